This is an optimization exercise on Yosys and OpenROAD, whose aim is small area, not a production implementation. Where RTL was checked, it was by simulation tests only, not by an equivalence proof against the original. Order is by start time. A run may have started before the one above it ended, and the first run may already hold edits. Not every run is shown, and edits may drop behaviour that the tests do not exercise. No functional check of the RTL was part of runs 4 and 5. Power figures rest on the tool's default switching activity, not on a simulated workload.

==> flow/design.v <==
module i2c_top(
    input           clk,
    input           rstn,
    input           apb_sel,
    input           apb_en,
    input           apb_write,
    output          apb_ready,
    input  [31:0]   apb_addr,
    input  [31:0]   apb_wdata,
    output [31:0]   apb_rdata,
    output          i2c_irq,
    input           i2c_scl_i,
    output          i2c_scl_o,
    input           i2c_sda_i,
    output          i2c_sda_o
);
    wire [4:0]                  tx_fifo_ocy                     ;
    wire                        tx_fifo_wr                      ;
    wire [9:0]                  tx_fifo_din                     ;
    wire [4:0]                  rx_fifo_ocy                     ;
    wire                        rx_fifo_rd                      ;
    wire [7:0]                  rx_fifo_dout                    ;
    wire [4:0]                  rx_fifo_pirq                    ;
    wire [9:0]                  slv_adr                         ;
    wire                        srstn                           ;
    wire [6:0]                  cr                              ;
    wire [7:0]                  cr_clr                          ;
    wire [6:0]                  cr_set                          ;  
    wire [7:0]                  sr                              ;
    wire [7:0]                  irq_req                         ;
    wire [31:0]                 tsusta                          ;
    wire [31:0]                 tsusto                          ;
    wire [31:0]                 thdsta                          ;
    wire [31:0]                 tsudat                          ;
    wire [31:0]                 tbuf                            ;
    wire [31:0]                 thigh                           ;
    wire [31:0]                 tlow                            ;
    wire [31:0]                 thddat                          ;
    wire                        cr_msms                         ;
i2c_reg u_i2c_reg ( 
        .clk                    (clk                            ),  
        .rstn                   (rstn                           ),  
        .apb_sel                (apb_sel                        ),  
        .apb_en                 (apb_en                         ),  
        .apb_write              (apb_write                      ),  
        .apb_ready              (apb_ready                      ),  
        .apb_addr               (apb_addr[31:0]                 ),  
        .apb_wdata              (apb_wdata[31:0]                ),  
        .apb_rdata              (apb_rdata[31:0]                ),  
        .irq                    (i2c_irq                        ),  
        .tx_fifo_ocy            (tx_fifo_ocy[4:0]               ),  
        .tx_fifo_wr             (tx_fifo_wr                     ),  
        .tx_fifo_wdat           (tx_fifo_din[9:0]               ),  
        .rx_fifo_ocy            (rx_fifo_ocy[4:0]               ),  
        .rx_fifo_rd             (rx_fifo_rd                     ),  
        .rx_fifo_rdat           (rx_fifo_dout[7:0]              ),  
        .rx_fifo_pirq           (rx_fifo_pirq[4:0]              ),  
        .slv_adr                (slv_adr[9:0]                   ),  
        .srstn                  (srstn                          ),  
        .cr                     (cr[6:0]                        ),  
        .cr_clr                 (cr_clr[6:0]                    ),  
        .cr_set                 (cr_set[6:0]                    ),  
        .sr                     (sr[7:0]                        ),  
        .irq_req                (irq_req[7:0]                   ),  
        .tsusta                 (tsusta[31:0]                   ),  
        .tsusto                 (tsusto[31:0]                   ),  
        .thdsta                 (thdsta[31:0]                   ),  
        .tsudat                 (tsudat[31:0]                   ),  
        .tbuf                   (tbuf[31:0]                     ),  
        .thigh                  (thigh[31:0]                    ),  
        .tlow                   (tlow[31:0]                     ),  
        .thddat                 (thddat[31:0]                   )   
    );
i2c_core u_i2c_core( 
        .clk                    (clk                            ),  
        .rstn                   (rstn                           ),  
        .slv_adr                (slv_adr[6:0]                   ),  
        .cr                     ({1'b0, cr[6:0]}                ),  
        .cr_clr                 (cr_clr[7:0]                    ),  
        .cr_set                 (cr_set[6:0]                    ),  
        .sr                     (sr[7:0]                        ),  
        .irq_req                (irq_req[7:0]                   ),  
        .tx_fifo_ocy            (tx_fifo_ocy[4:0]               ),  
        .tx_fifo_wr             (tx_fifo_wr                     ),  
        .tx_fifo_din            (tx_fifo_din[9:0]               ),  
        .rx_fifo_pirq           (rx_fifo_pirq[4:0]              ),  
        .rx_fifo_ocy            (rx_fifo_ocy[4:0]               ),  
        .rx_fifo_rd             (rx_fifo_rd                     ),  
        .rx_fifo_dout           (rx_fifo_dout[7:0]              ),  
        .debounce_cnt           (14'd10                         ),  
        .tsusta                 (tsusta[31:0]                   ),  
        .thdsta                 (thdsta[31:0]                   ),  
        .tsusto                 (tsusto[31:0]                   ),  
        .tsudat                 (tsudat[31:0]                   ),  
        .thddat                 (thddat[31:0]                   ),  
        .tlow                   (tlow[31:0]                     ),  
        .thigh                  (thigh[31:0]                    ),  
        .tbuf                   (tbuf[31:0]                     ),  
        .sda_in                 (i2c_sda_i                      ),  
        .sda_out                (i2c_sda_o                      ),  
        .scl_in                 (i2c_scl_i                      ),  
        .scl_out                (i2c_scl_o                      )   
    );
endmodule
module i2c_reg(
    input               clk,
    input               rstn,
    input               apb_sel,
    input               apb_en,
    input               apb_write,
    output              apb_ready,
    input       [31:0]  apb_addr,
    input       [31:0]  apb_wdata,
    output reg  [31:0]  apb_rdata,
    output              irq,
    input       [4:0]   tx_fifo_ocy,
    output              tx_fifo_wr,
    output      [9:0]   tx_fifo_wdat,
    input       [4:0]   rx_fifo_ocy,
    output              rx_fifo_rd,
    input       [7:0]   rx_fifo_rdat,
    output      [4:0]   rx_fifo_pirq,
    output      [9:0]   slv_adr,
    output reg          srstn,
    output reg  [6:0]   cr,
    input       [6:0]   cr_clr,
    input       [6:0]   cr_set,
    input       [7:0]   sr,
    input       [7:0]   irq_req,
    output reg  [31:0]  tsusta,
    output reg  [31:0]  tsusto,
    output reg  [31:0]  thdsta,
    output reg  [31:0]  tsudat,
    output reg  [31:0]  tbuf,
    output reg  [31:0]  thigh,
    output reg  [31:0]  tlow,
    output reg  [31:0]  thddat
);
reg         gie;
reg  [7:0]  isr;
wire [7:0]  isr_nxt;
wire [7:0]  isr_clr;
wire [7:0]  isr_set;
reg  [7:0]  ier;
reg  [9:0]  txr;
reg  [6:0]  adr;
reg  [2:0]  ten_adr;
reg  [4:0]  rx_pirq;
wire        srst_set;
wire        srst_clr;
reg  [3:0]  srst_cnt;
wire        wr_en;
wire        rd_en;
wire        wr_isr;
assign apb_ready = 1'b1;
assign rx_fifo_pirq[4:0] = rx_pirq[4:0];
assign slv_adr      = {ten_adr, adr};
assign wr_en =  apb_write & apb_en & apb_sel;
assign rd_en = ~apb_write & apb_en & apb_sel;
always @(posedge clk or negedge rstn)
begin
    if (!rstn) begin
        gie         <= 1'b0;
        ier         <= 8'h0;
        adr         <= 7'b0;
        ten_adr     <= 3'b0;
        rx_pirq     <= 5'b1;
        txr         <= 10'b0;
        tsusta      <= 'h23a;
        tsusto      <= 'h1f4;
        thdsta      <= 'h1ae;
        tsudat      <= 'h100;
        tbuf        <= 'h1f4;
        thigh       <= 'h1ed;
        tlow        <= 'h1ed;
        thddat      <= 'h40;
    end else if (wr_en) begin
        case (apb_addr[8:0])
            9'h01c : gie        <= apb_wdata[31];
            9'h028 : ier        <= apb_wdata[7:0];
            9'h108 : txr        <= apb_wdata[9:0];
            9'h110 : adr        <= apb_wdata[7:1];
            9'h11c : ten_adr    <= apb_wdata[2:0];
            9'h120 : rx_pirq    <= apb_wdata[4:0];
            9'h128 : tsusta     <= apb_wdata[31:0];
            9'h12c : tsusto     <= apb_wdata[31:0];
            9'h130 : thdsta     <= apb_wdata[31:0];
            9'h134 : tsudat     <= apb_wdata[31:0];
            9'h138 : tbuf       <= apb_wdata[31:0];
            9'h13c : thigh      <= apb_wdata[31:0];
            9'h140 : tlow       <= apb_wdata[31:0];
            9'h144 : thddat     <= apb_wdata[31:0];
            default: ;
        endcase
    end
end
always @(posedge clk or negedge rstn)
begin
    if (!rstn) begin
        cr[6:0] <= 7'b0;
    end else begin
        if(wr_en && apb_addr[8:0] == 9'h100)
            cr[6:0]<= apb_wdata[6:0];
        else
            cr[6:0] <=(cr[6:0] | cr_set) & (~cr_clr);
    end
end
always @(posedge clk)
begin
    case (apb_addr[8:0]) 
        9'h01c: apb_rdata <= {gie, 31'b0 };
        9'h020: apb_rdata <= {24'b0, isr };
        9'h028: apb_rdata <= {24'b0, ier }; 
        9'h100: apb_rdata <= {25'b0, cr  }; 
        9'h104: apb_rdata <= {24'b0, sr  }; 
        9'h108: apb_rdata <= {24'b0, txr };
        9'h10c: apb_rdata <= {26'b0, rx_fifo_rdat};
        9'h110: apb_rdata <= {26'b0, adr, 1'b0};
        9'h114: apb_rdata <= {27'b0, tx_fifo_ocy};
        9'h118: apb_rdata <= {27'b0, rx_fifo_ocy};
        9'h11c: apb_rdata <= {29'b0, ten_adr};
        9'h120: apb_rdata <= {27'b0, rx_pirq};
        9'h128: apb_rdata <= tsusta;
        9'h12c: apb_rdata <= tsusto;
        9'h130: apb_rdata <= thdsta;
        9'h134: apb_rdata <= tsudat;
        9'h138: apb_rdata <= tbuf;
        9'h13c: apb_rdata <= thigh;
        9'h140: apb_rdata <= tlow;
        9'h144: apb_rdata <= thddat;
        default : apb_rdata <= 32'hdeadbeef;
    endcase
end
assign srst_set = wr_en && 
                  apb_addr[8:0] == 9'h040 &&
                  apb_wdata[31:0] == 32'ha;
assign srst_clr = srst_cnt == 0;
always@(posedge clk)
begin
    if(srst_set)
        srst_cnt <= 4'ha;
    else if(|srst_cnt)
        srst_cnt <= srst_cnt - 1'b1;
    if(srst_set)
        srstn <= 1'b0;
    else if(srst_clr)
        srstn <= 1'b1;
end
always @(posedge clk or negedge rstn)
begin
    if (!rstn)
        isr <= 8'h0;
    else
        isr <= isr_nxt;
end
assign tx_fifo_wr   = wr_en && (apb_addr[8:0] == 9'h108);
assign tx_fifo_wdat = apb_wdata[9:0];
assign rx_fifo_rd   = rd_en && (apb_addr[8:0] == 9'h10c);
assign wr_isr       = wr_en && (apb_addr[8:0] == 9'h020);
assign isr_clr[7:0] = {8{wr_isr}} & apb_wdata[7:0];
assign isr_set[7:0] = irq_req[7:0];
assign isr_nxt[7:0] = (isr[7:0] & (~isr_clr[7:0])) | isr_set[7:0];
assign irq          = |(isr & ier) & gie;
endmodule
module i2c_core(
    input           clk,
    input           rstn,
    input   [6:0]   slv_adr,
    input   [7:0]   cr,
    output  [7:0]   cr_clr,
    output  [6:0]   cr_set,
    output  [7:0]   sr,
    output  [7:0]   irq_req,
    output  [4:0]   tx_fifo_ocy,
    input           tx_fifo_wr,
    input   [9:0]   tx_fifo_din,
    input   [4:0]   rx_fifo_pirq,
    output  [4:0]   rx_fifo_ocy,
    input           rx_fifo_rd,
    output  [7:0]   rx_fifo_dout,
    input      [13:0]   debounce_cnt,
    input      [31:0]   tsusta,
    input      [31:0]   thdsta,
    input      [31:0]   tsusto,
    input      [31:0]   tsudat,
    input      [31:0]   thddat,
    input      [31:0]   tlow,
    input      [31:0]   thigh,
    input      [31:0]   tbuf,
    input           sda_in,
    output          sda_out,
    input           scl_in,
    output          scl_out
);
    wire                        sr_bb                           ;
    wire                        cr_rsta_set                     ;
    wire                        cr_tx_set                       ;
    wire                        cr_tx_clr                       ;
    wire                        cr_txak_set                     ;
    wire                        cr_txak_clr                     ;
    wire                        cr_msms_set                     ;
    wire                        cr_msms_clr                     ;
    wire                        tx_fifo_rd                      ;
    wire [9:0]                  tx_fifo_dout                    ;
    wire                        tx_fifo_empty                   ;
    wire                        tx_fifo_full                    ;
    wire                        rx_fifo_empty                   ;
    wire                        rx_fifo_wr                      ;
    wire [7:0]                  rx_fifo_din                     ;
    wire                        rx_fifo_full                    ;
    wire                        cr_en                           ;
    wire                        dyna_msms_set                   ;
    wire                        dyna_msms_clr                   ;
    wire                        dyna_txak_set                   ;
    wire                        dyna_txak_clr                   ;
    wire                        dyna_tx_set                     ;
    wire                        dyna_tx_clr                     ;
    wire                        dyna_rsta_set                   ;
    wire                        fsm_msms_clr                    ;  
    wire                        cr_tx                           ;
    wire                        cr_gcen                         ;
    wire                        cr_txak                         ;
    wire                        cr_rsta                         ;
    wire                        cr_rsta_clr                     ;
    wire                        sr_abgc                         ;
    wire                        sr_aas                          ;
    wire                        sr_srw                          ;
    wire                        irq_nas                         ;
    wire                        irq_tx_err                      ;
    wire                        irq_tx_empty                    ;
    wire [3:0]                  cmd                             ;
    wire                        cmd_ack                         ;
    wire                        phy_rx                          ;
    wire                        phy_tx                          ;
    wire                        al                              ;
    wire                        irq_rx_pfull                   ;
    wire                        scl_gauge_en                    ;
    wire                        msms                            ;
    wire                        rsta_det                        ;
    wire                        sta_det                         ;
    wire                        sto_det                         ;
    wire                        busy                            ;
    wire                        scl_rising                      ;
    wire                        scl_faling                      ;
    wire                        cr_msms                         ;
    wire                        cr_txfifo_rst                   ;
    wire [4:0] tx_usedw; 
    wire [4:0] rx_usedw; 
    wire [4:0] rx_fifo_pfull_th;
    wire fsm_tx_set;
    wire fsm_tx_clr;
assign sr_bb = busy;
assign {
    cr_gcen,
    cr_rsta,
    cr_txak,
    cr_tx,
    cr_msms,
    cr_txfifo_rst,
    cr_en } = cr;
assign cr_clr = {
    1'b0,
    cr_rsta_clr,
    cr_txak_clr,
    cr_tx_clr,
    cr_msms_clr, 2'b0};
assign cr_set = {
    1'b0,
    cr_rsta_set,
    cr_txak_set,
    cr_tx_set,
    cr_msms_set,
    2'b0
    };
assign cr_rsta_set = dyna_rsta_set;
assign cr_tx_set   = dyna_tx_set || fsm_tx_set;
assign cr_tx_clr   = dyna_tx_clr || fsm_tx_clr;
assign cr_txak_set = dyna_txak_set;
assign cr_txak_clr = dyna_txak_clr;
assign cr_msms_set = dyna_msms_set;
assign cr_msms_clr = al || dyna_msms_clr || fsm_msms_clr;
assign sr = {
    tx_fifo_empty,
    rx_fifo_empty,
    rx_fifo_full,
    tx_fifo_full,
    sr_srw,
    sr_bb,
    sr_aas,
    sr_abgc
    };
assign irq_req = {
    !tx_fifo_ocy[3],
    irq_nas,
    sr_aas,
    !sr_bb,
    irq_rx_pfull,
    irq_tx_empty,
    irq_tx_err,
    al};
assign tx_fifo_ocy[4:0] = tx_usedw[4:0] - !tx_fifo_empty;
assign rx_fifo_ocy[4:0] = rx_usedw[4:0] - !rx_fifo_empty;
assign rx_fifo_pfull_th[4:0] = rx_fifo_pirq[4:0];
sync_fifo#(.DW(10), .DEPTH(16)) u_tx_fifo ( 
        .clk                    (clk                            ),  
        .rstn                   (rstn && (!cr_txfifo_rst)       ),  
        .rd                     (tx_fifo_rd                     ),  
        .dout                   (tx_fifo_dout[9:0]              ),  
        .empty                  (tx_fifo_empty                  ),  
        .wr                     (tx_fifo_wr                     ),  
        .din                    (tx_fifo_din[9:0]               ),  
        .full                   (tx_fifo_full                   ),  
        .usedw                  (tx_usedw[4:0]               )   
    );
sync_fifo #( .DW(8), .DEPTH(16)) u_rx_fifo ( 
        .clk                    (clk                            ),  
        .rstn                   (rstn                           ),  
        .rd                     (rx_fifo_rd                     ),  
        .dout                   (rx_fifo_dout[7:0]              ),  
        .empty                  (rx_fifo_empty                  ),  
        .wr                     (rx_fifo_wr                     ),  
        .din                    (rx_fifo_din[7:0]               ),  
        .full                   (rx_fifo_full                   ),  
        .usedw                  (rx_usedw[4:0]               )   
    );
i2c_dynamic_ctrl u_i2c_dynamic_ctrl( 
        .clk                    (clk                            ),  
        .rstn                   (rstn                           ),  
        .cr_en                  (cr_en                          ),  
        .cr_msms                (cr_msms                        ),  
        .dyna_msms_set          (dyna_msms_set                  ),  
        .dyna_msms_clr          (dyna_msms_clr                  ),  
        .dyna_txak_set          (dyna_txak_set                  ),  
        .dyna_txak_clr          (dyna_txak_clr                  ),  
        .dyna_tx_set            (dyna_tx_set                    ),  
        .dyna_tx_clr            (dyna_tx_clr                    ),  
        .dyna_rsta_set          (dyna_rsta_set                  ),  
        .tx_fifo_empty          (tx_fifo_empty                  ),  
        .tx_fifo_rd             (tx_fifo_rd                     ),  
        .tx_fifo_dout           (tx_fifo_dout[9:0]              ),  
        .tx_fifo_wr             (tx_fifo_wr                     ),  
        .tx_fifo_din            (tx_fifo_din[9:0]               ),  
        .rx_fifo_wr             (rx_fifo_wr                     )   
    );
i2c_core_fsm u_i2c_core_fsm( 
        .clk                    (clk                            ),  
        .rstn                   (rstn                           ),  
        .slv_addr               (slv_adr[6:0]                   ),  
        .cr_msms                (cr_msms                        ),  
        .cr_msms_clr            (fsm_msms_clr                   ),  
        .cr_tx                  (cr_tx                          ),  
        .cr_tx_set              (fsm_tx_set                     ),  
        .cr_tx_clr              (fsm_tx_clr                     ),  
        .cr_gcen                (cr_gcen                        ),  
        .cr_txak                (cr_txak                        ),  
        .cr_en                  (cr_en                          ),  
        .cr_rsta                (cr_rsta                        ),  
        .cr_rsta_clr            (cr_rsta_clr                    ),  
        .sr_abgc                (sr_abgc                        ),  
        .sr_aas                 (sr_aas                         ),  
        .sr_srw                 (sr_srw                         ),  
        .irq_nas                (irq_nas                        ),  
        .irq_tx_err             (irq_tx_err                     ),  
        .irq_tx_empty           (irq_tx_empty                   ),  
        .irq_rx_pfull           (irq_rx_pfull                   ),  
        .cmd                    (cmd[3:0]                       ),  
        .cmd_ack                (cmd_ack                        ),  
        .phy_rx                 (phy_rx                         ),  
        .phy_tx                 (phy_tx                         ),  
        .phy_abort              (al                             ),  
        .rx_fifo_pirq           (rx_fifo_pfull_th[4:0]          ),  
        .rx_fifo_wr             (rx_fifo_wr                     ),  
        .rx_fifo_din            (rx_fifo_din[7:0]               ),  
        .rx_fifo_ocy            (rx_fifo_ocy[4:0]               ),  
        .rx_fifo_empty          (rx_fifo_empty                  ),  
        .tx_fifo_empty          (tx_fifo_empty                  ),  
        .tx_fifo_rd             (tx_fifo_rd                     ),  
        .tx_fifo_dout           (tx_fifo_dout[9:0]              ),  
        .tx_fifo_ocy            (tx_fifo_ocy[4:0]               ),  
        .scl_gauge_en           (scl_gauge_en                   ),  
        .msms                   (msms                           ),  
        .rcv_rsta               (rsta_det                       ),  
        .rcv_sta                (sta_det                        ),  
        .rcv_sto                (sto_det                        )   
    );
i2c_phy u_i2c_phy( 
        .clk                    (clk                            ),  
        .rstn                   (rstn                           ),  
        .ena                    (cr_en                          ),  
        .cmd                    (cmd[3:0]                       ),  
        .cmd_ack                (cmd_ack                        ),  
        .al                     (al                             ),  
        .rsta_det               (rsta_det                       ),  
        .din                    (phy_tx                         ),  
        .dout                   (phy_rx                         ),  
        .debounce_cnt           (debounce_cnt[13:0]             ),  
        .tsusta                 (tsusta[31:0]                   ),  
        .thdsta                 (thdsta[31:0]                   ),  
        .tsusto                 (tsusto[31:0]                   ),  
        .tsudat                 (tsudat[31:0]                   ),  
        .thddat                 (thddat[31:0]                   ),  
        .tlow                   (tlow[31:0]                     ),  
        .thigh                  (thigh[31:0]                    ),  
        .tbuf                   (tbuf[31:0]                     ),  
        .cr_msms                (msms                           ),  
        .sta_det                (sta_det                        ),  
        .sto_det                (sto_det                        ),  
        .busy                   (busy                           ),  
        .scl_rising             (scl_rising                     ),  
        .scl_faling             (scl_faling                     ),  
        .scl_gauge_en           (scl_gauge_en                   ),  
        .scl_in                 (scl_in                         ),  
        .scl_out                (scl_out                        ),  
        .sda_in                 (sda_in                         ),  
        .sda_out                (sda_out                        )   
    );
endmodule
module sync_fifo#(
    parameter DW = 8,
    parameter DEPTH = 128,
    parameter AW = clog2(DEPTH)
)(
    input               clk,
    input               rstn,
    input               rd,
    output      [DW-1:0]dout,
    output  reg         empty,
    input               wr,
    input       [DW-1:0]din,
    output  reg         full,
    output  reg  [AW:0] usedw
);
reg  [DW-1:0]   mem [DEPTH-1:0];
wire [AW-1:0]   rptr_nxt;
wire [AW-1:0]   wptr_nxt;
reg  [AW-1:0]   rptr;
reg  [AW-1:0]   wptr;
wire            empty_set;
wire            empty_clr;
wire            empty_nxt;
wire            full_set;
wire            full_clr;
wire            full_nxt;
reg  [DW-1:0]   q_cache;
reg  [DW-1:0]   q_tmp;
reg             show_ahead;
wire            wr_int;
wire            rd_int;
assign wr_int     = wr & (!full);
assign rd_int     = rd & (!empty);
assign wptr_nxt   = wr_int? wptr + 1 : wptr;
assign rptr_nxt   = rd_int? rptr + 1 : rptr;
assign empty_set  = rd_int && !wr_int && (usedw == 1);
assign empty_clr  = wr_int;
assign empty_nxt  = empty_set ? 1'b1 :
                    empty_clr ? 1'b0 : empty;
assign full_set = wr_int && !rd_int && (usedw == DEPTH - 1);
assign full_clr = rd_int;
assign full_nxt = full_set ? 1'b1 : 
                  full_clr ? 1'b0 : (usedw == DEPTH);
always @(posedge clk or negedge rstn) 
begin
    if(!rstn) begin
        wptr        <= 0;
        rptr        <= 0;
        empty       <= 1'b1;
        full        <= 1'b0;
        show_ahead  <= 1'b0;
    end
    else begin
        wptr        <= wptr_nxt;
        rptr        <= rptr_nxt;
        empty       <= empty_nxt;
        full        <= full_nxt;
        if(wr_int && (usedw == {{AW-1{1'b0}}, rd_int}))
            show_ahead <= 1'b1;
        else 
            show_ahead <= 1'b0;
    end
end
always @(posedge clk or negedge rstn) begin : proc_usedw
    if(!rstn) begin
        usedw <= 0;
    end else if(rd_int && !wr_int) begin
        usedw <= usedw - 1;
    end else if(!rd_int && wr_int) begin
        usedw <= usedw + 1;
    end
end
always @(posedge clk) begin
    if(wr_int)
        mem[wptr] <= din;
    q_tmp   <= mem[rptr_nxt];
    q_cache <= din;
end
assign dout = empty ? {DW{1'b0}} : show_ahead ? q_cache : q_tmp;
function integer clog2;
    input integer depth;
begin
    depth = depth - 1;
    for(clog2 = 1; depth > 1; depth = depth >> 1)
        clog2 = clog2 + 1;
end
endfunction
endmodule  
module i2c_dynamic_ctrl(
    input           clk,
    input           rstn,
    input           cr_en,
    input           cr_msms,
    output          dyna_msms_set,
    output          dyna_msms_clr,
    output          dyna_txak_set,
    output          dyna_txak_clr,
    output          dyna_tx_set,
    output          dyna_tx_clr,
    output          dyna_rsta_set,
    input           tx_fifo_empty,
    input           tx_fifo_rd,
    input   [9:0]   tx_fifo_dout,
    input           tx_fifo_wr,
    input   [9:0]   tx_fifo_din,
    input           rx_fifo_wr
);
reg [7:0]   rcnt;
reg         load;
reg         start_hold;
wire        start_set;
wire        start;
assign start         = !tx_fifo_empty & tx_fifo_dout[8] |
                        tx_fifo_empty & tx_fifo_wr & tx_fifo_din[8];
assign start_set     = !start_hold & start;
assign dyna_msms_set = start_set & cr_en & !cr_msms;
assign dyna_rsta_set = start_set & cr_en &  cr_msms;
assign dyna_msms_clr = (tx_fifo_rd | (rx_fifo_wr & rcnt == 1)) & tx_fifo_dout[9];
assign dyna_txak_set = rx_fifo_wr && rcnt == 2;
assign dyna_txak_clr = start_set & cr_en;
assign dyna_tx_set   = tx_fifo_rd && tx_fifo_dout[8] && (!tx_fifo_dout[0]);
assign dyna_tx_clr   = tx_fifo_rd && tx_fifo_dout[9] || 
                       tx_fifo_rd && tx_fifo_dout[8] && tx_fifo_dout[0];
always@(posedge clk or negedge rstn)
begin
    if(!rstn) begin
        rcnt <= 8'b0;
        load <= 1'b0;
        start_hold <= 1'b0;
    end
    else begin
        load <= tx_fifo_rd && tx_fifo_dout[8] && tx_fifo_dout[0];
        start_hold <= start;
        if(load)
            rcnt <= tx_fifo_dout[7:0];
        else if(rx_fifo_wr)
            rcnt <= rcnt - 1;
    end
end
endmodule
module i2c_core_fsm(
    input               clk,
    input               rstn,
    input       [6:0]   slv_addr,
    input               cr_msms,
    output              cr_msms_clr,
    input               cr_tx,
    output              cr_tx_set,
    output              cr_tx_clr,
    input               cr_gcen,
    input               cr_txak,
    input               cr_en,
    input               cr_rsta,
    output              cr_rsta_clr,
    output reg          sr_abgc,
    output reg          sr_aas,
    output reg          sr_srw,
    output reg          irq_nas, 
    output              irq_tx_err,
    output              irq_tx_empty,
    output              irq_rx_pfull,
    output reg [ 3:0]   cmd,       
    input               cmd_ack,   
    input               phy_rx,
    output reg          phy_tx,
    input               phy_abort,
    input       [4:0]   rx_fifo_pirq,
    output              rx_fifo_wr, 
    output      [7:0]   rx_fifo_din,
    input       [4:0]   rx_fifo_ocy,
    input               rx_fifo_empty,
    input               tx_fifo_empty,
    output              tx_fifo_rd,
    input       [9:0]   tx_fifo_dout,
    input       [4:0]   tx_fifo_ocy,
    output              scl_gauge_en,
    output reg          msms,
    input               rcv_rsta,
    input               rcv_sta,
    input               rcv_sto
);
    localparam ST_IDLE  = 4'h0;
    localparam ST_START = 4'h1;
    localparam ST_READ  = 4'h3;
    localparam ST_RACK  = 4'h4;
    localparam ST_WRITE = 4'h5;
    localparam ST_WACK  = 4'h6;
    localparam ST_WSUSP = 4'h8;
    localparam ST_RSUSP = 4'h9;
    localparam ST_STOP  = 4'h7;
    reg  [3:0]  cstate;
    reg  [3:0]  nstate;
    reg  [3:0]  pstate;
    reg  [2:0]  cnt;
    wire [2:0]  cnt_x;
    reg  [7:0]  sr;
    wire        load;
    wire        tx_ready;
    wire        rx_ready;
    reg         cr_msms_r;
    wire        msms_set;
    wire        msms_clr;
    wire        msms_x;
    wire        active_abort;
    wire        tx; 
    wire        cnt_clr;
    reg         adr_phase;
    wire        adr_phase_x;
    wire        adr_phase_set;
    wire        ack_done;
    wire                        aas_set                         ;
    wire                        gc_set                          ;
    wire                        aas_x                           ;
    wire                        abgc_x                          ;
    wire                        nas_clr                         ;
    wire                        nas_set                         ;
    wire                        nas_x                           ;
    wire                        shift                           ;
    wire                        cnt_done                       ;
    wire rack_done;
    wire wack_done;
assign msms_set = cr_msms && !cr_msms_r;
assign msms_clr = cstate == ST_STOP && cmd_ack;
assign msms_x   = msms_set ? 1'b1:
                  msms_clr ? 1'b0:
                  msms;
assign tx            = msms? cr_tx : (aas_set? phy_rx : sr_srw);
assign scl_gauge_en  = cstate == ST_READ && adr_phase;
assign rack_done     = (cstate == ST_RACK) & cmd_ack;
assign wack_done     = (cstate == ST_WACK) & cmd_ack;
assign ack_done      = rack_done | wack_done;
assign adr_phase_set = (cstate == ST_IDLE)  & rcv_sta |
                       (cstate == ST_START) & cmd_ack;
assign adr_phase_x   = ack_done ? 1'b0 :
                       adr_phase_set ? 1'b1 : adr_phase;
assign active_abort   = !cr_msms & msms;
always@(*)
begin
    nstate = cstate;
    cmd    = 4'h0;
    phy_tx = 1'b0;
    case(cstate)
        ST_IDLE : begin
            if(msms && tx_ready)
                nstate = ST_START;
            else if(rcv_sta)
                nstate = ST_READ;
        end
        ST_START : begin
            cmd  = 4'h1;
            if(cmd_ack) nstate = ST_WRITE; 
        end
        ST_READ  : begin
            cmd = 4'h4;
            if(cnt_done) nstate = ST_RACK;
        end
        ST_RACK : begin
            cmd    = 4'h3;
            phy_tx = adr_phase & !(sr_aas | sr_abgc) | !adr_phase & cr_txak;
            if(cmd_ack) begin
                if(!msms & phy_rx)
                    nstate = ST_IDLE;
                else if(tx)
                    nstate = ST_WSUSP;
                else
                    nstate = ST_RSUSP;
            end
        end
        ST_WRITE : begin
            cmd = 4'h3;
            phy_tx = sr[7];
            if(phy_abort)
                nstate = ST_IDLE;
            else if(cnt_done) 
                nstate = ST_WACK;
        end
        ST_WACK : begin
            cmd = 4'h4;
            if(cmd_ack) begin
                if(phy_rx | active_abort)
                    nstate = msms ? ST_STOP : ST_IDLE;
                else if(tx)
                    nstate = ST_WSUSP;
                else
                    nstate = ST_RSUSP;
            end
        end
        ST_WSUSP : begin
            cmd = 4'h5;
            if(tx_ready)
                nstate = cr_rsta? ST_START : ST_WRITE;
        end
        ST_RSUSP : begin
            cmd = 4'h5;
            if(cr_rsta)
                nstate = ST_WSUSP;
            else if(rx_ready)
                nstate = active_abort ? ST_STOP : ST_READ;
        end
        ST_STOP : begin
            cmd = 4'h2;
            if(cmd_ack) nstate = ST_IDLE;
        end
        default:;
    endcase
end
assign cnt_clr       = cnt_done || rcv_rsta;
assign cnt_x         = cnt_clr ? 3'h7 :
                       shift   ? cnt - 1'b1 : cnt;
assign cnt_done      = ~(|cnt) & cmd_ack;
assign rx_ready      = rx_fifo_ocy[4:0] < rx_fifo_pirq[4:0] | rx_fifo_empty;
assign rx_fifo_wr    = rack_done && !adr_phase;
assign rx_fifo_din   = sr[7:0];
assign tx_ready      = !tx_fifo_empty;
assign tx_fifo_rd    = load;
assign shift = (cstate == ST_READ || cstate == ST_WRITE) && cmd_ack;
assign load  = (cstate != ST_WRITE) && (nstate == ST_WRITE);
assign gc_set    = !msms & adr_phase & cnt_done & (sr[6:0] == 7'b0) & cr_gcen;
assign aas_set   = !msms & adr_phase & cnt_done & (sr[6:0] == slv_addr[6:0]);
assign cr_tx_set =  msms & adr_phase & cnt_done & !phy_rx;
assign cr_tx_clr =  msms & adr_phase & cnt_done &  phy_rx;
assign cr_msms_clr = wack_done & phy_rx;
assign cr_rsta_clr = cr_rsta && (cstate == ST_START) && cmd_ack;
assign aas_x     = rcv_sto ? 1'b0 : 
                   aas_set ? 1'b1 : 
                   sr_aas;
assign abgc_x    = rcv_sto  ? 1'b0 :
                   gc_set   ? 1'b1 :
                   sr_abgc;
assign nas_clr   = aas_set | gc_set;
assign nas_set   = rcv_sto;
assign nas_x     = nas_clr ? 1'b0 : 
                   nas_set ? 1'b1 :
                   irq_nas ;
assign irq_tx_err   = ack_done & phy_rx;
assign irq_tx_empty = (cstate == ST_WSUSP) && tx_fifo_empty;
assign irq_rx_pfull = !rx_ready && (cstate == ST_RSUSP);
always@(posedge clk or negedge rstn)
begin
    if(!rstn) begin
        cstate          <= ST_IDLE;
        pstate          <= ST_IDLE;
        cnt             <= 3'h7; 
        irq_nas         <= 1'b1;
        sr_aas          <= 1'b0;
        sr_abgc         <= 1'b0;
        sr_srw          <= 1'b0;
        cr_msms_r       <= 1'b0;
        msms            <= 1'b0;
        adr_phase       <= 1'b0;
    end
    else begin
        cstate          <= nstate;
        cnt             <= cnt_x;
        pstate          <= (nstate == cstate)? pstate : cstate;
        sr_srw          <= aas_set ? phy_rx : sr_srw;
        irq_nas         <= nas_x;
        sr_aas          <= aas_x;
        sr_abgc         <= abgc_x;
        cr_msms_r       <= cr_msms;
        msms            <= msms_x;
        adr_phase       <= adr_phase_x;
    end
end
always @(posedge clk or negedge rstn)
begin
    if (!rstn)      sr <= 8'h0;
    else if (load)       sr <= tx_fifo_dout[7:0];
    else if(shift)  sr <= {sr[6:0], phy_rx};
end
endmodule
module i2c_phy(
    input               clk,
    input               rstn,
    input               ena,
    input      [ 3:0]   cmd,
    output              cmd_ack,
    output              al,
    output              rsta_det,
    input               din,
    output              dout,
    input      [13:0]   debounce_cnt,
    input      [31:0]   tsusta,
    input      [31:0]   thdsta,
    input      [31:0]   tsusto,
    input      [31:0]   tsudat,
    input      [31:0]   thddat,
    input      [31:0]   tlow,
    input      [31:0]   thigh,
    input      [31:0]   tbuf,
    input               cr_msms,
    output              sta_det,
    output              sto_det,
    output              busy,
    output              scl_rising,
    output              scl_faling,
    input               scl_gauge_en,
    input               scl_in,
    output              scl_out,
    input               sda_in,
    output              sda_out
);
    wire [31:0]                 thigh_gauge                     ;
    wire [31:0]                 tlow_gauge                      ;
    wire                        scl_o                           ;
    wire                        scl_i                           ;
    wire                        sda_o                           ;
    wire                        sda_i                           ;
    wire [31:0]                 tlow_mux                        ;
    wire [31:0]                 thigh_mux                       ;
assign scl_out = scl_o;
assign sda_out = sda_o;
assign tlow_mux  = cr_msms ? tlow  : tlow_gauge;
assign thigh_mux = cr_msms ? thigh : thigh_gauge;
i2c_phy_debounce u_i2c_phy_debounce( 
        .clk                    (clk                            ),  
        .rstn                   (rstn                           ),  
        .scl                    (scl_in                         ),  
        .sda                    (sda_in                         ),  
        .debounce_cnt           (debounce_cnt[13:0]             ),  
        .sta_det                (sta_det                        ),  
        .sto_det                (sto_det                        ),  
        .busy                   (busy                           ),  
        .scl_rising             (scl_rising                     ),  
        .scl_faling             (scl_faling                     ),  
        .scl_gauge_en           (scl_gauge_en                   ),  
        .thigh                  (thigh_gauge[31:0]              ),  
        .tlow                   (tlow_gauge[31:0]               ),  
        .scl_o                  (scl_o                          ),  
        .scl_i                  (scl_i                          ),  
        .sda_o                  (sda_o                          ),  
        .sda_i                  (sda_i                          )   
    );
i2c_phy_fsm u_i2c_phy_fsm( 
        .clk                    (clk                            ),  
        .rstn                   (rstn                           ),  
        .ena                    (ena                            ),  
        .msms                   (cr_msms                        ),  
        .cmd                    (cmd[3:0]                       ),  
        .cmd_ack                (cmd_ack                        ),  
        .al                     (al                             ),  
        .rsta_det               (rsta_det                       ),  
        .din                    (din                            ),  
        .dout                   (dout                           ),  
        .tsusta                 (tsusta[31:0]                   ),  
        .thdsta                 (thdsta[31:0]                   ),  
        .tsusto                 (tsusto[31:0]                   ),  
        .tsudat                 (tsudat[31:0]                   ),  
        .thddat                 (thddat[31:0]                   ),  
        .tlow                   (tlow_mux[31:0]                 ),  
        .thigh                  (thigh_mux[31:0]                ),  
        .tbuf                   (tbuf[31:0]                     ),  
        .sto_det                (sto_det                        ),  
        .sta_det                (sta_det                        ),  
        .scl_rising             (scl_rising                     ),  
        .scl_falling            (scl_faling                     ),  
        .scl_i                  (scl_i                          ),  
        .sda_i                  (sda_i                          ),  
        .scl_o                  (scl_o                          ),  
        .sda_o                  (sda_o                          )   
    );
endmodule
module i2c_phy_debounce (
    input               clk,
    input               rstn,
    input               scl,
    input               sda,
    input       [13:0]  debounce_cnt,
    output              sta_det,
    output              sto_det,
    output  reg         busy,
    output              scl_rising,
    output              scl_faling,
    input               scl_gauge_en,
    output  reg [31:0]  thigh,
    output  reg [31:0]  tlow,
    input               scl_o,
    output              scl_i,
    input               sda_o,
    output              sda_i
);
reg [ 1:0] cSCL, cSDA;       
reg [ 2:0] fSCL, fSDA;       
reg        sSCL, sSDA;       
reg        dSCL, dSDA;       
reg [13:0] filter_cnt;       
reg [31:0] timing_cnt;
always@(posedge clk or negedge rstn)
begin
    if(!rstn) begin
        timing_cnt <= 32'b0;
        thigh      <= 32'hffff_ffff;
        tlow       <= 32'hffff_ffff;
    end
    else if(scl_gauge_en) begin
        if(scl_rising || scl_faling)
            timing_cnt <= 32'b0;
        else if(busy)
            timing_cnt <= timing_cnt + 1'b1;
        if(scl_rising) tlow  <= timing_cnt;
        if(scl_faling) thigh <= timing_cnt;
    end
end
always @(posedge clk or negedge rstn)
    if (!rstn) begin
        cSCL <= 2'b00;
        cSDA <= 2'b00;
    end else begin
        cSCL <= {cSCL[0],scl};
        cSDA <= {cSDA[0],sda};
    end
always @(posedge clk or negedge rstn)
    if (!rstn) 
        filter_cnt <= 14'h0;
    else if (~|filter_cnt)
        filter_cnt <= debounce_cnt;  
    else
        filter_cnt <= filter_cnt -1;
always @(posedge clk or negedge rstn)
    if (!rstn) begin
        fSCL <= 3'b111;
        fSDA <= 3'b111;
    end else if (~|filter_cnt) begin
        fSCL <= {fSCL[1:0],cSCL[1]};
        fSDA <= {fSDA[1:0],cSDA[1]};
    end
always @(posedge clk or negedge rstn)
    if (~rstn) begin
        sSCL <= 1'b1;
        sSDA <= 1'b1;
        dSCL <= 1'b1;
        dSDA <= 1'b1;
    end else begin
        sSCL <= &fSCL[2:1] | &fSCL[1:0] | (fSCL[2] & fSCL[0]);
        sSDA <= &fSDA[2:1] | &fSDA[1:0] | (fSDA[2] & fSDA[0]);
        dSCL <= sSCL;
        dSDA <= sSDA;
    end
always @(posedge clk or negedge rstn)
    if (~rstn)
        busy <= 1'b0;
    else if(sta_det)
        busy <= 1'b1;
    else if(sto_det)
        busy <= 1'b0;
assign sta_det = sSCL && (!sSDA) && dSDA;
assign sto_det = sSCL && sSDA && (!dSDA);
assign scl_i   = dSCL;
assign sda_i   = dSDA;
assign scl_faling = dSCL && (!sSCL);
assign scl_rising = (!dSCL) && sSCL;
endmodule
module i2c_phy_fsm (
    input             clk,       
    input             rstn,      
    input             ena,       
    input             msms,      
    input      [ 3:0] cmd,       
    output            cmd_ack,   
    output reg        al,        
    output reg        rsta_det,
    input             din,
    output reg        dout,
    input      [31:0] tsusta,
    input      [31:0] thdsta,
    input      [31:0] tsusto,
    input      [31:0] tsudat,
    input      [31:0] thddat,
    input      [31:0] tlow,
    input      [31:0] thigh,
    input      [31:0] tbuf,
    input             sto_det,
    input             sta_det,
    input             scl_rising,
    input             scl_falling,
    input             scl_i,     
    input             sda_i,     
    output reg        scl_o,     
    output reg        sda_o      
);
    localparam idle    = 4'd1;
    localparam start_a = 4'd2;
    localparam start_b = 4'd3;
    localparam start_c = 4'd4;
    localparam start_d = 4'd5;
    localparam stop_a  = 4'd6;
    localparam stop_b  = 4'd7;
    localparam stop_c  = 4'd8;
    localparam rd_a    = 4'd9;
    localparam rd_b    = 4'd10;
    localparam rd_c    = 4'd11;
    localparam wr_a    = 4'd12;
    localparam wr_b    = 4'd13;
    localparam wr_c    = 4'd14;
    localparam hang    = 4'd15;
    parameter TSUSTA = 0;
    parameter THDSTA = 1;
    parameter THDSTO = 2;
    parameter TSUDAT = 3;
    parameter THDDAT = 4;
    parameter TLOW   = 5;
    parameter THIGH  = 6;
    parameter TBUF   = 7;
    reg        dscl_o  ;         
    wire       sda_chk;          
    reg        slv_wait;       
    wire       slv_wait_set;
    wire       slv_wait_clr;
    reg [31:0] cnt;              
    wire[31:0] cnt_nxt;
    wire       cnt_clr;
    wire       wait_thigh_done;
    wire       wait_tlow_done;  
    wire       wait_tbuf_done;  
    wire       wait_tsusta_done;
    wire       wait_thdsta_done;
    wire       wait_tsudat_done;
    wire       wait_thddat_done;
    wire       wait_tsusto_done;
    reg       scl_x;
    reg       sda_x;
    reg [3:0] cstate, nstate; 
    assign cnt_clr = cstate != nstate;
    assign cnt_nxt = cnt_clr ? 32'b0 : 
                     slv_wait ? cnt : cnt + 1'b1;
    assign wait_thigh_done  = cnt >= thigh;
    assign wait_tlow_done  = cnt >= (tlow[31:1] + tlow[0]);
    assign wait_tbuf_done  = cnt >= (tbuf[31:1] + tlow[0]);
    assign wait_tsusta_done = cnt == tsusta;
    assign wait_thdsta_done = cnt == thdsta;
    assign wait_tsudat_done = cnt == tsudat;
    assign wait_thddat_done = cnt == thddat;
    assign wait_tsusto_done = cnt == tsusto;
    assign cmd_ack = cstate == start_d & wait_tlow_done |
                     cstate == stop_c  & wait_tbuf_done |
                     cstate == rd_c    & (wait_tlow_done || !msms) |
                     cstate == wr_c    & wait_thddat_done;
    always @(posedge clk or negedge rstn)
      if (!rstn) dscl_o <= 1'b1;
      else       dscl_o <= scl_o  ;
    assign slv_wait_set = (!dscl_o & scl_o) & (!scl_i);
    assign slv_wait_clr = slv_wait & scl_i;
    always @(posedge clk or negedge rstn)
      if (!rstn) slv_wait <= 1'b0;
      else       slv_wait <= (slv_wait & ~slv_wait_clr) | slv_wait_set ;
    wire cmd_stop;
    assign cmd_stop = (cmd == 4'h2);
    assign sda_chk = cstate == wr_b && nstate == wr_c;
    always @(posedge clk or negedge rstn)
      if (~rstn)
          al <= 1'b0;
      else
          al <= (sda_chk & ~sda_i & sda_o) | (sto_det & ~cmd_stop & msms);
    always @(posedge clk or negedge rstn)
      if (!rstn) begin
        dout     <= 1'b1;
        rsta_det <= 1'b0;
      end
      else begin
      if (scl_rising) dout <= sda_i;
      if (scl_falling && (dout != sda_i) && cstate == rd_b) 
          rsta_det <=1'b1;
      else if(cmd_ack)
          rsta_det <=1'b0;
      end
    always @(posedge clk or negedge rstn)
      if (!rstn) begin
          cstate <= idle;
          scl_o   <= 1'b1;
          sda_o   <= 1'b1;
          cnt     <= 32'b0;
      end
      else if (al) begin
          cstate <= idle;
          scl_o   <= 1'b1;
          sda_o   <= 1'b1;
          cnt     <= 32'b0;
      end
      else if(ena) begin 
        cnt     <= cnt_nxt;
        cstate  <= nstate;
        scl_o   <= scl_x;
        sda_o   <= sda_x;
      end
    always@(*) begin
        nstate = cstate;
        scl_x  = scl_o;
        sda_x  = sda_o;
        case (cstate) 
              idle: begin
                  case (cmd) 
                       4'h1: nstate = start_a;
                       4'h2:  nstate = stop_a; 
                       4'h3: nstate = wr_a;
                       4'h4:  nstate = rd_a;
                       4'h5:  nstate = hang;
                       default:        nstate = idle;
                  endcase
                  scl_x   = scl_o  ;  
                  sda_x   = sda_o  ;  
              end
              start_a: begin
                  scl_x = scl_o; 
                  sda_x = 1'b1; 
                  if(wait_tlow_done) nstate = start_b;
              end
              start_b: begin
                  scl_x = 1'b1;
                  sda_x = 1'b1;
                  if(wait_tsusta_done) nstate = start_c;
              end
              start_c: begin
                  scl_x = 1'b1;
                  sda_x = 1'b0;
                  if(wait_thdsta_done) nstate = start_d;
              end
              start_d: begin
                  scl_x = 1'b0; 
                  sda_x = 1'b0; 
                  if(wait_tlow_done) nstate = idle;
              end
              stop_a: begin
                  scl_x = 1'b0;  
                  sda_x = 1'b0;  
                  if(wait_tsudat_done) nstate = stop_b;
              end
              stop_b: begin
                  scl_x = 1'b1;  
                  sda_x = 1'b0;  
                  if(wait_tsusto_done) nstate = stop_c;
              end
              stop_c: begin
                  scl_x = 1'b1;  
                  sda_x = 1'b1;  
                  if(wait_tbuf_done) nstate = idle;
              end
              rd_a: begin
                  scl_x = !msms;  
                  sda_x = 1'b1;  
                  if(wait_tlow_done && msms || scl_rising && !msms) nstate = rd_b;
              end
              rd_b: begin
                  scl_x = 1'b1;  
                  sda_x = 1'b1;  
                  if(wait_thigh_done && msms || scl_falling && !msms) nstate = rd_c;
              end
              rd_c: begin
                  scl_x = !msms;  
                  sda_x = 1'b1;  
                  if(wait_tlow_done || !msms) nstate = idle;
              end
              wr_a: begin
                  scl_x = 1'b0;  
                  sda_x = din;   
                  if(wait_tsudat_done) nstate = wr_b;
              end
              wr_b: begin
                  scl_x = 1'b1;  
                  sda_x = din;   
                  if(wait_thigh_done && msms || scl_falling && !msms) nstate = wr_c;
              end
              wr_c: begin
                  scl_x = !msms;  
                  sda_x = din;
                  if(wait_thddat_done) nstate = idle;
              end
              hang: begin
                  scl_x = 1'b0;  
                  sda_x = sda_o;
                  if(cmd != 4'h5) nstate = idle;
              end
              default: ;
        endcase
    end
endmodule
==> flow/run.sh <==
#!/bin/bash
# synth_recipe.tcl (not shown) runs the flow's synth.tcl, then flattens the netlist and writes it again
# the make line also repeats each setting of config.mk as NAME=value (left out here)
make -C /OpenROAD-flow-scripts/flow DESIGN_CONFIG=/design/flow/config.mk WORK_HOME=/design/flow/orfs CLKGATE_MAP_FILE= SYNTH_SCRIPT=/design/flow/synth_recipe.tcl finish
==> flow/config.mk <==
export PLATFORM = sky130hd
export DESIGN_NAME = i2c_top
export DESIGN_NICKNAME = i2c_top
export VERILOG_FILES = /design/flow/design.v
export SDC_FILE = /design/flow/constraint.sdc
export NUM_CORES = 4
export LEC_CHECK = 0
export CAP_MARGIN = 20
export CORE_MARGIN = 2
export CORE_UTILIZATION = 40
export SLEW_MARGIN = 20
==> flow/constraint.sdc <==
create_clock -name core_clock -period 12.0 [get_ports {clk}]
set_input_delay 2.4000 -clock core_clock [delete_from_list [all_inputs] [get_ports {clk}]]
set_output_delay 2.4000 -clock core_clock [all_outputs]
set_load 0.01 [all_outputs]
==> results of run 1 <==
power by group:
group	total [mW]	internal (mW)	switching [mW]
clock network	3.26	1.93	1.33
registers	3.45	3.26	0.192
logic	1.09	0.371	0.716
total	7.80	5.56	2.23
final timing paths:
check,to,slack (ps),cells past startpoint
worst max-delay path,u_i2c_core.u_tx_fifo.q_tmp[2],2120,29
worst min-delay path,u_i2c_core.u_i2c_phy.u_i2c_phy_debounce.cSCL[1],350,0
worst max register to register,u_i2c_core.u_tx_fifo.q_tmp[2],2120,29
worst min register to register,u_i2c_core.u_i2c_phy.u_i2c_phy_debounce.cSCL[1],350,0
max in group asynchronous,asynchronous set/reset pin,7860,3
min in group asynchronous,u_i2c_core.u_tx_fifo.full,400,2
per-stage QoR:
stage,std cells,worst slack (ps),hold slack (ps),utilization [%],power (mW)
floorplan,4030,3300,331,-,4.12
global placement,5460,2130,336,42.7,4.56
detailed placement,5462,2010,338,42.7,4.57
CTS,5647,1980,352,45.8,7.84
global route,5649,1560,356,45.9,8.09
finish,5650,2120,350,45.9,7.80
cells by family (layout without fill, tap and decap cells):
| family | Yosys count | count (layout) |
|---|---|---|
| other cells | 1 | 2 |
| compound gates | 672 | 672 |
| fa+ha+maj | 143 | 143 |
| xor+xnor | 319 | 319 |
| flops | 893 | 893 |
| mux | 505 | 505 |
| simple gates | 1195 | 1195 |
| buf+inv | 302 | 421 |
metal layers:
layer | up-vias | part of all wire [%] | GRT usage (%)
li1 | 14900 | - | -
met1 | 16900 | 45 | 34.6
met2 | 1271 | 45 | 37.1
met3 | 212 | 7.0 | 3.76
met4 | 0 | 3.0 | 7.60
met5 | - | 0 | 0
area by class of cell:
type                    count  area (µm²)  area share [%]
flip-flops and latches    893       23600            45.6
inverters                  82         308           0.595
clock buffers             126        2710            5.24
diodes                      1        2.50         0.00484
well taps                1500        1880            3.63
clock inverters            59         805            1.55
repair buffers            154        1420            2.75
multi-input cells        2835       21000            40.6
Yosys cell counts, types with 77 or more instances:
cell type                  count
sky130_fd_sc_hd__edfxtp_1    288
sky130_fd_sc_hd__nand3_1     135
sky130_fd_sc_hd__nor2_1      232
sky130_fd_sc_hd__a21oi_1     124
sky130_fd_sc_hd__mux2_2      368
sky130_fd_sc_hd__xnor2_1     115
sky130_fd_sc_hd__nand4_1      81
sky130_fd_sc_hd__xor2_1      204
sky130_fd_sc_hd__o21ai_0     119
sky130_fd_sc_hd__ha_1        141
sky130_fd_sc_hd__dfstp_2     125
sky130_fd_sc_hd__clkbuf_1    152
sky130_fd_sc_hd__a22oi_1      77
sky130_fd_sc_hd__dfrtp_1     412
sky130_fd_sc_hd__nand2_1     443
sky130_fd_sc_hd__mux2i_1     115
==> flow_metrics.env, run 1 <==
export IMPL_cts_tree="built"
export IMPL_avgRoutedWirePerCell_um=25.1
export IMPL_crit_path_class="reg2reg"
export IMPL_worst_pin_slew_ps=1170
export IMPL_report_final_setup_viol=0
export IMPL_worstSetupEndpointType="flip-flop"
export IMPL_final_min_period_over_clock_period_pct=82.3
export IMPL_netlist_top_cell_by_area="sky130_fd_sc_hd__dfrtp_1"
export IMPL_io_buffers=82
export IMPL_synth_net_count=4242
export IMPL_r2r_start="u_i2c_core.u_i2c_core_fsm.msms"
export IMPL_crit_top_cell="sky130_fd_sc_hd__nand2_1"
export IMPL_register_ranked_first_by_flip_flop_count="u_i2c_core.u_tx_fifo.mem"
export IMPL_critPathArrivalTime_ps=10470
export IMPL_synth_seq_cells=893
export IMPL_die_boundary_height_um=342
export IMPL_clk_root_buffer_cell="sky130_fd_sc_hd__clkbuf_16"
export IMPL_postPlaceCellArea_mm2=0.0482
export IMPL_core_region_area_mm2=0.113
export IMPL_synth_top_family_by_area="multiplexers"
export IMPL_post_cts_setup_buffers=0
export IMPL_antenna_violations_before_repair=2
export IMPL_cts_buffers_inserted=98
export IMPL_track_usage_pct=24.0
export IMPL_synth_enable_flop_cells=288
export IMPL_max_slew_margin_rel_pct=21.9
export IMPL_critPathMaxFanout=40
export IMPL_slowest_delay_ps=650
export IMPL_first_global_vias=32000
export IMPL_synthDominantCellAreaShare_pct=22.6
export IMPL_drive_gt1_share_pct=19.5
export IMPL_ctsLongestPathBuffers=3
export IMPL_syn_inst=4030
export IMPL_final_hold_violation_count=0
export IMPL_finalCriticalPeriod_ps=9880
export IMPL_synth_cell_type_count=94
export IMPL_largest_reg_flops=160
export IMPL_most_common_library_cell_in_the_layout_ignoring_fill_and_taps="sky130_fd_sc_hd__nand2_1"
export IMPL_critPathSlowestCell="sky130_fd_sc_hd__mux2_2"
export IMPL_top_level_ports=107
export IMPL_avgViaCountPerCell=5.88
export IMPL_async_reset_ff_share_pct=60.1
export IMPL_cap_viol_max_count=0
export IMPL_worstSetupStartpoint="u_i2c_core.u_i2c_core_fsm.msms"
export IMPL_final_antenna_net_count=0
export IMPL_post_cts_hold_buffer_count=0
export IMPL_drc_errors=0
export IMPL_yosys_mux_area_fraction_pct=12.7
export IMPL_grt_first_pass_wirelength_um=212000
export IMPL_ctsHtreeMaxLevel=3
export IMPL_hold_path_startpoint="u_i2c_core.u_i2c_phy.u_i2c_phy_debounce.cSCL[0]"
export IMPL_drt_first_iter_violations=3276
export IMPL_mostFrequentLayoutCells="sky130_fd_sc_hd__nand2_1 (441), sky130_fd_sc_hd__dfrtp_1 (411), sky130_fd_sc_hd__mux2_2 (368), sky130_fd_sc_hd__edfxtp_1 (288), sky130_fd_sc_hd__nor2_1 (222)"
export IMPL_total_number_of_vias=33200
export IMPL_max_clock_freq_mhz=101
export IMPL_post_synth_main_area_contributors="sky130_fd_sc_hd__dfrtp_1 (23%), sky130_fd_sc_hd__edfxtp_1 (19%), sky130_fd_sc_hd__mux2_2 (9.1%)"
export IMPL_final_design_area_no_fill_mm2=0.0517
export IMPL_power_leakage_nw=21.7
export IMPL_outcome="finished clean"
export IMPL_power_density_cell_area_mw_per_mm2=151
export IMPL_class_of_the_worst_hold_path="reg2reg"
export IMPL_synth_seq_area_share_pct=51.7
export IMPL_first_pass_iters=6
export IMPL_timing_critical_path_from_type="flip-flop"
export IMPL_cts_sinks=893
export IMPL_fin_worst_skew_ps=68.2
export IMPL_worst_ir_drop_vdd_uv=128
export IMPL_globalplace_congestion=0.956
export IMPL_setup_tns_ps=0
export IMPL_worst_ep_required_time_ps=12590
export IMPL_critPathTopFamily="compound AO/OA/AOI/OAI gates"
export IMPL_globalRoute_totalOverflow=0
export IMPL_synth_area_mm2=0.0457
export IMPL_synth_warning_count=7
export IMPL_largestRegisters="u_i2c_core.u_tx_fifo.mem (160), u_i2c_core.u_rx_fifo.mem (128)"
export IMPL_clock_insertion_delay_worst_skew_ps=730
export IMPL_synthXorXnorAreaFrac_pct=6.12
export IMPL_synth_compound_area_share_pct=10.6
export IMPL_postSynth_topFlopCell="sky130_fd_sc_hd__dfrtp_1"
export IMPL_flow_area_growth_from_synthesis_pct=13.3
export IMPL_finalWirelength_um=142000
export IMPL_synthesis_area_per_instance_um2=11.3
export IMPL_post_synth_and_or_nand_nor_area_fraction_pct=12.4
export IMPL_floorplan_initialDensity_pct=40.5
export IMPL_drv_slew=0
export IMPL_fp_dieArea_mm2=0.117
export IMPL_grt_max_degree=148
export IMPL_cts_resized=0
export IMPL_rows=123
export IMPL_grt_setup_unrepaired="false"
export IMPL_fillCellCount=10300
export IMPL_place_detailed_hpwl_um=95900
export IMPL_nNetsFinal=4276
export IMPL_synthAdderAreaFrac_pct=3.91
export IMPL_chipWidth_um=342
export IMPL_clk_pin_slew_ps=60
export IMPL_critPathBufInv=2
==> run 2: changes to the inputs <==
--- a/flow/design.v
+++ b/flow/design.v
@@ -24,3 +24,2 @@
     wire [9:0]                  slv_adr                         ;
-    wire                        srstn                           ;
     wire [6:0]                  cr                              ;
@@ -58,3 +57,2 @@
         .slv_adr                (slv_adr[9:0]                   ),  
-        .srstn                  (srstn                          ),  
         .cr                     (cr[6:0]                        ),  
@@ -123,3 +121,2 @@
     output      [9:0]   slv_adr,
-    output reg          srstn,
     output reg  [6:0]   cr,
@@ -148,5 +145,2 @@
 reg  [4:0]  rx_pirq;
-wire        srst_set;
-wire        srst_clr;
-reg  [3:0]  srst_cnt;
 wire        wr_en;
@@ -233,17 +227,2 @@
 end
-assign srst_set = wr_en && 
-                  apb_addr[8:0] == 9'h040 &&
-                  apb_wdata[31:0] == 32'ha;
-assign srst_clr = srst_cnt == 0;
-always@(posedge clk)
-begin
-    if(srst_set)
-        srst_cnt <= 4'ha;
-    else if(|srst_cnt)
-        srst_cnt <= srst_cnt - 1'b1;
-    if(srst_set)
-        srstn <= 1'b0;
-    else if(srst_clr)
-        srstn <= 1'b1;
-end
 always @(posedge clk or negedge rstn)
@@ -346,4 +325,2 @@
     wire                        cr_txfifo_rst                   ;
-    wire [4:0] tx_usedw; 
-    wire [4:0] rx_usedw; 
     wire [4:0] rx_fifo_pfull_th;
@@ -400,4 +377,2 @@
     al};
-assign tx_fifo_ocy[4:0] = tx_usedw[4:0] - !tx_fifo_empty;
-assign rx_fifo_ocy[4:0] = rx_usedw[4:0] - !rx_fifo_empty;
 assign rx_fifo_pfull_th[4:0] = rx_fifo_pirq[4:0];
@@ -412,3 +387,3 @@
         .full                   (tx_fifo_full                   ),  
-        .usedw                  (tx_usedw[4:0]               )   
+        .ocy                    (tx_fifo_ocy[4:0]               )   
     );
@@ -423,3 +398,3 @@
         .full                   (rx_fifo_full                   ),  
-        .usedw                  (rx_usedw[4:0]               )   
+        .ocy                    (rx_fifo_ocy[4:0]               )   
     );
@@ -519,4 +494,4 @@
     parameter DW = 8,
-    parameter DEPTH = 128,
-    parameter AW = clog2(DEPTH)
+    parameter DEPTH = 16,
+    parameter AW = 4
 )(
@@ -529,77 +504,34 @@
     input       [DW-1:0]din,
-    output  reg         full,
-    output  reg  [AW:0] usedw
+    output              full,
+    output      [AW:0]  ocy
 );
-reg  [DW-1:0]   mem [DEPTH-1:0];
-wire [AW-1:0]   rptr_nxt;
-wire [AW-1:0]   wptr_nxt;
-reg  [AW-1:0]   rptr;
-reg  [AW-1:0]   wptr;
-wire            empty_set;
-wire            empty_clr;
-wire            empty_nxt;
-wire            full_set;
-wire            full_clr;
-wire            full_nxt;
-reg  [DW-1:0]   q_cache;
-reg  [DW-1:0]   q_tmp;
-reg             show_ahead;
-wire            wr_int;
-wire            rd_int;
-assign wr_int     = wr & (!full);
-assign rd_int     = rd & (!empty);
-assign wptr_nxt   = wr_int? wptr + 1 : wptr;
-assign rptr_nxt   = rd_int? rptr + 1 : rptr;
-assign empty_set  = rd_int && !wr_int && (usedw == 1);
-assign empty_clr  = wr_int;
-assign empty_nxt  = empty_set ? 1'b1 :
-                    empty_clr ? 1'b0 : empty;
-assign full_set = wr_int && !rd_int && (usedw == DEPTH - 1);
-assign full_clr = rd_int;
-assign full_nxt = full_set ? 1'b1 : 
-                  full_clr ? 1'b0 : (usedw == DEPTH);
-always @(posedge clk or negedge rstn) 
+reg  [DW*DEPTH-1:0] mem;
+reg  [AW-1:0]       cnt;
+wire                wr_int;
+wire                rd_int;
+assign full   = !empty & (&cnt);
+assign wr_int = wr & !full;
+assign rd_int = rd & !empty;
+assign ocy    = {1'b0, cnt};
+always @(posedge clk or negedge rstn)
 begin
     if(!rstn) begin
-        wptr        <= 0;
-        rptr        <= 0;
-        empty       <= 1'b1;
-        full        <= 1'b0;
-        show_ahead  <= 1'b0;
+        empty <= 1'b1;
+        cnt   <= {AW{1'b0}};
     end
-    else begin
-        wptr        <= wptr_nxt;
-        rptr        <= rptr_nxt;
-        empty       <= empty_nxt;
-        full        <= full_nxt;
-        if(wr_int && (usedw == {{AW-1{1'b0}}, rd_int}))
-            show_ahead <= 1'b1;
-        else 
-            show_ahead <= 1'b0;
+    else if(wr_int && !rd_int) begin
+        empty <= 1'b0;
+        if(!empty) cnt <= cnt + 1'b1;
     end
-end
-always @(posedge clk or negedge rstn) begin : proc_usedw
-    if(!rstn) begin
-        usedw <= 0;
-    end else if(rd_int && !wr_int) begin
-        usedw <= usedw - 1;
-    end else if(!rd_int && wr_int) begin
-        usedw <= usedw + 1;
+    else if(rd_int && !wr_int) begin
+        if(cnt == 0) empty <= 1'b1;
+        else         cnt   <= cnt - 1'b1;
     end
 end
-always @(posedge clk) begin
-    if(wr_int)
-        mem[wptr] <= din;
-    q_tmp   <= mem[rptr_nxt];
-    q_cache <= din;
-end
-assign dout = empty ? {DW{1'b0}} : show_ahead ? q_cache : q_tmp;
-function integer clog2;
-    input integer depth;
+always @(posedge clk)
 begin
-    depth = depth - 1;
-    for(clog2 = 1; depth > 1; depth = depth >> 1)
-        clog2 = clog2 + 1;
+    if(wr_int)
+        mem <= {mem[DW*(DEPTH-1)-1:0], din};
 end
-endfunction
+assign dout = empty ? {DW{1'b0}} : mem[cnt*DW +: DW];
 endmodule  
@@ -919,3 +851,2 @@
 );
-    wire [31:0]                 thigh_gauge                     ;
     wire [31:0]                 tlow_gauge                      ;
@@ -930,3 +861,3 @@
 assign tlow_mux  = cr_msms ? tlow  : tlow_gauge;
-assign thigh_mux = cr_msms ? thigh : thigh_gauge;
+assign thigh_mux = thigh;
 i2c_phy_debounce u_i2c_phy_debounce( 
@@ -943,3 +874,2 @@
         .scl_gauge_en           (scl_gauge_en                   ),  
-        .thigh                  (thigh_gauge[31:0]              ),  
         .tlow                   (tlow_gauge[31:0]               ),  
@@ -991,3 +921,2 @@
     input               scl_gauge_en,
-    output  reg [31:0]  thigh,
     output  reg [31:0]  tlow,
@@ -1002,3 +931,3 @@
 reg        dSCL, dSDA;       
-reg [13:0] filter_cnt;       
+reg [3:0]  filter_cnt;       
 reg [31:0] timing_cnt;
@@ -1008,3 +937,2 @@
         timing_cnt <= 32'b0;
-        thigh      <= 32'hffff_ffff;
         tlow       <= 32'hffff_ffff;
@@ -1017,3 +945,2 @@
         if(scl_rising) tlow  <= timing_cnt;
-        if(scl_faling) thigh <= timing_cnt;
     end
@@ -1030,5 +957,5 @@
     if (!rstn) 
-        filter_cnt <= 14'h0;
+        filter_cnt <= 4'h0;
     else if (~|filter_cnt)
-        filter_cnt <= debounce_cnt;  
+        filter_cnt <= debounce_cnt[3:0];  
     else
@@ -1143,4 +1070,4 @@
     assign wait_thigh_done  = cnt >= thigh;
-    assign wait_tlow_done  = cnt >= (tlow[31:1] + tlow[0]);
-    assign wait_tbuf_done  = cnt >= (tbuf[31:1] + tlow[0]);
+    assign wait_tlow_done  = {cnt, 1'b0} >= {1'b0, tlow};
+    assign wait_tbuf_done  = {cnt, 1'b0} >= {1'b0, tbuf[31:1], tlow[0]};
     assign wait_tsusta_done = cnt == tsusta;
==> flow_metrics.env, run 2 <==
export IMPL_outcome="finished clean"
export IMPL_synthesis_area_per_instance_um2=12.9
export IMPL_post_cts_hold_buffer_count=0
export IMPL_worst_ep_required_time_ps=12540
export IMPL_first_pass_iters=6
export IMPL_worst_ir_drop_vdd_uv=110
export IMPL_grt_setup_unrepaired="false"
export IMPL_grtUsageMet2_pct=36.0
export IMPL_nNetsFinal=3213
export IMPL_critPathMaxFanout=68
export IMPL_fp_dieArea_mm2=0.0987
export IMPL_clk_pin_slew_ps=60
export IMPL_post_route_worst_setup_slack_ps=5720
export IMPL_power_density_cell_area_mw_per_mm2=146
export IMPL_antenna_violations_before_repair=6
export IMPL_synth_seq_area_share_pct=55.2
export IMPL_synth_enable_flop_cells=288
export IMPL_ctsHtreeMaxLevel=3
export IMPL_die_boundary_height_um=314
export IMPL_globalplace_congestion=0.957
export IMPL_setup_tns_ps=0
export IMPL_final_min_period_over_clock_period_pct=52.3
export IMPL_cts_buffers_inserted=87
export IMPL_largest_reg_flops=160
export IMPL_post_place_cells=4203
export IMPL_avgRoutedWirePerCell_um=26.8
export IMPL_synth_area_mm2=0.0385
export IMPL_class_of_the_worst_hold_path="reg2reg"
export IMPL_post_synth_top_count_cell="sky130_fd_sc_hd__dfrtp_1"
export IMPL_avgViaCountPerCell=6.02
export IMPL_total_number_of_vias=26300
export IMPL_cts_sinks=793
export IMPL_finalCriticalPeriod_ps=6280
export IMPL_final_antenna_net_count=0
export IMPL_drc_errors=0
export IMPL_syn_inst=2974
export IMPL_synthDominantCellAreaShare_pct=24.7
export IMPL_globalRouteMet3Util_pct=4.16
export IMPL_flow_area_growth_from_synthesis_pct=13.2
export IMPL_grt_busiest_layer="met2"
export IMPL_synth_cell_type_count=84
export IMPL_synth_net_count=3160
export IMPL_drive_gt1_share_pct=24.1
export IMPL_drv_slew=0
export IMPL_most_common_library_cell_in_the_layout_ignoring_fill_and_taps="sky130_fd_sc_hd__dfrtp_1"
export IMPL_floorplan_initialDensity_pct=40.4
export IMPL_clock_insertion_delay_worst_skew_ps=680
export IMPL_mostFrequentLayoutCells="sky130_fd_sc_hd__dfrtp_1 (376), sky130_fd_sc_hd__mux2_2 (336), sky130_fd_sc_hd__edfxtp_1 (288), sky130_fd_sc_hd__nand2_1 (156), sky130_fd_sc_hd__nor2_1 (131)"
export IMPL_first_global_vias=26400
export IMPL_cts_resized=0
export IMPL_core_region_area_mm2=0.0952
export IMPL_max_clock_freq_mhz=159
export IMPL_final_cell_count_no_fill=4368
export IMPL_detailedPlace_worstSlack_ps=5120
export IMPL_critPathArrivalTime_ps=6820
export IMPL_met1_usage_pct=34.2
export IMPL_power_leakage_nw=17.8
export IMPL_clk_root_buffer_cell="sky130_fd_sc_hd__clkbuf_16"
export IMPL_synth_warning_count=7
export IMPL_drt_first_iter_violations=2940
export IMPL_max_slew_margin_rel_pct=18.0
export IMPL_final_hold_violation_count=0
export IMPL_async_reset_ff_share_pct=59.6
export IMPL_place_detailed_hpwl_um=79900
export IMPL_finalWirelength_um=117000
export IMPL_io_buffers=82
export IMPL_worst_pin_slew_ps=1220
export IMPL_netlist_top_cell_by_area="sky130_fd_sc_hd__dfrtp_1"
export IMPL_postSynth_topFlopCell="sky130_fd_sc_hd__dfrtp_1"
export IMPL_crit_path_class="in2reg"
export IMPL_synth_seq_cells=793
export IMPL_cap_viol_max_count=0
export IMPL_report_final_setup_viol=0
export IMPL_chipWidth_um=314
export IMPL_design_power_total_mw=6.38
export IMPL_globalRoute_totalOverflow=0
export IMPL_post_cts_setup_buffers=0
export IMPL_fin_worst_skew_ps=24.4
export IMPL_rows=113
export IMPL_grt_max_degree=154
export IMPL_cts_tree="built"
export IMPL_register_ranked_first_by_flip_flop_count="u_i2c_core.u_tx_fifo.mem"
export IMPL_post_synth_main_area_contributors="sky130_fd_sc_hd__dfrtp_1 (25%), sky130_fd_sc_hd__edfxtp_1 (22%), sky130_fd_sc_hd__mux2_2 (9.8%)"
export IMPL_ctsLongestPathBuffers=3
export IMPL_top_level_ports=107
export IMPL_grt_first_pass_wirelength_um=175000
export IMPL_timing_critical_path_from_type="primary input"
export IMPL_synth_top_cells_by_count="sky130_fd_sc_hd__dfrtp_1 (380), sky130_fd_sc_hd__mux2_2 (336), sky130_fd_sc_hd__edfxtp_1 (288), sky130_fd_sc_hd__nand2_1 (157), sky130_fd_sc_hd__nor2_1 (142)"
export IMPL_track_usage_pct=23.6
export IMPL_worstSetupEndpointType="flip-flop"
export IMPL_largestRegisters="u_i2c_core.u_tx_fifo.mem (160), u_i2c_core.u_rx_fifo.mem (128)"
run 2: changes by cell type after synthesis, moves of 37 or more:
cell | previous run | this run
sky130_fd_sc_hd__nand2_1 | 443 | 157
sky130_fd_sc_hd__a21oi_1 | 124 | 74
sky130_fd_sc_hd__clkbuf_1 | 152 | 94
sky130_fd_sc_hd__mux4_2 | 22 | 90
sky130_fd_sc_hd__xor2_1 | 204 | 128
sky130_fd_sc_hd__nor2_1 | 232 | 142
sky130_fd_sc_hd__inv_1 | 74 | 115
sky130_fd_sc_hd__mux2i_1 | 115 | 39
sky130_fd_sc_hd__nand3_1 | 135 | 62
sky130_fd_sc_hd__o21ai_0 | 119 | 60
sky130_fd_sc_hd__and2_1 | 47 | 7
sky130_fd_sc_hd__and3_1 | 58 | 21
run 2: worst paths after layout:
check                                                                start                                         endpoint  slack [ps]  cells after the start
setup / recovery                                               apb_addr[5]                      u_i2c_core.u_tx_fifo.cnt[3]        5720                     16
hold / removal             u_i2c_core.u_i2c_phy.u_i2c_phy_debounce.cSDA[0]  u_i2c_core.u_i2c_phy.u_i2c_phy_debounce.cSDA[1]         350                      0
setup reg to reg                            u_i2c_core.u_i2c_core_fsm.msms                      u_i2c_core.u_rx_fifo.cnt[3]        5720                     20
hold reg to reg            u_i2c_core.u_i2c_phy.u_i2c_phy_debounce.cSDA[0]  u_i2c_core.u_i2c_phy.u_i2c_phy_debounce.cSDA[1]         350                      0
max in group asynchronous                                             rstn                      u_i2c_core.u_tx_fifo.cnt[0]        7900                      4
min in group asynchronous                                  u_i2c_reg.cr[1]                      u_i2c_core.u_tx_fifo.cnt[3]         390                      1
run 2: cell families (layout without fill, tap and decap cells):
family / Yosys count / in the layout / synth area share (%)
buf+inv: 285 / 413 / 3.01
compound gates: 446 / 446 / 8.29
fa+ha+maj: 117 / 117 / 3.83
mux: 465 / 465 / 16.1
simple gates: 646 / 646 / 8.51
flops: 793 / 793 / 55.2
xor+xnor: 221 / 221 / 5.03
other cells: 1 / 2 / 0.00975
run 2: stage by stage:
stage / hold WS (ps) / util, % / instance area, µm²
floorplan: 263 / - / 38500
global placement: 333 / 42.7 / 40600
detailed placement: 336 / 42.7 / 40600
CTS: 348 / 45.8 / 43500
global route: 363 / 45.8 / 43600
finish: 346 / 45.8 / 43600
run 2: cell type report:
type | instances | area, µm²
timing repair buffer | 132 | 1220
inverter | 117 | 439
multi-input combinational | 1896 | 16200
fill | 8469 | 51600
tap | 1265 | 1580
clock inverter | 39 | 404
sequential | 793 | 21200
antenna | 1 | 2.50
clock buffer | 125 | 2490
run 2: routing by layer:
metal | vias up | part of all wire (%)
li1 | 11300 | -
met1 | 13700 | 44
met2 | 1115 | 45
met3 | 229 | 8.1
met4 | 6 | 3.0
met5 | - | 0.032
run 2: report_power, final:
group | leakage [nW] | switching [mW] | total, mW | internal [mW]
registers | 8.91 | 0.122 | 2.97 | 2.85
clock network | 1.41 | 1.16 | 2.70 | 1.55
logic | 7.49 | 0.459 | 0.700 | 0.241
total | 17.8 | 1.74 | 6.38 | 4.64
run 2: critical path: stages:
cell                              delay (ps)
sky130_fd_sc_hd__clkdlybuf4s50_1         500
sky130_fd_sc_hd__nor2_1                  240
sky130_fd_sc_hd__nand2_1                 160
sky130_fd_sc_hd__nor3_1                  230
sky130_fd_sc_hd__buf_4                   260
sky130_fd_sc_hd__nand3_1                 560
sky130_fd_sc_hd__nor2_4                  250
sky130_fd_sc_hd__buf_4                   680
sky130_fd_sc_hd__ha_1                    380
sky130_fd_sc_hd__inv_1                   130
sky130_fd_sc_hd__ha_1                    290
sky130_fd_sc_hd__a21o_1                  160
sky130_fd_sc_hd__a21oi_1                 180
sky130_fd_sc_hd__xnor2_1                 140
sky130_fd_sc_hd__nor2_1                   80
sky130_fd_sc_hd__xor2_1                  130
==> run 3: changes to the inputs <==
--- a/flow/design.v
+++ b/flow/design.v
@@ -37,2 +37,3 @@
     wire [31:0]                 thddat                          ;
+    wire [7:0]                  tim_dflt                        ;
     wire                        cr_msms                         ;
@@ -69,3 +70,4 @@
         .tlow                   (tlow[31:0]                     ),  
-        .thddat                 (thddat[31:0]                   )   
+        .thddat                 (thddat[31:0]                   ),  
+        .tim_dflt               (tim_dflt[7:0]                  )   
     );
@@ -93,2 +95,3 @@
         .thddat                 (thddat[31:0]                   ),  
+        .tim_dflt               (tim_dflt[7:0]                  ),  
         .tlow                   (tlow[31:0]                     ),  
@@ -133,9 +136,15 @@
     output reg  [31:0]  tlow,
-    output reg  [31:0]  thddat
+    output reg  [31:0]  thddat,
+    output reg  [7:0]   tim_dflt    
 );
+localparam [31:0] D_TSUSTA = 32'h23a;
+localparam [31:0] D_TSUSTO = 32'h1f4;
+localparam [31:0] D_THDSTA = 32'h1ae;
+localparam [31:0] D_TSUDAT = 32'h100;
+localparam [31:0] D_TBUF   = 32'h1f4;
+localparam [31:0] D_THIGH  = 32'h1ed;
+localparam [31:0] D_TLOW   = 32'h1ed;
+localparam [31:0] D_THDDAT = 32'h40;
 reg         gie;
 reg  [7:0]  isr;
-wire [7:0]  isr_nxt;
-wire [7:0]  isr_clr;
-wire [7:0]  isr_set;
 reg  [7:0]  ier;
@@ -147,3 +156,2 @@
 wire        rd_en;
-wire        wr_isr;
 assign apb_ready = 1'b1;
@@ -153,2 +161,28 @@
 assign rd_en = ~apb_write & apb_en & apb_sel;
+wire [8:0] a = apb_addr[8:0];
+wire a_gie    = a == 9'h01c;
+wire a_isr    = a == 9'h020;
+wire a_ier    = a == 9'h028;
+wire a_cr     = a == 9'h100;
+wire a_sr     = a == 9'h104;
+wire a_txr    = a == 9'h108;
+wire a_rx     = a == 9'h10c;
+wire a_adr    = a == 9'h110;
+wire a_txocy  = a == 9'h114;
+wire a_rxocy  = a == 9'h118;
+wire a_tenadr = a == 9'h11c;
+wire a_pirq   = a == 9'h120;
+wire a_tsusta = a == 9'h128;
+wire a_tsusto = a == 9'h12c;
+wire a_thdsta = a == 9'h130;
+wire a_tsudat = a == 9'h134;
+wire a_tbuf   = a == 9'h138;
+wire a_thigh  = a == 9'h13c;
+wire a_tlow   = a == 9'h140;
+wire a_thddat = a == 9'h144;
+wire a_none   = !(a_gie | a_isr | a_ier | a_cr | a_sr | a_txr | a_rx | a_adr |
+                  a_txocy | a_rxocy | a_tenadr | a_pirq | a_tsusta | a_tsusto |
+                  a_thdsta | a_tsudat | a_tbuf | a_thigh | a_tlow | a_thddat);
+wire [7:0] a_tim = {a_thddat, a_tlow, a_thigh, a_tbuf, a_tsudat, a_thdsta, a_tsusto, a_tsusta};
+wire [7:0] we_tim = {8{wr_en}} & a_tim;
 always @(posedge clk or negedge rstn)
@@ -162,28 +196,9 @@
         txr         <= 10'b0;
-        tsusta      <= 'h23a;
-        tsusto      <= 'h1f4;
-        thdsta      <= 'h1ae;
-        tsudat      <= 'h100;
-        tbuf        <= 'h1f4;
-        thigh       <= 'h1ed;
-        tlow        <= 'h1ed;
-        thddat      <= 'h40;
     end else if (wr_en) begin
-        case (apb_addr[8:0])
-            9'h01c : gie        <= apb_wdata[31];
-            9'h028 : ier        <= apb_wdata[7:0];
-            9'h108 : txr        <= apb_wdata[9:0];
-            9'h110 : adr        <= apb_wdata[7:1];
-            9'h11c : ten_adr    <= apb_wdata[2:0];
-            9'h120 : rx_pirq    <= apb_wdata[4:0];
-            9'h128 : tsusta     <= apb_wdata[31:0];
-            9'h12c : tsusto     <= apb_wdata[31:0];
-            9'h130 : thdsta     <= apb_wdata[31:0];
-            9'h134 : tsudat     <= apb_wdata[31:0];
-            9'h138 : tbuf       <= apb_wdata[31:0];
-            9'h13c : thigh      <= apb_wdata[31:0];
-            9'h140 : tlow       <= apb_wdata[31:0];
-            9'h144 : thddat     <= apb_wdata[31:0];
-            default: ;
-        endcase
+        if (a_gie)    gie     <= apb_wdata[31];
+        if (a_ier)    ier     <= apb_wdata[7:0];
+        if (a_txr)    txr     <= apb_wdata[9:0];
+        if (a_adr)    adr     <= apb_wdata[7:1];
+        if (a_tenadr) ten_adr <= apb_wdata[2:0];
+        if (a_pirq)   rx_pirq <= apb_wdata[4:0];
     end
@@ -192,2 +207,18 @@
 begin
+    if (!rstn) tim_dflt <= 8'hff;
+    else       tim_dflt <= tim_dflt & ~we_tim;
+end
+always @(posedge clk)
+begin
+    if (we_tim[0]) tsusta <= apb_wdata;
+    if (we_tim[1]) tsusto <= apb_wdata;
+    if (we_tim[2]) thdsta <= apb_wdata;
+    if (we_tim[3]) tsudat <= apb_wdata;
+    if (we_tim[4]) tbuf   <= apb_wdata;
+    if (we_tim[5]) thigh  <= apb_wdata;
+    if (we_tim[6]) tlow   <= apb_wdata;
+    if (we_tim[7]) thddat <= apb_wdata;
+end
+always @(posedge clk or negedge rstn)
+begin
     if (!rstn) begin
@@ -195,3 +226,3 @@
     end else begin
-        if(wr_en && apb_addr[8:0] == 9'h100)
+        if(wr_en && a_cr)
             cr[6:0]<= apb_wdata[6:0];
@@ -201,27 +232,35 @@
 end
+wire [7:0] rs_tim = a_tim & ~tim_dflt;
+wire [7:0] rd_tim = a_tim &  tim_dflt;
 always @(posedge clk)
 begin
-    case (apb_addr[8:0]) 
-        9'h01c: apb_rdata <= {gie, 31'b0 };
-        9'h020: apb_rdata <= {24'b0, isr };
-        9'h028: apb_rdata <= {24'b0, ier }; 
-        9'h100: apb_rdata <= {25'b0, cr  }; 
-        9'h104: apb_rdata <= {24'b0, sr  }; 
-        9'h108: apb_rdata <= {24'b0, txr };
-        9'h10c: apb_rdata <= {26'b0, rx_fifo_rdat};
-        9'h110: apb_rdata <= {26'b0, adr, 1'b0};
-        9'h114: apb_rdata <= {27'b0, tx_fifo_ocy};
-        9'h118: apb_rdata <= {27'b0, rx_fifo_ocy};
-        9'h11c: apb_rdata <= {29'b0, ten_adr};
-        9'h120: apb_rdata <= {27'b0, rx_pirq};
-        9'h128: apb_rdata <= tsusta;
-        9'h12c: apb_rdata <= tsusto;
-        9'h130: apb_rdata <= thdsta;
-        9'h134: apb_rdata <= tsudat;
-        9'h138: apb_rdata <= tbuf;
-        9'h13c: apb_rdata <= thigh;
-        9'h140: apb_rdata <= tlow;
-        9'h144: apb_rdata <= thddat;
-        default : apb_rdata <= 32'hdeadbeef;
-    endcase
+    apb_rdata <= ({32{a_gie}}    & {gie, 31'b0})
+               | ({32{a_isr}}    & {24'b0, isr})
+               | ({32{a_ier}}    & {24'b0, ier})
+               | ({32{a_cr}}     & {25'b0, cr})
+               | ({32{a_sr}}     & {24'b0, sr})
+               | ({32{a_txr}}    & {22'b0, txr})
+               | ({32{a_rx}}     & {24'b0, rx_fifo_rdat})
+               | ({32{a_adr}}    & {24'b0, adr, 1'b0})
+               | ({32{a_txocy}}  & {27'b0, tx_fifo_ocy})
+               | ({32{a_rxocy}}  & {27'b0, rx_fifo_ocy})
+               | ({32{a_tenadr}} & {29'b0, ten_adr})
+               | ({32{a_pirq}}   & {27'b0, rx_pirq})
+               | ({32{rs_tim[0]}} & tsusta)
+               | ({32{rs_tim[1]}} & tsusto)
+               | ({32{rs_tim[2]}} & thdsta)
+               | ({32{rs_tim[3]}} & tsudat)
+               | ({32{rs_tim[4]}} & tbuf)
+               | ({32{rs_tim[5]}} & thigh)
+               | ({32{rs_tim[6]}} & tlow)
+               | ({32{rs_tim[7]}} & thddat)
+               | ({32{rd_tim[0]}} & D_TSUSTA)
+               | ({32{rd_tim[1]}} & D_TSUSTO)
+               | ({32{rd_tim[2]}} & D_THDSTA)
+               | ({32{rd_tim[3]}} & D_TSUDAT)
+               | ({32{rd_tim[4]}} & D_TBUF)
+               | ({32{rd_tim[5]}} & D_THIGH)
+               | ({32{rd_tim[6]}} & D_TLOW)
+               | ({32{rd_tim[7]}} & D_THDDAT)
+               | ({32{a_none}}   & 32'hdeadbeef);
 end
@@ -232,11 +271,7 @@
     else
-        isr <= isr_nxt;
+        isr <= (isr & ~({8{wr_en & a_isr}} & apb_wdata[7:0])) | irq_req;
 end
-assign tx_fifo_wr   = wr_en && (apb_addr[8:0] == 9'h108);
+assign tx_fifo_wr   = wr_en && a_txr;
 assign tx_fifo_wdat = apb_wdata[9:0];
-assign rx_fifo_rd   = rd_en && (apb_addr[8:0] == 9'h10c);
-assign wr_isr       = wr_en && (apb_addr[8:0] == 9'h020);
-assign isr_clr[7:0] = {8{wr_isr}} & apb_wdata[7:0];
-assign isr_set[7:0] = irq_req[7:0];
-assign isr_nxt[7:0] = (isr[7:0] & (~isr_clr[7:0])) | isr_set[7:0];
+assign rx_fifo_rd   = rd_en && a_rx;
 assign irq          = |(isr & ier) & gie;
@@ -265,2 +300,3 @@
     input      [31:0]   thddat,
+    input      [7:0]    tim_dflt,
     input      [31:0]   tlow,
@@ -476,2 +512,3 @@
         .thddat                 (thddat[31:0]                   ),  
+        .tim_dflt               (tim_dflt[7:0]                  ),  
         .tlow                   (tlow[31:0]                     ),  
@@ -836,2 +873,3 @@
     input      [31:0]   thddat,
+    input      [7:0]    tim_dflt,
     input      [31:0]   tlow,
@@ -852,2 +890,3 @@
     wire [31:0]                 tlow_gauge                      ;
+    wire                        tlow_g_dflt                     ;
     wire                        scl_o                           ;
@@ -856,3 +895,2 @@
     wire                        sda_i                           ;
-    wire [31:0]                 tlow_mux                        ;
     wire [31:0]                 thigh_mux                       ;
@@ -860,3 +898,2 @@
 assign sda_out = sda_o;
-assign tlow_mux  = cr_msms ? tlow  : tlow_gauge;
 assign thigh_mux = thigh;
@@ -875,2 +912,3 @@
         .tlow                   (tlow_gauge[31:0]               ),  
+        .tlow_dflt              (tlow_g_dflt                    ),  
         .scl_o                  (scl_o                          ),  
@@ -896,3 +934,6 @@
         .thddat                 (thddat[31:0]                   ),  
-        .tlow                   (tlow_mux[31:0]                 ),  
+        .tim_dflt               (tim_dflt[7:0]                  ),  
+        .tlow                   (tlow[31:0]                     ),  
+        .tlow_g                 (tlow_gauge[31:0]               ),  
+        .tlow_g_dflt            (tlow_g_dflt                    ),  
         .thigh                  (thigh_mux[31:0]                ),  
@@ -921,3 +962,4 @@
     input               scl_gauge_en,
-    output  reg [31:0]  tlow,
+    output  reg [31:0]  tlow,        
+    output  reg         tlow_dflt,   
     input               scl_o,
@@ -937,3 +979,3 @@
         timing_cnt <= 32'b0;
-        tlow       <= 32'hffff_ffff;
+        tlow_dflt  <= 1'b1;
     end
@@ -944,5 +986,9 @@
             timing_cnt <= timing_cnt + 1'b1;
-        if(scl_rising) tlow  <= timing_cnt;
+        if(scl_rising) tlow_dflt <= 1'b0;
     end
 end
+always@(posedge clk)
+begin
+    if(scl_gauge_en && scl_rising) tlow <= timing_cnt;
+end
 always @(posedge clk or negedge rstn)
@@ -1013,2 +1059,5 @@
     input      [31:0] tlow,
+    input      [31:0] tlow_g,    
+    input             tlow_g_dflt,  
+    input      [7:0]  tim_dflt,  
     input      [31:0] thigh,
@@ -1024,17 +1073,17 @@
 );
-    localparam idle    = 4'd1;
-    localparam start_a = 4'd2;
-    localparam start_b = 4'd3;
-    localparam start_c = 4'd4;
-    localparam start_d = 4'd5;
-    localparam stop_a  = 4'd6;
-    localparam stop_b  = 4'd7;
-    localparam stop_c  = 4'd8;
-    localparam rd_a    = 4'd9;
-    localparam rd_b    = 4'd10;
-    localparam rd_c    = 4'd11;
-    localparam wr_a    = 4'd12;
-    localparam wr_b    = 4'd13;
-    localparam wr_c    = 4'd14;
-    localparam hang    = 4'd15;
+    localparam idle    = 4'b0000;
+    localparam hang    = 4'b0001;
+    localparam wr_c    = 4'b0010;    
+    localparam start_a = 4'b0100;    
+    localparam start_d = 4'b0101;    
+    localparam rd_a    = 4'b0110;    
+    localparam rd_c    = 4'b0111;    
+    localparam rd_b    = 4'b1000;    
+    localparam wr_b    = 4'b1001;    
+    localparam stop_a  = 4'b1010;    
+    localparam wr_a    = 4'b1011;    
+    localparam start_b = 4'b1100;    
+    localparam start_c = 4'b1101;    
+    localparam stop_b  = 4'b1110;    
+    localparam stop_c  = 4'b1111;    
     parameter TSUSTA = 0;
@@ -1069,10 +1118,42 @@
                      slv_wait ? cnt : cnt + 1'b1;
-    assign wait_thigh_done  = cnt >= thigh;
-    assign wait_tlow_done  = {cnt, 1'b0} >= {1'b0, tlow};
-    assign wait_tbuf_done  = {cnt, 1'b0} >= {1'b0, tbuf[31:1], tlow[0]};
-    assign wait_tsusta_done = cnt == tsusta;
-    assign wait_thdsta_done = cnt == thdsta;
-    assign wait_tsudat_done = cnt == tsudat;
-    assign wait_thddat_done = cnt == thddat;
-    assign wait_tsusto_done = cnt == tsusto;
+    wire       s_tlow   = cstate[3:2] == 2'b01;
+    wire       s_thigh  = cstate[3:1] == 3'b100;
+    wire       s_tsudat = cstate[3:1] == 3'b101;
+    wire       s_tsusta = cstate == start_b;
+    wire       s_thdsta = cstate == start_c;
+    wire       s_tsusto = cstate == stop_b;
+    wire       s_tbuf   = cstate == stop_c;
+    wire       s_thddat = cstate == wr_c;
+    wire [7:0] d        = tim_dflt;
+    wire       tlow0    = msms ? (tlow[0] | d[6]) : (tlow_g[0] | tlow_g_dflt);
+    wire       s_tlow_m = s_tlow &  msms;
+    wire       s_tlow_g = s_tlow & !msms;
+    wire [32:0] tsel    = ({33{s_tlow_m & !d[6]}}    & {1'b0, tlow})
+                        | ({33{s_tlow_m &  d[6]}}    & {1'b0, 32'h1ed})
+                        | ({33{s_tlow_g & !tlow_g_dflt}} & {1'b0, tlow_g})
+                        | ({33{s_tlow_g &  tlow_g_dflt}} & {1'b0, 32'hffff_ffff})
+                        | ({33{s_tbuf & !d[4]}}      & {1'b0, tbuf[31:1], tlow0})
+                        | ({33{s_tbuf &  d[4]}}      & {1'b0, 31'h1f4 >> 1, tlow0})
+                        | ({33{s_thigh & !d[5]}}     & {thigh,  1'b0})
+                        | ({33{s_thigh &  d[5]}}     & {32'h1ed, 1'b0})
+                        | ({33{s_tsudat & !d[3]}}    & {tsudat, 1'b0})
+                        | ({33{s_tsudat &  d[3]}}    & {32'h100, 1'b0})
+                        | ({33{s_tsusta & !d[0]}}    & {tsusta, 1'b0})
+                        | ({33{s_tsusta &  d[0]}}    & {32'h23a, 1'b0})
+                        | ({33{s_thdsta & !d[2]}}    & {thdsta, 1'b0})
+                        | ({33{s_thdsta &  d[2]}}    & {32'h1ae, 1'b0})
+                        | ({33{s_tsusto & !d[1]}}    & {tsusto, 1'b0})
+                        | ({33{s_tsusto &  d[1]}}    & {32'h1f4, 1'b0})
+                        | ({33{s_thddat & !d[7]}}    & {thddat, 1'b0})
+                        | ({33{s_thddat &  d[7]}}    & {32'h40, 1'b0});
+    wire       cnt_ge   = {cnt, 1'b0} >= tsel;
+    wire       cnt_eq   = {cnt, 1'b0} == tsel;
+    assign wait_thigh_done  = cnt_ge;
+    assign wait_tlow_done   = cnt_ge;
+    assign wait_tbuf_done   = cnt_ge;
+    assign wait_tsusta_done = cnt_eq;
+    assign wait_thdsta_done = cnt_eq;
+    assign wait_tsudat_done = cnt_eq;
+    assign wait_thddat_done = cnt_eq;
+    assign wait_tsusto_done = cnt_eq;
     assign cmd_ack = cstate == start_d & wait_tlow_done |
==> flow_metrics.env, run 3 <==
export IMPL_power_leakage_nw=13.7
export IMPL_power_combinational_fraction_pct=7.4
export IMPL_grt_first_pass_wirelength_um=149000
export IMPL_synth_seq_area_share_pct=65.5
export IMPL_p_clk_share_pct=43.3
export IMPL_critPathTopFamily="simple AND/OR/NAND/NOR gates"
export IMPL_final_hold_violation_count=0
export IMPL_antenna_violations_before_repair=5
export IMPL_syn_inst=2485
export IMPL_floorplan_initialDensity_pct=40.2
export IMPL_power_density_cell_area_mw_per_mm2=155
export IMPL_cts_tree="built"
export IMPL_post_cts_hold_buffer_count=0
export IMPL_clk_root_buffer_cell="sky130_fd_sc_hd__clkbuf_16"
export IMPL_cellInternalPower_mw=4.72
export IMPL_synth_net_count=2609
export IMPL_max_slew_margin_rel_pct=20.4
export IMPL_worst_ir_drop_vdd_uv=98.8
export IMPL_outcome="finished clean"
export IMPL_total_number_of_vias=23400
export IMPL_final_antenna_net_count=0
export IMPL_cts_buffers_inserted=84
export IMPL_top_level_ports=107
export IMPL_power_switching_share_pct=23.8
export IMPL_fp_dieArea_mm2=0.0895
export IMPL_first_pass_iters=8
export IMPL_largestRegisters="u_i2c_core.u_tx_fifo.mem (160), u_i2c_core.u_rx_fifo.mem (128)"
export IMPL_synthDominantCellAreaShare_pct=49.6
export IMPL_avgViaCountPerCell=6.16
export IMPL_drive_gt1_share_pct=15.0
export IMPL_regToRegSetupSlack_ps=3940
export IMPL_ctsLongestPathBuffers=3
export IMPL_grt_max_degree=98
export IMPL_grt_setup_unrepaired="false"
export IMPL_synth_seq_cells=802
export IMPL_synth_enable_flop_cells=576
export IMPL_rows=108
export IMPL_flow_area_growth_from_synthesis_pct=14.8
export IMPL_power_switching_mw=1.47
export IMPL_nNetsFinal=2700
export IMPL_timing_rr_end="u_i2c_core.u_rx_fifo.cnt[3]"
export IMPL_r2r_start="u_i2c_core.u_i2c_phy.u_i2c_phy_fsm.cstate[1]"
export IMPL_place_detailed_hpwl_um=61700
export IMPL_io_buffers=82
export IMPL_fillCellCount=7460
export IMPL_finalCriticalPeriod_ps=8060
export IMPL_synthesis_area_per_instance_um2=14.0
export IMPL_post_cts_setup_buffers=0
export IMPL_finalWirelength_um=99100
export IMPL_globalRoute_totalOverflow=0
export IMPL_first_global_vias=23500
export IMPL_cts_sinks=802
export IMPL_final_min_period_over_clock_period_pct=67.2
export IMPL_cts_resized=0
export IMPL_chipWidth_um=299
export IMPL_synth_cell_type_count=87
export IMPL_post_synth_top_count_cell="sky130_fd_sc_hd__edfxtp_1"
export IMPL_class_of_the_worst_hold_path="reg2reg"
export IMPL_critPathBufInv=4
export IMPL_register_ranked_first_by_flip_flop_count="u_i2c_core.u_tx_fifo.mem"
export IMPL_clk_pin_slew_ps=60
export IMPL_synth_top_cells_by_count="sky130_fd_sc_hd__edfxtp_1 (576), sky130_fd_sc_hd__a22oi_1 (176), sky130_fd_sc_hd__nand2_1 (176), sky130_fd_sc_hd__dfrtp_1 (164), sky130_fd_sc_hd__nor2_1 (152)"
export IMPL_setup_tns_ps=0
export IMPL_largest_reg_flops=160
export IMPL_worst_pin_slew_ps=1180
export IMPL_clock_insertion_delay_worst_skew_ps=650
export IMPL_critPathArrivalTime_ps=8570
export IMPL_share_seq_of_total_power_pct=49.3
export IMPL_die_boundary_height_um=299
export IMPL_synth_warning_count=7
export IMPL_critPathSlowestCell="sky130_fd_sc_hd__dfrtp_1"
export IMPL_worstSetupEndpointType="flip-flop"
export IMPL_drv_slew=0
export IMPL_mostFrequentLayoutCells="sky130_fd_sc_hd__edfxtp_1 (576), sky130_fd_sc_hd__nand2_1 (176), sky130_fd_sc_hd__a22oi_1 (176), sky130_fd_sc_hd__dfrtp_1 (161), sky130_fd_sc_hd__nor2_1 (135)"
export IMPL_worst_ep_required_time_ps=12510
export IMPL_core_region_area_mm2=0.0866
export IMPL_finalHoldWorstSlack_ps=347
export IMPL_worstSetupStartpoint="u_i2c_core.u_i2c_phy.u_i2c_phy_fsm.cstate[1]"
export IMPL_report_final_setup_viol=0
export IMPL_timing_critical_path_from_type="flip-flop"
export IMPL_slowest_delay_ps=950
export IMPL_globalplace_congestion=0.899
export IMPL_track_usage_pct=21.8
export IMPL_setup_worst_path_end="u_i2c_core.u_rx_fifo.cnt[3]"
export IMPL_post_synth_main_area_contributors="sky130_fd_sc_hd__edfxtp_1 (50%), sky130_fd_sc_hd__dfrtp_1 (12%), sky130_fd_sc_hd__mux4_2 (5.8%)"
export IMPL_fin_worst_skew_ps=20.3
export IMPL_crit_path_class="reg2reg"
export IMPL_most_common_library_cell_in_the_layout_ignoring_fill_and_taps="sky130_fd_sc_hd__edfxtp_1"
export IMPL_async_reset_ff_share_pct=24.2
export IMPL_drt_first_iter_violations=3209
export IMPL_avgRoutedWirePerCell_um=26.1
export IMPL_drc_errors=0
export IMPL_cap_viol_max_count=0
export IMPL_critPathMaxFanout=66
export IMPL_synth_area_mm2=0.0349
export IMPL_reg2reg_depth=26
export IMPL_netlist_top_cell_by_area="sky130_fd_sc_hd__edfxtp_1"
export IMPL_postSynth_topFlopCell="sky130_fd_sc_hd__edfxtp_1"
export IMPL_cp_num_cells=26
export IMPL_max_clock_freq_mhz=124
export IMPL_ctsHtreeMaxLevel=3
==> run 3: how the worst min path moves through the flow <==
| stage | from | end | slack [ps] | depth (start not counted) |
|---|---|---|---|---|
| floorplan | u_i2c_reg.cr[1] | u_i2c_core.u_tx_fifo.cnt[0] | 270 | 1 |
| global placement | u_i2c_core.u_i2c_phy.u_i2c_phy_debounce.cSCL[0] | u_i2c_core.u_i2c_phy.u_i2c_phy_debounce.cSCL[1] | 330 | 0 |
| detailed placement | u_i2c_core.u_i2c_phy.u_i2c_phy_debounce.cSDA[0] | u_i2c_core.u_i2c_phy.u_i2c_phy_debounce.cSDA[1] | 340 | 0 |
| CTS | u_i2c_core.u_i2c_phy.u_i2c_phy_debounce.cSDA[0] | u_i2c_core.u_i2c_phy.u_i2c_phy_debounce.cSDA[1] | 350 | 0 |
| global route | u_i2c_core.u_i2c_phy.u_i2c_phy_debounce.cSDA[0] | u_i2c_core.u_i2c_phy.u_i2c_phy_debounce.cSDA[1] | 360 | 0 |
| finish | u_i2c_core.u_i2c_phy.u_i2c_phy_debounce.cSCL[0] | u_i2c_core.u_i2c_phy.u_i2c_phy_debounce.cSCL[1] | 350 | 0 |
==> run 3: per-stage QoR <==
step | utilization, % | std cells | total power, mW | area [µm²] | setup slack, ps
floorplan | - | 2485 | 3.37 | 34900 | 2440
global placement | 42.9 | 3644 | 3.54 | 37100 | 4050
detailed placement | 42.9 | 3644 | 3.55 | 37100 | 3860
CTS | 46.2 | 3800 | 6.23 | 40000 | 3970
global route | 46.2 | 3803 | 6.39 | 40000 | 3380
finish | 46.2 | 3803 | 6.19 | 40000 | 3940
==> run 3: cell type report <==
type | count | area [µm²] | share of cell area, %
clock buffers | 108 | 2350 | 5.86
clock inverters | 48 | 512 | 1.28
inverters | 45 | 169 | 0.422
repair buffers | 134 | 1230 | 3.07
multi-input cells | 1509 | 11500 | 28.7
diodes | 2 | 5.00 | 0.0125
well taps | 1155 | 1450 | 3.61
flip-flops and latches | 802 | 22800 | 57.0
==> run 3: power groups by stage <==
stage                     clock network, mW  registers, mW  logic, mW
after floorplan                           0           3.07      0.300
after global placement                    0           3.10      0.441
after detailed placement                  0           3.10      0.449
after CTS                              2.73           3.05      0.450
after global routing                   2.84           3.05      0.497
final                                  2.68           3.05      0.457
==> run 3: layer usage <==
layer,GRT usage (%),up-vias,wire length [µm],share of wire (%)
li1,-,10100,-,-
met4,7.02,6,2780,2.8
met1,30.9,11900,41800,42
met3,5.91,212,10200,10
met5,0.212,-,39,0.039
met2,32.7,1255,44300,45
==> run 3: worst reg2reg max path, delay by kind of cell, from the launching register on <==
kind / cells / cell delay (ps)
DFF: 1 / 950
adders and majority gates: 3 / 1020
muxes: 1 / 200
AOI/OAI and AO/OA: 5 / 880
buffers and inverters: 4 / 1070
xor gates and xnor gates: 1 / 150
and+or+nand+nor: 12 / 3670
==> run 3: kinds of logic (layout without fill, tap and decap cells) <==
| group | count (synthesis) | in the layout | share of synthesized area (%) |
|---|---|---|---|
| other | 1 | 3 | 0.0108 |
| DFF | 802 | 802 | 65.5 |
| AOI/OAI and AO/OA | 559 | 559 | 11.5 |
| xor gates and xnor gates | 56 | 56 | 1.41 |
| and+or+nand+nor | 689 | 689 | 9.90 |
| buffers and inverters | 174 | 335 | 1.96 |
| muxes | 149 | 149 | 7.68 |
| adders and majority gates | 55 | 55 | 2.00 |
==> run 4: changes to the inputs <==
--- a/flow/design.v
+++ b/flow/design.v
@@ -572,3 +572,10 @@
 end
-assign dout = empty ? {DW{1'b0}} : mem[cnt*DW +: DW];
+reg [DW-1:0] rd_q;
+integer i;
+always @(*) begin
+    rd_q = {DW{1'b0}};
+    for (i = 0; i < DEPTH; i = i + 1)
+        rd_q = rd_q | ({DW{!empty && cnt == i}} & mem[i*DW +: DW]);
+end
+assign dout = rd_q;
 endmodule  
--- a/flow/config.mk
+++ b/flow/config.mk
@@ -9,3 +9,6 @@
 export CORE_MARGIN = 2
-export CORE_UTILIZATION = 40
+export CORE_UTILIZATION = 50
+export CTS_BUF_LIST = sky130_fd_sc_hd__clkbuf_16
+export CTS_CLUSTER_DIAMETER = 100
+export CTS_CLUSTER_SIZE = 30
 export SLEW_MARGIN = 20
==> flow_metrics.env, run 4 <==
export IMPL_post_cts_hold_buffer_count=0
export IMPL_cts_sinks=802
export IMPL_max_slew_margin_rel_pct=21.6
export IMPL_share_seq_of_total_power_pct=57.8
export IMPL_globalplace_congestion=0.974
export IMPL_post_place_cells=3478
export IMPL_synth_warning_count=7
export IMPL_die_boundary_height_um=266
export IMPL_power_leakage_nw=13.1
export IMPL_cts_resized=0
export IMPL_netlist_top_cell_by_area="sky130_fd_sc_hd__edfxtp_1"
export IMPL_synthDominantCellAreaShare_pct=50.6
export IMPL_largest_reg_flops=160
export IMPL_max_clock_freq_mhz=129
export IMPL_crit_path_class="reg2reg"
export IMPL_synth_top_cells_by_count="sky130_fd_sc_hd__edfxtp_1 (576), sky130_fd_sc_hd__nor2_1 (217), sky130_fd_sc_hd__nand2_1 (191), sky130_fd_sc_hd__dfrtp_1 (164), sky130_fd_sc_hd__a22oi_1 (159)"
export IMPL_worstSetupStartpoint="u_i2c_core.u_i2c_phy.u_i2c_phy_fsm.cstate[3]"
export IMPL_finish_utilization_pct=55.5
export IMPL_clk_pin_slew_ps=120
export IMPL_total_number_of_vias=24400
export IMPL_avgRoutedWirePerCell_um=29.5
export IMPL_finalCriticalPeriod_ps=7760
export IMPL_r2r_start="u_i2c_core.u_i2c_phy.u_i2c_phy_fsm.cstate[3]"
export IMPL_cts_tree="built"
export IMPL_post_cts_setup_buffers=0
export IMPL_final_antenna_net_count=0
export IMPL_report_final_setup_viol=0
export IMPL_final_min_period_over_clock_period_pct=64.6
export IMPL_power_switching_share_pct=27.5
export IMPL_nNetsFinal=2771
export IMPL_timing_critical_path_from_type="flip-flop"
export IMPL_worst_ir_drop_vdd_uv=112
export IMPL_ctsLongestPathBuffers=3
export IMPL_critPathArrivalTime_ps=8280
export IMPL_post_synth_top_count_cell="sky130_fd_sc_hd__edfxtp_1"
export IMPL_slowest_delay_ps=890
export IMPL_grt_max_degree=91
export IMPL_floorplan_initialDensity_pct=50.7
export IMPL_final_hold_violation_count=0
export IMPL_reg2reg_depth=19
export IMPL_top_level_ports=107
export IMPL_class_of_the_worst_hold_path="reg2async"
export IMPL_place_detailed_hpwl_um=66900
export IMPL_avgViaCountPerCell=6.90
export IMPL_fp_dieArea_mm2=0.0705
export IMPL_area_sequential_mm2=0.0228
export IMPL_syn_inst=2578
export IMPL_power_switching_mw=1.47
export IMPL_worst_pin_slew_ps=1170
export IMPL_regToRegSetupSlack_ps=4240
export IMPL_clock_insertion_delay_worst_skew_ps=610
export IMPL_p_clk_share_pct=27.9
export IMPL_power_combinational_fraction_pct=14.2
export IMPL_synth_seq_area_share_pct=66.8
export IMPL_multi_input_comb_area_mm2=0.0109
export IMPL_mostFrequentLayoutCells="sky130_fd_sc_hd__edfxtp_1 (576), sky130_fd_sc_hd__nor2_1 (195), sky130_fd_sc_hd__nand2_1 (191), sky130_fd_sc_hd__dfrtp_1 (164), sky130_fd_sc_hd__a22oi_1 (159)"
export IMPL_cellInternalPower_mw=3.88
export IMPL_outcome="finished clean"
export IMPL_detailedPlace_worstSlack_ps=4560
export IMPL_critPathBufInv=1
export IMPL_synthesis_area_per_instance_um2=13.3
export IMPL_synth_area_mm2=0.0342
export IMPL_cap_viol_max_count=0
export IMPL_cts_buffers_inserted=36
export IMPL_first_pass_iters=9
export IMPL_globalRoute_totalOverflow=0
export IMPL_drt_first_iter_violations=3939
export IMPL_timing_rr_end="u_i2c_core.u_tx_fifo.cnt[3]"
export IMPL_crit_path_cell_trace="nand2_1 > nor2_2 > buf_4 > a222oi_1 > and3_1 > ha_1 > nand4_1 > nor4_2 > nand2b_1 > o22a_1 > a21o_1 > o211ai_1 > o2111a_1 > and4_1 > nand2_1 > ha_1 > or4_1 > a21oi_1 > xor2_1"
export IMPL_worst_ep_required_time_ps=12530
export IMPL_antenna_violations_before_repair=2
export IMPL_synth_seq_cells=802
export IMPL_chipWidth_um=266
export IMPL_first_global_vias=23400
export IMPL_synth_cell_type_count=87
export IMPL_grt_first_pass_wirelength_um=153000
export IMPL_ctsHtreeMaxLevel=2
export IMPL_most_common_library_cell_in_the_layout_ignoring_fill_and_taps="sky130_fd_sc_hd__edfxtp_1"
export IMPL_clk_root_buffer_cell="sky130_fd_sc_hd__clkbuf_16"
export IMPL_track_usage_pct=29.3
export IMPL_post_synth_main_area_contributors="sky130_fd_sc_hd__edfxtp_1 (51%), sky130_fd_sc_hd__dfrtp_1 (12%), sky130_fd_sc_hd__a22oi_1 (3.5%)"
export IMPL_io_buffers=82
export IMPL_power_density_cell_area_mw_per_mm2=143
export IMPL_postSynth_topFlopCell="sky130_fd_sc_hd__edfxtp_1"
export IMPL_fin_worst_skew_ps=29.4
export IMPL_critPathSlowestCell="sky130_fd_sc_hd__dfrtp_1"
export IMPL_cp_num_cells=19
export IMPL_fillCellCount=5449
export IMPL_synth_enable_flop_cells=576
export IMPL_worstSetupEndpointType="flip-flop"
export IMPL_setup_tns_ps=0
export IMPL_finalWirelength_um=104000
export IMPL_flow_area_growth_from_synthesis_pct=9.41
export IMPL_core_region_area_mm2=0.0674
export IMPL_async_reset_ff_share_pct=24.2
export IMPL_critPathTopFamily="simple AND/OR/NAND/NOR gates"
export IMPL_drc_errors=0
export IMPL_rows=95
export IMPL_drive_gt1_share_pct=8.77
export IMPL_drv_slew=0
export IMPL_register_ranked_first_by_flip_flop_count="u_i2c_core.u_tx_fifo.mem"
export IMPL_post_route_worst_setup_slack_ps=4240
export IMPL_synth_net_count=2706
export IMPL_critPathMaxFanout=27
export IMPL_grt_setup_unrepaired="false"
export IMPL_largestRegisters="u_i2c_core.u_tx_fifo.mem (160), u_i2c_core.u_rx_fifo.mem (128)"
export IMPL_final_cell_count_no_fill=3543
-- run 4: changes by cell type after synthesis, sizes merged, moves of 24 or more --
cell	delta
a22o	+42
nand4	+27
nor2	+65
a222oi	+67
mux4	-90
a211oi	+24
o21ai	-29
-- run 4: power groups by stage --
stage / clock [mW] / combinational, mW / sequential (mW)
floorplan: 0 / 0.524 / 3.09
global placement: 0 / 0.726 / 3.15
detailed placement: 0 / 0.733 / 3.15
CTS: 1.53 / 0.739 / 3.09
global route: 1.61 / 0.820 / 3.10
finish: 1.49 / 0.761 / 3.09
-- run 4: kinds of logic (layout without fill, tap and decap cells) --
| logic type | Yosys count | in the layout | share of synthesized area (%) |
|---|---|---|---|
| compound gates | 627 | 627 | 14.0 |
| xor+xnor | 79 | 79 | 2.02 |
| fa+ha+maj | 59 | 59 | 2.14 |
| buf+inv | 161 | 252 | 1.83 |
| flops | 802 | 802 | 66.8 |
| mux | 51 | 51 | 1.65 |
| other cells | 1 | 2 | 0.0110 |
| simple gates | 798 | 798 | 11.6 |
-- run 4: worst max path at each step --
stage	end	slack (ps)
2_1_floorplan	u_i2c_core.u_tx_fifo.cnt[1]	270
3_3_place_gp	u_i2c_core.u_tx_fifo.cnt[3]	4600
3_5_place_dp	u_i2c_core.u_tx_fifo.cnt[3]	4560
4_1_cts	u_i2c_core.u_tx_fifo.cnt[3]	4540
5_1_grt	u_i2c_core.u_tx_fifo.cnt[3]	4030
6_report	u_i2c_core.u_tx_fifo.cnt[3]	4240
-- run 4: cell type report --
class | instances | area share, %
flip-flops and latches | 802 | 61.0
clock buffers | 37 | 2.48
repair buffers | 141 | 3.39
clock inverters | 27 | 0.579
diodes | 1 | 0.00669
well taps | 873 | 2.92
inverters | 47 | 0.472
multi-input cells | 1615 | 29.1
-- run 4: stage by stage --
stage | cell area [µm²] | power [mW] | hold WS, ps
4_1_cts | 37400 | 5.36 | 362
3_3_place_gp | 36300 | 3.88 | 333
6_report | 37400 | 5.35 | 358
2_1_floorplan | 34200 | 3.62 | 265
5_1_grt | 37400 | 5.54 | 372
3_5_place_dp | 36300 | 3.88 | 337
-- run 4: metal layers --
metal	up-vias	share of wire, %	track usage [%]
met5	-	0.012	0
met4	2	2.7	8.26
met3	184	13	7.68
met2	1661	43	42.1
met1	12300	42	43.9
li1	10300	-	-
==> run 5: changes to the inputs <==
--- a/flow/config.mk
+++ b/flow/config.mk
@@ -10,5 +10,5 @@
 export CORE_UTILIZATION = 50
-export CTS_BUF_LIST = sky130_fd_sc_hd__clkbuf_16
-export CTS_CLUSTER_DIAMETER = 100
-export CTS_CLUSTER_SIZE = 30
+export CTS_BUF_LIST = sky130_fd_sc_hd__clkbuf_8
+export CTS_CLUSTER_DIAMETER = 60
+export CTS_CLUSTER_SIZE = 16
 export SLEW_MARGIN = 20
==> flow_metrics.env, run 5 <==
export IMPL_outcome="finished clean"
export IMPL_max_slew_margin_rel_pct=21.5
export IMPL_synthDominantCellAreaShare_pct=50.6
export IMPL_crit_path_class="reg2reg"
export IMPL_critPathBufInv=1
export IMPL_final_min_period_over_clock_period_pct=64.0
export IMPL_finish_utilization_pct=55.5
export IMPL_largestRegisters="u_i2c_core.u_tx_fifo.mem (160), u_i2c_core.u_rx_fifo.mem (128)"
export IMPL_largest_reg_flops=160
export IMPL_die_boundary_height_um=266
export IMPL_chipWidth_um=266
export IMPL_slowest_delay_ps=870
export IMPL_async_reset_ff_share_pct=24.2
export IMPL_grt_max_degree=91
export IMPL_cellInternalPower_mw=3.79
export IMPL_ctsLongestPathBuffers=3
export IMPL_rows=95
export IMPL_p_clk_share_pct=27.1
export IMPL_syn_inst=2578
export IMPL_drc_errors=0
export IMPL_critPathTopFamily="simple AND/OR/NAND/NOR gates"
export IMPL_drv_slew=0
export IMPL_power_switching_mw=1.50
export IMPL_design_power_total_mw=5.29
export IMPL_cts_buffers_inserted=61
export IMPL_cap_viol_max_count=0
export IMPL_cts_tree="built"
export IMPL_register_ranked_first_by_flip_flop_count="u_i2c_core.u_tx_fifo.mem"
export IMPL_clock_insertion_delay_worst_skew_ps=760
export IMPL_cts_sinks=802
export IMPL_crit_path_cell_trace="nor2_1 > nand3_1 > nor2_2 > buf_4 > a222oi_1 > nand4_1 > a211oi_1 > ha_1 > nand4_1 > nor4_1 > a32oi_1 > and4b_1 > a21o_1 > o211ai_1 > o2111a_1 > and4_1 > nand2_1 > ha_1 > or4_1 > a21oi_1 > xor2_1"
export IMPL_r2r_start="u_i2c_core.u_i2c_phy.u_i2c_phy_fsm.cstate[3]"
export IMPL_finalCriticalPeriod_ps=7680
export IMPL_ctsHtreeMaxLevel=2
export IMPL_first_pass_iters=9
export IMPL_hold_path_startpoint="u_i2c_core.u_i2c_phy.u_i2c_phy_debounce.cSDA[0]"
export IMPL_fillCellCount=5467
export IMPL_post_cts_hold_buffer_count=0
export IMPL_first_global_vias=23600
export IMPL_avgViaCountPerCell=6.80
export IMPL_io_buffers=82
export IMPL_drive_gt1_share_pct=9.82
export IMPL_post_synth_top_count_cell="sky130_fd_sc_hd__edfxtp_1"
export IMPL_setup_tns_ps=0
export IMPL_cts_resized=0
export IMPL_mostFrequentLayoutCells="sky130_fd_sc_hd__edfxtp_1 (576), sky130_fd_sc_hd__nor2_1 (195), sky130_fd_sc_hd__nand2_1 (191), sky130_fd_sc_hd__dfrtp_1 (164), sky130_fd_sc_hd__a22oi_1 (159)"
export IMPL_core_region_area_mm2=0.0674
export IMPL_synthesis_area_per_instance_um2=13.3
export IMPL_track_usage_pct=29.5
export IMPL_critPathArrivalTime_ps=8370
export IMPL_power_leakage_nw=13.2
export IMPL_post_cts_setup_buffers=0
export IMPL_power_combinational_fraction_pct=14.3
export IMPL_grt_setup_unrepaired="false"
export IMPL_top_level_ports=107
export IMPL_drt_first_iter_violations=4147
export IMPL_class_of_the_worst_hold_path="reg2reg"
export IMPL_report_final_setup_viol=0
export IMPL_avgRoutedWirePerCell_um=29.2
export IMPL_timing_critical_path_from_type="flip-flop"
export IMPL_post_synth_main_area_contributors="sky130_fd_sc_hd__edfxtp_1 (51%), sky130_fd_sc_hd__dfrtp_1 (12%), sky130_fd_sc_hd__a22oi_1 (3.5%)"
export IMPL_max_clock_freq_mhz=130
export IMPL_fp_dieArea_mm2=0.0705
export IMPL_synth_warning_count=7
export IMPL_clk_root_buffer_cell="sky130_fd_sc_hd__clkbuf_8"
export IMPL_grt_first_pass_wirelength_um=154000
export IMPL_synth_area_mm2=0.0342
export IMPL_power_density_cell_area_mw_per_mm2=141
export IMPL_final_hold_violation_count=0
export IMPL_synth_top_cells_by_count="sky130_fd_sc_hd__edfxtp_1 (576), sky130_fd_sc_hd__nor2_1 (217), sky130_fd_sc_hd__nand2_1 (191), sky130_fd_sc_hd__dfrtp_1 (164), sky130_fd_sc_hd__a22oi_1 (159)"
export IMPL_synth_enable_flop_cells=576
export IMPL_place_detailed_hpwl_um=66900
export IMPL_flow_area_growth_from_synthesis_pct=9.39
export IMPL_fin_worst_skew_ps=56.0
export IMPL_share_seq_of_total_power_pct=58.5
export IMPL_nNetsFinal=2796
export IMPL_finalWirelength_um=105000
export IMPL_synth_net_count=2706
export IMPL_most_common_library_cell_in_the_layout_ignoring_fill_and_taps="sky130_fd_sc_hd__edfxtp_1"
export IMPL_worst_ep_required_time_ps=12680
export IMPL_floorplan_initialDensity_pct=50.7
export IMPL_synth_seq_cells=802
export IMPL_clk_pin_slew_ps=110
export IMPL_worst_pin_slew_ps=1170
export IMPL_postSynth_topFlopCell="sky130_fd_sc_hd__edfxtp_1"
export IMPL_worst_ir_drop_vdd_uv=98.3
export IMPL_critPathSlowestCell="sky130_fd_sc_hd__dfrtp_1"
export IMPL_synth_seq_area_share_pct=66.8
export IMPL_power_switching_share_pct=28.3
export IMPL_worstSetupEndpointType="flip-flop"
export IMPL_total_number_of_vias=24400
export IMPL_synth_cell_type_count=87
export IMPL_final_antenna_net_count=0
export IMPL_antenna_violations_before_repair=3
export IMPL_globalRoute_totalOverflow=0
export IMPL_critPathMaxFanout=27
export IMPL_netlist_top_cell_by_area="sky130_fd_sc_hd__edfxtp_1"
export IMPL_worstSetupStartpoint="u_i2c_core.u_i2c_phy.u_i2c_phy_fsm.cstate[3]"
export IMPL_globalplace_congestion=0.974
run 5: cell count changes in the layout (fill, tap and decap cells not counted), moves of 4 or more:
cell                        before  now
sky130_fd_sc_hd__clkinv_2        1    5
sky130_fd_sc_hd__inv_1          60   77
sky130_fd_sc_hd__inv_4           1    5
sky130_fd_sc_hd__clkbuf_8        1   65
sky130_fd_sc_hd__clkbuf_16      37    0
run 5: kinds of logic after synthesis:
logic type	count (synthesis)	share of synthesized area [%]
DFF	802	66.8
and+or+nand+nor	798	11.6
AOI/OAI and AO/OA	627	14.0
buffers and inverters	161	1.83
xor gates and xnor gates	79	2.02
adders and majority gates	59	2.14
muxes	51	1.65
other	1	0.0110
run 5: per-stage QoR:
step                cell area (µm²)  instances  setup slack [ps]  hold WS, ps
finish                        37400       3594              4320          357
global route                  37400       3594              3920          371
CTS                           37400       3593              4540          360
detailed placement            36300       3478              4560          337
global placement              36300       3478              4600          333
floorplan                     34200       2578               272          265
run 5: final timing paths:
check / endpoint / cells past startpoint / slack [ps]
setup / recovery: u_i2c_core.u_tx_fifo.cnt[3] / 21 / 4320
hold / removal: u_i2c_core.u_i2c_phy.u_i2c_phy_debounce.cSDA[1] / 0 / 360
setup reg to reg: u_i2c_core.u_tx_fifo.cnt[3] / 21 / 4320
hold reg to reg: u_i2c_core.u_i2c_phy.u_i2c_phy_debounce.cSDA[1] / 0 / 360
max in group asynchronous: asynchronous set/reset pin / 3 / 8160
min in group asynchronous: u_i2c_core.u_tx_fifo.cnt[3] / 1 / 380
run 5: layout make-up:
| type | count | area [µm²] | area share, % |
|---|---|---|---|
| Antenna cell | 1 | 2.50 | 0.00669 |
| Clock buffer | 64 | 881 | 2.36 |
| Clock inverter | 51 | 254 | 0.679 |
| Inverter | 47 | 176 | 0.472 |
| Multi-Input combinational cell | 1615 | 10900 | 29.1 |
| Sequential cell | 802 | 22800 | 61.0 |
| Tap cell | 873 | 1090 | 2.92 |
| Timing Repair Buffer | 141 | 1270 | 3.39 |
run 5: power by group through the flow:
stage          combinational, mW  clock, mW  sequential, mW
4_1_cts                    0.738       1.47            3.09
2_1_floorplan              0.524          0            3.09
3_5_place_dp               0.733          0            3.15
6_report                   0.759       1.43            3.10
3_3_place_gp               0.726          0            3.15
5_1_grt                    0.821       1.56            3.10
run 5: per-layer routing:
metal | global-route usage (%) | up-vias | part of all wire, %
met5 | 0 | - | 0.012
met3 | 8.08 | 196 | 13
met1 | 44.2 | 12200 | 42
met4 | 8.49 | 2 | 2.6
li1 | - | 10400 | -
met2 | 42.2 | 1647 | 43
==> run 6: changes to the inputs <==
--- a/flow/design.v
+++ b/flow/design.v
@@ -988,8 +988,6 @@
     end
-    else if(scl_gauge_en) begin
-        if(scl_rising || scl_faling)
-            timing_cnt <= 32'b0;
-        else if(busy)
-            timing_cnt <= timing_cnt + 1'b1;
-        if(scl_rising) tlow_dflt <= 1'b0;
+    else begin
+        timing_cnt <= (scl_gauge_en & (scl_rising | scl_faling)) ? 32'b0 :
+                      timing_cnt + {31'b0, scl_gauge_en & busy};
+        if(scl_gauge_en & scl_rising) tlow_dflt <= 1'b0;
     end
@@ -1198,2 +1196,5 @@
     always @(posedge clk or negedge rstn)
+      if (!rstn) cnt <= 32'b0;
+      else       cnt <= (al | (ena & cnt_clr)) ? 32'b0 : cnt + {31'b0, ena & !slv_wait};
+    always @(posedge clk or negedge rstn)
       if (!rstn) begin
@@ -1202,3 +1203,2 @@
           sda_o   <= 1'b1;
-          cnt     <= 32'b0;
       end
@@ -1208,6 +1208,4 @@
           sda_o   <= 1'b1;
-          cnt     <= 32'b0;
       end
       else if(ena) begin 
-        cnt     <= cnt_nxt;
         cstate  <= nstate;
==> flow_metrics.env, run 6 <==
export IMPL_first_pass_iters=8
export IMPL_post_synth_and_or_nand_nor_area_fraction_pct=10.4
export IMPL_grt_first_pass_wirelength_um=154000
export IMPL_final_cell_count_no_fill=3548
export IMPL_syn_inst=2514
export IMPL_clock_insertion_delay_worst_skew_ps=700
export IMPL_rows=95
export IMPL_synthDominantCellAreaShare_pct=51.0
export IMPL_synth_warning_count=7
export IMPL_critPathMaxFanout=83
export IMPL_track_usage_pct=29.8
export IMPL_outcome="finished clean"
export IMPL_clk_pin_slew_ps=90
export IMPL_grt_max_degree=97
export IMPL_core_region_area_mm2=0.0672
export IMPL_critPathArrivalTime_ps=8390
export IMPL_final_hold_violation_count=0
export IMPL_crit_path_class="reg2reg"
export IMPL_most_common_library_cell_in_the_layout_ignoring_fill_and_taps="sky130_fd_sc_hd__edfxtp_1"
export IMPL_synth_area_mm2=0.0339
export IMPL_power_leakage_nw=13.2
export IMPL_mostFrequentLayoutCells="sky130_fd_sc_hd__edfxtp_1 (576), sky130_fd_sc_hd__a22oi_1 (218), sky130_fd_sc_hd__nor2_1 (190), sky130_fd_sc_hd__dfrtp_1 (164), sky130_fd_sc_hd__nand2_1 (138)"
export IMPL_finalCriticalPeriod_ps=8100
export IMPL_drt_first_iter_violations=3758
export IMPL_synth_net_count=2644
export IMPL_io_buffers=82
export IMPL_synth_top_family_by_area="compound AO/OA/AOI/OAI gates"
export IMPL_clk_root_buffer_cell="sky130_fd_sc_hd__clkbuf_8"
export IMPL_worst_ir_drop_vdd_uv=95.5
export IMPL_largestRegisters="u_i2c_core.u_tx_fifo.mem (160), u_i2c_core.u_rx_fifo.mem (128)"
export IMPL_post_cts_setup_buffers=0
export IMPL_drv_slew=0
export IMPL_synth_top_cells_by_count="sky130_fd_sc_hd__edfxtp_1 (576), sky130_fd_sc_hd__a22oi_1 (218), sky130_fd_sc_hd__nor2_1 (212), sky130_fd_sc_hd__dfrtp_1 (164), sky130_fd_sc_hd__nand2_1 (138)"
export IMPL_avgRoutedWirePerCell_um=29.7
export IMPL_final_min_period_over_clock_period_pct=67.5
export IMPL_power_density_cell_area_mw_per_mm2=139
export IMPL_fin_worst_skew_ps=46.1
export IMPL_cts_sinks=802
export IMPL_worst_ep_required_time_ps=12290
export IMPL_place_detailed_hpwl_um=68600
export IMPL_post_synth_top_count_cell="sky130_fd_sc_hd__edfxtp_1"
export IMPL_drive_gt1_share_pct=11.2
export IMPL_max_clock_freq_mhz=123
export IMPL_finish_utilization_pct=55.8
export IMPL_ctsLongestPathBuffers=3
export IMPL_setup_tns_ps=0
export IMPL_yosys_mux_area_fraction_pct=1.85
export IMPL_fp_dieArea_mm2=0.0700
export IMPL_class_of_the_worst_hold_path="reg2reg"
export IMPL_final_antenna_net_count=0
export IMPL_synth_cell_type_count=83
export IMPL_register_ranked_first_by_flip_flop_count="u_i2c_core.u_tx_fifo.mem"
export IMPL_top_level_ports=107
export IMPL_cap_viol_max_count=0
export IMPL_first_global_vias=23400
export IMPL_timing_critical_path_from_type="flip-flop"
export IMPL_ctsHtreeMaxLevel=3
export IMPL_synth_compound_area_share_pct=14.1
export IMPL_synth_seq_cells=802
export IMPL_cts_buffers_inserted=66
export IMPL_synth_seq_area_share_pct=67.2
export IMPL_die_boundary_height_um=265
export IMPL_antenna_violations_before_repair=3
export IMPL_worst_pin_slew_ps=1100
export IMPL_report_final_setup_viol=0
export IMPL_avgViaCountPerCell=6.73
export IMPL_post_cts_hold_buffer_count=0
export IMPL_total_number_of_vias=23900
export IMPL_netlist_top_cell_by_area="sky130_fd_sc_hd__edfxtp_1"
export IMPL_chipWidth_um=265
export IMPL_cts_tree="built"
export IMPL_nNetsFinal=2753
export IMPL_flow_area_growth_from_synthesis_pct=10.4
export IMPL_async_reset_ff_share_pct=24.2
export IMPL_cts_resized=0
export IMPL_post_synth_main_area_contributors="sky130_fd_sc_hd__edfxtp_1 (51%), sky130_fd_sc_hd__dfrtp_1 (12%), sky130_fd_sc_hd__a22oi_1 (4.8%)"
export IMPL_worstSetupEndpointType="flip-flop"
export IMPL_globalRoute_totalOverflow=0
export IMPL_post_place_cells=3427
export IMPL_largest_reg_flops=160
export IMPL_synthesis_area_per_instance_um2=13.5
export IMPL_synthAdderAreaFrac_pct=2.23
export IMPL_grt_setup_unrepaired="false"
export IMPL_postSynth_topFlopCell="sky130_fd_sc_hd__edfxtp_1"
export IMPL_drc_errors=0
export IMPL_finalWirelength_um=105000
export IMPL_floorplan_initialDensity_pct=50.5
export IMPL_globalplace_congestion=0.932
export IMPL_synth_enable_flop_cells=576
export IMPL_synthXorXnorAreaFrac_pct=2.24
export IMPL_max_slew_margin_rel_pct=26.3
run 6: worst max-delay path, stage by stage (launching register included):
cell and delay, ps:
sky130_fd_sc_hd__dfrtp_1 940, sky130_fd_sc_hd__nand2b_1 410, sky130_fd_sc_hd__nor2_2 910, sky130_fd_sc_hd__nand2_1 150, sky130_fd_sc_hd__nand2_1 300, sky130_fd_sc_hd__a31oi_1 210
sky130_fd_sc_hd__nand4_1 340, sky130_fd_sc_hd__nor2_1 150, sky130_fd_sc_hd__ha_1 320, sky130_fd_sc_hd__nand4_1 110, sky130_fd_sc_hd__or4_1 590, sky130_fd_sc_hd__nor3_4 310
sky130_fd_sc_hd__or3_1 360, sky130_fd_sc_hd__o31ai_4 160, sky130_fd_sc_hd__and2_4 220, sky130_fd_sc_hd__or4_4 620, sky130_fd_sc_hd__nor2_4 130, sky130_fd_sc_hd__buf_4 480
sky130_fd_sc_hd__buf_4 860
run 6: area by class of cell:
class | instances | area [µm²]
Fill cell | 5485 | 29700
Sequential cell | 802 | 22800
Multi-Input combinational cell | 1547 | 10700
Timing Repair Buffer | 155 | 1390
Tap cell | 873 | 1090
Clock buffer | 69 | 950
Clock inverter | 48 | 322
Inverter | 51 | 191
Antenna cell | 3 | 7.51
run 6: cell families after synthesis:
logic type | Yosys count
flip-flops | 802
AND/OR/NAND/NOR | 712
AO/OA/AOI/OAI | 629
buffers and inverters | 165
XOR/XNOR | 87
adder cells (fa/ha/maj) | 61
multiplexers | 57
other | 1
run 6: path summary, 6_finish.rpt:
check	endpoint	cells past startpoint	from	slack, ps
min in group asynchronous	u_i2c_core.u_tx_fifo.cnt[2]	1	u_i2c_reg.cr[1]	370
worst min register to register	u_i2c_core.u_i2c_phy.u_i2c_phy_debounce.cSCL[1]	0	u_i2c_core.u_i2c_phy.u_i2c_phy_debounce.cSCL[0]	350
worst max register to register	u_i2c_core.u_rx_fifo.mem[85]	18	u_i2c_core.u_i2c_phy.u_i2c_phy_fsm.cstate[2]	3900
worst max-delay path	u_i2c_core.u_rx_fifo.mem[85]	18	u_i2c_core.u_i2c_phy.u_i2c_phy_fsm.cstate[2]	3900
worst min-delay path	u_i2c_core.u_i2c_phy.u_i2c_phy_debounce.cSCL[1]	0	u_i2c_core.u_i2c_phy.u_i2c_phy_debounce.cSCL[0]	350
max in group asynchronous	u_i2c_core.u_tx_fifo.empty	3	rstn	8390
run 6: power breakdown:
part / total, mW / switching [mW] / leakage, nW / internal (mW)
combinational: 0.586 / 0.381 / 4.53 / 0.205
sequential: 3.07 / 0.0735 / 7.99 / 3.00
clock: 1.54 / 0.942 / 0.727 / 0.601
run 6: routing by layer:
layer	GRT usage, %	share of wire [%]
met3	8.34	12
met2	42.9	43
met4	9.92	3.0
met5	0	0
met1	43.8	42
run 6: metrics by stage:
stage | hold WS [ps] | total power [mW] | instance area [µm²] | setup WS, ps
5_1_grt | 367 | 5.38 | 37500 | 3680
6_report | 355 | 5.20 | 37500 | 3900
3_3_place_gp | 332 | 3.70 | 36200 | 4210
3_5_place_dp | 337 | 3.70 | 36200 | 4120
2_1_floorplan | 269 | 3.50 | 34000 | 185
4_1_cts | 352 | 5.22 | 37400 | 4100
==> run 7: changes to the inputs <==
--- a/flow/config.mk
+++ b/flow/config.mk
@@ -7,8 +7,8 @@
 export LEC_CHECK = 0
-export CAP_MARGIN = 20
+export CAP_MARGIN = 10
 export CORE_MARGIN = 2
 export CORE_UTILIZATION = 50
-export CTS_BUF_LIST = sky130_fd_sc_hd__clkbuf_8
+export CTS_BUF_LIST = sky130_fd_sc_hd__clkbuf_4 sky130_fd_sc_hd__clkbuf_8 sky130_fd_sc_hd__clkbuf_16
 export CTS_CLUSTER_DIAMETER = 60
-export CTS_CLUSTER_SIZE = 16
-export SLEW_MARGIN = 20
+export CTS_CLUSTER_SIZE = 20
+export SLEW_MARGIN = 10
==> flow_metrics.env, run 7 <==
export IMPL_synth_warning_count=7
export IMPL_worstHoldEndpoint="u_i2c_core.u_i2c_phy.u_i2c_phy_debounce.cSCL[1]"
export IMPL_grt_first_pass_wirelength_um=154000
export IMPL_worst_ir_drop_vdd_uv=130
export IMPL_floorplan_initialDensity_pct=50.5
export IMPL_rows=95
export IMPL_finalCriticalPeriod_ps=8120
export IMPL_worst_ep_required_time_ps=12250
export IMPL_first_global_vias=23400
export IMPL_drv_slew=0
export IMPL_min_path_cells=0
export IMPL_grt_max_degree=97
export IMPL_clock_insertion_delay_worst_skew_ps=650
export IMPL_globalRoute_totalOverflow=0
export IMPL_chipWidth_um=265
export IMPL_track_usage_pct=29.7
export IMPL_largest_reg_flops=160
export IMPL_setup_tns_ps=0
export IMPL_final_hold_violation_count=0
export IMPL_cts_buffers_inserted=57
export IMPL_crit_path_cell_trace="nand2_1 > nor2_1 > nand2_1 > nor2_2 > buf_4 > nand2_1 > nand4_1 > nor2_1 > ha_1 > nand4_1 > or4_1 > nor3_4 > or3_1 > o31ai_4 > and2_4 > or4_4 > nor2_4 > buf_4 > buf_4"
export IMPL_worstSetupEndpointType="flip-flop"
export IMPL_syn_inst=2514
export IMPL_class_of_the_worst_hold_path="reg2reg"
export IMPL_drt_first_iter_violations=3756
export IMPL_r2r_start="u_i2c_core.u_i2c_phy.u_i2c_phy_fsm.cstate[2]"
export IMPL_post_cts_setup_buffers=0
export IMPL_synth_net_count=2644
export IMPL_flow_area_growth_from_synthesis_pct=12.0
export IMPL_grt_setup_unrepaired="false"
export IMPL_fin_worst_skew_ps=34.6
export IMPL_critPathArrivalTime_ps=8370
export IMPL_slowest_delay_ps=930
export IMPL_die_boundary_height_um=265
export IMPL_drive_gt1_share_pct=11.7
export IMPL_reg2reg_depth=19
export IMPL_register_ranked_first_by_flip_flop_count="u_i2c_core.u_tx_fifo.mem"
export IMPL_hold_path_startpoint="u_i2c_core.u_i2c_phy.u_i2c_phy_debounce.cSCL[0]"
export IMPL_post_place_cells=3427
export IMPL_worst_pin_slew_ps=1190
export IMPL_final_cell_count_no_fill=3531
export IMPL_max_clock_freq_mhz=123
export IMPL_synth_seq_cells=802
export IMPL_top_level_ports=107
export IMPL_finalHoldWorstSlack_ps=358
export IMPL_drc_errors=0
export IMPL_post_synth_top_count_cell="sky130_fd_sc_hd__edfxtp_1"
export IMPL_clk_pin_slew_ps=80
export IMPL_antenna_violations_before_repair=1
export IMPL_fp_dieArea_mm2=0.0700
export IMPL_cts_resized=0
export IMPL_async_reset_ff_share_pct=24.2
export IMPL_finalWirelength_um=105000
export IMPL_final_min_period_over_clock_period_pct=67.7
export IMPL_synthesis_area_per_instance_um2=13.5
export IMPL_ctsLongestPathBuffers=3
export IMPL_avgViaCountPerCell=6.74
export IMPL_timing_critical_path_from_type="flip-flop"
export IMPL_core_region_area_mm2=0.0672
export IMPL_io_buffers=82
export IMPL_synthDominantCellAreaShare_pct=51.0
export IMPL_timing_rr_end="u_i2c_core.u_rx_fifo.mem[93]"
export IMPL_fillCellCount=5405
export IMPL_synth_cell_type_count=83
export IMPL_first_pass_iters=9
export IMPL_power_density_cell_area_mw_per_mm2=148
export IMPL_synth_top_cells_by_count="sky130_fd_sc_hd__edfxtp_1 (576), sky130_fd_sc_hd__a22oi_1 (218), sky130_fd_sc_hd__nor2_1 (212), sky130_fd_sc_hd__dfrtp_1 (164), sky130_fd_sc_hd__nand2_1 (138)"
export IMPL_cts_sinks=802
export IMPL_largestRegisters="u_i2c_core.u_tx_fifo.mem (160), u_i2c_core.u_rx_fifo.mem (128)"
export IMPL_postSynth_topFlopCell="sky130_fd_sc_hd__edfxtp_1"
export IMPL_post_synth_main_area_contributors="sky130_fd_sc_hd__edfxtp_1 (51%), sky130_fd_sc_hd__dfrtp_1 (12%), sky130_fd_sc_hd__a22oi_1 (4.8%)"
export IMPL_report_final_setup_viol=0
export IMPL_nNetsFinal=2743
export IMPL_design_power_total_mw=5.64
export IMPL_most_common_library_cell_in_the_layout_ignoring_fill_and_taps="sky130_fd_sc_hd__edfxtp_1"
export IMPL_post_cts_hold_buffer_count=0
export IMPL_power_leakage_nw=13.4
export IMPL_avgRoutedWirePerCell_um=29.9
export IMPL_max_slew_margin_rel_pct=20.5
export IMPL_critPathMaxFanout=83
export IMPL_synth_area_mm2=0.0339
export IMPL_globalplace_congestion=0.932
export IMPL_regToRegSetupSlack_ps=3880
export IMPL_place_detailed_hpwl_um=68600
export IMPL_final_antenna_net_count=0
export IMPL_netlist_top_cell_by_area="sky130_fd_sc_hd__edfxtp_1"
export IMPL_ctsHtreeMaxLevel=2
export IMPL_synth_seq_area_share_pct=67.2
export IMPL_clk_root_buffer_cell="sky130_fd_sc_hd__clkbuf_16"
export IMPL_cap_viol_max_count=0
export IMPL_outcome="finished clean"
export IMPL_mostFrequentLayoutCells="sky130_fd_sc_hd__edfxtp_1 (576), sky130_fd_sc_hd__a22oi_1 (218), sky130_fd_sc_hd__nor2_1 (190), sky130_fd_sc_hd__dfrtp_1 (164), sky130_fd_sc_hd__nand2_1 (138)"
export IMPL_crit_path_class="reg2reg"
export IMPL_cts_tree="built"
export IMPL_synth_enable_flop_cells=576
export IMPL_total_number_of_vias=23800
export IMPL_critPathSlowestCell="sky130_fd_sc_hd__dfrtp_1"
## run 7: cell counts after synthesis
No cell type changed its count.
## run 7: final cells by class
| type | instances | area, µm² | area share (%) |
|---|---|---|---|
| antenna | 1 | 2.50 | 0.00658 |
| clock buffer | 73 | 1560 | 4.10 |
| clock inverter | 30 | 302 | 0.793 |
| inverter | 51 | 191 | 0.503 |
| multi-input combinational | 1547 | 10700 | 28.1 |
| sequential | 802 | 22800 | 60.0 |
| tap | 873 | 1090 | 2.87 |
| timing repair buffer | 154 | 1370 | 3.59 |
## run 7: kinds of logic (layout without fill, tap and decap cells)
logic type	count (synthesis)	count (layout)	synth area share (%)
simple gates	712	712	10.4
compound gates	629	629	14.1
fa+ha+maj	61	61	2.23
buf+inv	165	308	1.92
mux	57	57	1.85
xor+xnor	87	87	2.24
flops	802	802	67.2
other cells	1	2	0.0110
## run 7: worst max path at each step
stage	startpoint	endpoint	slack, ps	depth (start not counted)
detailed placement	u_i2c_core.u_i2c_phy.u_i2c_phy_fsm.cstate[2]	u_i2c_core.u_rx_fifo.mem[111]	4120	20
global route	u_i2c_core.u_i2c_phy.u_i2c_phy_fsm.cstate[2]	u_i2c_core.u_rx_fifo.mem[69]	3670	20
global placement	u_i2c_core.u_i2c_phy.u_i2c_phy_fsm.cstate[2]	u_i2c_core.u_rx_fifo.mem[45]	4210	20
finish	u_i2c_core.u_i2c_phy.u_i2c_phy_fsm.cstate[2]	u_i2c_core.u_rx_fifo.mem[93]	3880	19
floorplan	u_i2c_core.u_i2c_phy.u_i2c_phy_fsm.cstate[3]	u_i2c_core.u_rx_fifo.cnt[3]	180	25
CTS	u_i2c_core.u_i2c_phy.u_i2c_phy_fsm.cstate[2]	u_i2c_core.u_rx_fifo.mem[79]	4080	20
## run 7: stage by stage
stage	util, %	cell area [µm²]	setup WS (ps)
after floorplan	-	34000	185
after CTS	56.6	38000	4080
after detailed placement	53.9	36200	4120
after global placement	53.9	36200	4210
after global routing	56.6	38000	3670
final	56.6	38000	3880
## run 7: metal layers
| layer | global-route usage [%] | up-vias | share of wire (%) |
|---|---|---|---|
| li1 | - | 10200 | - |
| met1 | 43.2 | 12000 | 42 |
| met2 | 42.9 | 1434 | 43 |
| met3 | 9.14 | 230 | 13 |
| met4 | 9.47 | 0 | 3.2 |
| met5 | 0 | - | 0 |
## run 7: power by group
group	internal, mW	leakage, nW	total, mW	switching [mW]
combinational	0.205	4.52	0.585	0.380
sequential	3.00	7.99	3.07	0.0736
clock	0.957	0.918	1.98	1.03
total	4.16	13.4	5.64	1.48
## run 7: worst max-delay path, delay by kind of cell, from the launching register on
kind / cells / cell delay [ps]
fa+ha+maj: 1 / 320
simple gates: 14 / 4360
flops: 1 / 930
compound gates: 1 / 160
buf+inv: 3 / 1790
==> run 8: changes to the inputs <==
==> flow/flow/run.sh (new file) <==
#!/bin/bash
# The standard layout (standard.sh: the ORFS flow, standard synthesis included) with two
# changes: port buffers are sky130_fd_sc_hd__buf_1 instead of the tool's pick, and clock tree
# synthesis inserts no dummy loads. All of make's output goes to flow_make.log here; each ORFS
# step keeps its own log under orfs/logs/.
set -euo pipefail
bash standard.sh \
  "BUFFER_PORTS_ARGS=-buffer_cell sky130_fd_sc_hd__buf_1" \
  "CTS_ARGS=-sink_clustering_enable -repair_clock_nets -buf_list sky130_fd_sc_hd__clkbuf_8 -sink_clustering_size 16 -sink_clustering_max_diameter 60 -dont_use_dummy_load" \
  finish > flow_make.log 2>&1
==> flow/standard.sh (new file) <==
#!/bin/bash
# synth_recipe.tcl (not shown) runs the flow's synth.tcl, then flattens the netlist and writes it again
# the make line also repeats each setting of config.mk as NAME=value (left out here)
make -C /OpenROAD-flow-scripts/flow DESIGN_CONFIG=/design/flow/config.mk WORK_HOME=/design/flow/orfs CLKGATE_MAP_FILE= SYNTH_SCRIPT=/design/flow/synth_recipe.tcl "${@:-finish}"
==> flow/config.mk (replaced) <==
export PLATFORM = sky130hd
export DESIGN_NAME = i2c_top
export DESIGN_NICKNAME = i2c_top
export VERILOG_FILES = /design/flow/design.v
export SDC_FILE = /design/flow/constraint.sdc
export NUM_CORES = 4
export LEC_CHECK = 0
export CAP_MARGIN = 20
export CORE_MARGIN = 2
export CORE_UTILIZATION = 50
export CTS_BUF_LIST = sky130_fd_sc_hd__clkbuf_8
export CTS_CLUSTER_DIAMETER = 60
export CTS_CLUSTER_SIZE = 16
export SLEW_MARGIN = 20
removed: flow/run.sh
==> flow_metrics.env, run 8 <==
export IMPL_nNetsFinal=2755
export IMPL_worstSetupEndpointType="flip-flop"
export IMPL_synth_top_cells_by_count="sky130_fd_sc_hd__edfxtp_1 (576), sky130_fd_sc_hd__a22oi_1 (218), sky130_fd_sc_hd__nor2_1 (212), sky130_fd_sc_hd__dfrtp_1 (164), sky130_fd_sc_hd__nand2_1 (138)"
export IMPL_max_clock_freq_mhz=128
export IMPL_total_number_of_vias=23800
export IMPL_postSynth_topFlopCell="sky130_fd_sc_hd__edfxtp_1"
export IMPL_post_place_cells=3426
export IMPL_worst_pin_slew_ps=1130
export IMPL_final_design_area_no_fill_mm2=0.0366
export IMPL_first_global_vias=23000
export IMPL_crit_path_class="reg2reg"
export IMPL_synthesis_area_per_instance_um2=13.5
export IMPL_drv_slew=0
export IMPL_floorplan_initialDensity_pct=50.5
export IMPL_critPathMaxFanout=73
export IMPL_flow_area_growth_from_synthesis_pct=7.94
export IMPL_netlist_top_cell_by_area="sky130_fd_sc_hd__edfxtp_1"
export IMPL_antenna_violations_before_repair=11
export IMPL_post_cts_setup_buffers=0
export IMPL_setup_tns_ps=0
export IMPL_cap_viol_max_count=0
export IMPL_fin_worst_skew_ps=83.8
export IMPL_grt_setup_unrepaired="false"
export IMPL_finalHoldWorstSlack_ps=358
export IMPL_drive_gt1_share_pct=10.7
export IMPL_final_cell_count_no_fill=3501
export IMPL_most_common_library_cell_in_the_layout_ignoring_fill_and_taps="sky130_fd_sc_hd__edfxtp_1"
export IMPL_top_level_ports=107
export IMPL_final_min_period_over_clock_period_pct=65.0
export IMPL_grt_busiest_layer="met1"
export IMPL_post_synth_top_count_cell="sky130_fd_sc_hd__edfxtp_1"
export IMPL_synth_net_count=2644
export IMPL_first_pass_iters=6
export IMPL_place_detailed_hpwl_um=67400
export IMPL_power_density_cell_area_mw_per_mm2=137
export IMPL_post_synth_main_area_contributors="sky130_fd_sc_hd__edfxtp_1 (51%), sky130_fd_sc_hd__dfrtp_1 (12%), sky130_fd_sc_hd__a22oi_1 (4.8%)"
export IMPL_cts_tree="built"
export IMPL_cts_buffers_inserted=68
export IMPL_register_ranked_first_by_flip_flop_count="u_i2c_core.u_tx_fifo.mem"
export IMPL_power_leakage_nw=12.8
export IMPL_timing_rr_end="u_i2c_core.u_rx_fifo.mem[79]"
export IMPL_core_region_area_mm2=0.0672
export IMPL_globalplace_congestion=0.934
export IMPL_ctsHtreeMaxLevel=3
export IMPL_fillCellCount=5545
export IMPL_finalCriticalPeriod_ps=7800
export IMPL_io_buffers=82
export IMPL_synthDominantCellAreaShare_pct=51.0
export IMPL_largest_reg_flops=160
export IMPL_synth_enable_flop_cells=576
export IMPL_globalRoute_totalOverflow=0
export IMPL_drt_first_iter_violations=3568
export IMPL_syn_inst=2514
export IMPL_fp_dieArea_mm2=0.0700
export IMPL_async_reset_ff_share_pct=24.2
export IMPL_outcome="finished clean"
export IMPL_ctsLongestPathBuffers=3
export IMPL_finish_utilization_pct=54.6
export IMPL_regToRegSetupSlack_ps=4200
export IMPL_cts_sinks=802
export IMPL_worst_ep_required_time_ps=12250
export IMPL_avgRoutedWirePerCell_um=30.0
export IMPL_chipWidth_um=265
export IMPL_final_antenna_net_count=0
export IMPL_timing_critical_path_from_type="flip-flop"
export IMPL_synth_warning_count=7
export IMPL_r2r_start="u_i2c_core.u_i2c_phy.u_i2c_phy_fsm.cstate[1]"
export IMPL_postPlaceCellArea_mm2=0.0357
export IMPL_drc_errors=0
export IMPL_synth_cell_type_count=83
export IMPL_met1_usage_pct=44.2
export IMPL_clk_pin_slew_ps=100
export IMPL_class_of_the_worst_hold_path="reg2async"
export IMPL_grtUsageMet2_pct=42.2
export IMPL_reg2reg_depth=21
export IMPL_grt_max_degree=140
export IMPL_worst_ir_drop_vdd_uv=88.3
export IMPL_track_usage_pct=29.6
export IMPL_die_boundary_height_um=265
export IMPL_clock_insertion_delay_worst_skew_ps=700
export IMPL_critPathArrivalTime_ps=8050
export IMPL_globalRouteMet3Util_pct=8.02
export IMPL_grt_first_pass_wirelength_um=153000
export IMPL_cts_resized=0
export IMPL_finalWirelength_um=105000
export IMPL_synth_seq_cells=802
export IMPL_rows=95
export IMPL_avgViaCountPerCell=6.81
export IMPL_max_slew_margin_rel_pct=24.3
export IMPL_clk_root_buffer_cell="sky130_fd_sc_hd__clkbuf_8"
export IMPL_report_final_setup_viol=0
export IMPL_post_cts_hold_buffer_count=0
export IMPL_mostFrequentLayoutCells="sky130_fd_sc_hd__edfxtp_1 (576), sky130_fd_sc_hd__a22oi_1 (218), sky130_fd_sc_hd__nor2_1 (190), sky130_fd_sc_hd__dfrtp_1 (164), sky130_fd_sc_hd__nand2_1 (138)"
export IMPL_final_hold_violation_count=0
export IMPL_synth_area_mm2=0.0339
export IMPL_largestRegisters="u_i2c_core.u_tx_fifo.mem (160), u_i2c_core.u_rx_fifo.mem (128)"
export IMPL_synth_seq_area_share_pct=67.2
run 8: worst max path at each step:
stage                     slack [ps]                             to                                         start
after floorplan                  180    u_i2c_core.u_rx_fifo.cnt[3]  u_i2c_core.u_i2c_phy.u_i2c_phy_fsm.cstate[3]
after global placement          4530    u_i2c_core.u_rx_fifo.mem[6]  u_i2c_core.u_i2c_phy.u_i2c_phy_fsm.cstate[1]
after detailed placement        4350    u_i2c_core.u_rx_fifo.mem[6]  u_i2c_core.u_i2c_phy.u_i2c_phy_fsm.cstate[1]
after CTS                       4260    u_i2c_core.u_rx_fifo.mem[6]  u_i2c_core.u_i2c_phy.u_i2c_phy_fsm.cstate[1]
after global routing            3740  u_i2c_core.u_rx_fifo.mem[127]  u_i2c_core.u_i2c_phy.u_i2c_phy_fsm.cstate[1]
final                           4200   u_i2c_core.u_rx_fifo.mem[79]  u_i2c_core.u_i2c_phy.u_i2c_phy_fsm.cstate[1]
run 8: metal layers:
layer,share of wire (%),wire (µm)
met3,12,12900
met2,43,44700
met1,42,44000
met5,0.090,94
met4,3.1,3250
run 8: cell type report:
type,instances,area [µm²],area share [%]
Multi-Input combinational cell,1547,10700,29.2
Tap cell,873,1090,2.98
Clock buffer,68,936,2.55
Antenna cell,5,12.5,0.0341
Inverter,51,191,0.522
Timing Repair Buffer,155,893,2.44
Sequential cell,802,22800,62.3
run 8: cell families after synthesis:
kind of cell    share of synthesized area [%]
xor+xnor                                 2.24
fa+ha+maj                                2.23
other cells                            0.0110
mux                                      1.85
flops                                    67.2
compound gates                           14.1
simple gates                             10.4
buf+inv                                  1.92
run 8: worst max-delay path: stages (launching register included):
cell and delay [ps]:
sky130_fd_sc_hd__dfrtp_1 880, sky130_fd_sc_hd__inv_1 260, sky130_fd_sc_hd__nand2_1 230, sky130_fd_sc_hd__nor2_1 150, sky130_fd_sc_hd__nand2_1 180, sky130_fd_sc_hd__and2_1 260, sky130_fd_sc_hd__nand2_1 190, sky130_fd_sc_hd__a21oi_1 180
sky130_fd_sc_hd__nand3_1 80, sky130_fd_sc_hd__a2111oi_0 560, sky130_fd_sc_hd__buf_4 240, sky130_fd_sc_hd__ha_1 140, sky130_fd_sc_hd__nand4_2 150, sky130_fd_sc_hd__or4_1 580, sky130_fd_sc_hd__nor3_4 330, sky130_fd_sc_hd__or3_1 370
sky130_fd_sc_hd__o31ai_4 160, sky130_fd_sc_hd__and2_4 210, sky130_fd_sc_hd__or4_4 610, sky130_fd_sc_hd__nor2_4 130, sky130_fd_sc_hd__buf_4 710, sky130_fd_sc_hd__buf_4 690
run 8: metrics by stage:
stage               setup slack (ps)  power (mW)
CTS                             4260        5.02
global placement                4530        3.68
global route                    3740        5.18
floorplan                        185        3.50
detailed placement              4350        3.68
finish                          4200        5.01
run 8: power by group:
| group | leakage (nW) | internal [mW] | switching (mW) |
|---|---|---|---|
| clock | 0.489 | 0.509 | 0.863 |
| combinational | 4.30 | 0.188 | 0.376 |
| sequential | 7.99 | 3.00 | 0.0732 |
| total | 12.8 | 3.70 | 1.31 |
==> run 9: changes to the inputs <==
--- a/flow/flow/run.sh
+++ b/flow/flow/run.sh
@@ -8,3 +8,3 @@
   "BUFFER_PORTS_ARGS=-buffer_cell sky130_fd_sc_hd__buf_1" \
-  "CTS_ARGS=-sink_clustering_enable -repair_clock_nets -buf_list sky130_fd_sc_hd__clkbuf_8 -sink_clustering_size 16 -sink_clustering_max_diameter 60 -dont_use_dummy_load" \
+  "CTS_ARGS=-sink_clustering_enable -repair_clock_nets -buf_list sky130_fd_sc_hd__clkbuf_8 -sink_clustering_size 20 -sink_clustering_max_diameter 45 -dont_use_dummy_load" \
   finish > flow_make.log 2>&1
--- a/flow/config.mk
+++ b/flow/config.mk
@@ -9,6 +9,3 @@
 export CORE_MARGIN = 2
-export CORE_UTILIZATION = 50
-export CTS_BUF_LIST = sky130_fd_sc_hd__clkbuf_8
-export CTS_CLUSTER_DIAMETER = 60
-export CTS_CLUSTER_SIZE = 16
+export CORE_UTILIZATION = 60
 export SLEW_MARGIN = 20
==> flow_metrics.env, run 9 <==
export IMPL_outcome="finished clean"
export IMPL_most_common_library_cell_in_the_layout_ignoring_fill_and_taps="sky130_fd_sc_hd__edfxtp_1"
export IMPL_class_of_the_worst_hold_path="reg2reg"
export IMPL_cts_resized=0
export IMPL_final_hold_violation_count=0
export IMPL_area_sequential_mm2=0.0228
export IMPL_syn_inst=2514
export IMPL_postSynth_topFlopCell="sky130_fd_sc_hd__edfxtp_1"
export IMPL_worstSetupEndpointType="flip-flop"
export IMPL_synthAdderAreaFrac_pct=2.23
export IMPL_ctsLongestPathBuffers=3
export IMPL_mostFrequentLayoutCells="sky130_fd_sc_hd__edfxtp_1 (576), sky130_fd_sc_hd__a22oi_1 (218), sky130_fd_sc_hd__nor2_1 (190), sky130_fd_sc_hd__dfrtp_1 (164), sky130_fd_sc_hd__nand2_1 (138)"
export IMPL_grt_first_pass_wirelength_um=149000
export IMPL_avgViaCountPerCell=6.99
export IMPL_met2WireLength_um=43100
export IMPL_die_boundary_height_um=242
export IMPL_globalRoute_totalOverflow=0
export IMPL_timing_critical_path_from_type="flip-flop"
export IMPL_report_final_setup_viol=0
export IMPL_clock_insertion_delay_worst_skew_ps=730
export IMPL_finalCriticalPeriod_ps=7990
export IMPL_synth_area_mm2=0.0339
export IMPL_register_ranked_first_by_flip_flop_count="u_i2c_core.u_tx_fifo.mem"
export IMPL_track_usage_pct=34.3
export IMPL_critPathSlowestCell="sky130_fd_sc_hd__a2111oi_0"
export IMPL_fillCellCount=4181
export IMPL_worst_ep_required_time_ps=12550
export IMPL_drt_first_iter_violations=3742
export IMPL_power_density_cell_area_mw_per_mm2=142
export IMPL_critPathMaxFanout=68
export IMPL_synth_enable_flop_cells=576
export IMPL_nNetsFinal=2777
export IMPL_netlist_top_cell_by_area="sky130_fd_sc_hd__edfxtp_1"
export IMPL_synthesis_area_per_instance_um2=13.5
export IMPL_setup_tns_ps=0
export IMPL_async_reset_ff_share_pct=24.2
export IMPL_worst_ir_drop_vdd_uv=101
export IMPL_fp_dieArea_mm2=0.0585
export IMPL_place_detailed_hpwl_um=65000
export IMPL_crit_path_class="reg2reg"
export IMPL_wl_met3_um=14100
export IMPL_post_cts_setup_buffers=0
export IMPL_synthDominantCellAreaShare_pct=51.0
export IMPL_synth_net_count=2644
export IMPL_synth_seq_cells=802
export IMPL_crit_path_cell_trace="inv_1 > nand2_1 > nor3_2 > buf_4 > a222oi_1 > nand3_1 > a2111oi_0 > ha_1 > nand4_1 > or4_1 > nor3_4 > or3_1 > o31ai_4 > and2_4 > or4_4 > nor2_4 > buf_4 > ha_1 > nor2_1 > a211o_1 > nor2_1 > xor2_1"
export IMPL_synth_top_family_by_area="compound AO/OA/AOI/OAI gates"
export IMPL_first_global_vias=23100
export IMPL_largest_reg_flops=160
export IMPL_post_synth_top_count_cell="sky130_fd_sc_hd__edfxtp_1"
export IMPL_max_slew_margin_rel_pct=15.8
export IMPL_core_region_area_mm2=0.0562
export IMPL_drive_gt1_share_pct=11.3
export IMPL_power_leakage_nw=12.9
export IMPL_cts_buffers_inserted=92
export IMPL_grt_setup_unrepaired="false"
export IMPL_rows=87
export IMPL_critPathTopFamily="simple AND/OR/NAND/NOR gates"
export IMPL_cts_sinks=802
export IMPL_fin_worst_skew_ps=95.3
export IMPL_grt_max_degree=144
export IMPL_clk_pin_slew_ps=70
export IMPL_total_number_of_vias=23800
export IMPL_design_power_total_mw=5.21
export IMPL_critPathArrivalTime_ps=8540
export IMPL_sum_of_routed_wire_segments_on_met1_um=40900
export IMPL_finalHoldWorstSlack_ps=348
export IMPL_synth_top_cells_by_count="sky130_fd_sc_hd__edfxtp_1 (576), sky130_fd_sc_hd__a22oi_1 (218), sky130_fd_sc_hd__nor2_1 (212), sky130_fd_sc_hd__dfrtp_1 (164), sky130_fd_sc_hd__nand2_1 (138)"
export IMPL_synth_compound_area_share_pct=14.1
export IMPL_ctsHtreeMaxLevel=3
export IMPL_avgRoutedWirePerCell_um=29.8
export IMPL_floorplan_initialDensity_pct=60.4
export IMPL_finish_utilization_pct=65.5
export IMPL_finalWirelength_um=101000
export IMPL_post_synth_main_area_contributors="sky130_fd_sc_hd__edfxtp_1 (51%), sky130_fd_sc_hd__dfrtp_1 (12%), sky130_fd_sc_hd__a22oi_1 (4.8%)"
export IMPL_critPathBufInv=3
export IMPL_chipWidth_um=242
export IMPL_drc_errors=0
export IMPL_post_cts_hold_buffer_count=0
export IMPL_post_route_worst_setup_slack_ps=4010
export IMPL_multi_input_comb_area_mm2=0.0107
export IMPL_synth_seq_area_share_pct=67.2
export IMPL_first_pass_iters=10
export IMPL_max_clock_freq_mhz=125
export IMPL_globalplace_congestion=0.967
export IMPL_antenna_violations_before_repair=3
export IMPL_drv_slew=0
export IMPL_cts_tree="built"
export IMPL_worst_pin_slew_ps=1230
export IMPL_synth_cell_type_count=83
export IMPL_top_layer="met5"
export IMPL_detailedPlace_worstSlack_ps=4280
export IMPL_largestRegisters="u_i2c_core.u_tx_fifo.mem (160), u_i2c_core.u_rx_fifo.mem (128)"
export IMPL_synthXorXnorAreaFrac_pct=2.24
export IMPL_post_synth_and_or_nand_nor_area_fraction_pct=10.4
export IMPL_clk_root_buffer_cell="sky130_fd_sc_hd__clkbuf_8"
export IMPL_top_level_ports=107
export IMPL_cap_viol_max_count=0
export IMPL_yosys_mux_area_fraction_pct=1.85
export IMPL_flow_area_growth_from_synthesis_pct=8.37
export IMPL_synth_warning_count=7
export IMPL_final_antenna_net_count=0
export IMPL_io_buffers=82
export IMPL_slowest_delay_ps=1060
export IMPL_final_min_period_over_clock_period_pct=66.6
## run 9: per-stage QoR
| stage | instance area (µm²) | instances |
|---|---|---|
| finish | 36800 | 3404 |
| floorplan | 34000 | 2514 |
| global placement | 35500 | 3308 |
| global route | 36800 | 3402 |
| detailed placement | 35500 | 3308 |
| CTS | 36800 | 3400 |
## run 9: worst register-to-register path: cells and delay by family, from the launching register on
| family | cells | cell delay, ps |
|---|---|---|
| compound gates | 4 | 1870 |
| xor+xnor | 1 | 150 |
| fa+ha+maj | 2 | 750 |
| buf+inv | 3 | 1240 |
| flops | 1 | 860 |
| simple gates | 12 | 3010 |
## run 9: final cells by class
type,count,share of cell area (%)
Inverter,51,0.520
Antenna cell,3,0.0204
Clock buffer,92,3.44
Tap cell,756,2.57
Timing Repair Buffer,153,2.38
Multi-Input combinational cell,1547,29.0
Sequential cell,802,62.1
## run 9: kinds of logic (layout without fill, tap and decap cells)
kind of cell             after synthesis  after routing
AO/OA/AOI/OAI                        629            629
XOR/XNOR                              87             87
adder cells (fa/ha/maj)               61             61
buffers and inverters                165            296
flip-flops                           802            802
multiplexers                          57             57
other                                  1              4
AND/OR/NAND/NOR                      712            712
## run 9: where the power goes
group          internal, mW  leakage, nW  switching (mW)  total [mW]
Sequential             3.00         7.99          0.0670        3.07
Combinational         0.188         4.29           0.385       0.573
Clock                 0.677        0.661           0.888        1.56
## run 9: path summary, 6_finish.rpt
path	startpoint	endpoint	slack [ps]	cells after the start
worst max-delay path	u_i2c_core.u_i2c_phy.u_i2c_phy_fsm.cstate[1]	u_i2c_core.u_rx_fifo.cnt[2]	4010	22
worst min-delay path	u_i2c_core.u_i2c_phy.u_i2c_phy_debounce.cSDA[0]	u_i2c_core.u_i2c_phy.u_i2c_phy_debounce.cSDA[1]	350	0
worst max register to register	u_i2c_core.u_i2c_phy.u_i2c_phy_fsm.cstate[1]	u_i2c_core.u_rx_fifo.cnt[2]	4010	22
worst min register to register	u_i2c_core.u_i2c_phy.u_i2c_phy_debounce.cSDA[0]	u_i2c_core.u_i2c_phy.u_i2c_phy_debounce.cSDA[1]	350	0
max in group asynchronous	rstn	u_i2c_core.u_tx_fifo.empty	8570	3
min in group asynchronous	u_i2c_reg.cr[1]	u_i2c_core.u_tx_fifo.cnt[1]	420	1
## run 9: metal layers
layer / global-route usage (%) / vias up
met4: 11.3 / 2
met5: 0 / -
li1: - / 10100
met3: 11.3 / 256
met2: 48.0 / 1618
met1: 50.8 / 11800
==> run 10: changes to the inputs <==
--- a/flow/design.v
+++ b/flow/design.v
@@ -857,6 +857,5 @@
 end
-always @(posedge clk or negedge rstn)
+always @(posedge clk)
 begin
-    if (!rstn)      sr <= 8'h0;
-    else if (load)       sr <= tx_fifo_dout[7:0];
+    if (load)       sr <= tx_fifo_dout[7:0];
     else if(shift)  sr <= {sr[6:0], phy_rx};
@@ -1195,5 +1194,4 @@
       end
-    always @(posedge clk or negedge rstn)
-      if (!rstn) cnt <= 32'b0;
-      else       cnt <= (al | (ena & cnt_clr)) ? 32'b0 : cnt + {31'b0, ena & !slv_wait};
+    always @(posedge clk)
+      cnt <= (al | (ena & cnt_clr)) ? 32'b0 : cnt + {31'b0, ena & !slv_wait};
     always @(posedge clk or negedge rstn)
--- a/flow/flow/run.sh
+++ b/flow/flow/run.sh
@@ -8,3 +8,3 @@
   "BUFFER_PORTS_ARGS=-buffer_cell sky130_fd_sc_hd__buf_1" \
-  "CTS_ARGS=-sink_clustering_enable -repair_clock_nets -buf_list sky130_fd_sc_hd__clkbuf_8 -sink_clustering_size 20 -sink_clustering_max_diameter 45 -dont_use_dummy_load" \
+  "CTS_ARGS=-sink_clustering_enable -repair_clock_nets -buf_list sky130_fd_sc_hd__clkbuf_8 -sink_clustering_size 16 -sink_clustering_max_diameter 60 -dont_use_dummy_load" \
   finish > flow_make.log 2>&1
--- a/flow/config.mk
+++ b/flow/config.mk
@@ -9,3 +9,6 @@
 export CORE_MARGIN = 2
-export CORE_UTILIZATION = 60
+export CORE_UTILIZATION = 50
+export CTS_BUF_LIST = sky130_fd_sc_hd__clkbuf_8
+export CTS_CLUSTER_DIAMETER = 60
+export CTS_CLUSTER_SIZE = 16
 export SLEW_MARGIN = 20
==> flow_metrics.env, run 10 <==
export IMPL_avgRoutedWirePerCell_um=29.2
export IMPL_synthesis_area_per_instance_um2=13.4
export IMPL_die_boundary_height_um=266
export IMPL_class_of_the_worst_hold_path="reg2reg"
export IMPL_post_synth_top_count_cell="sky130_fd_sc_hd__edfxtp_1"
export IMPL_drv_slew=0
export IMPL_reg2reg_depth=21
export IMPL_synth_top_cells_by_count="sky130_fd_sc_hd__edfxtp_1 (584), sky130_fd_sc_hd__a22oi_1 (229), sky130_fd_sc_hd__nor2_1 (186), sky130_fd_sc_hd__nand2_1 (166), sky130_fd_sc_hd__dfrtp_1 (124)"
export IMPL_most_common_library_cell_in_the_layout_ignoring_fill_and_taps="sky130_fd_sc_hd__edfxtp_1"
export IMPL_rows=95
export IMPL_globalRoute_totalOverflow=0
export IMPL_post_cts_setup_buffers=0
export IMPL_timing_critical_path_from_type="flip-flop"
export IMPL_worstHoldEndpoint="u_i2c_core.u_i2c_phy.u_i2c_phy_debounce.cSDA[1]"
export IMPL_crit_path_class="reg2reg"
export IMPL_critPathMaxFanout=27
export IMPL_register_ranked_first_by_flip_flop_count="u_i2c_core.u_tx_fifo.mem"
export IMPL_final_antenna_net_count=0
export IMPL_post_cts_hold_buffer_count=0
export IMPL_power_density_cell_area_mw_per_mm2=141
export IMPL_grt_first_pass_wirelength_um=149000
export IMPL_largest_reg_flops=160
export IMPL_top_level_ports=107
export IMPL_hold_path_startpoint="u_i2c_core.u_i2c_phy.u_i2c_phy_debounce.cSDA[0]"
export IMPL_chipWidth_um=266
export IMPL_io_buffers=82
export IMPL_place_detailed_hpwl_um=65300
export IMPL_outcome="finished clean"
export IMPL_clk_pin_slew_ps=100
export IMPL_final_min_period_over_clock_period_pct=70.3
export IMPL_final_hold_violation_count=0
export IMPL_first_global_vias=22800
export IMPL_drive_gt1_share_pct=10.1
export IMPL_finalCriticalPeriod_ps=8430
export IMPL_globalplace_congestion=0.914
export IMPL_largestRegisters="u_i2c_core.u_tx_fifo.mem (160), u_i2c_core.u_rx_fifo.mem (128)"
export IMPL_regToRegSetupSlack_ps=3570
export IMPL_worst_ir_drop_vdd_uv=103
export IMPL_floorplan_initialDensity_pct=50.7
export IMPL_cap_viol_max_count=0
export IMPL_drc_errors=0
export IMPL_first_pass_iters=9
export IMPL_min_path_cells=0
export IMPL_worst_pin_slew_ps=1160
export IMPL_synth_seq_cells=802
export IMPL_post_synth_main_area_contributors="sky130_fd_sc_hd__edfxtp_1 (51%), sky130_fd_sc_hd__dfrtp_1 (9.1%), sky130_fd_sc_hd__a22oi_1 (5.0%)"
export IMPL_clk_root_buffer_cell="sky130_fd_sc_hd__clkbuf_8"
export IMPL_core_region_area_mm2=0.0674
export IMPL_grt_setup_unrepaired="false"
export IMPL_async_reset_ff_share_pct=19.2
export IMPL_synth_enable_flop_cells=584
export IMPL_ctsLongestPathBuffers=3
export IMPL_avgViaCountPerCell=6.70
export IMPL_design_power_total_mw=5.18
export IMPL_power_leakage_nw=12.3
export IMPL_antenna_violations_before_repair=2
export IMPL_synth_warning_count=7
export IMPL_worst_ep_required_time_ps=12600
export IMPL_setup_tns_ps=0
export IMPL_synthDominantCellAreaShare_pct=51.3
export IMPL_max_slew_margin_rel_pct=21.6
export IMPL_nNetsFinal=2748
export IMPL_synth_net_count=2681
export IMPL_max_clock_freq_mhz=119
export IMPL_mostFrequentLayoutCells="sky130_fd_sc_hd__edfxtp_1 (584), sky130_fd_sc_hd__a22oi_1 (229), sky130_fd_sc_hd__nor2_1 (168), sky130_fd_sc_hd__nand2_1 (166), sky130_fd_sc_hd__dfrtp_1 (124)"
export IMPL_syn_inst=2551
export IMPL_finalWirelength_um=102000
export IMPL_cts_resized=0
export IMPL_r2r_start="u_i2c_core.u_i2c_phy.u_i2c_phy_fsm.cstate[3]"
export IMPL_report_final_setup_viol=0
export IMPL_fin_worst_skew_ps=81.1
export IMPL_cts_tree="built"
export IMPL_cts_buffers_inserted=61
export IMPL_flow_area_growth_from_synthesis_pct=7.05
export IMPL_netlist_top_cell_by_area="sky130_fd_sc_hd__edfxtp_1"
export IMPL_worstSetupEndpointType="flip-flop"
export IMPL_ctsHtreeMaxLevel=2
export IMPL_timing_rr_end="u_i2c_core.u_tx_fifo.cnt[2]"
export IMPL_synth_cell_type_count=86
export IMPL_grt_max_degree=92
export IMPL_fp_dieArea_mm2=0.0705
export IMPL_clock_insertion_delay_worst_skew_ps=740
export IMPL_total_number_of_vias=23400
export IMPL_drt_first_iter_violations=3505
export IMPL_finalHoldWorstSlack_ps=332
export IMPL_track_usage_pct=28.5
export IMPL_critPathArrivalTime_ps=9030
export IMPL_synth_seq_area_share_pct=66.4
export IMPL_postSynth_topFlopCell="sky130_fd_sc_hd__edfxtp_1"
export IMPL_synth_area_mm2=0.0342
export IMPL_cts_sinks=802
export IMPL_fillCellCount=5587
## run 10: per-stage QoR
stage               cell area [µm²]  setup WS [ps]  util (%)  instances
floorplan                     34200            602         -       2551
detailed placement            35700           3680      53.0       3427
global placement              35700           3830      53.0       3427
global route                  36600           2980      54.3       3490
finish                        36600           3570      54.3       3493
CTS                           36600           3680      54.3       3488
## run 10: worst max-delay path by stage
stage | startpoint | slack (ps) | to
floorplan | u_i2c_core.u_i2c_phy.u_i2c_phy_fsm.cstate[3] | 600 | u_i2c_core.u_rx_fifo.cnt[3]
global placement | u_i2c_core.u_i2c_phy.u_i2c_phy_fsm.cstate[3] | 3830 | u_i2c_core.u_tx_fifo.cnt[2]
detailed placement | u_i2c_core.u_i2c_phy.u_i2c_phy_fsm.cstate[3] | 3680 | u_i2c_core.u_tx_fifo.cnt[2]
CTS | u_i2c_core.u_i2c_phy.u_i2c_phy_fsm.cstate[3] | 3680 | u_i2c_core.u_tx_fifo.cnt[2]
global route | u_i2c_core.u_i2c_phy.u_i2c_phy_fsm.cstate[3] | 2980 | u_i2c_core.u_tx_fifo.cnt[2]
finish | u_i2c_core.u_i2c_phy.u_i2c_phy_fsm.cstate[3] | 3570 | u_i2c_core.u_tx_fifo.cnt[2]
## run 10: kinds of logic (layout without fill, tap and decap cells)
kind of cell	after synthesis	count (layout)	share of synthesized area (%)
flip-flops	802	802	66.4
AND/OR/NAND/NOR	724	724	11.0
AO/OA/AOI/OAI	622	622	13.6
buffers and inverters	185	250	2.14
XOR/XNOR	90	90	2.31
multiplexers	66	66	2.31
adder cells (fa/ha/maj)	61	61	2.22
other	1	5	0.0110
## run 10: final cells by class
class,instances,area (µm²),area share (%)
tap,873,1090,2.98
sequential,802,22700,62.0
clock buffer,61,840,2.29
inverter,51,191,0.523
timing repair buffer,138,733,2.00
multi-input combinational,1564,11000,30.1
antenna,4,10.0,0.0273
## run 10: worst max-delay path, cell delays in order, from the launching register on
cell,delay [ps]
sky130_fd_sc_hd__dfrtp_1,930
sky130_fd_sc_hd__and2_0,440
sky130_fd_sc_hd__nand3_1,240
sky130_fd_sc_hd__nor2_2,510
sky130_fd_sc_hd__buf_4,490
sky130_fd_sc_hd__a22oi_1,180
sky130_fd_sc_hd__nand4_1,150
sky130_fd_sc_hd__a211oi_1,150
sky130_fd_sc_hd__ha_1,390
sky130_fd_sc_hd__nand4_1,230
sky130_fd_sc_hd__nor4_4,530
sky130_fd_sc_hd__a21boi_2,610
sky130_fd_sc_hd__o21ai_1,180
sky130_fd_sc_hd__buf_4,220
sky130_fd_sc_hd__or3_1,380
sky130_fd_sc_hd__o211a_1,290
sky130_fd_sc_hd__nor3_2,810
sky130_fd_sc_hd__nand2_1,280
sky130_fd_sc_hd__ha_1,380
sky130_fd_sc_hd__a211oi_1,600
sky130_fd_sc_hd__nand2_1,150
sky130_fd_sc_hd__xnor2_1,160
## run 10: power breakdown
group | switching, mW | total, mW | internal, mW
combinational | 0.560 | 0.823 | 0.264
sequential | 0.0670 | 3.06 | 3.00
clock | 0.842 | 1.29 | 0.451
total | 1.47 | 5.18 | 3.71
## run 10: layer usage
| layer | GRT usage, % | wire (µm) | up-vias |
|---|---|---|---|
| li1 | - | - | 10100 |
| met1 | 42.6 | 43900 | 11800 |
| met2 | 41.1 | 44000 | 1359 |
| met3 | 7.60 | 11700 | 172 |
| met5 | 0 | 0 | - |
| met4 | 7.80 | 2390 | 0 |
==> run 11: changes to the inputs <==
--- a/flow/config.mk
+++ b/flow/config.mk
@@ -10,5 +10,3 @@
 export CORE_UTILIZATION = 50
-export CTS_BUF_LIST = sky130_fd_sc_hd__clkbuf_8
-export CTS_CLUSTER_DIAMETER = 60
-export CTS_CLUSTER_SIZE = 16
+export PLACE_DENSITY = 0.8
 export SLEW_MARGIN = 20
==> flow_metrics.env, run 11 <==
export IMPL_syn_inst=2551
export IMPL_max_clock_freq_mhz=118
export IMPL_synth_seq_area_share_pct=66.4
export IMPL_grt_first_pass_wirelength_um=143000
export IMPL_final_hold_violation_count=0
export IMPL_clk_root_buffer_cell="sky130_fd_sc_hd__clkbuf_8"
export IMPL_die_boundary_height_um=266
export IMPL_chipWidth_um=266
export IMPL_wl_met3_um=13000
export IMPL_post_synth_main_area_contributors="sky130_fd_sc_hd__edfxtp_1 (51%), sky130_fd_sc_hd__dfrtp_1 (9.1%), sky130_fd_sc_hd__a22oi_1 (5.0%)"
export IMPL_antenna_violations_before_repair=7
export IMPL_most_common_library_cell_in_the_layout_ignoring_fill_and_taps="sky130_fd_sc_hd__edfxtp_1"
export IMPL_power_density_cell_area_mw_per_mm2=140
export IMPL_cts_tree="built"
export IMPL_netlist_top_cell_by_area="sky130_fd_sc_hd__edfxtp_1"
export IMPL_drc_errors=0
export IMPL_avgViaCountPerCell=6.91
export IMPL_synthesis_area_per_instance_um2=13.4
export IMPL_synth_enable_flop_cells=584
export IMPL_largestRegisters="u_i2c_core.u_tx_fifo.mem (160), u_i2c_core.u_rx_fifo.mem (128)"
export IMPL_clock_insertion_delay_worst_skew_ps=750
export IMPL_regToRegSetupSlack_ps=3530
export IMPL_share_seq_of_total_power_pct=59.6
export IMPL_class_of_the_worst_hold_path="reg2async"
export IMPL_first_global_vias=23200
export IMPL_ctsLongestPathBuffers=3
export IMPL_p_clk_share_pct=24.8
export IMPL_max_slew_margin_rel_pct=23.4
export IMPL_grt_setup_unrepaired="false"
export IMPL_largest_reg_flops=160
export IMPL_post_cts_setup_buffers=0
export IMPL_crit_path_class="reg2reg"
export IMPL_synth_warning_count=7
export IMPL_register_ranked_first_by_flip_flop_count="u_i2c_core.u_tx_fifo.mem"
export IMPL_total_number_of_vias=24100
export IMPL_drv_slew=0
export IMPL_area_sequential_mm2=0.0227
export IMPL_clk_pin_slew_ps=90
export IMPL_rows=95
export IMPL_worstSetupEndpointType="flip-flop"
export IMPL_critPathMaxFanout=31
export IMPL_flow_area_growth_from_synthesis_pct=6.94
export IMPL_power_switching_share_pct=27.7
export IMPL_reg2reg_depth=22
export IMPL_first_pass_iters=10
export IMPL_synth_seq_cells=802
export IMPL_top_layer="met5"
export IMPL_synth_top_cells_by_count="sky130_fd_sc_hd__edfxtp_1 (584), sky130_fd_sc_hd__a22oi_1 (229), sky130_fd_sc_hd__nor2_1 (186), sky130_fd_sc_hd__nand2_1 (166), sky130_fd_sc_hd__dfrtp_1 (124)"
export IMPL_synth_area_mm2=0.0342
export IMPL_worst_pin_slew_ps=1150
export IMPL_place_detailed_hpwl_um=61500
export IMPL_async_reset_ff_share_pct=19.2
export IMPL_drive_gt1_share_pct=9.92
export IMPL_critPathArrivalTime_ps=9060
export IMPL_sum_of_routed_wire_segments_on_met1_um=36100
export IMPL_top_level_ports=107
export IMPL_postSynth_topFlopCell="sky130_fd_sc_hd__edfxtp_1"
export IMPL_fp_dieArea_mm2=0.0705
export IMPL_finalCriticalPeriod_ps=8470
export IMPL_post_synth_top_count_cell="sky130_fd_sc_hd__edfxtp_1"
export IMPL_track_usage_pct=26.9
export IMPL_ctsHtreeMaxLevel=2
export IMPL_postPlaceCellArea_mm2=0.0357
export IMPL_drt_first_iter_violations=3794
export IMPL_met2WireLength_um=43300
export IMPL_mostFrequentLayoutCells="sky130_fd_sc_hd__edfxtp_1 (584), sky130_fd_sc_hd__a22oi_1 (229), sky130_fd_sc_hd__nor2_1 (169), sky130_fd_sc_hd__nand2_1 (166), sky130_fd_sc_hd__dfrtp_1 (124)"
export IMPL_cts_buffers_inserted=61
export IMPL_worst_ep_required_time_ps=12590
export IMPL_nNetsFinal=2744
export IMPL_avgRoutedWirePerCell_um=27.8
export IMPL_cap_viol_max_count=0
export IMPL_report_final_setup_viol=0
export IMPL_cts_resized=0
export IMPL_power_combinational_fraction_pct=15.6
export IMPL_timing_critical_path_from_type="flip-flop"
export IMPL_globalplace_congestion=0.950
export IMPL_fin_worst_skew_ps=114
export IMPL_fillCellCount=5249
export IMPL_outcome="finished clean"
export IMPL_post_cts_hold_buffer_count=0
export IMPL_multi_input_comb_area_mm2=0.0110
export IMPL_timing_rr_end="u_i2c_core.u_tx_fifo.cnt[2]"
export IMPL_post_place_cells=3424
export IMPL_globalRoute_totalOverflow=0
export IMPL_synth_net_count=2681
export IMPL_power_switching_mw=1.42
export IMPL_worst_ir_drop_vdd_uv=108
export IMPL_final_min_period_over_clock_period_pct=70.6
export IMPL_synth_cell_type_count=86
export IMPL_grt_max_degree=97
export IMPL_floorplan_initialDensity_pct=50.7
export IMPL_power_leakage_nw=12.3
export IMPL_synthDominantCellAreaShare_pct=51.3
export IMPL_io_buffers=82
export IMPL_cts_sinks=802
export IMPL_r2r_start="u_i2c_core.u_i2c_phy.u_i2c_phy_fsm.cstate[1]"
export IMPL_final_antenna_net_count=0
export IMPL_core_region_area_mm2=0.0674
export IMPL_cellInternalPower_mw=3.71
export IMPL_setup_tns_ps=0
export IMPL_final_cell_count_no_fill=3490
export IMPL_final_design_area_no_fill_mm2=0.0366
export IMPL_finalWirelength_um=97100
[run 11: layer usage]
layer	vias up	global-route usage, %
met3	332	6.47
met2	1906	40.7
met4	6	12.9
met1	11800	36.8
met5	-	0
li1	10100	-
[run 11: worst max-delay path by stage]
stage,startpoint,end,slack (ps),depth (start not counted)
after floorplan,u_i2c_core.u_i2c_phy.u_i2c_phy_fsm.cstate[3],u_i2c_core.u_rx_fifo.cnt[3],600,23
after global placement,u_i2c_core.u_i2c_phy.u_i2c_phy_fsm.cstate[1],u_i2c_core.u_tx_fifo.cnt[2],4070,21
after detailed placement,u_i2c_core.u_i2c_phy.u_i2c_phy_fsm.cstate[1],u_i2c_core.u_tx_fifo.cnt[2],3770,21
after CTS,u_i2c_core.u_i2c_phy.u_i2c_phy_fsm.cstate[1],u_i2c_core.u_tx_fifo.cnt[2],3800,21
after global routing,u_i2c_core.u_i2c_phy.u_i2c_phy_fsm.cstate[1],u_i2c_core.u_tx_fifo.cnt[2],3210,22
final,u_i2c_core.u_i2c_phy.u_i2c_phy_fsm.cstate[1],u_i2c_core.u_tx_fifo.cnt[2],3530,22
[run 11: kinds of logic after synthesis]
logic type | after synthesis | share of synthesized area [%]
AOI/OAI and AO/OA | 622 | 13.6
muxes | 66 | 2.31
buffers and inverters | 185 | 2.14
and+or+nand+nor | 724 | 11.0
other | 1 | 0.0110
xor gates and xnor gates | 90 | 2.31
DFF | 802 | 66.4
adders and majority gates | 61 | 2.22
[run 11: final cells by class]
type | count | area share (%)
sequential | 802 | 62.1
multi-input combinational | 1564 | 30.1
timing repair buffer | 134 | 1.94
antenna | 5 | 0.0342
inverter | 51 | 0.523
clock buffer | 61 | 2.30
tap | 873 | 2.99
[run 11: worst max-delay path, cell delays in order (launching register included)]
cell and delay, ps:
sky130_fd_sc_hd__dfrtp_1 780, sky130_fd_sc_hd__clkinv_1 510, sky130_fd_sc_hd__nor2_1 450, sky130_fd_sc_hd__nand2_1 350, sky130_fd_sc_hd__nor2_2 180, sky130_fd_sc_hd__buf_4 470
sky130_fd_sc_hd__nand2_1 120, sky130_fd_sc_hd__nand4_1 120, sky130_fd_sc_hd__a211oi_1 130, sky130_fd_sc_hd__ha_1 380, sky130_fd_sc_hd__nand4_1 210, sky130_fd_sc_hd__nor4_4 540
sky130_fd_sc_hd__a21boi_2 600, sky130_fd_sc_hd__o21ai_1 100, sky130_fd_sc_hd__buf_4 200, sky130_fd_sc_hd__or3_1 370, sky130_fd_sc_hd__o211a_1 280, sky130_fd_sc_hd__nor3_2 870
sky130_fd_sc_hd__nand2_1 290, sky130_fd_sc_hd__ha_1 380, sky130_fd_sc_hd__a211oi_1 590, sky130_fd_sc_hd__nand2_1 190, sky130_fd_sc_hd__xnor2_1 180
[run 11: power groups by stage]
stage               sequential [mW]  clock (mW)  combinational [mW]
floorplan                      3.08           0               0.531
global placement               3.12           0               0.751
detailed placement             3.12           0               0.773
CTS                            3.06        1.29               0.776
global route                   3.06        1.38               0.855
finish                         3.06        1.27               0.803
[run 11: per-stage QoR]
stage / power [mW] / worst slack (ps) / hold slack (ps) / utilization, %
4_1_cts: 5.13 / 3800 / 335 / 54.2
2_1_floorplan: 3.61 / 602 / 269 / -
3_5_place_dp: 3.89 / 3770 / 335 / 53.0
3_3_place_gp: 3.87 / 4070 / 335 / 53.0
5_1_grt: 5.30 / 3210 / 377 / 54.3
6_report: 5.14 / 3530 / 335 / 54.3
==> run 12: changes to the inputs <==
--- a/flow/config.mk
+++ b/flow/config.mk
@@ -9,4 +9,4 @@
 export CORE_MARGIN = 2
-export CORE_UTILIZATION = 50
-export PLACE_DENSITY = 0.8
+export CORE_UTILIZATION = 55
+export PLACE_DENSITY = 0.7
 export SLEW_MARGIN = 20
==> flow_metrics.env, run 12 <==
export IMPL_cts_tree="built"
export IMPL_power_combinational_fraction_pct=16.3
export IMPL_globalplace_congestion=0.918
export IMPL_post_cts_setup_buffers=0
export IMPL_power_switching_share_pct=28.1
export IMPL_fin_worst_skew_ps=83.9
export IMPL_p_clk_share_pct=24.9
export IMPL_power_density_cell_area_mw_per_mm2=142
export IMPL_cap_viol_max_count=0
export IMPL_nNetsFinal=2746
export IMPL_worst_ir_drop_vdd_uv=102
export IMPL_drive_gt1_share_pct=9.95
export IMPL_first_global_vias=22800
export IMPL_share_seq_of_total_power_pct=58.8
export IMPL_clock_insertion_delay_worst_skew_ps=740
export IMPL_synth_cell_type_count=86
export IMPL_max_slew_margin_rel_pct=21.3
export IMPL_register_ranked_first_by_flip_flop_count="u_i2c_core.u_tx_fifo.mem"
export IMPL_postSynth_topFlopCell="sky130_fd_sc_hd__edfxtp_1"
export IMPL_fp_dieArea_mm2=0.0642
export IMPL_power_leakage_nw=12.3
export IMPL_largestRegisters="u_i2c_core.u_tx_fifo.mem (160), u_i2c_core.u_rx_fifo.mem (128)"
export IMPL_synth_warning_count=7
export IMPL_worst_ep_required_time_ps=12600
export IMPL_netlist_top_cell_by_area="sky130_fd_sc_hd__edfxtp_1"
export IMPL_mostFrequentLayoutCells="sky130_fd_sc_hd__edfxtp_1 (584), sky130_fd_sc_hd__a22oi_1 (229), sky130_fd_sc_hd__nor2_1 (169), sky130_fd_sc_hd__nand2_1 (166), sky130_fd_sc_hd__dfrtp_1 (124)"
export IMPL_power_switching_mw=1.45
export IMPL_report_final_setup_viol=0
export IMPL_final_antenna_net_count=0
export IMPL_synthDominantCellAreaShare_pct=51.3
export IMPL_place_detailed_hpwl_um=61800
export IMPL_clk_root_buffer_cell="sky130_fd_sc_hd__clkbuf_8"
export IMPL_total_number_of_vias=23600
export IMPL_die_boundary_height_um=253
export IMPL_flow_area_growth_from_synthesis_pct=6.83
export IMPL_most_common_library_cell_in_the_layout_ignoring_fill_and_taps="sky130_fd_sc_hd__edfxtp_1"
export IMPL_post_synth_main_area_contributors="sky130_fd_sc_hd__edfxtp_1 (51%), sky130_fd_sc_hd__dfrtp_1 (9.1%), sky130_fd_sc_hd__a22oi_1 (5.0%)"
export IMPL_synth_seq_area_share_pct=66.4
export IMPL_cts_resized=0
export IMPL_critPathMaxFanout=31
export IMPL_fillCellCount=4767
export IMPL_floorplan_initialDensity_pct=55.5
export IMPL_top_level_ports=107
export IMPL_core_region_area_mm2=0.0616
export IMPL_synth_net_count=2681
export IMPL_grt_first_pass_wirelength_um=144000
export IMPL_ctsLongestPathBuffers=3
export IMPL_final_min_period_over_clock_period_pct=69.5
export IMPL_outcome="finished clean"
export IMPL_avgViaCountPerCell=6.84
export IMPL_track_usage_pct=30.1
export IMPL_post_cts_hold_buffer_count=0
export IMPL_cellInternalPower_mw=3.72
export IMPL_drv_slew=0
export IMPL_grt_max_degree=97
export IMPL_globalRoute_totalOverflow=0
export IMPL_worstSetupEndpointType="flip-flop"
export IMPL_cts_buffers_inserted=61
export IMPL_antenna_violations_before_repair=10
export IMPL_rows=91
export IMPL_critPathArrivalTime_ps=8940
export IMPL_first_pass_iters=9
export IMPL_async_reset_ff_share_pct=19.2
export IMPL_finalWirelength_um=97300
export IMPL_worst_pin_slew_ps=1180
export IMPL_syn_inst=2551
export IMPL_clk_pin_slew_ps=100
export IMPL_setup_tns_ps=0
export IMPL_cts_sinks=802
export IMPL_max_clock_freq_mhz=120
export IMPL_synth_enable_flop_cells=584
export IMPL_class_of_the_worst_hold_path="reg2async"
export IMPL_chipWidth_um=253
export IMPL_synth_top_cells_by_count="sky130_fd_sc_hd__edfxtp_1 (584), sky130_fd_sc_hd__a22oi_1 (229), sky130_fd_sc_hd__nor2_1 (186), sky130_fd_sc_hd__nand2_1 (166), sky130_fd_sc_hd__dfrtp_1 (124)"
export IMPL_crit_path_class="reg2reg"
export IMPL_synthesis_area_per_instance_um2=13.4
export IMPL_finish_utilization_pct=59.3
export IMPL_post_synth_top_count_cell="sky130_fd_sc_hd__edfxtp_1"
export IMPL_final_hold_violation_count=0
export IMPL_ctsHtreeMaxLevel=2
export IMPL_finalCriticalPeriod_ps=8340
export IMPL_finalHoldWorstSlack_ps=349
export IMPL_drt_first_iter_violations=3424
export IMPL_grt_setup_unrepaired="false"
export IMPL_largest_reg_flops=160
export IMPL_timing_critical_path_from_type="flip-flop"
export IMPL_avgRoutedWirePerCell_um=28.1
export IMPL_synth_area_mm2=0.0342
export IMPL_io_buffers=82
export IMPL_drc_errors=0
export IMPL_synth_seq_cells=802
==> run 12: cell types whose count changed in the layout (fill, tap and decap cells not counted) <==
cell,before,now
sky130_fd_sc_hd__buf_4,50,52
sky130_fd_sc_hd__nor4b_2,3,1
sky130_fd_sc_hd__nor4b_4,0,2
sky130_fd_sc_hd__nor4bb_2,1,3
sky130_fd_sc_hd__nor4bb_4,7,5
sky130_fd_sc_hd__buf_6,2,1
sky130_fd_sc_hd__clkbuf_4,1,2
sky130_fd_sc_hd__nor3_1,28,29
sky130_fd_sc_hd__nor3_2,10,9
==> run 12: critical path: stages, from the launching register on <==
cell,delay [ps]
sky130_fd_sc_hd__dfrtp_1,770
sky130_fd_sc_hd__clkinv_1,470
sky130_fd_sc_hd__nor2_1,390
sky130_fd_sc_hd__nand2_1,320
sky130_fd_sc_hd__nor2_2,160
sky130_fd_sc_hd__buf_4,460
sky130_fd_sc_hd__nand2_1,130
sky130_fd_sc_hd__nand4_1,120
sky130_fd_sc_hd__a211oi_1,150
sky130_fd_sc_hd__ha_1,380
sky130_fd_sc_hd__nand4_1,210
sky130_fd_sc_hd__nor4_4,510
sky130_fd_sc_hd__a21boi_2,600
sky130_fd_sc_hd__o21ai_1,260
sky130_fd_sc_hd__buf_4,230
sky130_fd_sc_hd__or3_1,370
sky130_fd_sc_hd__o211a_1,290
sky130_fd_sc_hd__nor3_2,870
sky130_fd_sc_hd__nand2_1,260
sky130_fd_sc_hd__ha_1,370
sky130_fd_sc_hd__a211oi_1,580
sky130_fd_sc_hd__nand2_1,140
sky130_fd_sc_hd__xnor2_1,150
==> run 12: layout make-up <==
type                            count  area (µm²)  area share (%)
Tap cell                          837        1050            2.87
Clock buffer                       61         840            2.30
Sequential cell                   802       22700            62.2
Multi-Input combinational cell   1564       11000            30.1
Timing Repair Buffer              136         721            1.97
Antenna cell                        5        12.5          0.0343
Inverter                           51         191           0.524
==> run 12: worst paths after layout <==
kind,slack [ps],startpoint,end,cells past startpoint
min,350,u_i2c_reg.cr[1],u_i2c_core.u_tx_fifo.cnt[2],1
min reg2reg,350,u_i2c_reg.cr[1],u_i2c_core.u_tx_fifo.cnt[2],1
min in group core_clock,360,u_i2c_core.u_i2c_phy.u_i2c_phy_debounce.cSDA[0],u_i2c_core.u_i2c_phy.u_i2c_phy_debounce.cSDA[1],0
max reg2reg,3660,u_i2c_core.u_i2c_phy.u_i2c_phy_fsm.cstate[1],u_i2c_core.u_tx_fifo.cnt[3],22
max in group asynchronous,8310,rstn,asynchronous set/reset pin,3
max,3660,u_i2c_core.u_i2c_phy.u_i2c_phy_fsm.cstate[1],u_i2c_core.u_tx_fifo.cnt[3],22
==> run 12: through the flow <==
stage,cells,power (mW),cell area (µm²),worst slack [ps]
floorplan,2551,3.61,34200,602
global placement,3389,3.89,35700,3950
detailed placement,3389,3.91,35700,3830
CTS,3450,5.16,36500,3850
global route,3453,5.35,36500,3140
finish,3456,5.17,36500,3660
==> run 12: cells by family (layout without fill, tap and decap cells) <==
kind of cell / Yosys count / after routing / synth area share [%]
adder cells (fa/ha/maj): 61 / 61 / 2.22
flip-flops: 802 / 802 / 66.4
buffers and inverters: 185 / 248 / 2.14
other: 1 / 6 / 0.0110
multiplexers: 66 / 66 / 2.31
XOR/XNOR: 90 / 90 / 2.31
AND/OR/NAND/NOR: 724 / 724 / 11.0
AO/OA/AOI/OAI: 622 / 622 / 13.6
==> run 12: power by group through the flow <==
| stage | clock, mW | sequential [mW] | combinational (mW) |
|---|---|---|---|
| 2_1_floorplan | 0 | 3.08 | 0.531 |
| 3_3_place_gp | 0 | 3.10 | 0.788 |
| 3_5_place_dp | 0 | 3.10 | 0.810 |
| 4_1_cts | 1.31 | 3.04 | 0.813 |
| 5_1_grt | 1.40 | 3.04 | 0.904 |
| 6_report | 1.29 | 3.04 | 0.840 |
==> run 12: metal layers <==
layer,GRT usage (%),vias up,share of wire [%]
met5,0,-,0.083
met4,10.6,12,3.2
met3,8.69,250,13
met2,43.9,1616,44
met1,43.4,11700,40
li1,-,10100,-
==> run 13: changes to the inputs <==
--- a/flow/config.mk
+++ b/flow/config.mk
@@ -7,6 +7,8 @@
 export LEC_CHECK = 0
-export CAP_MARGIN = 20
+export CAP_MARGIN = 0
 export CORE_MARGIN = 2
-export CORE_UTILIZATION = 55
-export PLACE_DENSITY = 0.7
-export SLEW_MARGIN = 20
+export CORE_UTILIZATION = 50
+export CTS_BUF_LIST = sky130_fd_sc_hd__clkbuf_8
+export CTS_CLUSTER_DIAMETER = 60
+export CTS_CLUSTER_SIZE = 16
+export SLEW_MARGIN = 0
==> flow_metrics.env, run 13 <==
export IMPL_outcome="finished clean"
export IMPL_finalCriticalPeriod_ps=8500
export IMPL_floorplan_initialDensity_pct=50.7
export IMPL_cts_tree="built"
export IMPL_finalWirelength_um=101000
export IMPL_most_common_library_cell_in_the_layout_ignoring_fill_and_taps="sky130_fd_sc_hd__edfxtp_1"
export IMPL_total_number_of_vias=23300
export IMPL_cts_resized=0
export IMPL_synth_seq_cells=802
export IMPL_cap_viol_max_count=0
export IMPL_globalRoute_totalOverflow=0
export IMPL_power_leakage_nw=12.3
export IMPL_nNetsFinal=2746
export IMPL_synth_top_cells_by_count="sky130_fd_sc_hd__edfxtp_1 (584), sky130_fd_sc_hd__a22oi_1 (229), sky130_fd_sc_hd__nor2_1 (186), sky130_fd_sc_hd__nand2_1 (166), sky130_fd_sc_hd__dfrtp_1 (124)"
export IMPL_syn_inst=2551
export IMPL_report_final_setup_viol=0
export IMPL_async_reset_ff_share_pct=19.2
export IMPL_avgRoutedWirePerCell_um=29.0
export IMPL_largestRegisters="u_i2c_core.u_tx_fifo.mem (160), u_i2c_core.u_rx_fifo.mem (128)"
export IMPL_timing_critical_path_from_type="flip-flop"
export IMPL_final_antenna_net_count=0
export IMPL_io_buffers=82
export IMPL_finish_utilization_pct=54.3
export IMPL_register_ranked_first_by_flip_flop_count="u_i2c_core.u_tx_fifo.mem"
export IMPL_netlist_top_cell_by_area="sky130_fd_sc_hd__edfxtp_1"
export IMPL_synthDominantCellAreaShare_pct=51.3
export IMPL_avgViaCountPerCell=6.68
export IMPL_cts_buffers_inserted=60
export IMPL_post_cts_setup_buffers=0
export IMPL_postPlaceCellArea_mm2=0.0357
export IMPL_critPathMaxFanout=27
export IMPL_first_pass_iters=8
export IMPL_final_cell_count_no_fill=3492
export IMPL_class_of_the_worst_hold_path="reg2reg"
export IMPL_final_hold_violation_count=0
export IMPL_max_slew_margin_rel_pct=16.0
export IMPL_synth_enable_flop_cells=584
export IMPL_worst_ir_drop_vdd_uv=85.8
export IMPL_drc_errors=0
export IMPL_rows=95
export IMPL_post_synth_top_count_cell="sky130_fd_sc_hd__edfxtp_1"
export IMPL_globalplace_congestion=0.914
export IMPL_post_synth_main_area_contributors="sky130_fd_sc_hd__edfxtp_1 (51%), sky130_fd_sc_hd__dfrtp_1 (9.1%), sky130_fd_sc_hd__a22oi_1 (5.0%)"
export IMPL_ctsHtreeMaxLevel=2
export IMPL_fp_dieArea_mm2=0.0705
export IMPL_max_clock_freq_mhz=118
export IMPL_mostFrequentLayoutCells="sky130_fd_sc_hd__edfxtp_1 (584), sky130_fd_sc_hd__a22oi_1 (229), sky130_fd_sc_hd__nor2_1 (169), sky130_fd_sc_hd__nand2_1 (166), sky130_fd_sc_hd__dfrtp_1 (124)"
export IMPL_clock_insertion_delay_worst_skew_ps=720
export IMPL_final_min_period_over_clock_period_pct=70.8
export IMPL_die_boundary_height_um=266
export IMPL_track_usage_pct=28.5
export IMPL_worst_ep_required_time_ps=12570
export IMPL_setup_tns_ps=0
export IMPL_grt_setup_unrepaired="false"
export IMPL_finalHoldWorstSlack_ps=338
export IMPL_drt_first_iter_violations=3490
export IMPL_synth_area_mm2=0.0342
export IMPL_fin_worst_skew_ps=52.6
export IMPL_core_region_area_mm2=0.0674
export IMPL_post_place_cells=3427
export IMPL_worstSetupEndpointType="flip-flop"
export IMPL_clk_root_buffer_cell="sky130_fd_sc_hd__clkbuf_8"
export IMPL_flow_area_growth_from_synthesis_pct=6.96
export IMPL_top_level_ports=107
export IMPL_chipWidth_um=266
export IMPL_worst_pin_slew_ps=1260
export IMPL_place_detailed_hpwl_um=65200
export IMPL_synth_warning_count=7
export IMPL_antenna_violations_before_repair=5
export IMPL_fillCellCount=5635
export IMPL_first_global_vias=22900
export IMPL_cts_sinks=802
export IMPL_largest_reg_flops=160
export IMPL_clk_pin_slew_ps=100
export IMPL_synth_net_count=2681
export IMPL_postSynth_topFlopCell="sky130_fd_sc_hd__edfxtp_1"
export IMPL_synth_cell_type_count=86
export IMPL_grt_first_pass_wirelength_um=149000
export IMPL_critPathArrivalTime_ps=9070
export IMPL_ctsLongestPathBuffers=3
export IMPL_synthesis_area_per_instance_um2=13.4
export IMPL_drv_slew=0
export IMPL_synth_seq_area_share_pct=66.4
export IMPL_grt_max_degree=92
export IMPL_final_design_area_no_fill_mm2=0.0366
export IMPL_crit_path_class="reg2reg"
export IMPL_post_cts_hold_buffer_count=0
export IMPL_drive_gt1_share_pct=9.95
export IMPL_power_density_cell_area_mw_per_mm2=141
## run 13: layer usage
layer  GRT usage, %  vias to the layer above  wire (µm)
li1               -                    10100          -
met1           42.4                    11800      43700
met2           40.6                     1307      43500
met3           8.12                      176      11600
met4           8.32                        2       2480
met5              0                        -         12
## run 13: cell type report
class / instances / area [µm²] / share of cell area [%]
tap: 873 / 1090 / 2.99
inverter: 51 / 191 / 0.523
timing repair buffer: 137 / 724 / 1.98
sequential: 802 / 22700 / 62.1
multi-input combinational: 1564 / 11000 / 30.1
clock buffer: 60 / 826 / 2.26
antenna: 5 / 12.5 / 0.0342
## run 13: logic make-up after synthesis
logic type | count (synthesis) | synth area share [%]
AOI/OAI and AO/OA | 622 | 13.6
DFF | 802 | 66.4
buffers and inverters | 185 | 2.14
other | 1 | 0.0110
adders and majority gates | 61 | 2.22
muxes | 66 | 2.31
xor gates and xnor gates | 90 | 2.31
and+or+nand+nor | 724 | 11.0
## run 13: path summary, 6_finish.rpt
| kind | slack [ps] | cells after the start | end | start |
|---|---|---|---|---|
| min in group asynchronous | 360 | 1 | u_i2c_core.u_tx_fifo.cnt[0] | u_i2c_reg.cr[1] |
| max in group asynchronous | 8910 | 2 | u_i2c_core.u_i2c_phy.u_i2c_phy_fsm.slv_wait | rstn |
| setup / recovery | 3500 | 21 | u_i2c_core.u_tx_fifo.cnt[2] | u_i2c_core.u_i2c_phy.u_i2c_phy_fsm.cstate[3] |
| hold / removal | 340 | 0 | u_i2c_core.u_i2c_phy.u_i2c_phy_debounce.cSDA[1] | u_i2c_core.u_i2c_phy.u_i2c_phy_debounce.cSDA[0] |
| setup reg to reg | 3500 | 21 | u_i2c_core.u_tx_fifo.cnt[2] | u_i2c_core.u_i2c_phy.u_i2c_phy_fsm.cstate[3] |
| hold reg to reg | 340 | 0 | u_i2c_core.u_i2c_phy.u_i2c_phy_debounce.cSDA[1] | u_i2c_core.u_i2c_phy.u_i2c_phy_debounce.cSDA[0] |
## run 13: where the power goes
group | switching (mW) | total, mW | internal [mW]
Sequential | 0.0666 | 3.06 | 3.00
Clock | 0.838 | 1.28 | 0.445
Combinational | 0.558 | 0.821 | 0.263
## run 13: critical path: stages (launching register included)
cell and delay, ps:
sky130_fd_sc_hd__dfrtp_1 940, sky130_fd_sc_hd__and2_0 430, sky130_fd_sc_hd__nand3_1 240, sky130_fd_sc_hd__nor2_2 550
sky130_fd_sc_hd__buf_4 500, sky130_fd_sc_hd__a22oi_1 170, sky130_fd_sc_hd__nand4_1 150, sky130_fd_sc_hd__a211oi_1 150
sky130_fd_sc_hd__ha_1 390, sky130_fd_sc_hd__nand4_1 220, sky130_fd_sc_hd__nor4_4 520, sky130_fd_sc_hd__a21boi_2 630
sky130_fd_sc_hd__o21ai_1 190, sky130_fd_sc_hd__buf_4 220, sky130_fd_sc_hd__or3_1 380, sky130_fd_sc_hd__o211a_1 290
sky130_fd_sc_hd__nor3_2 820, sky130_fd_sc_hd__nand2_1 300, sky130_fd_sc_hd__ha_1 380, sky130_fd_sc_hd__a211oi_1 570
sky130_fd_sc_hd__nand2_1 160, sky130_fd_sc_hd__xnor2_1 160
## run 13: per-stage QoR
stage	total power, mW	setup WS, ps
final	5.17	3500
after global routing	5.35	2940
after CTS	5.18	3680
after detailed placement	3.92	3690
after global placement	3.90	3830
after floorplan	3.61	602
==> run 14: changes to the inputs <==
--- a/flow/flow/run.sh
+++ b/flow/flow/run.sh
@@ -8,3 +8,3 @@
   "BUFFER_PORTS_ARGS=-buffer_cell sky130_fd_sc_hd__buf_1" \
-  "CTS_ARGS=-sink_clustering_enable -repair_clock_nets -buf_list sky130_fd_sc_hd__clkbuf_8 -sink_clustering_size 16 -sink_clustering_max_diameter 60 -dont_use_dummy_load" \
+  "CTS_ARGS=-sink_clustering_enable -repair_clock_nets -buf_list sky130_fd_sc_hd__clkbuf_8 -sink_clustering_size 18 -sink_clustering_max_diameter 70 -dont_use_dummy_load" \
   finish > flow_make.log 2>&1
==> flow_metrics.env, run 14 <==
export IMPL_worstHoldEndpoint="u_i2c_core.u_i2c_phy.u_i2c_phy_debounce.cSCL[1]"
export IMPL_drc_errors=0
export IMPL_rows=95
export IMPL_synth_net_count=2681
export IMPL_finalWirelength_um=101000
export IMPL_cap_viol_max_count=0
export IMPL_synth_seq_area_share_pct=66.4
export IMPL_crit_top_cell="sky130_fd_sc_hd__nand2_1"
export IMPL_avgRoutedWirePerCell_um=29.1
export IMPL_finalCriticalPeriod_ps=8460
export IMPL_die_boundary_height_um=266
export IMPL_most_common_library_cell_in_the_layout_ignoring_fill_and_taps="sky130_fd_sc_hd__edfxtp_1"
export IMPL_final_design_area_no_fill_mm2=0.0365
export IMPL_postPlaceCellArea_mm2=0.0357
export IMPL_worst_pin_slew_ps=1230
export IMPL_grt_first_pass_wirelength_um=149000
export IMPL_final_cell_count_no_fill=3484
export IMPL_avgViaCountPerCell=6.72
export IMPL_clk_root_buffer_cell="sky130_fd_sc_hd__clkbuf_8"
export IMPL_register_ranked_first_by_flip_flop_count="u_i2c_core.u_tx_fifo.mem"
export IMPL_min_path_cells=0
export IMPL_first_global_vias=22900
export IMPL_antenna_violations_before_repair=5
export IMPL_setup_tns_ps=0
export IMPL_cts_sinks=802
export IMPL_post_place_cells=3427
export IMPL_globalRoute_totalOverflow=0
export IMPL_critPathArrivalTime_ps=9020
export IMPL_clk_pin_slew_ps=110
export IMPL_async_reset_ff_share_pct=19.2
export IMPL_globalplace_congestion=0.914
export IMPL_io_buffers=82
export IMPL_crit_path_class="reg2reg"
export IMPL_critPathTopFamily="simple AND/OR/NAND/NOR gates"
export IMPL_total_number_of_vias=23400
export IMPL_timing_rr_end="u_i2c_core.u_tx_fifo.cnt[2]"
export IMPL_flow_area_growth_from_synthesis_pct=6.67
export IMPL_drive_gt1_share_pct=9.70
export IMPL_ctsLongestPathBuffers=3
export IMPL_netlist_top_cell_by_area="sky130_fd_sc_hd__edfxtp_1"
export IMPL_synth_cell_type_count=86
export IMPL_grt_max_degree=92
export IMPL_final_min_period_over_clock_period_pct=70.5
export IMPL_first_pass_iters=8
export IMPL_class_of_the_worst_hold_path="reg2reg"
export IMPL_fp_dieArea_mm2=0.0705
export IMPL_synthDominantCellAreaShare_pct=51.3
export IMPL_slowest_delay_ps=800
export IMPL_nNetsFinal=2739
export IMPL_finish_utilization_pct=54.1
export IMPL_synthesis_area_per_instance_um2=13.4
export IMPL_mostFrequentLayoutCells="sky130_fd_sc_hd__edfxtp_1 (584), sky130_fd_sc_hd__a22oi_1 (229), sky130_fd_sc_hd__nor2_1 (169), sky130_fd_sc_hd__nand2_1 (166), sky130_fd_sc_hd__dfrtp_1 (124)"
export IMPL_drt_first_iter_violations=3516
export IMPL_core_region_area_mm2=0.0674
export IMPL_worst_ep_required_time_ps=12550
export IMPL_cts_resized=0
export IMPL_top_level_ports=107
export IMPL_place_detailed_hpwl_um=65200
export IMPL_post_synth_main_area_contributors="sky130_fd_sc_hd__edfxtp_1 (51%), sky130_fd_sc_hd__dfrtp_1 (9.1%), sky130_fd_sc_hd__a22oi_1 (5.0%)"
export IMPL_fin_worst_skew_ps=78.3
export IMPL_area_sequential_mm2=0.0227
export IMPL_outcome="finished clean"
export IMPL_postSynth_topFlopCell="sky130_fd_sc_hd__edfxtp_1"
export IMPL_critPathBufInv=3
export IMPL_max_clock_freq_mhz=118
export IMPL_post_cts_hold_buffer_count=0
export IMPL_final_antenna_net_count=0
export IMPL_drv_slew=0
export IMPL_clock_insertion_delay_worst_skew_ps=730
export IMPL_synth_top_cells_by_count="sky130_fd_sc_hd__edfxtp_1 (584), sky130_fd_sc_hd__a22oi_1 (229), sky130_fd_sc_hd__nor2_1 (186), sky130_fd_sc_hd__nand2_1 (166), sky130_fd_sc_hd__dfrtp_1 (124)"
export IMPL_r2r_start="u_i2c_core.u_i2c_phy.u_i2c_phy_fsm.cstate[1]"
export IMPL_post_synth_top_count_cell="sky130_fd_sc_hd__edfxtp_1"
export IMPL_report_final_setup_viol=0
export IMPL_multi_input_comb_area_mm2=0.0110
export IMPL_grt_setup_unrepaired="false"
export IMPL_synth_enable_flop_cells=584
export IMPL_syn_inst=2551
export IMPL_track_usage_pct=28.5
export IMPL_final_hold_violation_count=0
export IMPL_crit_path_cell_trace="clkinv_1 > nor2_1 > nand2_1 > nor2_2 > buf_4 > a221oi_1 > and3_1 > ha_1 > nand4_1 > nor4_4 > a21boi_2 > o21ai_1 > buf_4 > or3_1 > o211a_1 > nor3_2 > nand2_1 > ha_1 > a211oi_1 > nand2_1 > xnor2_1"
export IMPL_regToRegSetupSlack_ps=3540
export IMPL_floorplan_initialDensity_pct=50.7
export IMPL_worstSetupEndpointType="flip-flop"
export IMPL_power_leakage_nw=12.3
export IMPL_critPathSlowestCell="sky130_fd_sc_hd__nor3_2"
export IMPL_critPathMaxFanout=31
export IMPL_worst_ir_drop_vdd_uv=89.8
export IMPL_power_density_cell_area_mw_per_mm2=140
export IMPL_fillCellCount=5631
export IMPL_timing_critical_path_from_type="flip-flop"
export IMPL_synth_seq_cells=802
export IMPL_cts_buffers_inserted=53
export IMPL_ctsHtreeMaxLevel=2
export IMPL_synth_area_mm2=0.0342
export IMPL_hold_path_startpoint="u_i2c_core.u_i2c_phy.u_i2c_phy_debounce.cSCL[0]"
export IMPL_cts_tree="built"
export IMPL_reg2reg_depth=21
export IMPL_synth_warning_count=7
export IMPL_chipWidth_um=266
export IMPL_largestRegisters="u_i2c_core.u_tx_fifo.mem (160), u_i2c_core.u_rx_fifo.mem (128)"
export IMPL_post_cts_setup_buffers=0
export IMPL_largest_reg_flops=160
export IMPL_max_slew_margin_rel_pct=17.8
run 14: changes by cell type in the layout (fill, tap and decap cells not counted):
cell / before / now
sky130_fd_sc_hd__clkbuf_8: 60 / 53
sky130_fd_sc_hd__diode_2: 5 / 4
run 14: per-stage QoR:
| stage | hold slack [ps] | power [mW] | worst slack [ps] |
|---|---|---|---|
| 5_1_grt | 378 | 5.29 | 2970 |
| 2_1_floorplan | 269 | 3.61 | 602 |
| 6_report | 358 | 5.11 | 3540 |
| 4_1_cts | 362 | 5.11 | 3660 |
| 3_5_place_dp | 337 | 3.92 | 3690 |
| 3_3_place_gp | 334 | 3.90 | 3830 |
run 14: cell families after synthesis:
family	synth area share [%]
DFF	66.4
and+or+nand+nor	11.0
AOI/OAI and AO/OA	13.6
buffers and inverters	2.14
xor gates and xnor gates	2.31
muxes	2.31
adders and majority gates	2.22
other	0.0110
run 14: power by group:
part           switching, mW  internal [mW]  leakage, nW
Clock                  0.830          0.396        0.381
Combinational          0.561          0.263         4.22
Sequential            0.0677           3.00         7.65
Total                   1.46           3.66         12.3
run 14: final cells by class:
type                       count  area share [%]
sequential                   802            62.3
multi-input combinational   1564            30.2
tap                          873            2.99
clock buffer                  53            2.00
timing repair buffer         137            1.99
inverter                      51           0.525
antenna                        4          0.0274
run 14: layer usage:
| layer | routed length, µm | vias to the layer above | track usage, % | share of wire, % |
|---|---|---|---|---|
| li1 | - | 10100 | - | - |
| met1 | 43100 | 11800 | 42.7 | 42 |
| met2 | 43500 | 1393 | 40.6 | 43 |
| met3 | 12300 | 183 | 7.92 | 12 |
| met4 | 2470 | 2 | 7.94 | 2.4 |
| met5 | 13 | - | 0 | 0.013 |
run 14: how the worst max path moves through the flow:
stage / from / end / slack [ps] / cells after the start
after floorplan: u_i2c_core.u_i2c_phy.u_i2c_phy_fsm.cstate[3] / u_i2c_core.u_rx_fifo.cnt[3] / 600 / 23
after global placement: u_i2c_core.u_i2c_phy.u_i2c_phy_fsm.cstate[3] / u_i2c_core.u_tx_fifo.cnt[2] / 3830 / 21
after detailed placement: u_i2c_core.u_i2c_phy.u_i2c_phy_fsm.cstate[3] / u_i2c_core.u_tx_fifo.cnt[2] / 3690 / 21
after CTS: u_i2c_core.u_i2c_phy.u_i2c_phy_fsm.cstate[3] / u_i2c_core.u_tx_fifo.cnt[2] / 3660 / 21
after global routing: u_i2c_core.u_i2c_phy.u_i2c_phy_fsm.cstate[1] / u_i2c_core.u_tx_fifo.cnt[2] / 2970 / 21
final: u_i2c_core.u_i2c_phy.u_i2c_phy_fsm.cstate[1] / u_i2c_core.u_tx_fifo.cnt[2] / 3540 / 21

## re-timing with driven ports
Ports are ideal in the flow. The routed layouts listed here were re-timed in OpenROAD.
Step 1 assumes that a clkbuf_16 drives the clock port and a buf_2 every other input.
Step 2 adds t to the input delays and takes it off the output delays; t is the mean of the earliest and latest rising clock arrival at the registers after step 1. Input paths then give back, and output paths get back, about the clock's delay inside the block.
Three values: ideal, step 1, step 2; two values: the first two.
run	t (ns)	setup slack, ns	cell pins on the clock port's net
run 1	0.772	2.124 / 2.124 / 2.124	1
run 2	0.729	5.722 / 5.724 / 5.036	1
run 3	0.706	3.938 / 3.938 / 3.828	1
run 4	0.655	4.245 / 4.245 / 4.245	1
run 5	0.789	4.316 / 4.316 / 4.316	1
run 6	0.741	3.897 / 3.897 / 3.897	1
run 7	0.698	3.878 / 3.878 / 3.878	1
run 8	0.723	4.201 / 4.201 / 4.201	1
run 9	0.736	4.014 / 4.014 / 4.014	1
run 10	0.768	3.568 / 3.568 / 3.568	1
run 11	0.747	3.528 / 3.528 / 3.528	1
run 12	0.760	3.661 / 3.661 / 3.661	1
run 13	0.753	3.503 / 3.503 / 3.503	1
run 14	0.756	3.536 / 3.536 / 3.536	1
After both steps setup and hold are still met in every run listed. The setup slack of run 2, which loses most, moves by +0.002 ns with the drivers and by -0.686 ns with both steps.
